Context: an optimization exercise on an open-source flow, tuned for a short achievable clock period and few clock cycles. The choices shown serve that exercise and are no tape-out recipe.
At most, simulation tests tie the RTL to the original design; equivalence was not proved.
Runs are listed by start time; runs that overlapped did not see each other's results, and the first one shown may already differ from the original design.
The series may have gaps, and a smaller design here may also do less where the tests do not look.
For runs 2 to 4 and 7, only the layout was checked, not whether the RTL still works.
Power figures rest on the tool's default switching activity, not on a simulated workload.

[run.sh]
#!/bin/bash
# synth_recipe.tcl (not shown) runs the flow's synth.tcl, then flattens the netlist and writes it again
# the make line also repeats each setting of config.mk as NAME=value (left out here)
make -C /OpenROAD-flow-scripts/flow DESIGN_CONFIG=/design/flow/config.mk WORK_HOME=/design/flow/orfs CLKGATE_MAP_FILE= SYNTH_SCRIPT=/design/flow/synth_recipe.tcl finish
[config.mk]
export PLATFORM = sky130hd
export DESIGN_NAME = SingleCycle_MIPS
export DESIGN_NICKNAME = SingleCycle_MIPS
export VERILOG_FILES = /design/flow/design.v
export SDC_FILE = /design/flow/constraint.sdc
export NUM_CORES = 8
export LEC_CHECK = 0
export CAP_MARGIN = 20
export CORE_MARGIN = 2
export CORE_UTILIZATION = 40
export SETUP_SLACK_MARGIN = 4.0
export SLEW_MARGIN = 20
[constraint.sdc]
create_clock -name core_clock -period 7.5 [get_ports {clk}]
set_input_delay 1.5000 -clock core_clock [delete_from_list [all_inputs] [get_ports {clk}]]
set_output_delay 1.5000 -clock core_clock [all_outputs]
set_load 0.01 [all_outputs]
[design.v]
module SingleCycle_MIPS( 
    clk,
    rst_n,
    IR_addr,
    IR,
    ReadDataMem,
    CEN,
    WEN,
    A,
    ReadData2,
    OEN
);
    input         clk, rst_n;
    input  [31:0] IR;
    output [31:0] IR_addr;
    input  [31:0] ReadDataMem;   
    output        CEN;   
    output        WEN;   
    output  [6:0] A;   
    output [31:0] ReadData2;   
    output        OEN;   
	wire [31:0] PC_i;
	wire [31:0] PC_nxt;
	wire [31:0] PC_o;
	wire [31:0] PC_add4;
	wire [31:0] jump_addr;
	wire		RegDst;
	wire		Jump;
	wire		Branch;
	wire		MemRead;
	wire		MemToReg;
	wire [ 1:0]	ALUOp;
	wire		MemWrite;
	wire		ALUSrc;
	wire		RegWrite;
	wire		jal;
	wire		jr;
	wire [ 4:0] pre_Reg_W;
	wire [ 4:0] Reg_R1;
	wire [ 4:0] Reg_R2;
	wire [ 4:0] Reg_W;	
	wire [31:0] WriteData;
	wire [31:0] ReadData1;
	wire [31:0] IR_extend;
	wire [ 2:0] ALUctrl;
	wire [31:0] ALUin1;
	wire [31:0] ALUin2;
	wire [31:0] ALUresult;
	wire        ALUzero;
	wire [31:0] BranchAddr;
	wire [31:0] MUX_Branch_o;
	wire [31:0] MUX_Jump_o;
	wire [31:0] MUX_MemToReg_o;
	assign PC_i = PC_nxt ;
	PC PC (
	.PC_i(PC_i),
	.PC_o(IR_addr),
	.clk(clk),
	.rst_n(rst_n)
	);
	Control Control (
	.opcode_i(IR[31:26]),
	.func_i(IR[5:0]),
	.RegDst_o(RegDst),
	.Jump_o(Jump),
	.Branch_o(Branch),
	.MemRead_o(MemRead),
	.MemToReg_o(MemToReg),
	.ALUOp_o(ALUOp),
	.MemWrite_o(MemWrite),
	.ALUSrc_o(ALUSrc),
	.RegWrite_o(RegWrite),
	.jal_o(jal),
	.jr_o(jr)
	);
	MUX2_5b MUX_RegDST (
	.data0_i(IR[20:16]),
	.data1_i(IR[15:11]),
	.sel_i(RegDst),
	.data_o(pre_Reg_W)
	);
	MUX2_5b MUX_jal0 (
	.data0_i(pre_Reg_W),
	.data1_i(5'd31),
	.sel_i(jal),
	.data_o(Reg_W)
	);
	assign Reg_R1 = IR[25:21] ;
	assign Reg_R2 = IR[20:16] ;
	Register Register (
	.Reg_R1_i(Reg_R1),
	.Reg_R2_i(Reg_R2),
	.Reg_W_i(Reg_W),
	.RegWrite_i(RegWrite),
	.WriteData_i(WriteData),
	.ReadData1_o(ReadData1),
	.ReadData2_o(ReadData2),
	.clk(clk),
	.rst_n(rst_n)
	);
	Sign_Extend Sign_Extend (
	.data_i(IR[15:0]),
	.data_o(IR_extend)
	);
	MUX2_32b MUX_Src (
	.data0_i(ReadData2),
	.data1_i(IR_extend),
	.sel_i(ALUSrc),
	.data_o(ALUin2)
	);
	ALU_Control ALU_Control (
	.func_i(IR[3:0]),
	.ALUOp_i(ALUOp),
	.ALUctrl_o(ALUctrl)
	);
	assign ALUin1 = ReadData1 ;
	ALU ALU (
	.ALUin1_i(ALUin1),
	.ALUin2_i(ALUin2),
	.ALUctrl_i(ALUctrl),
	.ALUresult_o(ALUresult),
	.ALUzero_o(ALUzero)
	);
	assign A = ALUresult[8:2] ;
	Adder Adder0 (
	.data0_i(IR_addr),
	.data1_i(32'b100),
	.data_o(PC_add4)
	);
	assign jump_addr = {PC_add4[31:28],IR[25:0],2'b00} ;
	Adder Adder1 (
	.data0_i(PC_add4),
	.data1_i({IR_extend[29:0],2'b00}),
	.data_o(BranchAddr)
	);	
	MUX2_32b MUX_Branch (
	.data0_i(PC_add4),
	.data1_i(BranchAddr),
	.sel_i((Branch & ALUzero)),
	.data_o(MUX_Branch_o)
	);	
	MUX2_32b MUX_Jump (
	.data0_i(MUX_Branch_o),
	.data1_i(jump_addr),
	.sel_i(Jump),
	.data_o(MUX_Jump_o)
	);		
	MUX2_32b MUX_jr (
	.data0_i(MUX_Jump_o),
	.data1_i(ReadData1),
	.sel_i(jr),
	.data_o(PC_nxt)
	);	
	MUX2_32b MUX_MemToReg (
	.data0_i(ALUresult),
	.data1_i(ReadDataMem),
	.sel_i(MemToReg),
	.data_o(MUX_MemToReg_o)
	);	
	MUX2_32b MUX_jal1 (
	.data0_i(MUX_MemToReg_o),
	.data1_i(PC_add4),
	.sel_i(jal),
	.data_o(WriteData)
	);	
	assign CEN = ~(MemWrite | MemRead) ;
	assign WEN = ~MemWrite | MemRead ;
	assign OEN = 0 ;
endmodule
module Control (
	opcode_i,
	func_i,	
	RegDst_o,
	Jump_o,
	Branch_o,
	MemRead_o,
	MemToReg_o,
	ALUOp_o,
	MemWrite_o,
	ALUSrc_o,
	RegWrite_o,
	jal_o,
	jr_o
);
	input  [5:0] opcode_i;
	input  [5:0] func_i;
	output 	     RegDst_o;
	output 		 Jump_o;
	output		 Branch_o;
	output		 MemRead_o;
	output		 MemToReg_o;
	output [1:0] ALUOp_o;
	output		 MemWrite_o;
	output 		 ALUSrc_o;
	output 		 RegWrite_o;
	output		 jal_o;
	output		 jr_o;
	wire r,lw,sw,beq,jump,jal,jr;
	assign r    = ( opcode_i == 6'b000000 ) ? 1'b1 : 1'b0 ;
	assign lw   = ( opcode_i == 6'b100011 ) ? 1'b1 : 1'b0 ;
	assign sw   = ( opcode_i == 6'b101011 ) ? 1'b1 : 1'b0 ;
	assign beq  = ( opcode_i == 6'b000100 ) ? 1'b1 : 1'b0 ;
	assign jump = ( opcode_i == 6'b000010 ) ? 1'b1 : 1'b0 ;
	assign jal  = ( opcode_i == 6'b000011 ) ? 1'b1 : 1'b0 ;
	assign jr   = ( (opcode_i == 6'b000000) && (func_i == 6'b001000) ) ? 1'b1 : 1'b0 ;
	assign RegDst_o   = r ;
	assign Jump_o 	  = jump | jal ;
	assign Branch_o   = beq ;
    assign MemRead_o  = lw ;
	assign MemToReg_o = lw ;
	assign ALUOp_o	  = { r , beq } ;
	assign MemWrite_o = sw ;
	assign ALUSrc_o   = lw | sw ;
	assign RegWrite_o = r | lw | jal ;
	assign jal_o 	  = jal ;
	assign jr_o	      = jr ;	
endmodule
module Register (
	Reg_R1_i,
	Reg_R2_i,
	Reg_W_i,
	RegWrite_i,
	WriteData_i,
	ReadData1_o,
	ReadData2_o,
	clk,
	rst_n
);
	input		  clk;  
	input 	      rst_n;
	input		  RegWrite_i;
	input  [ 4:0] Reg_R1_i;
	input  [ 4:0] Reg_R2_i;
	input  [ 4:0] Reg_W_i;
	input  [31:0] WriteData_i;
	output [31:0] ReadData1_o;
	output [31:0] ReadData2_o;
	reg [31:0] register [0:31] ;  
	integer i ;  
	assign ReadData1_o = register[Reg_R1_i] ;
	assign ReadData2_o = register[Reg_R2_i] ;
	always @(posedge clk or negedge rst_n) begin
		if (~rst_n) begin
			for ( i = 0 ; i < 32 ; i = i + 1) begin
				register[i] <= 32'b0 ;
			end	
		end 
		else 
		if (RegWrite_i) begin  
			for ( i = 0 ; i < 32 ; i = i + 1) begin
				if ( i ==  Reg_W_i)
					register[i] <= WriteData_i ;
				else
					register[i] <= register[i] ;
			end			
		end
		else begin
			for ( i = 0 ; i < 32 ; i = i + 1)
				register[i] <= register[i] ;
		end	
	end	
endmodule
module PC (
	PC_i,
	PC_o,
	clk,
	rst_n
);
	input		  	  clk;
	input			  rst_n;	
	input  	   [31:0] PC_i;
	output reg [31:0] PC_o;
	always @ (posedge clk or negedge rst_n) begin
		if(~rst_n)
			PC_o <= 32'b0 ;
		else
			PC_o <= PC_i;	
	end
endmodule
module ALU (
	ALUin1_i,
	ALUin2_i,
	ALUctrl_i,
	ALUresult_o,
	ALUzero_o
);
	input signed [31:0] ALUin1_i;
	input signed [31:0] ALUin2_i;
	input 		 [ 2:0] ALUctrl_i;
	output reg signed [31:0] ALUresult_o;
	output 		  			 ALUzero_o;
	assign ALUzero_o = (ALUin1_i == ALUin2_i) ? 1'b1 : 1'b0 ;
	always @(*) begin
		case(ALUctrl_i)
			3'b000 : ALUresult_o = ALUin1_i & ALUin2_i ;  
			3'b001 : ALUresult_o = ALUin1_i | ALUin2_i ;  
			3'b010 : ALUresult_o = ALUin1_i + ALUin2_i ;  
			3'b110 : ALUresult_o = ALUin1_i - ALUin2_i ;  
			3'b111 : ALUresult_o = (ALUin1_i < ALUin2_i) ? 32'b1 : 32'b0 ;  
			default : ALUresult_o = 32'b0;
		endcase
	end 
endmodule
module ALU_Control (
	func_i,
	ALUOp_i,
	ALUctrl_o
);
	input  [3:0] func_i;
	input  [1:0] ALUOp_i;	
	output [2:0] ALUctrl_o;
	assign ALUctrl_o =
	( ALUOp_i == 2'b10 ) ?  
		(	( func_i == 4'b0000) ? 3'b010 :  
			( func_i == 4'b0010) ? 3'b110 :  
			( func_i == 4'b0100) ? 3'b000 :  
			( func_i == 4'b0101) ? 3'b001 :  
			( func_i == 4'b1010) ? 3'b111 : 3'b000  
		) :
	( ALUOp_i == 2'b01 ) ? 3'b110 :  
	( ALUOp_i == 2'b00 ) ? 3'b010 : 3'b000;  
endmodule
module Adder (
	data0_i,
	data1_i,
	data_o
);
	input  [31:0] data0_i;
	input  [31:0] data1_i;
	output [31:0] data_o;
	assign data_o = data0_i + data1_i ;
endmodule
module Sign_Extend (
	data_i,
	data_o
);
	input  [15:0] data_i;
	output [31:0] data_o;
	assign data_o = { {16{data_i[15]}} , data_i } ;
endmodule
module MUX2_5b (
	data0_i,
	data1_i,
	sel_i,
	data_o
);
	input  [4:0] data0_i;
	input  [4:0] data1_i;
	input		 sel_i;	
	output [4:0] data_o;
	assign data_o = sel_i ? data1_i : data0_i;
endmodule
module MUX2_32b (
	data0_i,
	data1_i,
	sel_i,
	data_o
);
	input  [31:0] data0_i;
	input  [31:0] data1_i;
	input	      sel_i;	
	output [31:0] data_o;
	assign data_o = sel_i ? data1_i : data0_i;
endmodule
==> key figures, run 1 <==
Yosys
  • Synth cell count leaders: dfrtp_1 (1056), nand2_1 (944), o21ai_0 (815), clkbuf_1 (508), a221oi_1 (340)
  • Seq/Total Area, Yosys: 45.9%
  • Largest family of logic cells by synthesized area: compound AO/OA/AOI/OAI gates
  • XOR/XNOR Fraction of Synth Area: 0.760%
  • Yosys top cell area share: 45.9%
  • Post-Synth Adder-Cell Area: 2.84%
  • Async S/R FF share, synth: 100%
  • Flops & latches, synth: 1056
  • Number of synthesized flops with an enable pin: 0
  • Synth area leaders: dfrtp_1 (46%), o21ai_0 (7.1%), nand2_1 (6.1%)
  • Distinct cell type count after synthesis: 86
  • Mux share of post-synthesis cell area: 4.25%
  • Cell Area, Synth: 57600 um^2
  • Top-count cell post-synth: dfrtp_1
  • Primary FF master, synth: dfrtp_1
  • Synth area leader: dfrtp_1
  • Synth Area in Simple Gates: 12.4%
  • YS warnings: 4
  • Synth Instances: 6241
  • Compound-Gate Fraction of Synth Area: 29.3%
  • Avg Synthesized Cell Area: 9.23 um^2

Critical path
  • Buf+Inv Stages, Crit Path: 9
  • Setup Crit Path Kind: input pin to output pin
  • CP max FO: 7
  • Family with the most delay on the worst path: compound AO/OA/AOI/OAI gates
  • Worst path slowest cell: o32a_1
  • Crit path DAT: 5.59 ns
  • R2r setup slk: 1.74 ns
  • Worst Setup EP: A[6]
  • Critical Path Start: IR[16]
  • Stages on worst setup path: 22
  • Critical Path Max Stage Delay: 0.46 ns
  • Crit path launch type: input pin
  • Worst reg2reg path startpoint: Register.register[29][2]$_DFFE_PN0P_
  • Worst R2R End: Register.register[15][27]$_DFFE_PN0P_
  • Reg2Reg Depth: 28
  • CP Cell Sequence: buf_6 -> buf_12 -> nor2b_4 -> nand2_4 -> nor2_4 -> buf_12 -> buf_12 -> a22o_1 -> a221oi_2 -> nand4_1 -> o32a_1 -> mux2i_1 -> buf_4 -> buf_4 -> ha_4 -> inv_2 -> a2111oi_4 -> buf_4 -> o31ai_4 -> a221o_1 -> a221o_1 -> buf_2
  • CP endpoint kind: output pin
  • Critical path data required time: 6.00 ns

Placed design
  • Gp weighted congestion: 1.05
  • Pre-CTS setup slack: -0.846 ns
  • I/O Buffers: 138
  • Area of placed instances: 71400 um^2
  • Dpl cells: 8825
  • Dpl hpwl: 271 mm

Routing
  • WL per Instance: 43.6 um
  • DR vias: 67454
  • Pre-Repair DR Iteration Count: 10
  • Post-DRT Antenna Nets: 0
  • Routed vias/inst: 7.15
  • DRC: 0
  • DR iter-0 viols: 11030
  • WL final: 411 mm

Layout
  • Seq. cell area: 26400 um^2
  • Fill cell count: 12271
  • Nets@finish: 7603
  • Finished Cell Area: 85700 um^2
  • P&R area growth vs syn: 48.7%
  • Share of post-route cells with drive strength above 1: 37.5%
  • Final cell count without fillers: 9431
  • Footprint of the multi-input gates: 34300 um^2

Clocking
  • CTS Buf Count: 115
  • Root Buffer: clkbuf_16
  • Clk slew on worst S/H paths: 0.06 ns
  • Clock buffer depth: 3
  • H-tree depth: 3
  • Clk sinks: 1056
  • Worst-skew pair later-pin latency: 0.81 ns
  • CTS tree: yes

Timing
  • Worst slew margin: 17.8%
  • RSZ-0062 raised after global routing: yes
  • Tcrit/Tclk final: 94.6%
  • Final Hold Vio Count: 0
  • PnR worst setup slack: 0.406 ns
  • Highest Clock Rate: 141 MHz
  • Count of pins over their slew limit: 0
  • Final Skew: 0.0701 ns
  • Final min period: 7.09 ns
  • Worst-Margin Slew: 1.23 ns
  • Count of final setup violators: 0

Power
  • Max VDD drop: 0.204 mV
  • Pwr/cell area: 180 nW/um^2
  • Lkg Pwr: 38.1 nW

Global routing
  • Number of global-route vias before repair: 60859
  • Largest net degree at the start of global routing: 156
  • Overflow after GRT: 0
  • Total Routing Usage GR: 51.5%
  • Antenna violations before repair: 22
  • Global-route wire length before repair: 521 mm

Floorplanning
  • Die W: 384 um
  • Die ar.: 147000 um^2
  • Die Y: 384 um
  • Initial Util: 40.2%
  • Core Box Area: 143000 um^2
  • Core Rows: 139
  • I/O pin count: 140

Status
  • Status: timing/DRC/antenna clean

Job
  • MaxCap Viol Count: 0

Worst hold path
  • Worst hold path class: flop to flop
## sequential cells by signal (all words and copies together), names as in the netlist
register / count
PC.PC_o: 32
Register.register: 1024
## logic make-up (layout without fill, tap and decap cells)
| kind of cell | after synthesis | after routing |
|---|---|---|
| xor+xnor | 50 | 50 |
| compound gates | 2462 | 2462 |
| fa+ha+maj | 129 | 129 |
| mux | 220 | 220 |
| other cells | 1 | 19 |
| buf+inv | 691 | 1958 |
| flops | 1056 | 1056 |
| simple gates | 1632 | 1634 |
## timing repair
item,CTS,global route
buffers inserted,104,176
resized for setup,220,1571
endpoints found under the setup margin,1097,1098
cloned,2,87
hold buffers,0,0
pin swaps,71,384
## worst min path at each step
stage | start | to | cells past startpoint
after CTS | Register.register[12][14]$_DFFE_PN0P_ | Register.register[12][14]$_DFFE_PN0P_ | 2
after detailed placement | Register.register[17][16]$_DFFE_PN0P_ | Register.register[17][16]$_DFFE_PN0P_ | 2
final | Register.register[17][8]$_DFFE_PN0P_ | Register.register[17][8]$_DFFE_PN0P_ | 2
after global placement | Register.register[5][16]$_DFFE_PN0P_ | Register.register[5][16]$_DFFE_PN0P_ | 2
after global routing | Register.register[12][14]$_DFFE_PN0P_ | Register.register[12][14]$_DFFE_PN0P_ | 2
after floorplan | Register.register[14][29]$_DFFE_PN0P_ | Register.register[14][29]$_DFFE_PN0P_ | 2
## layout make-up
type                    instances  area share [%]
diodes                         18          0.0526
clock buffers                 152            3.75
clock inverters                67            1.03
inverters                     119           0.536
multi-input cells            4496            40.0
flip-flops and latches       1056            30.8
well taps                    1903            2.78
repair buffers               1620            21.0
## power breakdown
| group | switching (mW) | total, mW | internal (mW) | leakage [nW] |
|---|---|---|---|---|
| combinational | 1.84 | 3.12 | 1.28 | 21.4 |
| clock | 2.76 | 6.29 | 3.53 | 1.99 |
| sequential | 0.210 | 6.04 | 5.83 | 14.7 |
## layer usage
metal	part of all wire (%)	track usage, %	vias to the layer above
met5	0.34	1.53	-
met4	9.1	34.2	30
met3	16	21.3	2075
met2	39	72.9	6189
met1	35	63.9	33180
li1	-	-	25980
## stage by stage
stage               util (%)  TNS (ns)  total power, mW  hold WS [ns]
floorplan                  -         0             7.20         0.471
global placement        49.8   -236.92             8.47         0.487
detailed placement      49.8   -237.47             8.48         0.494
CTS                     53.8         0             14.7         0.508
global route            59.8         0             15.7         0.531
finish                  59.8         0             15.5         0.506
## worst reg2reg max path: cells and delay by family, from the launching register on
family	cells	cell delay [ns]
AOI/OAI and AO/OA	11	2.92
buffers and inverters	12	1.69
DFF	1	0.46
and+or+nand+nor	3	0.32
muxes	1	0.16
adders and majority gates	1	0.14
## layout by cell type, fill, tap and decap left out, types with 32 or more instances in the layout
cell / n
nor2_4: 75
nand3_1: 99
o21ai_1: 251
buf_6: 185
a21oi_1: 198
buf_4: 948
a22oi_1: 313
clkdlybuf4s50_1: 79
o211ai_1: 32
buf_12: 264
a21oi_2: 39
a221oi_1: 210
nand4_1: 153
a221oi_2: 116
mux2_2: 190
ha_1: 92
inv_1: 103
o32a_1: 41
nand2_1: 893
xnor2_1: 32
buf_8: 37
dfrtp_1: 1056
a21o_1: 44
o21ai_2: 245
o21ai_0: 329
nor2_1: 164
a22o_1: 319
clkbuf_16: 174
Testbench counts, summed over its fixed seeds: cycles 80,427.
==> inputs of run 2 (changes only) <==
==> design.v (replaced) <==
module SingleCycle_MIPS(
    clk,
    rst_n,
    IR_addr,
    IR,
    ReadDataMem,
    CEN,
    WEN,
    A,
    ReadData2,
    OEN
);
    input         clk, rst_n;
    input  [31:0] IR;
    output [31:0] IR_addr;
    input  [31:0] ReadDataMem;
    output        CEN;
    output        WEN;
    output  [6:0] A;
    output [31:0] ReadData2;
    output        OEN;
    reg  [9:0]  pc_F;
    reg         v_D;
    reg  [31:0] ir_D;
    reg  [9:0]  pc_D;
    reg  [31:0] s1_D, s2_D;      
    reg         v_E;
    reg         we_E;
    reg  [4:0]  rd_E;
    reg         lw_E, beq_E;
    reg  [2:0]  alu_E;           
    reg  [31:0] a_E, b_E;
    reg  [9:0]  bt_E;            
    reg         cen_E, wen_E;
    reg  [6:0]  addr_E;
    reg  [31:0] sd_E;
    reg         we_M;
    reg  [4:0]  rd_M;
    reg  [31:0] res_M;
    reg  [31:0] rf [0:31];
    assign IR_addr   = {20'd0, pc_F, 2'b00};
    assign CEN       = cen_E;
    assign WEN       = wen_E;
    assign A         = addr_E;
    assign ReadData2 = sd_E;
    assign OEN       = 1'b0;
    wire [31:0] sum  = a_E + b_E;
    wire [32:0] diff = {a_E[31], a_E} - {b_E[31], b_E};
    reg  [31:0] alu_y;
    always @(*) begin
        case (alu_E)
            3'd0: alu_y = a_E & b_E;
            3'd1: alu_y = a_E | b_E;
            3'd2: alu_y = sum;
            3'd3: alu_y = diff[31:0];
            default: alu_y = {31'd0, diff[32]};
        endcase
    end
    wire [31:0] res_E = lw_E ? ReadDataMem : alu_y;
    wire taken = v_E & beq_E & (a_E == b_E);
    wire d_ok    = v_D & (pc_D == bt_E);
    wire f_ok    = ~d_ok & (pc_F == bt_E);
    wire kill_D  = taken & ~d_ok;
    wire redir_E = taken & ~d_ok & ~f_ok;
    wire [5:0]  op  = ir_D[31:26];
    wire [4:0]  rs  = ir_D[25:21];
    wire [4:0]  rt  = ir_D[20:16];
    wire [4:0]  rdf = ir_D[15:11];
    wire [5:0]  fn  = ir_D[5:0];
    wire [15:0] imm = ir_D[15:0];
    wire isR   = (op == 6'h00);
    wire isLW  = (op == 6'h23);
    wire isSW  = (op == 6'h2b);
    wire isBEQ = (op == 6'h04);
    wire isJAL = (op == 6'h03);
    wire isJR  = isR & (fn == 6'h08);
    wire wr_D  = isR | isLW | isJAL;
    wire [4:0] dst_D = isJAL ? 5'd31 : isR ? rdf : rt;
    reg  [31:0] rA, rB;
    integer k;
    always @(*) begin
        rA = 32'd0;
        rB = 32'd0;
        for (k = 0; k < 32; k = k + 1) begin
            rA = rA | ({32{s1_D[k]}} & rf[k]);
            rB = rB | ({32{s2_D[k]}} & rf[k]);
        end
    end
    wire byA = we_M & (rd_M == rs);
    wire byB = we_M & (rd_M == rt);
    wire [31:0] vA = byA ? res_M : rA;
    wire [31:0] vB = byB ? res_M : rB;
    wire hzA = v_E & we_E & (rd_E == rs);
    wire hzB = v_E & we_E & (rd_E == rt);
    wire stall = v_D & (((isLW | isSW | isJR) & hzA) | (isSW & hzB));
    wire go_D = v_D & ~kill_D & ~stall;       
    wire [8:0] ea = vA[8:0] + imm[8:0];
    wire redir_D = go_D & isJR;
    reg [2:0] alu_D;
    always @(*) begin
        if (isR) begin
            case (fn[3:0])
                4'b0000: alu_D = 3'd2;
                4'b0010: alu_D = 3'd3;
                4'b0101: alu_D = 3'd1;
                4'b1010: alu_D = 3'd4;
                default: alu_D = 3'd0;
            endcase
        end else alu_D = 3'd2;
    end
    wire [10:0] link = {1'b0, pc_D} + 11'd1;
    wire f_j = (IR[31:27] == 5'b00001);      
    wire [9:0] pc_seq = pc_F + 10'd1;
    integer i;
    always @(posedge clk or negedge rst_n) begin
        if (~rst_n) begin
            pc_F <= 10'd0;
            v_D <= 1'b0; ir_D <= 32'd0; pc_D <= 10'd0; s1_D <= 32'd0; s2_D <= 32'd0;
            v_E <= 1'b0; we_E <= 1'b0; rd_E <= 5'd0; lw_E <= 1'b0; beq_E <= 1'b0;
            alu_E <= 3'd0; a_E <= 32'd0; b_E <= 32'd0;
            bt_E <= 10'd0; cen_E <= 1'b1; wen_E <= 1'b1; addr_E <= 7'd0; sd_E <= 32'd0;
            we_M <= 1'b0; rd_M <= 5'd0; res_M <= 32'd0;
            for (i = 0; i < 32; i = i + 1) rf[i] <= 32'd0;
        end else begin
            if (redir_E) begin
                pc_F <= bt_E;
                v_D <= 1'b0;
            end else if (redir_D) begin
                pc_F <= vA[11:2];
                v_D <= 1'b0;
            end else if (stall & ~kill_D) begin
            end else begin
                pc_F <= f_j ? IR[9:0] : pc_seq;
                v_D <= 1'b1;
                ir_D <= IR;
                pc_D <= pc_F;
                for (i = 0; i < 32; i = i + 1) begin
                    s1_D[i] <= (IR[25:21] == i);
                    s2_D[i] <= (IR[20:16] == i);
                end
            end
            v_E   <= go_D;
            we_E  <= go_D & wr_D;
            rd_E  <= dst_D;
            lw_E  <= isLW;
            beq_E <= isBEQ;
            alu_E <= alu_D;
            a_E   <= isJAL ? {19'd0, link, 2'b00} : hzA ? res_E : vA;
            b_E   <= isJAL ? 32'd0 : hzB ? res_E : vB;
            bt_E  <= pc_D + 10'd1 + imm[9:0];
            cen_E <= ~(go_D & (isLW | isSW));
            wen_E <= ~(go_D & isSW);
            addr_E <= ea[8:2];
            sd_E  <= vB;
            we_M  <= we_E;
            rd_M  <= rd_E;
            res_M <= res_E;
            if (we_M)
                for (i = 0; i < 32; i = i + 1)
                    if (i == rd_M) rf[i] <= res_M;
        end
    end
endmodule
--- a/config.mk
+++ b/config.mk
@@ -7,2 +7,3 @@
 export LEC_CHECK = 0
+export ABC_CLOCK_PERIOD_IN_PS = 2000
 export CAP_MARGIN = 20
@@ -10,3 +11,3 @@
 export CORE_UTILIZATION = 40
-export SETUP_SLACK_MARGIN = 4.0
+export SETUP_SLACK_MARGIN = 5.0
 export SLEW_MARGIN = 20
==> run 2 against run 1 <==
  * Still clean
  * Utilization is 10 points lower
  * Sequential power is 23% higher
  * First-iteration DRC count is 3.1% higher
  * Sequential cell count is 249 higher
  * Final cell count is 11% lower
  * Critical path type is now flop to flop
  * Largest cell class unchanged
==> key figures, run 2 <==
Critical path
  • Reg2Reg Depth: 11
  • Worst path slowest cell: or4_4
  • Crit path DAT: 4.19 ns
  • Family with the most delay on the worst path: simple AND/OR/NAND/NOR gates
  • R2r setup slk: 3.98 ns
  • CP endpoint kind: flop
  • Critical path data required time: 8.18 ns
  • Worst R2R End: ir_D[25]$_DFFE_PN0P_
  • CP Cell Sequence: inv_2 -> ha_4 -> nor4_4 -> nand3_1 -> or3_4 -> or4_4 -> or2_4 -> nand3_4 -> buf_12 -> clkbuf_16 -> mux2_2
  • Crit path launch type: flop
  • Worst reg2reg path startpoint: b_E[31]$_DFF_PN0_
  • Setup Crit Path Kind: flop to flop
  • Critical Path Max Stage Delay: 0.61 ns
  • CP max FO: 9
  • Buf+Inv Stages, Crit Path: 3

Timing
  • Tcrit/Tclk final: 46.9%
  • Final min period: 3.52 ns
  • Highest Clock Rate: 284 MHz
  • Setup TNS Final: 0 ns
  • WHS: 0.377 ns
  • Worst slew margin: 22.5%
  • Count of final setup violators: 0
  • RSZ-0062 raised after global routing: yes
  • Final Hold Vio Count: 0
  • Final Skew: 0.0426 ns
  • Count of pins over their slew limit: 0
  • Worst-Margin Slew: 1.16 ns

Layout
  • Most flops, register: rf
  • Most frequent cells in the layout: dfrtp_1 (1213), mux2_2 (1030), a22oi_1 (761), buf_4 (283), nor2_1 (175)
  • Post-route core utilization: 49.5%
  • Fill cell count: 14417
  • P&R area growth vs syn: 23.0%
  • Finished Cell Area: 81400 um^2
  • Share of post-route cells with drive strength above 1: 38.6%
  • Commonest non-fill, non-tap cell in the layout: dfrtp_1
  • Nets@finish: 6224
  • Max reg flops: 1024

Floorplanning
  • Core Rows: 149
  • Die W: 411 um
  • Initial Util: 40.2%
  • Core Box Area: 165000 um^2
  • Die ar.: 169000 um^2
  • I/O pin count: 140
  • Die Y: 411 um

Clocking
  • CTS tree: yes
  • H-tree depth: 4
  • Worst-skew pair later-pin latency: 0.83 ns
  • CTS Buf Count: 142
  • Clk sinks: 1305
  • Clock buffer depth: 3
  • Clk slew on worst S/H paths: 0.06 ns
  • Root Buffer: clkbuf_16

Yosys
  • Synth cell count leaders: dfrtp_1 (1303), mux2_2 (1052), a22oi_1 (770), clkbuf_1 (435), nor2_1 (202)
  • Seq/Total Area, Yosys: 49.3%
  • Cell Area, Synth: 66200 um^2
  • Largest family of logic cells by synthesized area: multiplexers
  • Primary FF master, synth: dfrtp_1
  • Mux share of post-synthesis cell area: 18.1%
  • YS warnings: 2
  • XOR/XNOR Fraction of Synth Area: 1.26%
  • Number of synthesized flops with an enable pin: 0
  • Compound-Gate Fraction of Synth Area: 17.6%
  • Synth area leader: dfrtp_1
  • Post-Synth Adder-Cell Area: 2.25%
  • Synth area leaders: dfrtp_1 (49%), mux2_2 (18%), a22oi_1 (8.7%)
  • Avg Synthesized Cell Area: 11.4 um^2
  • Synth Area in Simple Gates: 7.36%
  • Top-count cell post-synth: dfrtp_1
  • Synth Instances: 5818
  • Distinct cell type count after synthesis: 79
  • Yosys top cell area share: 49.2%
  • Async S/R FF share, synth: 100%
  • Flops & latches, synth: 1305

Routing
  • DR iter-0 viols: 11370
  • DRC: 0
  • WL per Instance: 38.4 um
  • Post-DRT Antenna Nets: 0
  • WL final: 320 mm
  • DR vias: 59600
  • Routed vias/inst: 7.14
  • Pre-Repair DR Iteration Count: 10

Power
  • Max VDD drop: 0.264 mV
  • Lkg Pwr: 37.3 nW
  • Pwr Total: 16.2 mW
  • Pwr/cell area: 199 nW/um^2

Global routing
  • Overflow after GRT: 0
  • Antenna violations before repair: 15
  • Number of global-route vias before repair: 56918
  • Global-route wire length before repair: 440 mm
  • Total Routing Usage GR: 36.7%
  • Largest net degree at the start of global routing: 177

Placed design
  • I/O Buffers: 115
  • Gp weighted congestion: 0.957
  • Area of placed instances: 70000 um^2
  • Dpl hpwl: 175 mm

Job
  • MaxCap Viol Count: 0

Worst hold path
  • Worst hold path class: flop to flop
  • Worst hold stages: 0
  • Worst Hold Path EP: we_M$_DFF_PN0_
  • Hold Crit Start: we_E$_DFF_PN0_

Status
  • Status: timing/DRC/antenna clean
-- run 2: cell types whose count changed after synthesis, moves of 56 or more --
| cell | change |
|---|---|
| nor2_1 | -56 |
| nor4_1 | +71 |
| dfrtp_1 | +247 |
| a22o_1 | -181 |
| mux2_2 | +856 |
| a221oi_1 | -202 |
| o32a_1 | -64 |
| nor3_1 | +75 |
| nand3_1 | +57 |
| a22oi_1 | +444 |
| a21oi_1 | -64 |
| clkbuf_1 | -73 |
| o21ai_0 | -709 |
| nand2_1 | -769 |
-- run 2: worst max-delay path by stage --
stage	start	cells past startpoint	to	slack (ns)
global route	b_E[31]$_DFF_PN0_	13	ir_D[25]$_DFFE_PN0P_	3.95
CTS	a_E[29]$_DFF_PN0_	13	ir_D[21]$_DFFE_PN0P_	4.00
detailed placement	a_E[15]$_DFF_PN0_	10	s1_D[25]$_DFFE_PN0P_	2.23
floorplan	b_E[10]$_DFF_PN0_	15	s1_D[19]$_DFFE_PN0P_	4.32
global placement	a_E[15]$_DFF_PN0_	10	s2_D[23]$_DFFE_PN0P_	2.29
finish	b_E[31]$_DFF_PN0_	11	ir_D[25]$_DFFE_PN0P_	3.98
-- run 2: logic make-up after synthesis --
family | after synthesis
xor gates and xnor gates | 95
adders and majority gates | 117
and+or+nand+nor | 969
muxes | 1066
other | 1
buffers and inverters | 672
DFF | 1305
AOI/OAI and AO/OA | 1593
-- run 2: per-stage QoR --
| step | std cells | setup slack, ns |
|---|---|---|
| 2_1_floorplan | 5840 | 4.32 |
| 3_3_place_gp | 7760 | 2.29 |
| 3_5_place_dp | 7761 | 2.23 |
| 4_1_cts | 8250 | 4.00 |
| 5_1_grt | 8347 | 3.95 |
| 6_report | 8352 | 3.98 |
-- run 2: final cells by class --
cell class / count / area, um^2 / area share (%)
multi-input cells: 3873 / 34300 / 42.1
flip-flops and latches: 1305 / 32900 / 40.4
repair buffers: 599 / 6250 / 7.68
clock buffers: 210 / 4260 / 5.24
well taps: 2189 / 2740 / 3.36
clock inverters: 48 / 523 / 0.642
inverters: 120 / 474 / 0.582
diodes: 8 / 20.0 / 0.0246
-- run 2: repair_timing --
item / in CTS / in global routing
gates resized for setup: 830 / 245
buffers inserted: 215 / 85
hold buffers: 0 / 0
setup endpoints to repair: 1062 / 767
endpoints found under the hold margin: 0 / 0
pin swaps: 154 / 141
cloned: 16 / 7
-- run 2: metal layers --
layer / part of all wire (%) / track usage [%] / vias to the layer above
met1: 36 / 47.1 / 30073
met4: 9.0 / 25.0 / 20
met2: 39 / 49.9 / 5359
li1: - / - / 22510
met3: 15 / 15.5 / 1638
met5: 0.067 / 0.396 / -
-- run 2: power breakdown --
group          total [mW]  switching [mW]  internal, mW  leakage, nW
Combinational        1.52           0.881         0.638         17.0
Clock                7.29            3.13          4.16         2.37
Sequential           7.41           0.235          7.18         17.9
Total                16.2            4.24          12.0         37.3
==> inputs of run 3 (changes only) <==
==> design.v (replaced) <==
module SingleCycle_MIPS(
    clk,
    rst_n,
    IR_addr,
    IR,
    ReadDataMem,
    CEN,
    WEN,
    A,
    ReadData2,
    OEN
);
    input         clk, rst_n;
    input  [31:0] IR;
    output [31:0] IR_addr;
    input  [31:0] ReadDataMem;
    output        CEN;
    output        WEN;
    output  [6:0] A;
    output [31:0] ReadData2;
    output        OEN;
    reg  [9:0]  pc_F;            
    reg  [9:0]  pcn_F;           
    reg         v_D;
    reg  [31:0] ir_D;
    reg  [9:0]  pc_D;
    reg  [9:0]  bt_D;            
    reg  [31:0] rA, rB;          
    reg         hzA, hzB;        
    reg         byA, byB;        
    reg         bwA, bwB;        
    reg         we_E;            
    reg  [4:0]  rd_E;
    reg         eLW, eAND, eOR, eARI, eSLT;
    reg         cin_E;           
    reg  [31:0] a_E, b_E;
    reg  [31:0] bb_E;            
    reg  [31:0] an_E, bbn_E;     
    reg         cen_E, wen_E;
    reg  [6:0]  addr_E;
    reg  [31:0] sd_E;
    reg         we_M;
    reg  [4:0]  rd_M;
    reg  [31:0] res_M;
    reg  [31:0] res_W;           
    reg  [31:0] rf [0:31];
    reg  [9:0]  ras [0:7];
    reg  [7:0]  fv;
    reg  [9:0]  fkey [0:7];
    reg  [9:0]  ftgt [0:7];
    reg  [2:0]  fnext;
    reg         fpend;           
    reg  [9:0]  fpkey, fptgt;
    assign IR_addr   = {20'd0, pc_F, 2'b00};
    assign CEN       = cen_E;
    assign WEN       = wen_E;
    assign A         = addr_E;
    assign ReadData2 = sd_E;
    assign OEN       = 1'b0;
    integer i, k;
    wire [31:0] sum   = a_E + bb_E + {31'd0, cin_E};
    wire        slt_y = $signed(a_E) < $signed(b_E);
    wire [31:0] res_E = ({32{eLW}}  & ReadDataMem) |
                        ({32{eAND}} & (a_E & b_E)) |
                        ({32{eOR}}  & (a_E | b_E)) |
                        ({32{eARI}} & sum) |
                        {31'd0, eSLT & slt_y};
    wire [9:0]  pc  = ~pcn_F;
    wire [5:0]  op  = ir_D[31:26];
    wire [4:0]  rt  = ir_D[20:16];
    wire [4:0]  rdf = ir_D[15:11];
    wire [5:0]  fn  = ir_D[5:0];
    wire [15:0] imm = ir_D[15:0];
    wire isR   = (op == 6'h00);
    wire isLW  = (op == 6'h23);
    wire isSW  = (op == 6'h2b);
    wire isBEQ = (op == 6'h04);
    wire isJAL = (op == 6'h03);
    wire isJR  = isR & (fn == 6'h08);
    wire wr_D  = isR | isLW | isJAL;
    wire [4:0] dst_D = isJAL ? 5'd31 : isR ? rdf : rt;
    wire dADD = isR & (fn[3:0] == 4'b0000);
    wire dSUB = isR & (fn[3:0] == 4'b0010);
    wire dOR  = isR & (fn[3:0] == 4'b0101);
    wire dSLT = isR & (fn[3:0] == 4'b1010);
    wire dAND = isR & ~dADD & ~dSUB & ~dOR & ~dSLT;
    wire sub_D = dSUB | dSLT;
    wire [31:0] vA = byA ? res_M : bwA ? res_W : rA;
    wire [31:0] vB = byB ? res_M : bwB ? res_W : rB;
    wire [31:0] w  = hzA ? vB : vA;                   
    wire [31:0] ta = ~an_E;
    wire [31:0] tb = ~bbn_E;
    wire [31:0] pp = ta ^ tb;
    wire [31:0] gg = ta & tb;
    wire [31:0] cw1 = {gg[30:0], cin_E};              
    wire [31:0] cw0 = {gg[30:0] | pp[30:0], cin_E};   
    wire [31:0] sel1 = {w[30:0], 1'b1};
    reg  [31:0] zsel;
    always @(*) for (k = 0; k < 32; k = k + 1) zsel[k] = sel1[k] ? (pp[k] ^ cw1[k]) : (pp[k] ^ cw0[k]);
    wire e_arith = ~|(w ^ zsel);
    wire [31:0] xl = eLW ? ReadDataMem : eAND ? (ta & tb) : (ta | tb);
    wire e_logic = (xl == w);
    wire e_slt = ~|w[31:1] & (w[0] == slt_y);
    wire eqE = eARI ? e_arith : eSLT ? e_slt : e_logic;
    wire eqAB = (vA == vB);
    wire beq_eq = (hzA & hzB) | ((hzA | hzB) ? eqE : eqAB);
    wire stall = v_D & isJR & hzA;
    wire go_D  = v_D & ~stall;
    wire [8:0] ea_D = vA[8:0] + imm[8:0];
    wire [8:0] ea_S = ta[8:0] + tb[8:0] + {8'd0, cin_E} + imm[8:0];
    wire [8:0] ea_L = xl[8:0] + imm[8:0];
    wire [8:0] ea_T = {8'd0, slt_y} + imm[8:0];
    wire [8:0] ea = ~hzA ? ea_D : eARI ? ea_S : eSLT ? ea_T : ea_L;
    wire [10:0] link = {1'b0, pc_D} + 11'd1;
    wire taken   = v_D & isBEQ & beq_eq;
    wire redir_B = taken & (bt_D != pc);
    wire redir_J = v_D & isJR & ~hzA & (vA[11:2] != pc);
    wire redir   = redir_B | redir_J;
    wire [9:0] redir_pc = isJR ? vA[11:2] : bt_D;
    wire [31:0] fA = hzA ? res_E : isJAL ? {19'd0, link, 2'b00} : vA;
    wire [31:0] fB = hzB ? res_E : isJAL ? 32'd0 : vB;
    wire [31:0] fBB = sub_D ? ~fB : fB;
    wire f_j  = (IR[31:27] == 5'b00001);      
    wire f_jj = (IR[31:26] == 6'h02);         
    wire f_jr = (IR[31:26] == 6'h00) & (IR[5:0] == 6'h08);
    wire [9:0] pc_seq = pc + 10'd1;
    wire [9:0] ras_top = (v_D & isJAL) ? link[9:0] : (v_D & isJR) ? ras[1] : ras[0];
    reg        fhit, fdup;
    reg  [9:0] fpred;
    always @(*) begin
        fhit = 1'b0; fdup = 1'b0; fpred = 10'd0;
        for (k = 0; k < 8; k = k + 1) begin
            if (fv[k] && fkey[k] == pc) begin fhit = 1'b1; fpred = fpred | ftgt[k]; end
            if (fv[k] && fkey[k] == fpkey) fdup = 1'b1;
        end
    end
    reg  [31:0] rf_A, rf_B;
    always @(*) begin
        rf_A = 32'd0;
        rf_B = 32'd0;
        for (k = 0; k < 32; k = k + 1) begin
            rf_A = rf_A | ({32{IR[25:21] == k}} & rf[k]);
            rf_B = rf_B | ({32{IR[20:16] == k}} & rf[k]);
        end
    end
    wire [9:0] pc_pred = f_j ? IR[9:0] : f_jr ? ras_top : fhit ? fpred : pc_seq;
    wire [9:0] pc_nx = redir ? redir_pc : stall ? pc : pc_pred;
    wire uA = ~f_j;                           
    always @(posedge clk or negedge rst_n) begin
        if (~rst_n) begin
            pc_F <= 10'd0; pcn_F <= 10'h3ff;
            v_D <= 1'b0; ir_D <= 32'd0; pc_D <= 10'd0; bt_D <= 10'd0;
            rA <= 32'd0; rB <= 32'd0;
            hzA <= 1'b0; hzB <= 1'b0; byA <= 1'b0; byB <= 1'b0; bwA <= 1'b0; bwB <= 1'b0;
            we_E <= 1'b0; rd_E <= 5'd0;
            eLW <= 1'b0; eAND <= 1'b0; eOR <= 1'b0; eARI <= 1'b0; eSLT <= 1'b0; cin_E <= 1'b0;
            a_E <= 32'd0; b_E <= 32'd0; bb_E <= 32'd0;
            an_E <= 32'hffffffff; bbn_E <= 32'hffffffff;
            cen_E <= 1'b1; wen_E <= 1'b1; addr_E <= 7'd0; sd_E <= 32'd0;
            we_M <= 1'b0; rd_M <= 5'd0; res_M <= 32'd0; res_W <= 32'd0;
            for (i = 0; i < 32; i = i + 1) rf[i] <= 32'd0;
            for (i = 0; i < 8; i = i + 1) begin
                ras[i] <= 10'd0; fkey[i] <= 10'd0; ftgt[i] <= 10'd0;
            end
            fv <= 8'd0; fnext <= 3'd0; fpend <= 1'b0; fpkey <= 10'd0; fptgt <= 10'd0;
        end else begin
            pc_F  <= pc_nx;
            pcn_F <= ~pc_nx;
            if (!stall) begin
                hzA  <= uA & v_D & wr_D & (IR[25:21] == dst_D);
                hzB  <= uA & v_D & wr_D & (IR[20:16] == dst_D);
                byA  <= we_E & (IR[25:21] == rd_E);
                byB  <= we_E & (IR[20:16] == rd_E);
                bwA  <= we_M & (IR[25:21] == rd_M);
                bwB  <= we_M & (IR[20:16] == rd_M);
                rA   <= rf_A;
                rB   <= rf_B;
                ir_D <= IR;
                pc_D <= pc;
                bt_D <= pc + 10'd1 + IR[9:0];
            end else begin
                hzA  <= 1'b0;
                hzB  <= 1'b0;
                byA  <= hzA;
                byB  <= hzB;
                bwA  <= 1'b0;
                bwB  <= 1'b0;
                rA   <= vA;
                rB   <= vB;
            end
            v_D <= ~redir;
            fpend <= f_jj;
            fpkey <= pc - 10'd1;
            fptgt <= IR[9:0];
            if (fpend && !fdup) begin
                fv[fnext]   <= 1'b1;
                fkey[fnext] <= fpkey;
                ftgt[fnext] <= fptgt;
                fnext       <= fnext + 3'd1;
            end
            if (go_D & isJAL) begin
                for (i = 7; i > 0; i = i - 1) ras[i] <= ras[i-1];
                ras[0] <= link[9:0];
            end else if (go_D & isJR) begin
                for (i = 0; i < 7; i = i + 1) ras[i] <= ras[i+1];
            end
            we_E  <= go_D & wr_D;
            rd_E  <= dst_D;
            eLW   <= isLW;
            eAND  <= dAND;
            eOR   <= dOR;
            eARI  <= dADD | dSUB | isJAL;
            eSLT  <= dSLT;
            cin_E <= sub_D;
            a_E   <= fA;
            an_E  <= ~fA;
            b_E   <= fB;
            bb_E  <= fBB;
            bbn_E <= ~fBB;
            cen_E <= ~(go_D & (isLW | isSW));
            wen_E <= ~(go_D & isSW);
            addr_E <= ea[8:2];
            sd_E  <= fB;
            we_M  <= we_E;
            rd_M  <= rd_E;
            res_M <= res_E;
            res_W <= res_M;
            if (we_M)
                for (i = 0; i < 32; i = i + 1)
                    if (i == rd_M) rf[i] <= res_M;
        end
    end
endmodule
--- a/config.mk
+++ b/config.mk
@@ -7,3 +7,3 @@
 export LEC_CHECK = 0
-export ABC_CLOCK_PERIOD_IN_PS = 2000
+export ABC_CLOCK_PERIOD_IN_PS = 1000
 export CAP_MARGIN = 20
==> run 3 against run 2 <==
  * Clock power rose by 28%
  * Final cell count rose by 35%
  * Setup slack got worse by 0.37 ns
  * Count of clock-buffer cells in the layout up 48
  * Global-route usage shrank 0.90 points
  * Wire length rose by 30%
  * Register-to-register slack got worse by 0.37 ns
  * Fmax down 9.6%
  * Highest routed layer unchanged
==> key figures, run 3 <==
Status
  • Status: timing/DRC/antenna clean

Floorplanning
  • Core Box Area: 217000 um^2
  • Initial Util: 40.2%
  • Die W: 471 um
  • Die Y: 471 um
  • I/O pin count: 140
  • Die ar.: 222000 um^2
  • Core Rows: 171

Global routing
  • GR Util met2: 50.1%
  • Antenna violations before repair: 20
  • Busiest grt layer: met2
  • Total Routing Usage GR: 35.8%
  • Number of global-route vias before repair: 74225
  • Largest net degree at the start of global routing: 176
  • Met1 Usage GRT: 43.3%
  • Overflow after GRT: 0
  • Global-route wire length before repair: 569 mm
  • Met3 Track Usage GR: 16.2%

Layout
  • Share of post-route cells with drive strength above 1: 41.2%
  • Nets@finish: 8533
  • Most frequent cells in the layout: dfrtp_1 (1555), mux2_2 (1094), a22oi_1 (577), buf_4 (516), nand2_1 (339)
  • Fill cell count: 18115
  • Most flops, register: rf
  • Max reg flops: 1024
  • P&R area growth vs syn: 28.9%
  • Commonest non-fill, non-tap cell in the layout: dfrtp_1

Clocking
  • H-tree depth: 4
  • CTS Buf Count: 176
  • Clk sinks: 1683
  • Clock buffer depth: 3
  • Root Buffer: clkbuf_16
  • Hold_buf cts: 0
  • Clk slew on worst S/H paths: 0.06 ns
  • Worst-skew pair later-pin latency: 0.87 ns
  • CTS tree: yes

Yosys
  • Primary FF master, synth: dfrtp_1
  • Flops & latches, synth: 1683
  • Synth Instances: 7635
  • Avg Synthesized Cell Area: 11.4 um^2
  • YS warnings: 5
  • Seq/Total Area, Yosys: 48.4%
  • Synth cell count leaders: dfrtp_1 (1607), mux2_2 (1246), a22oi_1 (666), clkbuf_1 (505), nand2_1 (443)
  • Synth area leader: dfrtp_1
  • Synth area leaders: dfrtp_1 (46%), mux2_2 (16%), a22oi_1 (5.7%)
  • Top-count cell post-synth: dfrtp_1
  • Cell Area, Synth: 87300 um^2
  • Distinct cell type count after synthesis: 81
  • Yosys top cell area share: 46.1%
  • Async S/R FF share, synth: 100%
  • Number of synthesized flops with an enable pin: 0

Routing
  • DRC: 0
  • WL final: 416 mm
  • DR iter-0 viols: 12779
  • Routed vias/inst: 6.86
  • Pre-Repair DR Iteration Count: 12
  • Post-DRT Antenna Nets: 0
  • DR vias: 77181
  • WL per Instance: 37.0 um

Critical path
  • CP max FO: 11
  • Setup Crit Path Kind: flop to flop
  • CP endpoint kind: flop
  • Crit path DAT: 4.63 ns
  • Critical path data required time: 8.24 ns
  • Crit path launch type: flop

Power
  • Pwr/cell area: 202 nW/um^2
  • Max VDD drop: 0.201 mV
  • Lkg Pwr: 52.0 nW

Timing
  • Worst-Margin Slew: 1.20 ns
  • Highest Clock Rate: 257 MHz
  • Worst slew margin: 19.7%
  • Count of final setup violators: 0
  • RSZ-0062 raised after global routing: yes
  • PnR worst setup slack: 3.61 ns
  • Final Skew: 0.0574 ns
  • Final Hold Vio Count: 0
  • Tcrit/Tclk final: 51.8%
  • Count of pins over their slew limit: 0
  • Final min period: 3.89 ns
  • Setup TNS Final: 0 ns

Placed design
  • Gp weighted congestion: 0.977
  • Dpl hpwl: 231 mm
  • I/O Buffers: 115
  • Pre-CTS setup slack: 2.05 ns

Job
  • MaxCap Viol Count: 0

Worst hold path
  • Worst hold path class: flop to flop
run 3: changes by cell type in the layout (fill, tap and decap cells not counted), sizes merged, moves of 74 or more:
| cell | change |
|---|---|
| a22oi | -104 |
| a22o | +77 |
| buf | +418 |
| xor2 | +170 |
| inv | +128 |
| a221oi | +87 |
| dfrtp | +304 |
| ha | +115 |
| nand2 | +280 |
| dfstp | +74 |
| mux2i | +100 |
| mux2 | +211 |
| xnor2 | +192 |
run 3: final timing paths:
kind | end | from | depth (start not counted) | slack (ns)
max reg2reg | pc_F[1]$_DFF_PN0_ | bwA$_DFF_PN0_ | 15 | 3.61
min in group asynchronous | b_E[28]$_DFF_PN0_ | rst_n | 1 | 0.56
min reg2reg | we_M$_DFF_PN0_ | we_E$_DFF_PN0_ | 0 | 0.45
max | pc_F[1]$_DFF_PN0_ | bwA$_DFF_PN0_ | 15 | 3.61
min | we_M$_DFF_PN0_ | we_E$_DFF_PN0_ | 0 | 0.45
max in group asynchronous | fkey[2][3]$_DFFE_PN0P_ | rst_n | 3 | 5.19
run 3: layout make-up:
class | count | area [um^2] | share of cell area [%]
flip-flops and latches | 1683 | 42300 | 37.6
clock buffers | 258 | 5120 | 4.55
inverters | 244 | 923 | 0.820
diodes | 19 | 47.5 | 0.0422
repair buffers | 1008 | 11400 | 10.1
multi-input cells | 5114 | 48200 | 42.8
clock inverters | 67 | 960 | 0.853
well taps | 2854 | 3570 | 3.17
run 3: what timing repair did:
action / CTS / global route
pin swaps: 290 / 234
buffers inserted: 464 / 128
setup endpoints to repair: 1435 / 959
gates resized for setup: 1079 / 531
cloned: 57 / 13
run 3: stage by stage:
step / hold WS [ns] / cell area (um^2) / util, % / cells / power, mW
after detailed placement: 0.420 / 93700 / 43.2 / 10240 / 12.6
after global placement: 0.431 / 93600 / 43.1 / 10237 / 12.5
after global routing: 0.464 / 113000 / 51.9 / 11236 / 23.4
after CTS: 0.441 / 109000 / 50.0 / 11086 / 22.3
final: 0.446 / 113000 / 51.9 / 11247 / 22.8
after floorplan: 0.373 / 90300 / - / 7657 / 11.6
run 3: layer usage:
| layer | part of all wire (%) | up-vias | wire length (um) |
|---|---|---|---|
| met3 | 15 | 2250 | 60800 |
| li1 | - | 29573 | - |
| met5 | 0.11 | - | 458 |
| met2 | 41 | 6651 | 169000 |
| met1 | 35 | 38685 | 147000 |
| met4 | 9.3 | 22 | 38700 |
run 3: worst max-delay path: stages (launching register included):
cell and delay, ns:
dfrtp_4 0.53, buf_12 0.19, buf_8 0.17, mux2_2 0.25, mux2i_4 0.07, buf_12 0.19
o21ai_4 0.20, mux2i_1 0.26, xnor2_1 0.12, nor4_1 0.30, nand4_1 0.24, nor3_2 0.28
a311oi_2 0.15, o21a_2 0.26, buf_12 0.16, mux2_4 0.34
run 3: cell families after synthesis:
logic type | count (synthesis) | synth area share, %
AOI/OAI and AO/OA | 1684 | 14.5
DFF | 1683 | 48.4
muxes | 1376 | 17.7
and+or+nand+nor | 1314 | 7.27
buffers and inverters | 880 | 4.00
xor gates and xnor gates | 457 | 4.59
adders and majority gates | 240 | 3.53
other | 1 | 0.00430
run 3: report_power, final:
part	switching [mW]	total [mW]	internal, mW
combinational	1.77	3.22	1.45
sequential	0.731	10.2	9.47
clock	3.99	9.34	5.35
total	6.49	22.8	16.3
==> inputs of run 4 (changes only) <==
--- a/design.v
+++ b/design.v
@@ -29,4 +29,2 @@
     reg         hzA, hzB;        
-    reg         byA, byB;        
-    reg         bwA, bwB;        
     reg         we_E;            
@@ -35,3 +33,3 @@
     reg         cin_E;           
-    reg  [31:0] a_E, b_E;
+    reg  [31:0] a_E;
     reg  [31:0] bb_E;            
@@ -44,3 +42,2 @@
     reg  [31:0] res_M;
-    reg  [31:0] res_W;           
     reg  [31:0] rf [0:31];
@@ -59,8 +56,23 @@
     assign OEN       = 1'b0;
-    integer i, k;
-    wire [31:0] sum   = a_E + bb_E + {31'd0, cin_E};
-    wire        slt_y = $signed(a_E) < $signed(b_E);
+    integer i, k, d;
+    wire [31:0] p0 = a_E ^ bb_E;
+    wire [31:0] g0 = a_E & bb_E;
+    reg  [31:0] G, P, Gn, Pn;
+    reg  [32:0] cy;
+    always @(*) begin
+        G = g0; P = p0;
+        for (d = 1; d < 32; d = d * 2) begin
+            for (i = 0; i < 32; i = i + 1)
+                if (i >= d) begin Gn[i] = G[i] | (P[i] & G[i-d]); Pn[i] = P[i] & P[i-d]; end
+                else begin Gn[i] = G[i]; Pn[i] = P[i]; end
+            G = Gn; P = Pn;
+        end
+        cy[0] = cin_E;
+        for (i = 0; i < 32; i = i + 1) cy[i+1] = G[i] | (P[i] & cin_E);
+    end
+    wire [31:0] sum   = p0 ^ cy[31:0];
+    wire        slt_y = a_E[31] ^ bb_E[31] ^ cy[32];
     wire [31:0] res_E = ({32{eLW}}  & ReadDataMem) |
-                        ({32{eAND}} & (a_E & b_E)) |
-                        ({32{eOR}}  & (a_E | b_E)) |
+                        ({32{eAND}} & (a_E & bb_E)) |
+                        ({32{eOR}}  & (a_E | bb_E)) |
                         ({32{eARI}} & sum) |
@@ -87,5 +99,3 @@
     wire sub_D = dSUB | dSLT;
-    wire [31:0] vA = byA ? res_M : bwA ? res_W : rA;
-    wire [31:0] vB = byB ? res_M : bwB ? res_W : rB;
-    wire [31:0] w  = hzA ? vB : vA;                   
+    wire [31:0] w  = hzA ? rB : rA;                   
     wire [31:0] ta = ~an_E;
@@ -101,11 +111,13 @@
     wire [31:0] xl = eLW ? ReadDataMem : eAND ? (ta & tb) : (ta | tb);
-    wire e_logic = (xl == w);
+    wire e_logic = ~|(xl ^ w);
     wire e_slt = ~|w[31:1] & (w[0] == slt_y);
     wire eqE = eARI ? e_arith : eSLT ? e_slt : e_logic;
-    wire eqAB = (vA == vB);
+    wire eqAB = ~|(rA ^ rB);
     wire beq_eq = (hzA & hzB) | ((hzA | hzB) ? eqE : eqAB);
-    wire stall = v_D & isJR & hzA;
+    wire stall = v_D & ((isJR & hzA) | (isSW & hzB));
     wire go_D  = v_D & ~stall;
-    wire [8:0] ea_D = vA[8:0] + imm[8:0];
-    wire [8:0] ea_S = ta[8:0] + tb[8:0] + {8'd0, cin_E} + imm[8:0];
+    wire [8:0] ea_D = rA[8:0] + imm[8:0];
+    wire [8:0] cs_s = ta[8:0] ^ tb[8:0] ^ imm[8:0];
+    wire [8:0] cs_c = (ta[8:0] & tb[8:0]) | (ta[8:0] & imm[8:0]) | (tb[8:0] & imm[8:0]);
+    wire [8:0] ea_S = cs_s + {cs_c[7:0], cin_E};
     wire [8:0] ea_L = xl[8:0] + imm[8:0];
@@ -116,7 +128,7 @@
     wire redir_B = taken & (bt_D != pc);
-    wire redir_J = v_D & isJR & ~hzA & (vA[11:2] != pc);
+    wire redir_J = v_D & isJR & ~hzA & (rA[11:2] != pc);
     wire redir   = redir_B | redir_J;
-    wire [9:0] redir_pc = isJR ? vA[11:2] : bt_D;
-    wire [31:0] fA = hzA ? res_E : isJAL ? {19'd0, link, 2'b00} : vA;
-    wire [31:0] fB = hzB ? res_E : isJAL ? 32'd0 : vB;
+    wire [9:0] redir_pc = isJR ? rA[11:2] : bt_D;
+    wire [31:0] fA  = hzA ? res_E : isJAL ? {19'd0, link, 2'b00} : rA;
+    wire [31:0] fB  = hzB ? res_E : isJAL ? 32'd0 : rB;
     wire [31:0] fBB = sub_D ? ~fB : fB;
@@ -145,2 +157,8 @@
     end
+    wire byA = we_E & (IR[25:21] == rd_E);
+    wire byB = we_E & (IR[20:16] == rd_E);
+    wire bmA = we_M & (IR[25:21] == rd_M);
+    wire bmB = we_M & (IR[20:16] == rd_M);
+    wire [31:0] nA = byA ? res_E : bmA ? res_M : rf_A;
+    wire [31:0] nB = byB ? res_E : bmB ? res_M : rf_B;
     wire [9:0] pc_pred = f_j ? IR[9:0] : f_jr ? ras_top : fhit ? fpred : pc_seq;
@@ -152,10 +170,8 @@
             v_D <= 1'b0; ir_D <= 32'd0; pc_D <= 10'd0; bt_D <= 10'd0;
-            rA <= 32'd0; rB <= 32'd0;
-            hzA <= 1'b0; hzB <= 1'b0; byA <= 1'b0; byB <= 1'b0; bwA <= 1'b0; bwB <= 1'b0;
+            rA <= 32'd0; rB <= 32'd0; hzA <= 1'b0; hzB <= 1'b0;
             we_E <= 1'b0; rd_E <= 5'd0;
             eLW <= 1'b0; eAND <= 1'b0; eOR <= 1'b0; eARI <= 1'b0; eSLT <= 1'b0; cin_E <= 1'b0;
-            a_E <= 32'd0; b_E <= 32'd0; bb_E <= 32'd0;
-            an_E <= 32'hffffffff; bbn_E <= 32'hffffffff;
+            a_E <= 32'd0; bb_E <= 32'd0; an_E <= 32'hffffffff; bbn_E <= 32'hffffffff;
             cen_E <= 1'b1; wen_E <= 1'b1; addr_E <= 7'd0; sd_E <= 32'd0;
-            we_M <= 1'b0; rd_M <= 5'd0; res_M <= 32'd0; res_W <= 32'd0;
+            we_M <= 1'b0; rd_M <= 5'd0; res_M <= 32'd0;
             for (i = 0; i < 32; i = i + 1) rf[i] <= 32'd0;
@@ -171,8 +187,4 @@
                 hzB  <= uA & v_D & wr_D & (IR[20:16] == dst_D);
-                byA  <= we_E & (IR[25:21] == rd_E);
-                byB  <= we_E & (IR[20:16] == rd_E);
-                bwA  <= we_M & (IR[25:21] == rd_M);
-                bwB  <= we_M & (IR[20:16] == rd_M);
-                rA   <= rf_A;
-                rB   <= rf_B;
+                rA   <= nA;
+                rB   <= nB;
                 ir_D <= IR;
@@ -183,8 +195,4 @@
                 hzB  <= 1'b0;
-                byA  <= hzA;
-                byB  <= hzB;
-                bwA  <= 1'b0;
-                bwB  <= 1'b0;
-                rA   <= vA;
-                rB   <= vB;
+                rA   <= hzA ? res_E : rA;
+                rB   <= hzB ? res_E : rB;
             end
@@ -216,3 +224,2 @@
             an_E  <= ~fA;
-            b_E   <= fB;
             bb_E  <= fBB;
@@ -222,3 +229,3 @@
             addr_E <= ea[8:2];
-            sd_E  <= fB;
+            sd_E  <= rB;
             we_M  <= we_E;
@@ -226,3 +233,2 @@
             res_M <= res_E;
-            res_W <= res_M;
             if (we_M)
==> run 4 against run 3 <==
  * Sequential cell count fell by 36
  * Clock skew increased by 0.014 ns
  * Global-route usage grew 0.84 points
  * Still clean
  * Largest power group unchanged
  * Non-clock buffer count down 25
  * Combinational power increased by 1%
  * Utilization increased by 1.1 points
  * Clock power about the same
  * Sequential share of layout area fell by 0.81 points
  * Wire length increased by 1.4%
==> key figures, run 4 <==
Yosys
  • Top-count cell post-synth: dfrtp_1
  • Synth Instances: 7911
  • Seq/Total Area, Yosys: 48.2%
  • Synth area leader: dfrtp_1
  • Primary FF master, synth: dfrtp_1
  • Number of synthesized flops with an enable pin: 0
  • Yosys top cell area share: 45.8%
  • Synth area leaders: dfrtp_1 (46%), mux2_2 (16%), a22oi_1 (9.2%)
  • Avg Synthesized Cell Area: 10.8 um^2
  • Async S/R FF share, synth: 100%
  • Distinct cell type count after synthesis: 78
  • Cell Area, Synth: 85800 um^2
  • YS warnings: 5
  • Flops & latches, synth: 1647
  • Synth cell count leaders: dfrtp_1 (1571), mux2_2 (1190), a22oi_1 (1050), nand2_1 (629), clkbuf_1 (539)

Timing
  • Final Hold Vio Count: 0
  • Count of final setup violators: 0
  • RSZ-0062 raised after global routing: yes
  • Final min period: 3.78 ns
  • Count of pins over their slew limit: 0
  • Setup TNS Final: 0 ns
  • Worst-Margin Slew: 1.23 ns
  • Tcrit/Tclk final: 50.4%
  • Worst slew margin: 17.9%
  • Highest Clock Rate: 265 MHz
  • Final Skew: 0.0712 ns

Placed design
  • Dpl hpwl: 216 mm
  • I/O Buffers: 115
  • Gp weighted congestion: 0.942

Floorplanning
  • Die Y: 467 um
  • I/O pin count: 140
  • Core Box Area: 213000 um^2
  • Die ar.: 218000 um^2
  • Core Rows: 169
  • Die W: 467 um
  • Initial Util: 40.3%

Layout
  • Max reg flops: 1024
  • Fill cell count: 17702
  • Nets@finish: 8713
  • Post-route core utilization: 52.9%
  • P&R area growth vs syn: 31.3%
  • Footprint of the multi-input gates: 47800 um^2
  • Seq. cell area: 41400 um^2
  • Most frequent cells in the layout: dfrtp_1 (1536), mux2_2 (1058), a22oi_1 (883), nand2_1 (548), buf_4 (367)
  • Most flops, register: rf
  • Share of post-route cells with drive strength above 1: 40.1%
  • Commonest non-fill, non-tap cell in the layout: dfrtp_1

Job
  • MaxCap Viol Count: 0

Global routing
  • Largest net degree at the start of global routing: 169
  • Overflow after GRT: 0
  • Antenna violations before repair: 28
  • Total Routing Usage GR: 36.7%
  • Number of global-route vias before repair: 74649
  • Global-route wire length before repair: 571 mm

Critical path
  • Crit path launch type: flop
  • Setup Crit Path Kind: flop to flop
  • CP endpoint kind: flop
  • Critical Path Max Stage Delay: 0.74 ns
  • Worst path slowest cell: dfrtp_1
  • Family with the most delay on the worst path: compound AO/OA/AOI/OAI gates
  • Crit path DAT: 4.53 ns
  • Critical path data required time: 8.25 ns
  • CP max FO: 7
  • CP Cell Sequence: xor2_1 -> nor4_2 -> nand4_1 -> o31ai_4 -> a211o_4 -> o311a_4 -> mux2_4
  • Buf+Inv Stages, Crit Path: 0

Worst hold path
  • Worst hold path class: flop to flop

Routing
  • WL met2: 169 mm
  • WL per Instance: 36.7 um
  • Pre-Repair DR Iteration Count: 12
  • Post-DRT Antenna Nets: 0
  • Routed vias/inst: 6.85
  • DR top layer: met5
  • Metal-1 WL: 148 mm
  • DR vias: 78596
  • DR iter-0 viols: 13679
  • DRC: 0
  • Met3 wire len: 62.4 mm
  • WL final: 422 mm

Clocking
  • H-tree depth: 4
  • Worst-skew pair later-pin latency: 0.90 ns
  • CTS Buf Count: 179
  • Clk slew on worst S/H paths: 0.06 ns
  • Clock buffer depth: 3
  • Clk sinks: 1647
  • CTS tree: yes
  • Root Buffer: clkbuf_16

Status
  • Status: timing/DRC/antenna clean

Power
  • Pwr/cell area: 201 nW/um^2
  • Max VDD drop: 0.214 mV
  • Lkg Pwr: 52.0 nW
## run 4: cells by family after synthesis
logic type,count (synthesis),share of synthesized area [%]
AOI/OAI and AO/OA,1731,14.3
adders and majority gates,182,2.74
buffers and inverters,900,4.11
other,1,0.00437
xor gates and xnor gates,456,4.66
DFF,1647,48.2
muxes,1289,16.8
and+or+nand+nor,1705,9.20
## run 4: repair_timing
action	in CTS	in global routing
pin swaps	247	185
gates cloned	65	40
setup buffers	481	116
resized for setup	1212	632
setup endpoints to repair	1312	1022
hold buffers	0	0
## run 4: worst reg2reg max path, delay by kind of cell (launching register included)
family	cells	cell delay, ns
AOI/OAI and AO/OA	3	1.19
and+or+nand+nor	2	0.97
DFF	1	0.74
xor gates and xnor gates	1	0.44
muxes	1	0.33
## run 4: per-stage QoR
step	power, mW	instance area (um^2)	std cells	setup slack (ns)	hold slack (ns)
after floorplan	11.4	89100	7933	4.11	0.373
after global placement	12.4	91600	10399	1.82	0.424
final	22.7	113000	11478	3.72	0.421
after CTS	22.2	108000	11273	3.90	0.440
after global routing	23.3	113000	11452	3.90	0.449
after detailed placement	12.4	91600	10402	1.73	0.424
## run 4: worst paths after layout
check | slack (ns) | endpoint | cells past startpoint | startpoint
worst max-delay path | 3.72 | pc_F[0]$_DFF_PN0_ | 7 | rA[7]$_DFFE_PN0P_
worst min-delay path | 0.42 | rd_M[3]$_DFF_PN0_ | 0 | rd_E[3]$_DFF_PN0_
worst max register to register | 3.72 | pc_F[0]$_DFF_PN0_ | 7 | rA[7]$_DFFE_PN0P_
worst min register to register | 0.42 | rd_M[3]$_DFF_PN0_ | 0 | rd_E[3]$_DFF_PN0_
max in group asynchronous | 5.16 | rf[6][31]$_DFFE_PN0P_ | 3 | rst_n
min in group asynchronous | 0.58 | pc_F[7]$_DFF_PN0_ | 1 | rst_n
## run 4: layout make-up
| cell class | count | area share, % |
|---|---|---|
| multi-input combinational | 5412 | 42.4 |
| timing repair buffer | 983 | 11.3 |
| inverter | 242 | 0.830 |
| sequential | 1647 | 36.8 |
| antenna | 48 | 0.107 |
| clock buffer | 249 | 4.56 |
| clock inverter | 76 | 0.876 |
| tap | 2821 | 3.13 |
## run 4: power breakdown
part	internal [mW]	total (mW)	switching, mW
clock	5.36	9.36	4.00
sequential	9.31	10.1	0.761
combinational	1.48	3.26	1.78
## run 4: per-layer routing
metal / global-route usage (%) / vias up
met5: 3.54 / -
met4: 26.5 / 38
met3: 17.7 / 2507
met2: 50.7 / 6882
met1: 43.8 / 39173
li1: - / 29996
==> inputs of run 5 (changes only) <==
==> design.v (replaced) <==
module SingleCycle_MIPS(
    clk,
    rst_n,
    IR_addr,
    IR,
    ReadDataMem,
    CEN,
    WEN,
    A,
    ReadData2,
    OEN
);
    input         clk, rst_n;
    input  [31:0] IR;
    output [31:0] IR_addr;
    input  [31:0] ReadDataMem;
    output        CEN;
    output        WEN;
    output  [6:0] A;
    output [31:0] ReadData2;
    output        OEN;
    reg  [9:0]  pc_F;            
    reg  [9:0]  pcn_F;           
    reg         v_D;
    reg  [31:0] ir_D;
    reg  [9:0]  pc_D;
    reg  [31:0] rA, rB;          
    reg         hzA, hzB;        
    reg         we_E;            
    reg  [4:0]  rd_E;
    reg         eLW, eAND, eOR, eARI, eSLT;
    reg         cin_E;           
    reg         slt_E;           
    reg  [31:0] a_E;
    reg  [31:0] bb_E;            
    reg  [31:0] z1_E, z0_E;      
    reg  [31:0] xl_E;            
    reg  [8:0]  lo_E;            
    reg         cen_E, wen_E;
    reg  [6:0]  addr_E;
    reg  [31:0] sd_E;
    reg         we_M;
    reg  [4:0]  rd_M;
    reg  [31:0] res_M;
    reg  [31:0] rf [0:31];
    reg  [9:0]  ras [0:7];
    reg  [7:0]  fv;
    reg  [9:0]  fkey [0:7];
    reg  [9:0]  ftgt [0:7];
    reg  [2:0]  fnext;
    reg         fpend;           
    reg  [9:0]  fpkey, fptgt;
    assign IR_addr   = {20'd0, pc_F, 2'b00};
    assign CEN       = cen_E;
    assign WEN       = wen_E;
    assign A         = addr_E;
    assign ReadData2 = sd_E;
    assign OEN       = 1'b0;
    integer i, k;
    wire [32:0] cy;
    ks_carry #(32) u_alu (.g(a_E & bb_E), .p(a_E ^ bb_E), .cin(cin_E), .c(cy));
    wire [31:0] sum   = a_E ^ bb_E ^ cy[31:0];
    wire [31:0] res_E = ({32{eLW}}  & ReadDataMem) |
                        ({32{eAND}} & (a_E & bb_E)) |
                        ({32{eOR}}  & (a_E | bb_E)) |
                        ({32{eARI}} & sum) |
                        {31'd0, eSLT & slt_E};
    wire [9:0]  pc  = ~pcn_F;
    wire [15:0] imm = ir_D[15:0];
    reg  isR, isLW, isSW, isBEQ, isJAL, isJR, wr_D;
    reg  dADD, dSUB, dOR, dSLT, dAND;
    reg  [4:0] dst_D;
    wire [31:0] vA = rA;
    wire [31:0] vB = rB;
    reg  [31:0] zA, zB;
    always @(*) begin
        zA[0] = z1_E[0];
        zB[0] = z1_E[0];
        for (k = 1; k < 32; k = k + 1) begin
            zA[k] = vB[k-1] ? z1_E[k] : z0_E[k];
            zB[k] = vA[k-1] ? z1_E[k] : z0_E[k];
        end
    end
    wire zeqA, zeqB, xeqA, xeqB, eqAB;
    eq32 u_zA (.a(zA), .b(vB), .eq(zeqA));
    eq32 u_zB (.a(zB), .b(vA), .eq(zeqB));
    eq32 u_xA (.a(xl_E), .b(vB), .eq(xeqA));
    eq32 u_xB (.a(xl_E), .b(vA), .eq(xeqB));
    eq32 u_ab (.a(vA), .b(vB), .eq(eqAB));
    wire eqA = eARI ? zeqA : eSLT ? (~|vB[31:1] & (vB[0] == slt_E)) : xeqA;
    wire eqB = eARI ? zeqB : eSLT ? (~|vA[31:1] & (vA[0] == slt_E)) : xeqB;
    wire beq_eq = (hzA & hzB) | (hzA & ~hzB & eqA) | (~hzA & hzB & eqB) | (~hzA & ~hzB & eqAB);
    wire e_agu = eARI | eAND | eOR;
    wire stall = v_D & ((hzA & isJR) |
                        (hzA & ~eLW & isR) | (hzB & ~eLW & (isR | isSW)) |
                        (hzA & ~e_agu & (isLW | isSW)) |
                        ((hzA | hzB) & eLW & isBEQ));
    wire go_D  = v_D & ~stall;
    wire [8:0] base = ~hzA ? vA[8:0] : eARI ? lo_E : xl_E[8:0];
    wire [9:0] c_e;
    ks_carry #(9) u_ea (.g(base & imm[8:0]), .p(base ^ imm[8:0]), .cin(1'b0), .c(c_e));
    wire [8:0] ea = base ^ imm[8:0] ^ c_e[8:0];
    wire [10:0] link = {1'b0, pc_D} + 11'd1;
    wire [9:0]  bt_D = pc_D + 10'd1 + imm[9:0];       
    wire taken   = v_D & isBEQ & ~stall & beq_eq;
    wire redir_B = taken & (bt_D != pc);
    wire redir_J = v_D & isJR & ~hzA & (vA[11:2] != pc);
    wire redir   = redir_B | redir_J | stall;
    wire [9:0] redir_pc = stall ? pc_D : isJR ? vA[11:2] : bt_D;
    wire [31:0] sA  = hzA ? ReadDataMem : vA;
    wire [31:0] sB  = hzB ? ReadDataMem : vB;
    wire [31:0] fA  = isJAL ? {19'd0, link, 2'b00} : sA;
    wire [31:0] fB  = isJAL ? 32'd0 : sB;
    wire [31:0] fBB = dSUB ? ~fB : fB;
    wire slt_D;
    lt32 u_slt (.a(sA), .b(sB), .lt(slt_D));
    wire [31:0] fp = fA ^ fBB;
    wire [31:0] fg = fA & fBB;
    wire [9:0]  c_o;
    ks_carry #(9) u_lo (.g(fg[8:0]), .p(fp[8:0]), .cin(dSUB), .c(c_o));
    wire f_j  = (IR[31:27] == 5'b00001);      
    wire f_jj = (IR[31:26] == 6'h02);         
    wire f_jr = (IR[31:26] == 6'h00) & (IR[5:0] == 6'h08);
    wire [9:0] pc_seq = pc + 10'd1;
    wire [9:0] ras_top = (v_D & isJAL) ? link[9:0] : (v_D & isJR) ? ras[1] : ras[0];
    reg        fhit, fdup;
    reg  [9:0] fpred;
    always @(*) begin
        fhit = 1'b0; fdup = 1'b0; fpred = 10'd0;
        for (k = 0; k < 8; k = k + 1) begin
            if (fv[k] && fkey[k] == pc) begin fhit = 1'b1; fpred = fpred | ftgt[k]; end
            if (fv[k] && fkey[k] == fpkey) fdup = 1'b1;
        end
    end
    reg  [31:0] rf_A, rf_B;
    always @(*) begin
        rf_A = 32'd0;
        rf_B = 32'd0;
        for (k = 0; k < 32; k = k + 1) begin
            rf_A = rf_A | ({32{IR[25:21] == k}} & rf[k]);
            rf_B = rf_B | ({32{IR[20:16] == k}} & rf[k]);
        end
    end
    wire byA = we_E & (IR[25:21] == rd_E);
    wire byB = we_E & (IR[20:16] == rd_E);
    wire bmA = we_M & (IR[25:21] == rd_M);
    wire bmB = we_M & (IR[20:16] == rd_M);
    wire [31:0] nA = byA ? res_E : bmA ? res_M : rf_A;
    wire [31:0] nB = byB ? res_E : bmB ? res_M : rf_B;
    wire [9:0] pc_pred = f_j ? IR[9:0] : f_jr ? ras_top : fhit ? fpred : pc_seq;
    wire [9:0] pc_nx = redir ? redir_pc : pc_pred;
    wire uA = ~f_j;                           
    always @(posedge clk or negedge rst_n) begin
        if (~rst_n) begin
            pc_F <= 10'd0; pcn_F <= 10'h3ff;
            v_D <= 1'b0; we_E <= 1'b0; we_M <= 1'b0;
            for (i = 0; i < 32; i = i + 1) rf[i] <= 32'd0;
            fv <= 8'd0; fnext <= 3'd0; fpend <= 1'b0;
        end else begin
            pc_F  <= pc_nx;
            pcn_F <= ~pc_nx;
            v_D <= ~redir;
            fpend <= f_jj;
            if (fpend && !fdup) begin
                fv[fnext] <= 1'b1;
                fnext     <= fnext + 3'd1;
            end
            we_E  <= go_D & wr_D;
            we_M  <= we_E;
            if (we_M)
                for (i = 0; i < 32; i = i + 1)
                    if (i == rd_M) rf[i] <= res_M;
        end
    end
    wire [5:0] f_op = IR[31:26];
    wire [5:0] f_fn = IR[5:0];
    wire f_R   = (f_op == 6'h00);
    wire f_LW  = (f_op == 6'h23);
    wire f_JAL = (f_op == 6'h03);
    wire f_ADD = f_R & (f_fn[3:0] == 4'b0000);
    wire f_SUB = f_R & (f_fn[3:0] == 4'b0010);
    wire f_OR  = f_R & (f_fn[3:0] == 4'b0101);
    wire f_SLT = f_R & (f_fn[3:0] == 4'b1010);
    always @(posedge clk) begin
        isR   <= f_R;
        isLW  <= f_LW;
        isSW  <= (f_op == 6'h2b);
        isBEQ <= (f_op == 6'h04);
        isJAL <= f_JAL;
        isJR  <= f_R & (f_fn == 6'h08);
        wr_D  <= f_R | f_LW | f_JAL;
        dst_D <= f_JAL ? 5'd31 : f_R ? IR[15:11] : IR[20:16];
        dADD  <= f_ADD;
        dSUB  <= f_SUB;
        dOR   <= f_OR;
        dSLT  <= f_SLT;
        dAND  <= f_R & ~f_ADD & ~f_SUB & ~f_OR & ~f_SLT;
        hzA  <= uA & v_D & wr_D & (IR[25:21] == dst_D);
        hzB  <= uA & v_D & wr_D & (IR[20:16] == dst_D);
        rA   <= nA;
        rB   <= nB;
        ir_D <= IR;
        pc_D <= pc;
        fpkey <= pc - 10'd1;
        fptgt <= IR[9:0];
        if (fpend && !fdup) begin
            fkey[fnext] <= fpkey;
            ftgt[fnext] <= fptgt;
        end
        if (go_D & isJAL) begin
            for (i = 7; i > 0; i = i - 1) ras[i] <= ras[i-1];
            ras[0] <= link[9:0];
        end else if (go_D & isJR) begin
            for (i = 0; i < 7; i = i + 1) ras[i] <= ras[i+1];
        end
        rd_E  <= dst_D;
        eLW   <= isLW;
        eAND  <= dAND;
        eOR   <= dOR;
        eARI  <= dADD | dSUB | isJAL;
        eSLT  <= dSLT;
        cin_E <= dSUB;
        slt_E <= slt_D;
        a_E   <= fA;
        bb_E  <= fBB;
        z1_E  <= fp ^ {fg[30:0], dSUB};
        z0_E  <= fp ^ {fg[30:0] | fp[30:0], dSUB};
        xl_E  <= dAND ? fg : (fA | fBB);
        lo_E  <= fp[8:0] ^ c_o[8:0];
        addr_E <= ea[8:2];
        cen_E <= ~(go_D & (isLW | isSW));
        wen_E <= ~(go_D & isSW);
        sd_E  <= sB;
        rd_M  <= rd_E;
        res_M <= res_E;
    end
endmodule
module ks_carry #(parameter W = 32) (
    input  [W-1:0] g,
    input  [W-1:0] p,
    input          cin,
    output [W:0]   c
);
    reg [W-1:0] G, P, Gn, Pn;
    integer i, d;
    always @(*) begin
        G = g; P = p;
        for (d = 1; d < W; d = d * 2) begin
            for (i = 0; i < W; i = i + 1)
                if (i >= d) begin
                    Gn[i] = G[i] | (P[i] & G[i-d]);
                    Pn[i] = P[i] & P[i-d];
                end else begin
                    Gn[i] = G[i];
                    Pn[i] = P[i];
                end
            G = Gn; P = Pn;
        end
    end
    assign c = {G | (P & {W{cin}}), cin};
endmodule
module eq32 (
    input  [31:0] a,
    input  [31:0] b,
    output        eq
);
    assign eq = ~|(a ^ b);
endmodule
module lt32 (
    input  [31:0] a,
    input  [31:0] b,
    output        lt
);
    wire [31:0] xa = {~a[31], a[30:0]};
    wire [31:0] xb = {b[31], ~b[30:0]};
    wire [32:0] c;
    ks_carry #(32) u_c (.g(xa & xb), .p(xa ^ xb), .cin(1'b1), .c(c));
    assign lt = ~c[32];
endmodule
==> run 5 against run 4 <==
  * Final cell count fell by 7.7%
  * Combinational power decreased by 21%
  * Area after synthesis down 3.1%
  * Critical path type is now input pin to flop
  * Sequential share of layout area rose by 0.87 points
  * Non-clock buffer count grew 25
  * Sequential cell count is 22 higher
  * Largest cell class unchanged
  * Critical path depth rose by 6
==> key figures, run 5 <==
Status
  • Status: timing/DRC/antenna clean

Clocking
  • Clk sinks: 1669
  • Clock buffer depth: 3
  • CTS tree: yes
  • H-tree depth: 4
  • Clk slew on worst S/H paths: 0.06 ns
  • Root Buffer: clkbuf_16
  • CTS Buf Count: 182
  • Worst-skew pair later-pin latency: 0.90 ns

Global routing
  • Antenna violations before repair: 17
  • Overflow after GRT: 0
  • Largest net degree at the start of global routing: 170
  • Number of global-route vias before repair: 68968
  • Global-route wire length before repair: 547 mm
  • Total Routing Usage GR: 36.8%

Floorplanning
  • Die ar.: 211000 um^2
  • Core Box Area: 207000 um^2
  • I/O pin count: 140
  • Initial Util: 40.2%
  • Core Rows: 167
  • Die Y: 460 um
  • Die W: 460 um

Critical path
  • Crit path DAT: 4.23 ns
  • Crit path launch type: input pin
  • CP endpoint kind: flop
  • CP max FO: 5
  • Critical path data required time: 8.24 ns
  • Setup Crit Path Kind: input pin to flop

Yosys
  • Primary FF master, synth: dfrtp_1
  • Synth cell count leaders: mux2_2 (1115), dfrtp_1 (1049), a22oi_1 (550), clkbuf_1 (398), dfxtp_1 (370)
  • Synth area leader: dfrtp_1
  • Avg Synthesized Cell Area: 11.7 um^2
  • Synth Area in Simple Gates: 6.39%
  • Yosys top cell area share: 31.6%
  • Largest family of logic cells by synthesized area: multiplexers
  • Synth area leaders: dfrtp_1 (32%), mux2_2 (15%), dfxtp_1 (8.9%)
  • Cell Area, Synth: 83100 um^2
  • XOR/XNOR Fraction of Synth Area: 5.55%
  • Top-count cell post-synth: mux2_2
  • Synth Instances: 7119
  • Mux share of post-synthesis cell area: 17.0%
  • Distinct cell type count after synthesis: 82
  • Flops & latches, synth: 1669
  • Post-Synth Adder-Cell Area: 3.45%
  • Async S/R FF share, synth: 63.5%
  • YS warnings: 5
  • Seq/Total Area, Yosys: 49.5%
  • Compound-Gate Fraction of Synth Area: 13.8%
  • Number of synthesized flops with an enable pin: 240

Placed design
  • Pre-CTS setup slack: 1.99 ns
  • Gp weighted congestion: 0.959
  • I/O Buffers: 115
  • Dpl hpwl: 213 mm

Job
  • MaxCap Viol Count: 0

Power
  • Lkg Pwr: 47.5 nW
  • Switching power: 5.99 mW
  • Internal Power: 16.2 mW
  • Combinational fraction of design power: 11.7%
  • Pwr/cell area: 201 nW/um^2
  • Max VDD drop: 0.251 mV
  • Seq pwr share: 45.1%
  • Clock Power Share: 43.3%
  • Switching Share: 27.1%

Routing
  • Routed vias/inst: 6.99
  • WL final: 412 mm
  • DR vias: 74109
  • DRC: 0
  • Pre-Repair DR Iteration Count: 22
  • WL per Instance: 38.9 um
  • Post-DRT Antenna Nets: 0
  • DR iter-0 viols: 13849

Layout
  • Footprint of the multi-input gates: 45400 um^2
  • Fill cell count: 16955
  • Most flops, register: rf
  • Nets@finish: 8010
  • Most frequent cells in the layout: mux2_2 (1090), dfrtp_1 (1047), a22oi_1 (465), buf_4 (429), xnor2_1 (262)
  • Share of post-route cells with drive strength above 1: 43.9%
  • Commonest non-fill, non-tap cell in the layout: mux2_2
  • P&R area growth vs syn: 32.4%
  • Max reg flops: 1024
  • Post-route core utilization: 53.2%
  • Seq. cell area: 41400 um^2

Timing
  • Final Skew: 0.0419 ns
  • Worst slew margin: 19.9%
  • Worst-Margin Slew: 1.20 ns
  • Setup TNS Final: 0 ns
  • Count of pins over their slew limit: 0
  • Final Hold Vio Count: 0
  • Count of final setup violators: 0
  • Tcrit/Tclk final: 46.6%
  • PnR worst setup slack: 4.01 ns
  • Final min period: 3.49 ns
  • RSZ-0062 raised after global routing: yes
  • Highest Clock Rate: 286 MHz

Worst hold path
  • Worst hold path class: flop to flop
run 5: worst max-delay path, cell delays in order:
cell	delay (ns)
buf_12	0.10
buf_4	0.12
or3_4	0.21
nor2_4	0.09
buf_4	0.16
bufbuf_16	0.28
buf_4	0.17
a22oi_1	0.26
nand4_1	0.22
nor3_4	0.37
nand2_1	0.11
o211ai_1	0.48
o21ai_1	0.13
run 5: area by class of cell:
type,instances,area share [%]
clock buffer,267,4.82
timing repair buffer,1008,11.4
inverter,256,0.893
clock inverter,72,0.894
antenna,18,0.0409
multi-input combinational,4603,41.3
tap,2704,3.07
sequential,1669,37.7
run 5: final timing paths:
check                             from                      to  slack, ns  depth (start not counted)
max                             IR[23]           rA[3]$_DFF_P_       4.01                         13
min                        dOR$_DFF_P_             eOR$_DFF_P_       0.33                          0
max reg2reg                hzA$_DFF_P_           slt_E$_DFF_P_       4.41                         12
min reg2reg                dOR$_DFF_P_             eOR$_DFF_P_       0.33                          0
max in group asynchronous        rst_n  rf[31][13]$_DFFE_PN0P_       5.18                          2
min in group asynchronous        rst_n    rf[9][2]$_DFFE_PN0P_       0.66                          1
run 5: kinds of logic (layout without fill, tap and decap cells):
family | after synthesis | in the layout
AND/OR/NAND/NOR | 1048 | 1054
XOR/XNOR | 525 | 525
other | 1 | 41
multiplexers | 1271 | 1271
buffers and inverters | 875 | 1603
flip-flops | 1669 | 1669
adder cells (fa/ha/maj) | 224 | 224
AO/OA/AOI/OAI | 1506 | 1506
run 5: per-stage QoR:
stage | power, mW | hold slack (ns) | instance area, um^2 | std cells
finish | 22.1 | 0.330 | 110000 | 10597
global route | 22.7 | 0.342 | 110000 | 10580
CTS | 21.8 | 0.332 | 106000 | 10334
detailed placement | 12.0 | 0.317 | 90100 | 9524
global placement | 11.9 | 0.318 | 90000 | 9522
floorplan | 11.2 | 0.310 | 87600 | 7141
run 5: metal layers:
metal / part of all wire, % / global-route usage, %
met5: 0.18 / 0.115
met4: 9.3 / 24.6
met3: 16 / 17.4
met1: 36 / 46.3
met2: 39 / 49.6
run 5: timing repair:
item	4_1_cts	5_1_grt
resized for setup	1270	433
pin swaps	269	286
setup endpoints to repair	1318	1061
setup buffers	429	227
cloned	42	18
hold buffers	0	0
run 5: power groups by stage:
stage | Combinational, mW | Sequential [mW] | Clock [mW]
finish | 2.58 | 9.98 | 9.58
CTS | 2.26 | 9.99 | 9.56
global route | 2.72 | 9.98 | 9.97
floorplan | 1.49 | 9.71 | 0
detailed placement | 1.80 | 10.2 | 0
global placement | 1.78 | 10.2 | 0
Testbench counts for the RTL of run 5, summed over its fixed seeds: cycles 80,066.
==> inputs of run 6 (changes only) <==
--- a/design.v
+++ b/design.v
@@ -26,2 +26,3 @@
     reg  [9:0]  pc_D;
+    reg  [9:0]  bt_D;            
     reg  [31:0] rA, rB;          
@@ -32,3 +33,4 @@
     reg         cin_E;           
-    reg         slt_E;           
+    reg  [3:0]  ltc_E;           
+    reg  [3:1]  eqc_E;           
     reg  [31:0] a_E;
@@ -62,2 +64,3 @@
     wire [31:0] sum   = a_E ^ bb_E ^ cy[31:0];
+    wire        slt_E = ltc_E[3] | eqc_E[3] & (ltc_E[2] | eqc_E[2] & (ltc_E[1] | eqc_E[1] & ltc_E[0]));
     wire [31:0] res_E = ({32{eLW}}  & ReadDataMem) |
@@ -103,3 +106,2 @@
     wire [10:0] link = {1'b0, pc_D} + 11'd1;
-    wire [9:0]  bt_D = pc_D + 10'd1 + imm[9:0];       
     wire taken   = v_D & isBEQ & ~stall & beq_eq;
@@ -114,4 +116,5 @@
     wire [31:0] fBB = dSUB ? ~fB : fB;
-    wire slt_D;
-    lt32 u_slt (.a(sA), .b(sB), .lt(slt_D));
+    wire [3:0] ltc_D = {{~sA[31], sA[30:24]} < {~sB[31], sB[30:24]},
+                        sA[23:16] < sB[23:16], sA[15:8] < sB[15:8], sA[7:0] < sB[7:0]};
+    wire [3:1] eqc_D = {sA[31:24] == sB[31:24], sA[23:16] == sB[23:16], sA[15:8] == sB[15:8]};
     wire [31:0] fp = fA ^ fBB;
@@ -154,3 +157,3 @@
         if (~rst_n) begin
-            pc_F <= 10'd0; pcn_F <= 10'h3ff;
+            pcn_F <= 10'h3ff;
             v_D <= 1'b0; we_E <= 1'b0; we_M <= 1'b0;
@@ -159,3 +162,2 @@
         end else begin
-            pc_F  <= pc_nx;
             pcn_F <= ~pc_nx;
@@ -184,2 +186,4 @@
     always @(posedge clk) begin
+        pc_F  <= rst_n ? pc_nx : 10'd0;
+        bt_D  <= pc + 10'd1 + IR[9:0];
         isR   <= f_R;
@@ -222,3 +226,4 @@
         cin_E <= dSUB;
-        slt_E <= slt_D;
+        ltc_E <= ltc_D;
+        eqc_E <= eqc_D;
         a_E   <= fA;
@@ -268,12 +273 @@
 endmodule
-module lt32 (
-    input  [31:0] a,
-    input  [31:0] b,
-    output        lt
-);
-    wire [31:0] xa = {~a[31], a[30:0]};
-    wire [31:0] xb = {b[31], ~b[30:0]};
-    wire [32:0] c;
-    ks_carry #(32) u_c (.g(xa & xb), .p(xa ^ xb), .cin(1'b1), .c(c));
-    assign lt = ~c[32];
-endmodule
--- a/config.mk
+++ b/config.mk
@@ -7,3 +7,3 @@
 export LEC_CHECK = 0
-export ABC_CLOCK_PERIOD_IN_PS = 1000
+export ABC_AREA = 1
 export CAP_MARGIN = 20
==> run 6 against run 5 <==
  * Still clean on timing, DRC and antenna
  * Setup slack better by 0.099 ns
  * Wire length up 7.2%
  * Power rose by 4.3%
  * Synthesized cell count grew 52%
  * Critical path type unchanged
==> key figures, run 6 <==
Floorplanning
  • Initial Util: 40.2%
  • Die W: 468 um
  • Die ar.: 219000 um^2
  • Core Box Area: 214000 um^2
  • Die Y: 468 um
  • Core Rows: 170
  • I/O pin count: 140

Layout
  • Finished Cell Area: 115000 um^2
  • Nets@finish: 11771
  • Most flops, register: rf
  • Most frequent cells in the layout: nand2_1 (2751), o21ai_0 (1298), inv_1 (1047), dfrtp_1 (1039), buf_4 (568)
  • Max reg flops: 1024
  • Share of post-route cells with drive strength above 1: 22.9%
  • P&R area growth vs syn: 32.9%
  • Fill cell count: 19252
  • Commonest non-fill, non-tap cell in the layout: nand2_1

Power
  • Clock Power Share: 41.6%
  • Combinational fraction of design power: 16.2%
  • Pwr Total: 23.1 mW
  • Seq pwr share: 42.2%
  • Max VDD drop: 0.277 mV
  • Switching Share: 29.0%
  • Switching power: 6.70 mW
  • Pwr/cell area: 201 nW/um^2
  • Internal Power: 16.4 mW
  • Lkg Pwr: 48.2 nW

Timing
  • Final min period: 3.39 ns
  • Setup TNS Final: 0 ns
  • Worst slew margin: 16.7%
  • RSZ-0062 raised after global routing: yes
  • Final Skew: 0.0372 ns
  • Tcrit/Tclk final: 45.2%
  • Count of final setup violators: 0
  • Final Hold Vio Count: 0
  • Count of pins over their slew limit: 0
  • Highest Clock Rate: 295 MHz
  • Worst-Margin Slew: 1.25 ns

Global routing
  • Number of global-route vias before repair: 82100
  • Overflow after GRT: 0
  • Total Routing Usage GR: 38.8%
  • Global-route wire length before repair: 610 mm
  • Antenna violations before repair: 22
  • Largest net degree at the start of global routing: 163

Yosys
  • Synth cell count leaders: nand2_1 (2915), o21ai_0 (1491), inv_1 (1149), dfrtp_1 (1039), nor2_1 (484)
  • Synth Instances: 10795
  • Avg Synthesized Cell Area: 7.99 um^2
  • Yosys top cell area share: 30.1%
  • Synth area leaders: dfrtp_1 (30%), nand2_1 (13%), dfxtp_1 (9.2%)
  • Top-count cell post-synth: nand2_1
  • Seq/Total Area, Yosys: 48.0%
  • Number of synthesized flops with an enable pin: 240
  • Cell Area, Synth: 86300 um^2
  • Flops & latches, synth: 1685
  • Async S/R FF share, synth: 62.3%
  • Primary FF master, synth: dfrtp_1
  • YS warnings: 5
  • Synth area leader: dfrtp_1
  • Distinct cell type count after synthesis: 69

Clocking
  • CTS Buf Count: 187
  • Hold_buf cts: 0
  • Root Buffer: clkbuf_16
  • H-tree depth: 4
  • Worst-skew pair later-pin latency: 0.90 ns
  • Clock buffer depth: 3
  • Clk slew on worst S/H paths: 0.06 ns
  • CTS tree: yes
  • Clk sinks: 1685

Critical path
  • Worst reg2reg path startpoint: rd_M[2]$_DFF_P_
  • Crit path DAT: 4.13 ns
  • Crit path launch type: input pin
  • CP endpoint kind: flop
  • Reg2Reg Depth: 10
  • R2r setup slk: 4.67 ns
  • CP max FO: 6
  • Worst R2R End: rB[10]$_DFF_P_
  • Setup Crit Path Kind: input pin to flop
  • Critical path data required time: 8.24 ns

Worst hold path
  • Worst Hold Path EP: eOR$_DFF_P_
  • Worst hold path class: flop to flop
  • Worst hold stages: 0
  • Hold Crit Start: dOR$_DFF_P_

Routing
  • Routed vias/inst: 6.13
  • Post-DRT Antenna Nets: 0
  • DR vias: 88877
  • Pre-Repair DR Iteration Count: 12
  • WL final: 442 mm
  • DRC: 0
  • WL per Instance: 30.5 um
  • DR iter-0 viols: 14211

Status
  • Status: timing/DRC/antenna clean

Placed design
  • I/O Buffers: 115
  • Dpl hpwl: 270 mm
  • Gp weighted congestion: 1.03
  • Area of placed instances: 91700 um^2

Job
  • MaxCap Viol Count: 0
run 6: cell types whose count changed after synthesis, moves of 130 or more:
cell,previous run,this run
o21ai_0,150,1491
a22oi_1,550,27
nand2_1,206,2915
xnor2_1,283,93
mux2_2,1115,0
a22o_1,253,21
a21oi_1,82,264
inv_1,254,1149
nand3_1,108,309
o22ai_1,7,333
nor2_1,220,484
xor2_1,241,108
a221oi_1,276,146
mux2i_1,154,0
run 6: layout make-up:
type	count	area, um^2	area share (%)
multi-input cells	7283	45200	39.4
flip-flops and latches	1685	41600	36.3
repair buffers	1093	12300	10.7
clock buffers	275	5470	4.77
inverters	1216	5450	4.75
well taps	2838	3550	3.10
clock inverters	74	857	0.747
repair inverters	16	181	0.158
diodes	12	30.0	0.0262
run 6: timing repair:
item | CTS | global route
pin swaps | 360 | 303
buffers inserted | 593 | 173
gates resized for setup | 1743 | 586
setup endpoints to repair | 757 | 725
cloned | 50 | 10
run 6: cells by family after synthesis:
family                   after synthesis  synth area share [%]
XOR/XNOR                             202                  2.06
buffers and inverters               1865                  8.63
adder cells (fa/ha/maj)              223                  3.31
AND/OR/NAND/NOR                     4112                  19.6
other                                  1               0.00435
AO/OA/AOI/OAI                       2707                  18.4
flip-flops                          1685                  48.0
run 6: critical path, cell delays in order:
cell and delay, ns:
buf_16 0.14, buf_16 0.17, buf_12 0.13, inv_16 0.05, nand2_8 0.16, inv_16 0.05, nand2_4 0.05, o221ai_4 0.10
a2111oi_4 0.68, nand4_1 0.57, o21ai_4 0.38, nand2_1 0.09
run 6: routing by layer:
layer / vias up / track usage, % / wire length [um]
li1: 37585 / - / -
met1: 42512 / 47.4 / 160000
met2: 6675 / 54.6 / 178000
met3: 2073 / 16.2 / 62700
met4: 32 / 28.1 / 40900
met5: - / 2.73 / 727
run 6: power by group through the flow:
stage / clock [mW] / sequential [mW] / combinational (mW)
global placement: 0 / 10.0 / 2.41
finish: 9.61 / 9.74 / 3.74
CTS: 9.64 / 9.73 / 3.35
floorplan: 0 / 9.81 / 1.60
global route: 10.0 / 9.75 / 3.91
detailed placement: 0 / 10.0 / 2.42
run 6: how the worst max path moves through the flow:
stage,startpoint,to,slack (ns),cells past startpoint
2_1_floorplan,ReadDataMem[1],lo_E[7]$_DFF_P_,3.97,14
3_3_place_gp,IR[16],rB[6]$_DFF_P_,1.54,9
6_report,IR[25],rA[3]$_DFF_P_,4.11,12
5_1_grt,IR[20],rB[5]$_DFF_P_,4.27,14
3_5_place_dp,IR[18],rB[17]$_DFF_P_,1.73,10
4_1_cts,IR[20],rB[9]$_DFF_P_,4.43,13
run 6: per-stage QoR:
| step | instances | setup WS [ns] | util (%) | hold slack, ns |
|---|---|---|---|---|
| after detailed placement | 13303 | 1.73 | 42.8 | 0.319 |
| after floorplan | 10817 | 3.97 | - | 0.310 |
| final | 14492 | 4.11 | 53.5 | 0.352 |
| after CTS | 14295 | 4.43 | 51.4 | 0.349 |
| after global routing | 14481 | 4.27 | 53.5 | 0.356 |
| after global placement | 13302 | 1.54 | 42.7 | 0.318 |
Testbench counts for the RTL of run 6, summed over its fixed seeds: cycles 80,066.
==> inputs of run 7 (changes only) <==
--- a/design.v
+++ b/design.v
@@ -22,3 +22,3 @@
     reg  [9:0]  pc_F;            
-    reg  [9:0]  pcn_F;           
+    reg  [9:0]  pci_F;           
     reg         v_D;
@@ -27,2 +27,7 @@
     reg  [9:0]  bt_D;            
+    reg  [9:0]  pn_D;            
+    reg         pt_D;            
+    reg         pv_D;            
+    reg  [6:0]  pi_D;            
+    reg  [1:0]  pc2_D;
     reg  [31:0] rA, rB;          
@@ -53,2 +58,10 @@
     reg         fpend;           
+    reg  [1:0]  pht [0:127];
+    reg  [3:0]  ghist;
+    reg         bu_v, bu_t;
+    reg  [6:0]  bu_i;
+    reg  [1:0]  bu_c;
+    reg  [1:0]  pp_F;
+    reg  [9:0]  ppc_F;
+    reg  [6:0]  ppi_F;
     reg  [9:0]  fpkey, fptgt;
@@ -70,3 +83,3 @@
                         {31'd0, eSLT & slt_E};
-    wire [9:0]  pc  = ~pcn_F;
+    wire [9:0]  pc  = pci_F;
     wire [15:0] imm = ir_D[15:0];
@@ -75,2 +88,3 @@
     reg  [4:0] dst_D;
+    reg  stp_D;
     wire [31:0] vA = rA;
@@ -95,7 +109,3 @@
     wire beq_eq = (hzA & hzB) | (hzA & ~hzB & eqA) | (~hzA & hzB & eqB) | (~hzA & ~hzB & eqAB);
-    wire e_agu = eARI | eAND | eOR;
-    wire stall = v_D & ((hzA & isJR) |
-                        (hzA & ~eLW & isR) | (hzB & ~eLW & (isR | isSW)) |
-                        (hzA & ~e_agu & (isLW | isSW)) |
-                        ((hzA | hzB) & eLW & isBEQ));
+    wire stall = v_D & stp_D;
     wire go_D  = v_D & ~stall;
@@ -106,7 +116,9 @@
     wire [10:0] link = {1'b0, pc_D} + 11'd1;
-    wire taken   = v_D & isBEQ & ~stall & beq_eq;
-    wire redir_B = taken & (bt_D != pc);
-    wire redir_J = v_D & isJR & ~hzA & (vA[11:2] != pc);
-    wire redir   = redir_B | redir_J | stall;
-    wire [9:0] redir_pc = stall ? pc_D : isJR ? vA[11:2] : bt_D;
+    wire brV = v_D & isBEQ & ~stp_D;                       
+    wire brB = brV & (bt_D != pc);                         
+    wire brN = brV & pt_D;                                 
+    wire rdJ = v_D & isJR & ~hzA & (vA[11:2] != pc);
+    wire rdo = rdJ | stall;
+    wire [9:0] rdo_pc = stall ? pc_D : vA[11:2];
+    wire redir = beq_eq ? (brB | rdo) : (brN | rdo);
     wire [31:0] sA  = hzA ? ReadDataMem : vA;
@@ -122,3 +134,4 @@
     wire [9:0]  c_o;
-    ks_carry #(9) u_lo (.g(fg[8:0]), .p(fp[8:0]), .cin(dSUB), .c(c_o));
+    wire [8:0]  sBB = dSUB ? ~sB[8:0] : sB[8:0];
+    ks_carry #(9) u_lo (.g(sA[8:0] & sBB), .p(sA[8:0] ^ sBB), .cin(dSUB), .c(c_o));
     wire f_j  = (IR[31:27] == 5'b00001);      
@@ -126,3 +139,5 @@
     wire f_jr = (IR[31:26] == 6'h00) & (IR[5:0] == 6'h08);
-    wire [9:0] pc_seq = pc + 10'd1;
+    wire [10:0] c_sq;
+    ks_carry #(10) u_sq (.g(10'd0), .p(pc), .cin(1'b1), .c(c_sq));
+    wire [9:0] pc_seq = pc ^ c_sq[9:0];
     wire [9:0] ras_top = (v_D & isJAL) ? link[9:0] : (v_D & isJR) ? ras[1] : ras[0];
@@ -152,8 +167,19 @@
     wire [31:0] nB = byB ? res_E : bmB ? res_M : rf_B;
-    wire [9:0] pc_pred = f_j ? IR[9:0] : f_jr ? ras_top : fhit ? fpred : pc_seq;
-    wire [9:0] pc_nx = redir ? redir_pc : pc_pred;
+    wire       pv_F = (pc == ppc_F);                       
+    wire       pt_F = f_BEQ & pv_F & pp_F[1];
+    wire [10:0] c_bt;
+    ks_carry #(10) u_bt (.g(pc & IR[9:0]), .p(pc ^ IR[9:0]), .cin(1'b1), .c(c_bt));
+    wire [9:0] bt_F = pc ^ IR[9:0] ^ c_bt[9:0];
+    wire [9:0] pc_pred = f_j ? IR[9:0] : f_jr ? ras_top : pt_F ? bt_F : fhit ? fpred : pc_seq;
+    wire [9:0] nxb = rdo ? rdo_pc : pc_pred;
+    wire [9:0] nx0 = brN ? pn_D : nxb;                     
+    wire [9:0] nx1 = brB ? bt_D : nxb;                     
+    wire [9:0] pc_nx = beq_eq ? nx1 : nx0;
+    wire [6:0] pre_i = pc_seq[6:0] ^ {ghist, 3'b000};
     wire uA = ~f_j;                           
+    wire hzA_n = uA & v_D & wr_D & (IR[25:21] == dst_D);
+    wire hzB_n = uA & v_D & wr_D & (IR[20:16] == dst_D);
     always @(posedge clk or negedge rst_n) begin
         if (~rst_n) begin
-            pcn_F <= 10'h3ff;
+            pci_F <= 10'd0;
             v_D <= 1'b0; we_E <= 1'b0; we_M <= 1'b0;
@@ -161,5 +187,13 @@
             fv <= 8'd0; fnext <= 3'd0; fpend <= 1'b0;
+            for (i = 0; i < 128; i = i + 1) pht[i] <= 2'b01;
+            ghist <= 4'd0; bu_v <= 1'b0;
         end else begin
-            pcn_F <= ~pc_nx;
+            pci_F <= pc_nx;
             v_D <= ~redir;
+            bu_v <= brV & pv_D;
+            if (bu_v) begin
+                ghist <= {ghist[2:0], bu_t};
+                pht[bu_i] <= bu_t ? (bu_c == 2'b11 ? 2'b11 : bu_c + 2'b01)
+                                  : (bu_c == 2'b00 ? 2'b00 : bu_c - 2'b01);
+            end
             fpend <= f_jj;
@@ -180,3 +214,6 @@
     wire f_LW  = (f_op == 6'h23);
+    wire f_SW  = (f_op == 6'h2b);
+    wire f_BEQ = (f_op == 6'h04);
     wire f_JAL = (f_op == 6'h03);
+    wire f_JR  = f_R & (f_fn == 6'h08);
     wire f_ADD = f_R & (f_fn[3:0] == 4'b0000);
@@ -187,9 +224,24 @@
         pc_F  <= rst_n ? pc_nx : 10'd0;
-        bt_D  <= pc + 10'd1 + IR[9:0];
+        bt_D  <= bt_F;
+        pn_D  <= pc_seq;
+        pt_D  <= pt_F;
+        pv_D  <= pv_F;
+        pi_D  <= ppi_F;
+        pc2_D <= pp_F;
+        bu_t  <= beq_eq;
+        bu_i  <= pi_D;
+        bu_c  <= pc2_D;
+        pp_F  <= pht[pre_i];
+        ppc_F <= pc_seq;
+        ppi_F <= pre_i;
         isR   <= f_R;
         isLW  <= f_LW;
-        isSW  <= (f_op == 6'h2b);
-        isBEQ <= (f_op == 6'h04);
+        isSW  <= f_SW;
+        isBEQ <= f_BEQ;
         isJAL <= f_JAL;
-        isJR  <= f_R & (f_fn == 6'h08);
+        isJR  <= f_JR;
+        stp_D <= (hzA_n & f_JR) |
+                 (hzA_n & ~isLW & f_R) | (hzB_n & ~isLW & (f_R | f_SW)) |
+                 (hzA_n & ~(dADD | dSUB | dAND | dOR) & (f_LW | f_SW)) |
+                 ((hzA_n | hzB_n) & isLW & f_BEQ);
         wr_D  <= f_R | f_LW | f_JAL;
@@ -201,4 +253,4 @@
         dAND  <= f_R & ~f_ADD & ~f_SUB & ~f_OR & ~f_SLT;
-        hzA  <= uA & v_D & wr_D & (IR[25:21] == dst_D);
-        hzB  <= uA & v_D & wr_D & (IR[20:16] == dst_D);
+        hzA  <= hzA_n;
+        hzB  <= hzB_n;
         rA   <= nA;
@@ -233,3 +285,3 @@
         xl_E  <= dAND ? fg : (fA | fBB);
-        lo_E  <= fp[8:0] ^ c_o[8:0];
+        lo_E  <= sA[8:0] ^ sBB ^ c_o[8:0];
         addr_E <= ea[8:2];
==> flow/run.sh (new file) <==
#!/bin/bash
# The standard layout (standard.sh, ORFS from synthesis to the final layout), with
# two ORFS settings changed:
#  - MATCH_CELL_FOOTPRINT=0: timing repair may resize a cell to one of another width
#    (the platform sets 1, which keeps most weak gates at their first size);
#  - BUFFER_PORTS_ARGS: the port buffers are sky130_fd_sc_hd__buf_4, not the delay cell
#    that buffer_ports picks by default.
# Each ORFS step writes its own log under orfs/logs/; make's output goes to flow.log here.
set -euo pipefail
bash standard.sh MATCH_CELL_FOOTPRINT=0 "BUFFER_PORTS_ARGS=-buffer_cell sky130_fd_sc_hd__buf_4" finish > flow.log 2>&1
==> standard.sh (new file) <==
#!/bin/bash
# synth_recipe.tcl (not shown) runs the flow's synth.tcl, then flattens the netlist and writes it again
# the make line also repeats each setting of config.mk as NAME=value (left out here)
make -C /OpenROAD-flow-scripts/flow DESIGN_CONFIG=/design/flow/config.mk WORK_HOME=/design/flow/orfs CLKGATE_MAP_FILE= SYNTH_SCRIPT=/design/flow/synth_recipe.tcl "${@:-finish}"
removed: run.sh
==> run 7 against run 6 <==
  * Power grew 24%
  * Register-to-register slack got worse by 0.23 ns
  * Final cell count up 18%
  * Area after synthesis up 17%
  * Largest power group is now the clock network
  * Highest routed layer unchanged
  * Setup slack worse by 0.13 ns
  * Clock power rose by about 20%
  * Wire length rose by 18%
  * Critical endpoint is now rA[0]$_DFF_P_
  * Utilization fell by 0.099 points
==> key figures, run 7 <==
Status
  • Status: timing/DRC/antenna clean

Layout
  • Max reg flops: 1024
  • Most flops, register: rf
  • Share of post-route cells with drive strength above 1: 23.5%
  • Nets@finish: 13832
  • Most frequent cells in the layout: nand2_1 (3478), o21ai_0 (1582), dfrtp_1 (1179), inv_1 (1075), buf_4 (665)
  • P&R area growth vs syn: 33.0%
  • Finished Cell Area: 134000 um^2
  • Post-route core utilization: 53.4%
  • Commonest non-fill, non-tap cell in the layout: nand2_1
  • Largest regs: rf x1024, pht x256

Yosys
  • Flops & latches, synth: 1983
  • Primary FF master, synth: dfrtp_1
  • Avg Synthesized Cell Area: 7.86 um^2
  • YS warnings: 7
  • Distinct cell type count after synthesis: 66
  • Synth area leader: dfrtp_1
  • Synth area leaders: dfrtp_1 (29%), nand2_1 (14%), o21ai_0 (8.8%)
  • Synth Instances: 12803
  • Async S/R FF share, synth: 66.1%
  • Cell Area, Synth: 101000 um^2
  • Synth cell count leaders: nand2_1 (3749), o21ai_0 (1765), inv_1 (1199), dfrtp_1 (1182), nor2_1 (679)
  • Number of synthesized flops with an enable pin: 240
  • Seq/Total Area, Yosys: 48.5%
  • Top-count cell post-synth: nand2_1
  • Yosys top cell area share: 29.4%

Timing
  • Count of final setup violators: 0
  • Tcrit/Tclk final: 47.0%
  • Setup TNS Final: 0 ns
  • Final Skew: 0.0737 ns
  • Worst-Margin Slew: 1.22 ns
  • RSZ-0062 raised after global routing: yes
  • Final Hold Vio Count: 0
  • Final min period: 3.52 ns
  • Highest Clock Rate: 284 MHz
  • Count of pins over their slew limit: 0
  • Worst slew margin: 18.7%
  • WHS: 0.288 ns

Global routing
  • Global-route wire length before repair: 696 mm
  • Overflow after GRT: 0
  • Total Routing Usage GR: 37.9%
  • Antenna violations before repair: 56
  • Largest net degree at the start of global routing: 164
  • Number of global-route vias before repair: 92730

Power
  • Pwr/cell area: 214 nW/um^2
  • Lkg Pwr: 56.8 nW
  • Max VDD drop: 0.260 mV
  • Pwr Total: 28.6 mW

Critical path
  • Reg2Reg Depth: 20
  • Setup Crit Path Kind: input pin to flop
  • Critical Path Start: IR[24]
  • Worst R2R End: pp_F[1]$_DFF_P_
  • CP max FO: 6
  • R2r setup slk: 4.44 ns
  • Worst reg2reg path startpoint: pci_F[1]$_DFF_PN0_
  • CP endpoint kind: flop
  • Critical path data required time: 8.24 ns
  • Crit path launch type: input pin
  • Crit path DAT: 4.27 ns

Clocking
  • Hold_buf cts: 0
  • Root Buffer: clkbuf_16
  • CTS Buf Count: 216
  • Clk sinks: 1983
  • Clock buffer depth: 3
  • Clk slew on worst S/H paths: 0.06 ns
  • CTS tree: yes
  • H-tree depth: 4
  • Worst-skew pair later-pin latency: 0.93 ns

Routing
  • WL met2: 205 mm
  • Metal-1 WL: 188 mm
  • DR vias: 104791
  • WL final: 522 mm
  • DR top layer: met5
  • Routed vias/inst: 6.12
  • Post-DRT Antenna Nets: 0
  • DR iter-0 viols: 18243
  • Met3 wire len: 79.5 mm
  • WL per Instance: 30.4 um
  • DRC: 0
  • Pre-Repair DR Iteration Count: 13

Worst hold path
  • Worst hold path class: flop to flop
  • Worst Hold Path EP: bu_c[0]$_DFF_P_
  • Worst hold stages: 0
  • Hold Crit Start: pc2_D[0]$_DFF_P_

Placed design
  • Area of placed instances: 107000 um^2
  • Gp weighted congestion: 1.03
  • Dpl hpwl: 300 mm
  • I/O Buffers: 115

Floorplanning
  • Die W: 506 um
  • Core Rows: 184
  • Initial Util: 40.1%
  • Die Y: 506 um
  • I/O pin count: 140
  • Core Box Area: 251000 um^2
  • Die ar.: 256000 um^2

Job
  • MaxCap Viol Count: 0
[run 7: cell count changes in the layout (fill, tap and decap cells not counted), moves of 36 or more]
cell,delta
buf_6,+54
dfrtp_1,+140
nand3_1,+243
nor2_1,+144
nand2_1,+727
clkbuf_16,+58
o21ai_0,+284
dfstp_2,+127
buf_4,+97
nand2_2,+94
nand4_1,-36
diode_2,+45
[run 7: cell families after synthesis]
group                      count (synthesis)  share of synthesized area (%)
and+or+nand+nor                         5391                           21.8
buffers and inverters                   1995                           7.81
AOI/OAI and AO/OA                       2973                           17.0
other                                      1                        0.00373
muxes                                      2                         0.0199
xor gates and xnor gates                 231                           2.02
adders and majority gates                227                           2.83
DFF                                     1983                           48.5
[run 7: routing by layer]
layer  track usage [%]  vias to the layer above
met5              1.71                        -
met4              26.9                       49
met3              15.4                     2408
met2              51.7                     8380
met1              47.9                    49791
li1                  -                    44163
[run 7: worst max-delay path, stage by stage]
cell and delay, ns:
buf_12 0.12, buf_4 0.14, nand2_4 0.11, inv_1 0.13
nand3_4 0.16, buf_4 0.37, o2111ai_2 0.18, a2111oi_4 0.80
nand4_1 0.38, o211ai_1 0.26, nand2_1 0.08
[run 7: report_power, final]
| group | switching [mW] | total, mW | internal [mW] | leakage, nW |
|---|---|---|---|---|
| Clock | 4.93 | 11.5 | 6.53 | 3.69 |
| Sequential | 0.238 | 11.4 | 11.1 | 23.6 |
| Combinational | 3.77 | 5.77 | 1.99 | 29.5 |
| Total | 8.94 | 28.6 | 19.7 | 56.8 |
[run 7: how the worst max path moves through the flow]
stage,endpoint,slack [ns],cells past startpoint
after floorplan,lo_E[8]$_DFF_P_,3.89,13
after global placement,rB[24]$_DFF_P_,1.82,10
after detailed placement,rB[24]$_DFF_P_,1.85,10
after CTS,rB[14]$_DFF_P_,4.37,12
after global routing,rA[0]$_DFF_P_,4.24,11
final,rA[0]$_DFF_P_,3.98,11
[run 7: cell type report]
type	instances	area, um^2
Fill cell	22780	117000
Multi-Input combinational cell	8861	52800
Antenna cell	57	143
Sequential cell	1983	49100
Tap cell	3348	4190
Timing Repair Buffer	1210	13900
Inverter	1255	6030
Clock buffer	309	6170
Timing Repair inverter	12	139
Clock inverter	99	1400
[run 7: repair_timing]
| item | 4_1_cts | 5_1_grt |
|---|---|---|
| buffers inserted | 488 | 356 |
| pin swaps | 346 | 477 |
| gates resized for setup | 1396 | 991 |
| gates cloned | 44 | 29 |
| setup endpoints to repair | 509 | 999 |
[run 7: stage by stage]
| step | cells | worst slack (ns) |
|---|---|---|
| floorplan | 12825 | 3.89 |
| global placement | 15749 | 1.82 |
| detailed placement | 15750 | 1.85 |
| CTS | 16690 | 4.37 |
| global route | 17088 | 4.24 |
| finish | 17134 | 3.98 |
==> inputs of run 8 (changes only) <==
--- a/design.v
+++ b/design.v
@@ -23,2 +23,12 @@
     reg  [9:0]  pci_F;           
+    reg         v_R;
+    reg  [31:0] ir_R;
+    reg  [9:0]  pc_R;
+    reg  [9:0]  bt_R, pn_R;
+    reg         pt_R, pv_R;
+    reg  [6:0]  pi_R;
+    reg  [1:0]  pc2_R;
+    reg  [31:0] s1_R, s2_R;      
+    reg         byA, byB;        
+    reg         bmA, bmB;        
     reg         v_D;
@@ -38,4 +48,3 @@
     reg         cin_E;           
-    reg  [3:0]  ltc_E;           
-    reg  [3:1]  eqc_E;           
+    reg         slt_E;           
     reg  [31:0] a_E;
@@ -77,3 +86,2 @@
     wire [31:0] sum   = a_E ^ bb_E ^ cy[31:0];
-    wire        slt_E = ltc_E[3] | eqc_E[3] & (ltc_E[2] | eqc_E[2] & (ltc_E[1] | eqc_E[1] & ltc_E[0]));
     wire [31:0] res_E = ({32{eLW}}  & ReadDataMem) |
@@ -117,5 +125,5 @@
     wire brV = v_D & isBEQ & ~stp_D;                       
-    wire brB = brV & (bt_D != pc);                         
+    wire brB = brV & ~(v_R & (pc_R == bt_D));              
     wire brN = brV & pt_D;                                 
-    wire rdJ = v_D & isJR & ~hzA & (vA[11:2] != pc);
+    wire rdJ = v_D & isJR & ~hzA & ~(v_R & (pc_R == vA[11:2]));
     wire rdo = rdJ | stall;
@@ -123,4 +131,5 @@
     wire redir = beq_eq ? (brB | rdo) : (brN | rdo);
-    wire [31:0] sA  = hzA ? ReadDataMem : vA;
-    wire [31:0] sB  = hzB ? ReadDataMem : vB;
+    wire [31:0] e_early = (hzA & eLW) | (hzB & eLW) ? ReadDataMem : eSLT ? {31'd0, slt_E} : xl_E;
+    wire [31:0] sA  = (hzA & eLW) ? ReadDataMem : hzA ? e_early : vA;
+    wire [31:0] sB  = (hzB & eLW) ? ReadDataMem : hzB ? e_early : vB;
     wire [31:0] fA  = isJAL ? {19'd0, link, 2'b00} : sA;
@@ -131,2 +140,3 @@
     wire [3:1] eqc_D = {sA[31:24] == sB[31:24], sA[23:16] == sB[23:16], sA[15:8] == sB[15:8]};
+    wire slt_D = ltc_D[3] | eqc_D[3] & (ltc_D[2] | eqc_D[2] & (ltc_D[1] | eqc_D[1] & ltc_D[0]));
     wire [31:0] fp = fA ^ fBB;
@@ -134,4 +144,4 @@
     wire [9:0]  c_o;
-    wire [8:0]  sBB = dSUB ? ~sB[8:0] : sB[8:0];
-    ks_carry #(9) u_lo (.g(sA[8:0] & sBB), .p(sA[8:0] ^ sBB), .cin(dSUB), .c(c_o));
+    wire [8:0]  vBB = dSUB ? ~vB[8:0] : vB[8:0];
+    ks_carry #(9) u_lo (.g(vA[8:0] & vBB), .p(vA[8:0] ^ vBB), .cin(dSUB), .c(c_o));
     wire f_j  = (IR[31:27] == 5'b00001);      
@@ -142,3 +152,6 @@
     wire [9:0] pc_seq = pc ^ c_sq[9:0];
-    wire [9:0] ras_top = (v_D & isJAL) ? link[9:0] : (v_D & isJR) ? ras[1] : ras[0];
+    wire [9:0] link_R = pc_R + 10'd1;
+    wire [9:0] ras_top = (v_R & r_JAL) ? link_R :
+                         (v_R & r_JR)  ? ((v_D & isJAL) ? ras[0] : (v_D & isJR) ? ras[2] : ras[1]) :
+                         (v_D & isJAL) ? link[9:0] : (v_D & isJR) ? ras[1] : ras[0];
     reg        fhit, fdup;
@@ -157,10 +170,6 @@
         for (k = 0; k < 32; k = k + 1) begin
-            rf_A = rf_A | ({32{IR[25:21] == k}} & rf[k]);
-            rf_B = rf_B | ({32{IR[20:16] == k}} & rf[k]);
+            rf_A = rf_A | ({32{s1_R[k]}} & rf[k]);
+            rf_B = rf_B | ({32{s2_R[k]}} & rf[k]);
         end
     end
-    wire byA = we_E & (IR[25:21] == rd_E);
-    wire byB = we_E & (IR[20:16] == rd_E);
-    wire bmA = we_M & (IR[25:21] == rd_M);
-    wire bmB = we_M & (IR[20:16] == rd_M);
     wire [31:0] nA = byA ? res_E : bmA ? res_M : rf_A;
@@ -168,3 +177,3 @@
     wire       pv_F = (pc == ppc_F);                       
-    wire       pt_F = f_BEQ & pv_F & pp_F[1];
+    wire       pt_F = (IR[31:26] == 6'h04) & pv_F & pp_F[1];
     wire [10:0] c_bt;
@@ -178,5 +187,5 @@
     wire [6:0] pre_i = pc_seq[6:0] ^ {ghist, 3'b000};
-    wire uA = ~f_j;                           
-    wire hzA_n = uA & v_D & wr_D & (IR[25:21] == dst_D);
-    wire hzB_n = uA & v_D & wr_D & (IR[20:16] == dst_D);
+    wire uA = ~(ir_R[31:27] == 5'b00001);    
+    wire hzA_n = uA & v_D & wr_D & (ir_R[25:21] == dst_D);
+    wire hzB_n = uA & v_D & wr_D & (ir_R[20:16] == dst_D);
     always @(posedge clk or negedge rst_n) begin
@@ -184,3 +193,3 @@
             pci_F <= 10'd0;
-            v_D <= 1'b0; we_E <= 1'b0; we_M <= 1'b0;
+            v_R <= 1'b0; v_D <= 1'b0; we_E <= 1'b0; we_M <= 1'b0;
             for (i = 0; i < 32; i = i + 1) rf[i] <= 32'd0;
@@ -191,3 +200,4 @@
             pci_F <= pc_nx;
-            v_D <= ~redir;
+            v_R <= ~redir;
+            v_D <= v_R & ~redir;
             bu_v <= brV & pv_D;
@@ -210,22 +220,38 @@
     end
-    wire [5:0] f_op = IR[31:26];
-    wire [5:0] f_fn = IR[5:0];
-    wire f_R   = (f_op == 6'h00);
-    wire f_LW  = (f_op == 6'h23);
-    wire f_SW  = (f_op == 6'h2b);
-    wire f_BEQ = (f_op == 6'h04);
-    wire f_JAL = (f_op == 6'h03);
-    wire f_JR  = f_R & (f_fn == 6'h08);
-    wire f_ADD = f_R & (f_fn[3:0] == 4'b0000);
-    wire f_SUB = f_R & (f_fn[3:0] == 4'b0010);
-    wire f_OR  = f_R & (f_fn[3:0] == 4'b0101);
-    wire f_SLT = f_R & (f_fn[3:0] == 4'b1010);
+    wire [5:0] r_op = ir_R[31:26];
+    wire [5:0] r_fn = ir_R[5:0];
+    wire r_R   = (r_op == 6'h00);
+    wire r_LW  = (r_op == 6'h23);
+    wire r_SW  = (r_op == 6'h2b);
+    wire r_BEQ = (r_op == 6'h04);
+    wire r_JAL = (r_op == 6'h03);
+    wire r_JR  = r_R & (r_fn == 6'h08);
+    wire r_ADD = r_R & (r_fn[3:0] == 4'b0000);
+    wire r_SUB = r_R & (r_fn[3:0] == 4'b0010);
+    wire r_OR  = r_R & (r_fn[3:0] == 4'b0101);
+    wire r_SLT = r_R & (r_fn[3:0] == 4'b1010);
     always @(posedge clk) begin
         pc_F  <= rst_n ? pc_nx : 10'd0;
-        bt_D  <= bt_F;
-        pn_D  <= pc_seq;
-        pt_D  <= pt_F;
-        pv_D  <= pv_F;
-        pi_D  <= ppi_F;
-        pc2_D <= pp_F;
+        ir_R  <= IR;
+        for (i = 0; i < 32; i = i + 1) begin
+            s1_R[i] <= (IR[25:21] == i);
+            s2_R[i] <= (IR[20:16] == i);
+        end
+        byA   <= v_D & wr_D & (IR[25:21] == dst_D);
+        byB   <= v_D & wr_D & (IR[20:16] == dst_D);
+        bmA   <= we_E & (IR[25:21] == rd_E);
+        bmB   <= we_E & (IR[20:16] == rd_E);
+        pc_R  <= pc;
+        bt_R  <= bt_F;
+        pn_R  <= pc_seq;
+        pt_R  <= pt_F;
+        pv_R  <= pv_F;
+        pi_R  <= ppi_F;
+        pc2_R <= pp_F;
+        bt_D  <= bt_R;
+        pn_D  <= pn_R;
+        pt_D  <= pt_R;
+        pv_D  <= pv_R;
+        pi_D  <= pi_R;
+        pc2_D <= pc2_R;
         bu_t  <= beq_eq;
@@ -236,19 +262,21 @@
         ppi_F <= pre_i;
-        isR   <= f_R;
-        isLW  <= f_LW;
-        isSW  <= f_SW;
-        isBEQ <= f_BEQ;
-        isJAL <= f_JAL;
-        isJR  <= f_JR;
-        stp_D <= (hzA_n & f_JR) |
-                 (hzA_n & ~isLW & f_R) | (hzB_n & ~isLW & (f_R | f_SW)) |
-                 (hzA_n & ~(dADD | dSUB | dAND | dOR) & (f_LW | f_SW)) |
-                 ((hzA_n | hzB_n) & isLW & f_BEQ);
-        wr_D  <= f_R | f_LW | f_JAL;
-        dst_D <= f_JAL ? 5'd31 : f_R ? IR[15:11] : IR[20:16];
-        dADD  <= f_ADD;
-        dSUB  <= f_SUB;
-        dOR   <= f_OR;
-        dSLT  <= f_SLT;
-        dAND  <= f_R & ~f_ADD & ~f_SUB & ~f_OR & ~f_SLT;
+        isR   <= r_R;
+        isLW  <= r_LW;
+        isSW  <= r_SW;
+        isBEQ <= r_BEQ;
+        isJAL <= r_JAL;
+        isJR  <= r_JR;
+        stp_D <= (hzA_n & r_JR) |
+                 (hzA_n & (dADD | dSUB | isJAL) & r_R) |
+                 (hzB_n & (dADD | dSUB | isJAL) & (r_R | r_SW)) |
+                 (hzA_n & ~(dADD | dSUB | dAND | dOR) & (r_LW | r_SW)) |
+                 (hzA_n & (dADD | dSUB) & (hzA | hzB) & (r_LW | r_SW)) |
+                 ((hzA_n | hzB_n) & isLW & r_BEQ);
+        wr_D  <= r_R | r_LW | r_JAL;
+        dst_D <= r_JAL ? 5'd31 : r_R ? ir_R[15:11] : ir_R[20:16];
+        dADD  <= r_ADD;
+        dSUB  <= r_SUB;
+        dOR   <= r_OR;
+        dSLT  <= r_SLT;
+        dAND  <= r_R & ~r_ADD & ~r_SUB & ~r_OR & ~r_SLT;
         hzA  <= hzA_n;
@@ -257,4 +285,4 @@
         rB   <= nB;
-        ir_D <= IR;
-        pc_D <= pc;
+        ir_D <= ir_R;
+        pc_D <= pc_R;
         fpkey <= pc - 10'd1;
@@ -278,4 +306,3 @@
         cin_E <= dSUB;
-        ltc_E <= ltc_D;
-        eqc_E <= eqc_D;
+        slt_E <= slt_D;
         a_E   <= fA;
@@ -285,3 +312,3 @@
         xl_E  <= dAND ? fg : (fA | fBB);
-        lo_E  <= sA[8:0] ^ sBB ^ c_o[8:0];
+        lo_E  <= vA[8:0] ^ vBB ^ c_o[8:0];
         addr_E <= ea[8:2];
==> run.sh (new file) <==
#!/bin/bash
# synth_recipe.tcl (not shown) runs the flow's synth.tcl, then flattens the netlist and writes it again
# the make line also repeats each setting of config.mk as NAME=value (left out here)
make -C /OpenROAD-flow-scripts/flow DESIGN_CONFIG=/design/flow/config.mk WORK_HOME=/design/flow/orfs CLKGATE_MAP_FILE= SYNTH_SCRIPT=/design/flow/synth_recipe.tcl finish
--- a/config.mk
+++ b/config.mk
@@ -11,2 +11,4 @@
 export CORE_UTILIZATION = 40
+export CTS_CLUSTER_DIAMETER = 150
+export CTS_CLUSTER_SIZE = 25
 export SETUP_SLACK_MARGIN = 5.0
removed: flow/run.sh
removed: standard.sh
==> run 8 against run 7 <==
  * Utilization decreased by 6.2 points
  * Final cell count decreased by 2.1%
  * Register-to-register slack improved by 0.17 ns
  * Synthesized cell count increased by 3.3%
  * Critical path type is now flop to output pin
  * Via count decreased by 5.2%
  * Fmax increased by 21%
  * Highest routed layer unchanged
  * Still clean
  * Count of clock-buffer cells in the layout decreased by 142
  * Die area increased by 3.2%
  * Area after synthesis increased by 3.2%
  * Critical endpoint is now ReadData2[26]
==> key figures, run 8 <==
Critical path
  • CP endpoint kind: output pin
  • Buf+Inv Stages, Crit Path: 1
  • Setup Crit Path Kind: flop to output pin
  • Reg2Reg Depth: 20
  • Stages on worst setup path: 1
  • Crit path DAT: 1.42 ns
  • CP max FO: 1
  • Critical path data required time: 6.00 ns
  • Critical Path Max Stage Delay: 0.47 ns
  • CP Cell Sequence: buf_6
  • Worst path slowest cell: dfxtp_4
  • Crit path launch type: flop
  • Family with the most delay on the worst path: flip-flops

Floorplanning
  • Die ar.: 264000 um^2
  • Core Rows: 187
  • Die W: 514 um
  • Initial Util: 40.1%
  • Die Y: 514 um
  • Core Box Area: 259000 um^2
  • I/O pin count: 140

Power
  • Lkg Pwr: 52.8 nW
  • Clock Power Share: 26.6%
  • Seq pwr share: 51.2%
  • Pwr Total: 24.2 mW
  • Switching power: 8.04 mW
  • Pwr/cell area: 198 nW/um^2
  • Max VDD drop: 0.255 mV
  • Combinational fraction of design power: 22.2%
  • Internal Power: 16.2 mW
  • Switching Share: 33.2%

Placed design
  • Dpl hpwl: 282 mm
  • Gp weighted congestion: 0.987
  • I/O Buffers: 115
  • Pre-CTS setup slack: 3.20 ns

Clocking
  • CTS tree: yes
  • Clock buffer depth: 3
  • Clk sinks: 2114
  • Worst-skew pair later-pin latency: 0.84 ns
  • H-tree depth: 3
  • Root Buffer: clkbuf_16
  • Clk slew on worst S/H paths: 0.12 ns
  • CTS Buf Count: 94

Timing
  • Worst-Margin Slew: 1.19 ns
  • RSZ-0062 raised after global routing: yes
  • Final Skew: 0.0547 ns
  • Setup TNS Final: 0 ns
  • Final Hold Vio Count: 0
  • Count of pins over their slew limit: 0
  • PnR worst setup slack: 4.58 ns
  • Tcrit/Tclk final: 38.9%
  • Worst slew margin: 20.6%
  • Count of final setup violators: 0
  • Final min period: 2.92 ns
  • Highest Clock Rate: 342 MHz

Job
  • MaxCap Viol Count: 0

Layout
  • Largest regs: rf x1024, pht x256
  • Nets@finish: 13560
  • Commonest non-fill, non-tap cell in the layout: nand2_1
  • Share of post-route cells with drive strength above 1: 15.8%
  • P&R area growth vs syn: 17.5%
  • Most frequent cells in the layout: nand2_1 (4369), o21ai_0 (1514), dfrtp_1 (1181), nand3_1 (696), inv_1 (655)
  • Most flops, register: rf
  • Max reg flops: 1024

Global routing
  • Total Routing Usage GR: 33.5%
  • Global-route wire length before repair: 645 mm
  • Number of global-route vias before repair: 90476
  • Overflow after GRT: 0
  • Largest net degree at the start of global routing: 158
  • Antenna violations before repair: 31

Yosys
  • YS warnings: 7
  • Synth Instances: 13225
  • Number of synthesized flops with an enable pin: 240
  • Synth area leaders: dfrtp_1 (29%), nand2_1 (17%), dfxtp_1 (11%)
  • Flops & latches, synth: 2114
  • Top-count cell post-synth: nand2_1
  • Distinct cell type count after synthesis: 68
  • Avg Synthesized Cell Area: 7.85 um^2
  • Synth cell count leaders: nand2_1 (4589), o21ai_0 (1625), dfrtp_1 (1183), nand3_1 (766), inv_1 (762)
  • Primary FF master, synth: dfrtp_1
  • Async S/R FF share, synth: 62.0%
  • Synth area leader: dfrtp_1
  • Seq/Total Area, Yosys: 49.5%
  • Cell Area, Synth: 104000 um^2
  • Yosys top cell area share: 28.5%

Routing
  • DRC: 0
  • Routed vias/inst: 5.93
  • Pre-Repair DR Iteration Count: 7
  • WL per Instance: 27.5 um
  • DR vias: 99352
  • WL final: 461 mm
  • DR iter-0 viols: 13967
  • Post-DRT Antenna Nets: 0

Worst hold path
  • Worst hold stages: 0
  • Worst hold path class: flop to flop

Status
  • Status: timing/DRC/antenna clean
-- run 8: cell types whose count changed after synthesis, sizes merged, moves of 42 or more --
cell / change
nor2: -48
clkbuf: +97
o22ai: -238
a22o: +96
o21ai: -124
o2111ai: -42
a221oi: -74
nand3: +167
o221ai: -53
nand2: +841
nand4: +137
inv: -455
dfxtp: +130
-- run 8: final timing paths --
path	startpoint	to	slack [ns]
min reg2reg	pi_R[4]$_DFF_P_	pi_D[4]$_DFF_P_	0.32
min in group asynchronous	rst_n	rf[28][21]$_DFFE_PN0P_	0.62
max	sd_E[26]$_DFF_P_	ReadData2[26]	4.58
min	pi_R[4]$_DFF_P_	pi_D[4]$_DFF_P_	0.32
max in group asynchronous	rst_n	bu_v$_DFF_PN0_	5.18
max reg2reg	hzB$_DFF_P_	slt_E$_DFF_P_	4.61
-- run 8: timing repair --
| item | CTS | global route |
|---|---|---|
| cloned | 21 | 9 |
| buffers inserted | 225 | 135 |
| gates resized for setup | 1207 | 670 |
| hold buffers | 0 | 0 |
| endpoints found under the setup margin | 1004 | 1194 |
| pin swaps | 191 | 265 |
-- run 8: cell type report --
cell class                 instances  area [um^2]
sequential                      2114        51900
antenna                           22         55.1
clock inverter                     7          105
tap                             3402         4260
inverter                         791         3210
fill                           25310       137000
timing repair buffer             708         7520
multi-input combinational       9556        52300
clock buffer                     167         2670
timing repair inverter             1         7.51
-- run 8: power by group through the flow --
stage,registers [mW],logic (mW),clock network (mW)
finish,12.4,5.36,6.44
global route,12.4,5.62,6.85
CTS,12.4,4.90,6.49
detailed placement,12.7,3.90,0
global placement,12.7,3.89,0
floorplan,12.4,2.38,0
-- run 8: metrics by stage --
stage / hold slack, ns / cell area, um^2 / instances / util [%]
after CTS: 0.329 / 118000 / 16601 / 45.6
after detailed placement: 0.312 / 109000 / 16181 / 42.3
after global routing: 0.327 / 122000 / 16760 / 47.1
final: 0.323 / 122000 / 16768 / 47.1
after floorplan: 0.310 / 105000 / 13247 / -
after global placement: 0.310 / 109000 / 16181 / 42.3
-- run 8: routing by layer --
| metal | up-vias | track usage, % | routed length [um] | part of all wire (%) |
|---|---|---|---|---|
| met1 | 47821 | 44.3 | 178000 | 39 |
| met5 | - | 0.767 | 506 | 0.11 |
| li1 | 43780 | - | - | - |
| met3 | 1492 | 8.37 | 55100 | 12 |
| met2 | 6239 | 48.9 | 192000 | 42 |
| met4 | 20 | 20.8 | 35600 | 7.7 |
-- run 8: cells by family after synthesis --
group                    count (synthesis)  share of synthesized area [%]
buffers and inverters                 1588                           6.02
AO/OA/AOI/OAI                         2494                           13.6
flip-flops                            2114                           49.5
XOR/XNOR                               254                           2.16
other                                    1                        0.00361
AND/OR/NAND/NOR                       6544                           25.9
multiplexers                             2                         0.0205
adder cells (fa/ha/maj)                228                           2.75
Testbench counts for the RTL of run 8, summed over its fixed seeds: cycles 81,751.
==> inputs of run 9 (changes only) <==
--- a/design.v
+++ b/design.v
@@ -28,3 +28,3 @@
     reg         pt_R, pv_R;
-    reg  [6:0]  pi_R;
+    reg  [5:0]  pi_R;
     reg  [1:0]  pc2_R;
@@ -40,3 +40,3 @@
     reg         pv_D;            
-    reg  [6:0]  pi_D;            
+    reg  [5:0]  pi_D;            
     reg  [1:0]  pc2_D;
@@ -44,2 +44,4 @@
     reg         hzA, hzB;        
+    reg         mAl, mBl;        
+    reg         mAe, mBe;        
     reg         we_E;            
@@ -48,3 +50,4 @@
     reg         cin_E;           
-    reg         slt_E;           
+    reg  [3:0]  ltc_E;           
+    reg  [3:1]  eqc_E;           
     reg  [31:0] a_E;
@@ -67,6 +70,6 @@
     reg         fpend;           
-    reg  [1:0]  pht [0:127];
+    reg  [1:0]  pht [0:63];
     reg  [3:0]  ghist;
     reg         bu_v, bu_t;
-    reg  [6:0]  bu_i;
+    reg  [5:0]  bu_i;
     reg  [1:0]  bu_c;
@@ -74,3 +77,3 @@
     reg  [9:0]  ppc_F;
-    reg  [6:0]  ppi_F;
+    reg  [5:0]  ppi_F;
     reg  [9:0]  fpkey, fptgt;
@@ -86,2 +89,3 @@
     wire [31:0] sum   = a_E ^ bb_E ^ cy[31:0];
+    wire        slt_E = ltc_E[3] | eqc_E[3] & (ltc_E[2] | eqc_E[2] & (ltc_E[1] | eqc_E[1] & ltc_E[0]));
     wire [31:0] res_E = ({32{eLW}}  & ReadDataMem) |
@@ -131,5 +135,5 @@
     wire redir = beq_eq ? (brB | rdo) : (brN | rdo);
-    wire [31:0] e_early = (hzA & eLW) | (hzB & eLW) ? ReadDataMem : eSLT ? {31'd0, slt_E} : xl_E;
-    wire [31:0] sA  = (hzA & eLW) ? ReadDataMem : hzA ? e_early : vA;
-    wire [31:0] sB  = (hzB & eLW) ? ReadDataMem : hzB ? e_early : vB;
+    wire [31:0] e_early = eSLT ? {31'd0, slt_E} : xl_E;
+    wire [31:0] sA  = mAl ? ReadDataMem : mAe ? e_early : vA;
+    wire [31:0] sB  = mBl ? ReadDataMem : mBe ? e_early : vB;
     wire [31:0] fA  = isJAL ? {19'd0, link, 2'b00} : sA;
@@ -140,3 +144,2 @@
     wire [3:1] eqc_D = {sA[31:24] == sB[31:24], sA[23:16] == sB[23:16], sA[15:8] == sB[15:8]};
-    wire slt_D = ltc_D[3] | eqc_D[3] & (ltc_D[2] | eqc_D[2] & (ltc_D[1] | eqc_D[1] & ltc_D[0]));
     wire [31:0] fp = fA ^ fBB;
@@ -186,3 +189,3 @@
     wire [9:0] pc_nx = beq_eq ? nx1 : nx0;
-    wire [6:0] pre_i = pc_seq[6:0] ^ {ghist, 3'b000};
+    wire [5:0] pre_i = pc_seq[5:0] ^ {ghist, 2'b00};
     wire uA = ~(ir_R[31:27] == 5'b00001);    
@@ -196,3 +199,3 @@
             fv <= 8'd0; fnext <= 3'd0; fpend <= 1'b0;
-            for (i = 0; i < 128; i = i + 1) pht[i] <= 2'b01;
+            for (i = 0; i < 64; i = i + 1) pht[i] <= 2'b01;
             ghist <= 4'd0; bu_v <= 1'b0;
@@ -283,2 +286,6 @@
         hzB  <= hzB_n;
+        mAl  <= hzA_n & isLW;
+        mBl  <= hzB_n & isLW;
+        mAe  <= hzA_n & ~isLW;
+        mBe  <= hzB_n & ~isLW;
         rA   <= nA;
@@ -306,3 +313,4 @@
         cin_E <= dSUB;
-        slt_E <= slt_D;
+        ltc_E <= ltc_D;
+        eqc_E <= eqc_D;
         a_E   <= fA;
==> run 9 against run 8 <==
  * Highest routed layer unchanged
  * Clock power decreased by 5.1%
  * Non-clock buffer count decreased by 69
  * Largest cell class is now flip-flops and latches
  * Die area down 6.2%
  * Utilization is 0.42 points lower
  * Count of clock-buffer cells in the layout fell by 14
  * Fmax is 2.4% higher
  * Global-route usage increased by 0.76 points
  * Critical endpoint is now pp_F[1]$_DFF_P_
  * Still clean
  * Combinational power shrank 14%
==> key figures, run 9 <==
Yosys
  • Flops & latches, synth: 1994
  • YS warnings: 7
  • Async S/R FF share, synth: 59.3%
  • Synth cell count leaders: nand2_1 (4177), o21ai_0 (1449), dfrtp_1 (1119), inv_1 (746), nor2_1 (706)
  • Number of synthesized flops with an enable pin: 240
  • Yosys top cell area share: 28.8%
  • Synth Instances: 12298
  • Seq/Total Area, Yosys: 49.7%
  • Distinct cell type count after synthesis: 69
  • Avg Synthesized Cell Area: 7.91 um^2
  • Cell Area, Synth: 97300 um^2
  • Synth area leader: dfrtp_1
  • Primary FF master, synth: dfrtp_1
  • Synth area leaders: dfrtp_1 (29%), nand2_1 (16%), dfxtp_1 (12%)
  • Top-count cell post-synth: nand2_1

Critical path
  • CP endpoint kind: flop
  • Critical Path Max Stage Delay: 0.39 ns
  • CP max FO: 6
  • Setup Crit Path Kind: flop to flop
  • Worst path slowest cell: dfrtp_1
  • Crit path launch type: flop
  • CP Cell Sequence: buf_12 -> clkinvlp_4 -> buf_8 -> nor3_4 -> inv_2 -> nand2_4 -> xor2_4 -> inv_8 -> nand2_8 -> nor2_2 -> nand2_2 -> nand2_1 -> a211oi_2 -> nand2_1 -> nor2_1 -> nand2_1 -> nor2_2 -> nand2_1
  • Crit path DAT: 3.53 ns
  • CP most frequent cell: nand2_1
  • Critical path data required time: 8.18 ns

Global routing
  • GR Util met2: 50.5%
  • Largest net degree at the start of global routing: 182
  • Antenna violations before repair: 39
  • Met1 Usage GRT: 44.6%
  • Number of global-route vias before repair: 86906
  • Global-route wire length before repair: 620 mm
  • Total Routing Usage GR: 34.2%
  • Overflow after GRT: 0
  • Met3 Track Usage GR: 10.4%
  • Busiest grt layer: met2

Clocking
  • CTS Buf Count: 90
  • CTS tree: yes
  • H-tree depth: 3
  • Hold_buf cts: 0
  • Clk sinks: 1994
  • Clk slew on worst S/H paths: 0.11 ns
  • Root Buffer: clkbuf_16
  • Worst-skew pair later-pin latency: 0.81 ns
  • Clock buffer depth: 3

Timing
  • Highest Clock Rate: 351 MHz
  • Setup TNS Final: 0 ns
  • PnR worst setup slack: 4.65 ns
  • Tcrit/Tclk final: 38.0%
  • RSZ-0062 raised after global routing: yes
  • Final min period: 2.85 ns
  • Worst-Margin Slew: 1.23 ns
  • Final Hold Vio Count: 0
  • Count of pins over their slew limit: 0
  • Final Skew: 0.0597 ns
  • Worst slew margin: 18.1%
  • Count of final setup violators: 0

Layout
  • Final cell count without fillers: 15649
  • Most flops, register: rf
  • Commonest non-fill, non-tap cell in the layout: nand2_1
  • Nets@finish: 12656
  • Max reg flops: 1024
  • Largest regs: rf x1024, pht x128
  • P&R area growth vs syn: 16.4%
  • Fill cell count: 23542
  • Most frequent cells in the layout: nand2_1 (3990), o21ai_0 (1331), dfrtp_1 (1117), nor2_1 (614), inv_1 (610)
  • Share of post-route cells with drive strength above 1: 15.3%

Placed design
  • Dpl cells: 15108
  • Dpl hpwl: 275 mm
  • I/O Buffers: 115
  • Gp weighted congestion: 0.988
  • Pre-CTS setup slack: 3.34 ns

Power
  • Max VDD drop: 0.169 mV
  • Pwr/cell area: 198 nW/um^2
  • Pwr Total: 22.5 mW
  • Lkg Pwr: 48.4 nW

Floorplanning
  • Die Y: 497 um
  • Die ar.: 247000 um^2
  • Core Rows: 181
  • Die W: 497 um
  • I/O pin count: 140
  • Initial Util: 40.1%
  • Core Box Area: 243000 um^2

Job
  • MaxCap Viol Count: 0

Routing
  • Pre-Repair DR Iteration Count: 6
  • WL final: 444 mm
  • WL per Instance: 28.4 um
  • Post-DRT Antenna Nets: 0
  • DR iter-0 viols: 13925
  • DRC: 0
  • Routed vias/inst: 6.00
  • DR vias: 93833

Status
  • Status: timing/DRC/antenna clean

Worst hold path
  • Worst hold path class: flop to flop
[run 9: worst max-delay path: cells and delay by family (launching register included)]
family / cells / cell delay, ns
flops: 1 / 0.39
compound gates: 1 / 0.24
simple gates: 11 / 1.17
buf+inv: 5 / 0.61
xor+xnor: 1 / 0.29
[run 9: path summary, 6_finish.rpt]
check | from | to | slack (ns) | depth (start not counted)
worst min register to register | pi_D[2]$_DFF_P_ | bu_i[2]$_DFF_P_ | 0.33 | 0
worst max register to register | pci_F[3]$_DFF_PN0_ | pp_F[1]$_DFF_P_ | 4.65 | 18
worst max-delay path | pci_F[3]$_DFF_PN0_ | pp_F[1]$_DFF_P_ | 4.65 | 18
min in group asynchronous | rst_n | rf[25][29]$_DFFE_PN0P_ | 0.68 | 1
worst min-delay path | pi_D[2]$_DFF_P_ | bu_i[2]$_DFF_P_ | 0.33 | 0
max in group asynchronous | rst_n | pht[10][1]$_DFFE_PN0P_ | 5.13 | 3
[run 9: layer usage]
layer  wire, um  share of wire (%)
met3      57900                 13
met4      32200                7.3
met2     186000                 42
met1     169000                 38
met5        231              0.052
[run 9: power by group]
group | switching, mW | internal, mW
clock network | 3.74 | 2.37
registers | 0.462 | 11.3
logic | 3.02 | 1.57
[run 9: kinds of logic (layout without fill, tap and decap cells)]
family	after synthesis	count (layout)	share of synthesized area (%)
other cells	1	40	0.00385
xor+xnor	251	251	2.32
buf+inv	1480	1573	5.94
flops	1994	1994	49.7
simple gates	5968	5985	25.1
fa+ha+maj	228	228	2.94
compound gates	2375	2375	14.0
mux	1	1	0.0116
[run 9: metrics by stage]
step	hold WS (ns)	util (%)	area [um^2]
detailed placement	0.312	42.1	102000
global route	0.337	46.7	113000
global placement	0.312	42.1	102000
finish	0.330	46.7	113000
floorplan	0.310	-	98200
CTS	0.335	45.4	110000
[run 9: repair_timing]
action	CTS	global route
pin swaps	226	231
gates resized for setup	1275	537
endpoints found under the setup margin	1166	971
cloned	18	9
buffers inserted	209	127
[run 9: area by class of cell]
type / count / area [um^2] / area share, %
well taps: 3202 / 4010 / 3.54
clock inverters: 7 / 98.8 / 0.0872
diodes: 17 / 42.5 / 0.0375
inverters: 771 / 3190 / 2.82
multi-input cells: 8863 / 48000 / 42.4
repair buffers: 639 / 6490 / 5.73
repair inverters: 3 / 15.0 / 0.0132
flip-flops and latches: 1994 / 48900 / 43.1
clock buffers: 153 / 2550 / 2.25
Testbench counts for the RTL of run 9, summed over its fixed seeds: cycles 81,967.
==> inputs of run 10 (changes only) <==
--- a/config.mk
+++ b/config.mk
@@ -11,4 +11,4 @@
 export CORE_UTILIZATION = 40
-export CTS_CLUSTER_DIAMETER = 150
-export CTS_CLUSTER_SIZE = 25
+export CTS_CLUSTER_DIAMETER = 120
+export CTS_CLUSTER_SIZE = 20
 export SETUP_SLACK_MARGIN = 5.0
==> run 10 against run 9 <==
  * Still clean on timing, DRC and antenna
  * Utilization grew 0.20 points
  * First-iteration DRC count is 2.2% lower
  * Combinational power down 3%
  * Via count about the same
  * Register-to-register slack worse by 0.09 ns
  * Final cell count up 0.19%
  * Non-clock buffer count shrank 10
  * Critical path depth is 1 higher
  * Critical path type unchanged
  * Critical endpoint unchanged
  * Largest cell class unchanged
==> key figures, run 10 <==
Status
  • Status: timing/DRC/antenna clean

Yosys
  • Distinct cell type count after synthesis: 69
  • Mux share of post-synthesis cell area: 0.0116%
  • Yosys top cell area share: 28.8%
  • Top-count cell post-synth: nand2_1
  • Number of synthesized flops with an enable pin: 240
  • Avg Synthesized Cell Area: 7.91 um^2
  • Compound-Gate Fraction of Synth Area: 14.0%
  • Primary FF master, synth: dfrtp_1
  • Synth Instances: 12298
  • YS warnings: 7
  • Synth cell count leaders: nand2_1 (4177), o21ai_0 (1449), dfrtp_1 (1119), inv_1 (746), nor2_1 (706)
  • Synth Area in Simple Gates: 25.1%
  • Async S/R FF share, synth: 59.3%
  • Cell Area, Synth: 97300 um^2
  • Flops & latches, synth: 1994
  • XOR/XNOR Fraction of Synth Area: 2.32%
  • Synth area leader: dfrtp_1
  • Post-Synth Adder-Cell Area: 2.94%
  • Seq/Total Area, Yosys: 49.7%
  • Largest family of logic cells by synthesized area: simple AND/OR/NAND/NOR gates
  • Synth area leaders: dfrtp_1 (29%), nand2_1 (16%), dfxtp_1 (12%)

Layout
  • Commonest non-fill, non-tap cell in the layout: nand2_1
  • Max reg flops: 1024
  • Nets@finish: 12662
  • Most flops, register: rf
  • P&R area growth vs syn: 16.9%
  • Final cell count without fillers: 15678
  • Share of post-route cells with drive strength above 1: 15.0%
  • Largest regs: rf x1024, pht x128
  • Most frequent cells in the layout: nand2_1 (3997), o21ai_0 (1331), dfrtp_1 (1117), inv_1 (622), nor2_1 (622)

Clocking
  • Hold_buf cts: 0
  • Clk sinks: 1994
  • Clk slew on worst S/H paths: 0.10 ns
  • H-tree depth: 3
  • Root Buffer: clkbuf_16
  • CTS tree: yes
  • Clock buffer depth: 3
  • Worst-skew pair later-pin latency: 0.86 ns
  • CTS Buf Count: 110

Critical path
  • CP most frequent cell: inv_2
  • Critical Path Max Stage Delay: 0.39 ns
  • Setup Crit Path Kind: flop to flop
  • CP endpoint kind: flop
  • Critical path data required time: 8.23 ns
  • Stages on worst setup path: 19
  • Family with the most delay on the worst path: simple AND/OR/NAND/NOR gates
  • Buf+Inv Stages, Crit Path: 8
  • Worst path slowest cell: dfrtp_1
  • Reg2Reg Depth: 19
  • CP Cell Sequence: buf_12 -> clkinvlp_4 -> buf_8 -> nor3_4 -> inv_2 -> nand2_4 -> xor2_4 -> clkinv_4 -> buf_12 -> nand2_8 -> inv_2 -> nand2_2 -> inv_2 -> nand2_1 -> nand3_2 -> nor3_4 -> nand4_1 -> nor2_2 -> nand2_1
  • CP max FO: 8
  • Crit path DAT: 3.67 ns
  • Crit path launch type: flop

Power
  • Pwr/cell area: 203 nW/um^2
  • Clock Power Share: 29.7%
  • Internal Power: 15.7 mW
  • Lkg Pwr: 48.7 nW
  • Combinational fraction of design power: 19.3%
  • Switching power: 7.34 mW
  • Switching Share: 31.8%
  • Max VDD drop: 0.236 mV
  • Seq pwr share: 51.0%

Global routing
  • Number of global-route vias before repair: 87546
  • Total Routing Usage GR: 34.5%
  • Global-route wire length before repair: 624 mm
  • Antenna violations before repair: 29
  • Largest net degree at the start of global routing: 182
  • Overflow after GRT: 0

Routing
  • DRC: 0
  • Post-DRT Antenna Nets: 0
  • DR iter-0 viols: 13614
  • WL final: 444 mm
  • Routed vias/inst: 5.99
  • WL per Instance: 28.3 um
  • Pre-Repair DR Iteration Count: 9
  • DR vias: 93897

Timing
  • Worst-Margin Slew: 1.22 ns
  • Highest Clock Rate: 340 MHz
  • Setup TNS Final: 0 ns
  • Count of pins over their slew limit: 0
  • Final Skew: 0.0385 ns
  • Worst slew margin: 18.6%
  • Count of final setup violators: 0
  • WHS: 0.322 ns
  • RSZ-0062 raised after global routing: yes
  • Final min period: 2.94 ns
  • Final Hold Vio Count: 0
  • Tcrit/Tclk final: 39.2%

Placed design
  • Gp weighted congestion: 0.988
  • I/O Buffers: 115
  • Dpl hpwl: 275 mm
  • Dpl cells: 15108

Floorplanning
  • Core Rows: 181
  • Initial Util: 40.1%
  • Core Box Area: 243000 um^2
  • Die ar.: 247000 um^2
  • I/O pin count: 140
  • Die Y: 497 um
  • Die W: 497 um

Job
  • MaxCap Viol Count: 0

Worst hold path
  • Worst hold stages: 0
  • Worst hold path class: flop to flop
run 10: cell counts after synthesis:
Identical to the previous run, type by type.
run 10: routing by layer:
layer / track usage [%] / part of all wire [%]
met3: 11.1 / 13
met5: 0.386 / 0.068
met4: 19.8 / 7.2
met1: 44.6 / 38
met2: 50.6 / 42
run 10: repair_timing:
item / in CTS / in global routing
setup buffers: 209 / 116
setup endpoints to repair: 1148 / 834
cloned: 20 / 4
gates resized for setup: 1252 / 525
endpoints found under the hold margin: 0 / 0
pin swaps: 232 / 213
run 10: cell type report:
| class | instances | area [um^2] |
|---|---|---|
| fill | 23528 | 129000 |
| inverter | 771 | 3180 |
| tap | 3202 | 4010 |
| clock buffer | 196 | 3130 |
| sequential | 1994 | 48900 |
| antenna | 14 | 35.0 |
| multi-input combinational | 8859 | 47900 |
| clock inverter | 10 | 184 |
| timing repair inverter | 3 | 15.0 |
| timing repair buffer | 629 | 6510 |
run 10: cell families after synthesis:
| kind of cell | after synthesis |
|---|---|
| adder cells (fa/ha/maj) | 228 |
| flip-flops | 1994 |
| XOR/XNOR | 251 |
| multiplexers | 1 |
| other | 1 |
| AND/OR/NAND/NOR | 5968 |
| buffers and inverters | 1480 |
| AO/OA/AOI/OAI | 2375 |
run 10: path summary, 6_finish.rpt:
kind                                           to          startpoint  slack, ns
max                               pp_F[1]$_DFF_P_  pci_F[3]$_DFF_PN0_       4.56
min                              pc2_D[0]$_DFF_P_    pc2_R[0]$_DFF_P_       0.32
max reg2reg                       pp_F[1]$_DFF_P_  pci_F[3]$_DFF_PN0_       4.56
min reg2reg                      pc2_D[0]$_DFF_P_    pc2_R[0]$_DFF_P_       0.32
max in group asynchronous  pht[22][1]$_DFFE_PN0P_               rst_n       5.16
min in group asynchronous  rf[12][25]$_DFFE_PN0P_               rst_n       0.63
run 10: power by group through the flow:
stage	Clock (mW)	Combinational, mW	Sequential, mW
final	6.85	4.46	11.8
after detailed placement	0	3.29	12.0
after global routing	7.27	4.68	11.8
after CTS	6.88	4.02	11.8
after global placement	0	3.28	12.0
after floorplan	0	1.95	11.8
run 10: per-stage QoR:
| step | setup slack [ns] | instance area (um^2) | utilization, % | power, mW |
|---|---|---|---|---|
| after floorplan | 4.49 | 98200 | - | 13.7 |
| after global placement | 3.33 | 102000 | 42.1 | 15.2 |
| after detailed placement | 3.34 | 102000 | 42.1 | 15.3 |
| after CTS | 4.60 | 111000 | 45.6 | 22.7 |
| after global routing | 4.52 | 114000 | 46.9 | 23.8 |
| final | 4.56 | 114000 | 46.9 | 23.1 |
==> inputs of run 11 (changes only) <==
--- a/design.v
+++ b/design.v
@@ -129,3 +129,5 @@
     wire brV = v_D & isBEQ & ~stp_D;                       
-    wire brB = brV & ~(v_R & (pc_R == bt_D));              
+    wire brT = brV & ~(v_R & (pc_R == bt_D));
+    wire brK = brT & (pc == bt_D);                         
+    wire brB = brT & ~(pc == bt_D);                        
     wire brN = brV & pt_D;                                 
@@ -180,3 +182,3 @@
     wire       pv_F = (pc == ppc_F);                       
-    wire       pt_F = (IR[31:26] == 6'h04) & pv_F & pp_F[1];
+    wire       pt_F = (IR[31:26] == 6'h04) & pv_F & pp_F[1] & (IR[15:0] != 16'd1);
     wire [10:0] c_bt;
@@ -204,3 +206,3 @@
             v_R <= ~redir;
-            v_D <= v_R & ~redir;
+            v_D <= v_R & ~redir & ~(beq_eq & brK);
             bu_v <= brV & pv_D;
--- a/config.mk
+++ b/config.mk
@@ -11,4 +11,4 @@
 export CORE_UTILIZATION = 40
-export CTS_CLUSTER_DIAMETER = 120
-export CTS_CLUSTER_SIZE = 20
+export CTS_CLUSTER_DIAMETER = 150
+export CTS_CLUSTER_SIZE = 25
 export SETUP_SLACK_MARGIN = 5.0
==> run 11 against run 10 <==
  * Still clean on timing, DRC and antenna
  * Global-route usage is 0.59 points higher
  * First-iteration DRC count is 7.2% higher
  * Non-clock buffer count is 36 higher
  * Sequential power hardly changed
  * Clock power is 11% lower
  * Area after synthesis is 0.40% higher
  * Sequential share of layout area is 0.076 points lower
  * Via count hardly changed
  * Sequential cell count stayed put
  * Fmax is 1.9% higher
  * Combinational power is 9.4% higher
  * Wire length is 2.1% higher
  * Critical path type unchanged
  * Highest routed layer unchanged
==> key figures, run 11 <==
Status
  • Status: timing/DRC/antenna clean

Layout
  • Most flops, register: rf
  • Nets@finish: 12716
  • Fill cell count: 23571
  • Post-route core utilization: 46.9%
  • Finished Cell Area: 114000 um^2
  • Largest regs: rf x1024, pht x128
  • Most frequent cells in the layout: nand2_1 (4018), o21ai_0 (1350), dfrtp_1 (1116), inv_1 (641), nor2_1 (567)
  • Max reg flops: 1024
  • P&R area growth vs syn: 16.6%
  • Seq. cell area: 48800 um^2
  • Final cell count without fillers: 15702
  • Share of post-route cells with drive strength above 1: 15.4%
  • Footprint of the multi-input gates: 48500 um^2
  • Commonest non-fill, non-tap cell in the layout: nand2_1

Timing
  • WHS: 0.336 ns
  • Final Hold Vio Count: 0
  • Worst slew margin: 15.3%
  • Worst-Margin Slew: 1.26 ns
  • Tcrit/Tclk final: 38.5%
  • PnR worst setup slack: 4.61 ns
  • Setup TNS Final: 0 ns
  • Final min period: 2.89 ns
  • Final Skew: 0.0424 ns
  • Count of pins over their slew limit: 0
  • RSZ-0062 raised after global routing: yes
  • Highest Clock Rate: 346 MHz
  • Count of final setup violators: 0

Floorplanning
  • I/O pin count: 140
  • Initial Util: 40.2%
  • Die ar.: 248000 um^2
  • Core Box Area: 243000 um^2
  • Die Y: 498 um
  • Die W: 498 um
  • Core Rows: 181

Yosys
  • Synth Instances: 12347
  • Yosys top cell area share: 28.7%
  • YS warnings: 7
  • Top-count cell post-synth: nand2_1
  • Distinct cell type count after synthesis: 66
  • Synth cell count leaders: nand2_1 (4216), o21ai_0 (1446), dfrtp_1 (1119), inv_1 (744), nor2_1 (682)
  • Seq/Total Area, Yosys: 49.5%
  • Cell Area, Synth: 97700 um^2
  • Synth area leaders: dfrtp_1 (29%), nand2_1 (16%), dfxtp_1 (12%)
  • Async S/R FF share, synth: 59.3%
  • Primary FF master, synth: dfrtp_1
  • Synth area leader: dfrtp_1
  • Avg Synthesized Cell Area: 7.91 um^2
  • Flops & latches, synth: 1994
  • Number of synthesized flops with an enable pin: 240

Power
  • Max VDD drop: 0.190 mV
  • Pwr Total: 22.8 mW
  • Pwr/cell area: 200 nW/um^2
  • Lkg Pwr: 49.1 nW

Routing
  • DR vias: 93959
  • Post-DRT Antenna Nets: 0
  • Routed vias/inst: 5.98
  • DR iter-0 viols: 14593
  • DRC: 0
  • WL final: 453 mm
  • Pre-Repair DR Iteration Count: 9
  • WL per Instance: 28.9 um

Critical path
  • R2r setup slk: 4.61 ns
  • Worst reg2reg path startpoint: pci_F[0]$_DFF_PN0_
  • Setup Crit Path Kind: flop to flop
  • Worst R2R End: pc_F[7]$_SDFF_PN0_
  • Critical path data required time: 8.21 ns
  • Worst Setup EP: pc_F[7]$_SDFF_PN0_
  • Crit path DAT: 3.60 ns
  • CP max FO: 8
  • Reg2Reg Depth: 22
  • Crit path launch type: flop
  • CP endpoint kind: flop
  • Critical Path Start: pci_F[0]$_DFF_PN0_

Clocking
  • Root Buffer: clkbuf_16
  • Clk slew on worst S/H paths: 0.12 ns
  • H-tree depth: 3
  • Hold_buf cts: 0
  • Worst-skew pair later-pin latency: 0.85 ns
  • CTS Buf Count: 89
  • Clock buffer depth: 3
  • CTS tree: yes
  • Clk sinks: 1994

Global routing
  • Antenna violations before repair: 19
  • Total Routing Usage GR: 35.1%
  • Largest net degree at the start of global routing: 147
  • Global-route wire length before repair: 636 mm
  • Overflow after GRT: 0
  • Number of global-route vias before repair: 87290

Placed design
  • Dpl cells: 15180
  • I/O Buffers: 116
  • Area of placed instances: 103000 um^2
  • Gp weighted congestion: 0.988
  • Pre-CTS setup slack: 3.37 ns
  • Dpl hpwl: 282 mm

Worst hold path
  • Worst hold path class: flop to flop

Job
  • MaxCap Viol Count: 0
-- run 11: worst min path at each step --
stage,from,endpoint,slack [ns],cells past startpoint
2_1_floorplan,bt_R[0]$_DFF_P_,bt_D[0]$_DFF_P_,0.31,0
3_3_place_gp,bt_R[0]$_DFF_P_,bt_D[0]$_DFF_P_,0.31,0
3_5_place_dp,pc2_R[0]$_DFF_P_,pc2_D[0]$_DFF_P_,0.31,0
4_1_cts,ppi_F[3]$_DFF_P_,pi_R[3]$_DFF_P_,0.34,0
5_1_grt,pi_R[3]$_DFF_P_,pi_D[3]$_DFF_P_,0.34,0
6_report,ppi_F[3]$_DFF_P_,pi_R[3]$_DFF_P_,0.34,0
-- run 11: logic make-up after synthesis --
| group | share of synthesized area [%] |
|---|---|
| other | 0.00384 |
| flip-flops | 49.5 |
| AND/OR/NAND/NOR | 25.0 |
| adder cells (fa/ha/maj) | 2.94 |
| XOR/XNOR | 2.69 |
| buffers and inverters | 5.97 |
| multiplexers | 0.0115 |
| AO/OA/AOI/OAI | 13.9 |
-- run 11: per-layer routing --
metal	GRT usage (%)	routed length (um)	vias to the layer above
li1	-	-	40893
met1	46.3	176000	45217
met2	51.9	190000	6287
met3	10.2	56600	1556
met4	18.4	30400	6
met5	0.868	259	-
-- run 11: power by group --
group	leakage (nW)	switching, mW	internal, mW
Sequential	23.2	0.521	11.3
Combinational	24.6	3.24	1.65
Clock	1.23	3.78	2.32
-- run 11: area by class of cell --
class,count,share of cell area (%)
clock buffer,148,2.19
sequential,1994,42.9
timing repair buffer,665,5.95
clock inverter,6,0.0692
inverter,773,2.85
antenna,16,0.0351
tap,3202,3.52
timing repair inverter,4,0.0209
multi-input combinational,8894,42.5
-- run 11: timing repair --
action | 4_1_cts | 5_1_grt
gates cloned | 19 | 8
setup endpoints to repair | 914 | 809
pin swaps | 169 | 190
resized for setup | 1259 | 525
buffers inserted | 223 | 102
-- run 11: worst max-delay path, stage by stage (launching register included) --
cell	delay [ns]
dfrtp_2	0.54
buf_6	0.15
buf_8	0.12
inv_12	0.06
buf_6	0.11
nand2_2	0.04
nand2_1	0.05
nor2_1	0.09
nand2_1	0.10
nor2_4	0.29
nand2_2	0.13
nand2_2	0.10
nor2_4	0.09
buf_4	0.15
buf_6	0.10
nand3_2	0.05
nand3_2	0.08
nand2_2	0.07
nand2_1	0.07
a21oi_2	0.12
nor2_1	0.05
nor2_1	0.13
nor2_1	0.05
Testbench counts for the RTL of run 11, summed over its fixed seeds: cycles 80,631.
==> inputs of run 12 (changes only) <==
--- a/design.v
+++ b/design.v
@@ -76,3 +76,5 @@
     reg  [1:0]  pp_F;
-    reg  [9:0]  ppc_F;
+    reg  [9:0]  ppc_F;           
+    reg         ffh_F;           
+    reg  [9:0]  fft_F;           
     reg  [5:0]  ppi_F;
@@ -161,8 +163,8 @@
                          (v_D & isJAL) ? link[9:0] : (v_D & isJR) ? ras[1] : ras[0];
-    reg        fhit, fdup;
-    reg  [9:0] fpred;
+    reg        fhit_n, fdup;
+    reg  [9:0] fpred_n;
     always @(*) begin
-        fhit = 1'b0; fdup = 1'b0; fpred = 10'd0;
+        fhit_n = 1'b0; fdup = 1'b0; fpred_n = 10'd0;
         for (k = 0; k < 8; k = k + 1) begin
-            if (fv[k] && fkey[k] == pc) begin fhit = 1'b1; fpred = fpred | ftgt[k]; end
+            if (fv[k] && fkey[k] == pc) begin fhit_n = 1'b1; fpred_n = fpred_n | ftgt[k]; end
             if (fv[k] && fkey[k] == fpkey) fdup = 1'b1;
@@ -182,2 +184,4 @@
     wire       pv_F = (pc == ppc_F);                       
+    wire       fhit = pv_F & ffh_F;
+    wire [9:0] fpred = fft_F;
     wire       pt_F = (IR[31:26] == 6'h04) & pv_F & pp_F[1] & (IR[15:0] != 16'd1);
@@ -191,3 +195,3 @@
     wire [9:0] pc_nx = beq_eq ? nx1 : nx0;
-    wire [5:0] pre_i = pc_seq[5:0] ^ {ghist, 2'b00};
+    wire [5:0] pre_i = pc[5:0] ^ {ghist, 2'b00};
     wire uA = ~(ir_R[31:27] == 5'b00001);    
@@ -266,2 +270,4 @@
         ppc_F <= pc_seq;
+        ffh_F <= fhit_n;
+        fft_F <= fpred_n;
         ppi_F <= pre_i;
@@ -296,3 +302,3 @@
         pc_D <= pc_R;
-        fpkey <= pc - 10'd1;
+        fpkey <= pc - 10'd2;
         fptgt <= IR[9:0];
==> run 12 against run 11 <==
  * Still clean
  * Clock skew up 0.015 ns
  * Setup slack gained 0.038 ns
  * Area after synthesis rose by 0.46%
  * Wire length down 4.0%
  * Clock power is 0.8% lower
  * Sequential cell count grew 11
  * Final cell count shrank 0.62%
  * Synthesized cell count rose by 0.39%
  * Worst hold slack got worse by 0.038 ns
  * Utilization down 0.66 points
  * Critical path type is now flop to output pin
==> key figures, run 12 <==
Status
  • Status: timing/DRC/antenna clean

Routing
  • WL final: 435 mm
  • DR vias: 94621
  • Routed vias/inst: 6.06
  • DRC: 0
  • WL per Instance: 27.9 um
  • Post-DRT Antenna Nets: 0
  • DR iter-0 viols: 13690
  • Pre-Repair DR Iteration Count: 10

Critical path
  • Family with the most delay on the worst path: flip-flops
  • CP Cell Sequence: buf_6
  • Setup Crit Path Kind: flop to output pin
  • Worst reg2reg path startpoint: s1_R[9]$_DFF_P_
  • Worst path slowest cell: dfxtp_4
  • Critical Path Max Stage Delay: 0.42 ns
  • Crit path DAT: 1.35 ns
  • Buf+Inv Stages, Crit Path: 1
  • Critical path data required time: 6.00 ns
  • Stages on worst setup path: 1
  • CP endpoint kind: output pin
  • Crit path launch type: flop
  • CP max FO: 1
  • Reg2Reg Depth: 8
  • R2r setup slk: 4.72 ns
  • Worst R2R End: rA[7]$_DFF_P_

Floorplanning
  • Die W: 499 um
  • Core Rows: 181
  • I/O pin count: 140
  • Initial Util: 40.3%
  • Die ar.: 249000 um^2
  • Core Box Area: 244000 um^2
  • Die Y: 499 um

Yosys
  • Synth Instances: 12395
  • Yosys top cell area share: 28.5%
  • Flops & latches, synth: 2005
  • Async S/R FF share, synth: 59.0%
  • Seq/Total Area, Yosys: 49.4%
  • Primary FF master, synth: dfrtp_1
  • Number of synthesized flops with an enable pin: 240
  • Synth area leaders: dfrtp_1 (29%), nand2_1 (16%), dfxtp_1 (12%)
  • Synth area leader: dfrtp_1
  • Avg Synthesized Cell Area: 7.92 um^2
  • YS warnings: 7
  • Distinct cell type count after synthesis: 68
  • Top-count cell post-synth: nand2_1
  • Synth cell count leaders: nand2_1 (4131), o21ai_0 (1487), dfrtp_1 (1119), inv_1 (821), nand3_1 (605)
  • Cell Area, Synth: 98200 um^2

Global routing
  • Global-route wire length before repair: 614 mm
  • Antenna violations before repair: 25
  • Overflow after GRT: 0
  • Number of global-route vias before repair: 87684
  • Total Routing Usage GR: 33.5%
  • Largest net degree at the start of global routing: 174

Worst hold path
  • Worst hold path class: flop to flop
  • Worst hold stages: 0
  • Worst Hold Path EP: bu_c[0]$_DFF_P_
  • Hold Crit Start: pc2_D[0]$_DFF_P_

Timing
  • Count of pins over their slew limit: 0
  • Tcrit/Tclk final: 38.0%
  • Final Hold Vio Count: 0
  • Count of final setup violators: 0
  • WHS: 0.298 ns
  • RSZ-0062 raised after global routing: yes
  • Final min period: 2.85 ns
  • Final Skew: 0.0578 ns
  • Setup TNS Final: 0 ns
  • Worst-Margin Slew: 1.20 ns
  • Worst slew margin: 20.2%
  • Highest Clock Rate: 351 MHz

Clocking
  • Root Buffer: clkbuf_16
  • CTS Buf Count: 90
  • Clk slew on worst S/H paths: 0.12 ns
  • CTS tree: yes
  • Worst-skew pair later-pin latency: 0.82 ns
  • H-tree depth: 3
  • Clock buffer depth: 3
  • Clk sinks: 2005
  • Hold_buf cts: 0

Placed design
  • Gp weighted congestion: 0.986
  • I/O Buffers: 116
  • Dpl hpwl: 274 mm

Layout
  • Post-route core utilization: 46.2%
  • Nets@finish: 12632
  • Most frequent cells in the layout: nand2_1 (3964), o21ai_0 (1404), dfrtp_1 (1112), inv_1 (745), nand3_1 (523)
  • P&R area growth vs syn: 14.8%
  • Largest regs: rf x1024, pht x128
  • Commonest non-fill, non-tap cell in the layout: nand2_1
  • Max reg flops: 1024
  • Most flops, register: rf
  • Share of post-route cells with drive strength above 1: 14.2%

Job
  • MaxCap Viol Count: 0

Power
  • Lkg Pwr: 47.9 nW
  • Pwr/cell area: 195 nW/um^2
  • Max VDD drop: 0.173 mV
-- run 12: cell families after synthesis --
kind of cell,count (synthesis),share of synthesized area (%)
xor+xnor,264,2.36
fa+ha+maj,229,2.93
buf+inv,1606,6.37
compound gates,2434,14.2
simple gates,5851,24.6
flops,2005,49.4
mux,5,0.0535
other cells,1,0.00382
-- run 12: where the power goes --
group / switching, mW / internal, mW / leakage (nW) / total (mW)
sequential: 0.475 / 11.4 / 23.3 / 11.9
clock: 3.73 / 2.32 / 1.23 / 6.04
combinational: 2.77 / 1.36 / 23.4 / 4.12
total: 6.97 / 15.1 / 47.9 / 22.0
-- run 12: worst max path at each step --
| stage | start | end | slack [ns] |
|---|---|---|---|
| 2_1_floorplan | IR[1] | pc_F[5]$_SDFF_PN0_ | 4.59 |
| 3_3_place_gp | IR[28] | pc_F[0]$_SDFF_PN0_ | 3.24 |
| 3_5_place_dp | IR[3] | pc_F[2]$_SDFF_PN0_ | 3.29 |
| 4_1_cts | sd_E[2]$_DFF_P_ | ReadData2[2] | 4.59 |
| 5_1_grt | sd_E[3]$_DFF_P_ | ReadData2[3] | 4.62 |
| 6_report | sd_E[11]$_DFF_P_ | ReadData2[11] | 4.65 |
-- run 12: worst register-to-register path: cells and delay by family, from the launching register on --
family / cells / cell delay [ns]
AND/OR/NAND/NOR: 3 / 0.96
AO/OA/AOI/OAI: 4 / 0.83
flip-flops: 1 / 0.56
buffers and inverters: 1 / 0.34
-- run 12: timing repair --
action,CTS,global route
setup buffers,104,115
gates cloned,8,9
resized for setup,927,727
pin swaps,95,220
setup endpoints to repair,977,785
-- run 12: layout make-up --
type                            count  area, um^2
Sequential cell                  2005       49000
Fill cell                       23537      131000
Antenna cell                       15        37.5
Inverter                          874        3500
Multi-Input combinational cell   8810       47700
Tap cell                         3202        4010
Clock buffer                      138        2470
Timing Repair Buffer              555        5830
Clock inverter                      5        91.3
Timing Repair inverter              1        7.51
-- run 12: per-layer routing --
metal  vias to the layer above  routed length (um)  track usage, %
met2                      6409              178000            47.9
met4                        30               32600            20.1
li1                      40967                   -               -
met5                         -                 203          0.0772
met1                     45718              169000            44.8
met3                      1497               56000            9.28
-- run 12: stage by stage --
step	cells	power, mW	setup slack, ns	area, um^2
after global placement	15210	15.2	3.24	103000
after global routing	15592	22.7	4.62	113000
after CTS	15466	21.5	4.59	109000
after detailed placement	15211	15.2	3.29	103000
final	15605	22.0	4.65	113000
after floorplan	12417	13.7	4.59	99100
Testbench counts for the RTL of run 12, summed over its fixed seeds: cycles 80,589.
==> inputs of run 13 (changes only) <==
--- a/design.v
+++ b/design.v
@@ -60,4 +60,3 @@
     reg  [31:0] sd_E;
-    reg         we_M;
-    reg  [4:0]  rd_M;
+    reg  [31:0] ws_M;            
     reg  [31:0] res_M;
@@ -202,3 +201,3 @@
             pci_F <= 10'd0;
-            v_R <= 1'b0; v_D <= 1'b0; we_E <= 1'b0; we_M <= 1'b0;
+            v_R <= 1'b0; v_D <= 1'b0; we_E <= 1'b0; ws_M <= 32'd0;
             for (i = 0; i < 32; i = i + 1) rf[i] <= 32'd0;
@@ -223,6 +222,5 @@
             we_E  <= go_D & wr_D;
-            we_M  <= we_E;
-            if (we_M)
-                for (i = 0; i < 32; i = i + 1)
-                    if (i == rd_M) rf[i] <= res_M;
+            for (i = 0; i < 32; i = i + 1) ws_M[i] <= we_E & (rd_E == i);
+            for (i = 0; i < 32; i = i + 1)
+                if (ws_M[i]) rf[i] <= res_M;
         end
@@ -333,3 +331,2 @@
         sd_E  <= sB;
-        rd_M  <= rd_E;
         res_M <= res_E;
==> flow/run.sh (new file) <==
#!/bin/bash
set -euo pipefail
here=$(pwd)
bash standard.sh "POST_GLOBAL_PLACE_TCL=$here/flow/move_oflops.tcl" finish > "$here/flow.log" 2>&1
==> flow/move_oflops.tcl (new file) <==
# Move each output port's buffer, and the flip-flop that drives only that buffer, to the
# point of the core nearest the port's pin; detailed placement then legalizes them there.
set block [ord::get_db_block]
set core [$block getCoreArea]
set cx0 [$core xMin]; set cy0 [$core yMin]; set cx1 [$core xMax]; set cy1 [$core yMax]
set moved 0
foreach bterm [$block getBTerms] {
  if {[$bterm getIoType] != "OUTPUT"} { continue }
  set net [$bterm getNet]
  if {$net == "NULL"} { continue }
  set buf ""
  foreach it [$net getITerms] { if {[$it isOutputSignal]} { set buf [$it getInst] } }
  if {$buf == ""} { continue }
  set innet ""
  foreach it [$buf getITerms] { if {[$it isInputSignal] && [$it getNet] != "NULL"} { set innet [$it getNet] } }
  if {$innet == ""} { continue }
  set ff ""
  foreach it [$innet getITerms] { if {[$it isOutputSignal]} { set ff [$it getInst] } }
  if {$ff == ""} { continue }
  if {![string match "*df*" [[$ff getMaster] getName]]} { continue }
  if {[llength [$innet getITerms]] != 2} { continue }
  set bb [$bterm getBBox]
  set px [expr {([$bb xMin] + [$bb xMax]) / 2}]
  set py [expr {([$bb yMin] + [$bb yMax]) / 2}]
  set w [[$ff getMaster] getWidth]
  set h [[$ff getMaster] getHeight]
  set x [expr {min(max($px, $cx0), $cx1 - 2 * $w)}]
  set y [expr {min(max($py, $cy0), $cy1 - 2 * $h)}]
  $buf setLocation $x $y
  $ff setLocation $x $y
  incr moved
}
puts "move_oflops: moved $moved output buffers and flip-flops next to their pins"
==> standard.sh (new file) <==
#!/bin/bash
# synth_recipe.tcl (not shown) runs the flow's synth.tcl, then flattens the netlist and writes it again
# the make line also repeats each setting of config.mk as NAME=value (left out here)
make -C /OpenROAD-flow-scripts/flow DESIGN_CONFIG=/design/flow/config.mk WORK_HOME=/design/flow/orfs CLKGATE_MAP_FILE= SYNTH_SCRIPT=/design/flow/synth_recipe.tcl "${@:-finish}"
removed: run.sh
==> run 13 against run 12 <==
  * Via count grew 1.6%
  * Power increased by 6.2%
  * Fmax increased by 2.4%
  * Worst hold slack gained 0.017 ns
  * Clock skew down 0.018 ns
  * Register-to-register slack improved by 0.13 ns
  * Critical path depth unchanged
  * Global-route usage rose by 2.1 points
  * Count of clock-buffer cells in the layout increased by 21
  * Design area grew 4.1%
  * Clock power grew 3%
==> key figures, run 13 <==
Status
  • Status: timing/DRC/antenna clean

Worst hold path
  • Worst Hold Path EP: bu_i[4]$_DFF_P_
  • Worst hold stages: 0
  • Worst hold path class: flop to flop
  • Hold Crit Start: pi_D[4]$_DFF_P_

Power
  • Max VDD drop: 0.179 mV
  • Lkg Pwr: 49.2 nW
  • Pwr/cell area: 199 nW/um^2
  • Pwr Total: 23.4 mW

Clocking
  • Clock buffer depth: 3
  • Root Buffer: clkbuf_16
  • Clk slew on worst S/H paths: 0.12 ns
  • H-tree depth: 3
  • Clk sinks: 2031
  • Worst-skew pair later-pin latency: 0.83 ns
  • CTS Buf Count: 91
  • Hold_buf cts: 0
  • CTS tree: yes

Layout
  • Most flops, register: rf
  • Final cell count without fillers: 15774
  • Finished Cell Area: 117000 um^2
  • Most frequent cells in the layout: nand2_1 (2956), inv_1 (1208), dfrtp_1 (1110), o21ai_0 (1028), nor2_1 (612)
  • Post-route core utilization: 46.8%
  • Footprint of the multi-input gates: 48000 um^2
  • Fill cell count: 24007
  • Commonest non-fill, non-tap cell in the layout: nand2_1
  • P&R area growth vs syn: 16.6%
  • Nets@finish: 12607
  • Share of post-route cells with drive strength above 1: 18.7%
  • Seq. cell area: 49700 um^2
  • Largest regs: rf x1024, pht x128
  • Max reg flops: 1024

Floorplanning
  • Die ar.: 255000 um^2
  • Die Y: 505 um
  • Die W: 505 um
  • I/O pin count: 140
  • Core Rows: 184
  • Core Box Area: 251000 um^2
  • Initial Util: 40.1%

Yosys
  • Yosys top cell area share: 28.6%
  • Flops & latches, synth: 2031
  • Top-count cell post-synth: nand2_1
  • Post-Synth Adder-Cell Area: 2.86%
  • Avg Synthesized Cell Area: 8.23 um^2
  • Synth cell count leaders: nand2_1 (3141), inv_1 (1332), dfrtp_1 (1150), o21ai_0 (1140), nor2_1 (720)
  • Number of synthesized flops with an enable pin: 240
  • XOR/XNOR Fraction of Synth Area: 2.26%
  • Primary FF master, synth: dfrtp_1
  • Largest family of logic cells by synthesized area: simple AND/OR/NAND/NOR gates
  • Cell Area, Synth: 101000 um^2
  • Synth Instances: 12222
  • Distinct cell type count after synthesis: 66
  • Mux share of post-synthesis cell area: 3.58%
  • Synth area leader: dfrtp_1
  • Synth Area in Simple Gates: 19.7%
  • Compound-Gate Fraction of Synth Area: 14.6%
  • Synth area leaders: dfrtp_1 (29%), nand2_1 (12%), dfxtp_1 (11%)
  • YS warnings: 7
  • Seq/Total Area, Yosys: 48.9%
  • Async S/R FF share, synth: 59.8%

Critical path
  • Reg2Reg Depth: 8
  • Critical path data required time: 6.00 ns
  • CP Cell Sequence: buf_2
  • R2r setup slk: 4.85 ns
  • CP max FO: 1
  • Family with the most delay on the worst path: flip-flops
  • Worst R2R End: rB[22]$_DFF_P_
  • Crit path launch type: flop
  • Critical Path Max Stage Delay: 0.33 ns
  • Buf+Inv Stages, Crit Path: 1
  • CP endpoint kind: output pin
  • Worst path slowest cell: dfxtp_1
  • Setup Crit Path Kind: flop to output pin
  • Crit path DAT: 1.28 ns
  • Worst reg2reg path startpoint: s2_R[21]$_DFF_P_

Routing
  • DR iter-0 viols: 15159
  • WL final: 474 mm
  • Post-DRT Antenna Nets: 0
  • Pre-Repair DR Iteration Count: 9
  • DRC: 0
  • WL per Instance: 30.1 um
  • Routed vias/inst: 6.09
  • DR vias: 96092

Placed design
  • Dpl cells: 15235
  • Dpl hpwl: 300 mm
  • I/O Buffers: 116
  • Area of placed instances: 106000 um^2

Timing
  • Final Skew: 0.0396 ns
  • Final min period: 2.78 ns
  • Count of final setup violators: 0
  • RSZ-0062 raised after global routing: yes
  • Worst slew margin: 18.6%
  • Worst-Margin Slew: 1.22 ns
  • Setup TNS Final: 0 ns
  • Tcrit/Tclk final: 37.1%
  • Final Hold Vio Count: 0
  • Count of pins over their slew limit: 0
  • Highest Clock Rate: 360 MHz

Global routing
  • Largest net degree at the start of global routing: 180
  • Number of global-route vias before repair: 89170
  • Antenna violations before repair: 33
  • Global-route wire length before repair: 658 mm
  • Overflow after GRT: 0
  • Total Routing Usage GR: 35.6%

Job
  • MaxCap Viol Count: 0
## run 13: cell types whose count changed in the layout (fill, tap and decap cells not counted), sizes merged, moves of 117 or more
| cell | delta |
|---|---|
| nand4 | -117 |
| mux2 | +316 |
| o22ai | +142 |
| nand2 | -986 |
| o21ai | -369 |
| buf | +136 |
| inv | +469 |
| nor2 | +201 |
| nand3 | -136 |
| a21oi | +125 |
## run 13: kinds of logic (layout without fill, tap and decap cells)
family	Yosys count	after routing
adders and majority gates	229	229
muxes	320	320
AOI/OAI and AO/OA	2460	2460
xor gates and xnor gates	259	259
and+or+nand+nor	4819	4824
buffers and inverters	2103	2239
DFF	2031	2031
other	1	64
## run 13: per-stage QoR
step / setup WS (ns) / hold WS (ns)
6_report: 4.72 / 0.315
5_1_grt: 4.69 / 0.336
4_1_cts: 4.68 / 0.329
3_5_place_dp: 3.13 / 0.312
3_3_place_gp: 3.22 / 0.310
2_1_floorplan: 4.56 / 0.310
## run 13: worst max path at each step
stage | start | to | slack, ns | cells past startpoint
after floorplan | IR[2] | pc_F[5]$_SDFF_PN0_ | 4.56 | 16
after global placement | IR[2] | pc_F[5]$_SDFF_PN0_ | 3.22 | 15
after detailed placement | IR[4] | pc_F[9]$_SDFF_PN0_ | 3.13 | 14
after CTS | pc_F[6]$_SDFF_PN0_ | IR_addr[8] | 4.68 | 1
after global routing | pc_F[0]$_SDFF_PN0_ | IR_addr[2] | 4.69 | 1
final | sd_E[17]$_DFF_P_ | ReadData2[17] | 4.72 | 1
## run 13: area by class of cell
class | count | area share, %
antenna | 41 | 0.0875
clock buffer | 159 | 2.20
multi-input combinational | 8115 | 41.0
inverter | 1381 | 4.82
timing repair buffer | 690 | 5.88
clock inverter | 7 | 0.0971
tap | 3348 | 3.57
timing repair inverter | 2 | 0.0107
sequential | 2031 | 42.4
## run 13: timing repair
| item | in CTS | in global routing |
|---|---|---|
| endpoints found under the setup margin | 674 | 535 |
| resized for setup | 1102 | 789 |
| pin swaps | 137 | 232 |
| setup buffers | 174 | 138 |
| gates cloned | 12 | 7 |
## run 13: routing by layer
layer  track usage, %  up-vias  share of wire, %
met1             46.6    46370                38
met2             50.3     7144                40
met4             21.6       30               7.8
met5           0.0563        -             0.050
li1                 -    40704                 -
met3             12.3     1844                14
## run 13: worst reg2reg max path, delay by kind of cell (launching register included)
family | cells | cell delay, ns
and+or+nand+nor | 2 | 0.36
buffers and inverters | 3 | 0.55
DFF | 1 | 0.32
AOI/OAI and AO/OA | 3 | 1.29
## run 13: report_power, final
| group | switching, mW | total, mW | internal (mW) |
|---|---|---|---|
| Combinational | 3.32 | 4.99 | 1.67 |
| Clock | 3.82 | 6.23 | 2.42 |
| Sequential | 0.560 | 12.2 | 11.6 |
| Total | 7.70 | 23.4 | 15.7 |
Testbench counts for the RTL of run 13, summed over its fixed seeds: cycles 80,589.
==> inputs of run 14 (changes only) <==
--- a/design.v
+++ b/design.v
@@ -202,3 +202,2 @@
             v_R <= 1'b0; v_D <= 1'b0; we_E <= 1'b0; ws_M <= 32'd0;
-            for (i = 0; i < 32; i = i + 1) rf[i] <= 32'd0;
             fv <= 8'd0; fnext <= 3'd0; fpend <= 1'b0;
@@ -223,4 +222,2 @@
             for (i = 0; i < 32; i = i + 1) ws_M[i] <= we_E & (rd_E == i);
-            for (i = 0; i < 32; i = i + 1)
-                if (ws_M[i]) rf[i] <= res_M;
         end
@@ -332,2 +329,4 @@
         res_M <= res_E;
+        for (i = 0; i < 32; i = i + 1)
+            if (ws_M[i] | ~rst_n) rf[i] <= res_M & {32{rst_n}};
     end
--- a/config.mk
+++ b/config.mk
@@ -11,4 +11,4 @@
 export CORE_UTILIZATION = 40
-export CTS_CLUSTER_DIAMETER = 150
-export CTS_CLUSTER_SIZE = 25
+export CTS_CLUSTER_DIAMETER = 140
+export CTS_CLUSTER_SIZE = 22
 export SETUP_SLACK_MARGIN = 5.0
==> run 14 against run 13 <==
  * Sequential cell count unchanged
  * Critical path depth unchanged
  * Critical path type unchanged
  * Clock power increased by 3.7%
  * Sequential power increased by 14%
  * Still clean on timing, DRC and antenna
==> key figures, run 14 <==
Status
  • Status: timing/DRC/antenna clean

Layout
  • Share of post-route cells with drive strength above 1: 18.0%
  • Largest regs: rf x1024, pht x128
  • Fill cell count: 21700
  • Footprint of the multi-input gates: 39500 um^2
  • Nets@finish: 10752
  • Max reg flops: 1024
  • Most frequent cells in the layout: nand2_1 (2943), edfxtp_1 (1264), inv_1 (668), nor2_1 (514), nand3_1 (488)
  • Commonest non-fill, non-tap cell in the layout: nand2_1
  • Seq. cell area: 54800 um^2
  • P&R area growth vs syn: 18.2%
  • Most flops, register: rf

Placed design
  • Dpl hpwl: 250 mm
  • I/O Buffers: 116

Routing
  • Post-DRT Antenna Nets: 0
  • Routed vias/inst: 6.21
  • WL per Instance: 32.0 um
  • WL final: 438 mm
  • Pre-Repair DR Iteration Count: 7
  • DR iter-0 viols: 13972
  • DR vias: 84996
  • DRC: 0

Timing
  • Final Hold Vio Count: 0
  • Final min period: 2.82 ns
  • Worst slew margin: 25.0%
  • Count of pins over their slew limit: 0
  • Highest Clock Rate: 354 MHz
  • Setup TNS Final: 0 ns
  • Worst-Margin Slew: 1.13 ns
  • Count of final setup violators: 0
  • Tcrit/Tclk final: 37.6%
  • WHS: 0.325 ns
  • RSZ-0062 raised after global routing: yes
  • Final Skew: 0.131 ns

Yosys
  • Flops & latches, synth: 2031
  • Yosys top cell area share: 40.3%
  • Async S/R FF share, synth: 9.35%
  • Avg Synthesized Cell Area: 9.29 um^2
  • Primary FF master, synth: edfxtp_1
  • Synth cell count leaders: nand2_1 (3137), edfxtp_1 (1264), inv_1 (783), nor2_1 (616), nand3_1 (578)
  • Synth Instances: 10142
  • Number of synthesized flops with an enable pin: 1264
  • Top-count cell post-synth: nand2_1
  • Cell Area, Synth: 94200 um^2
  • Synth area leaders: edfxtp_1 (40%), nand2_1 (12%), dfxtp_1 (12%)
  • Synth area leader: edfxtp_1
  • YS warnings: 7
  • Seq/Total Area, Yosys: 57.7%
  • Distinct cell type count after synthesis: 72

Power
  • Clock Power Share: 22.6%
  • Switching Share: 35.4%
  • Seq pwr share: 48.7%
  • Switching power: 10.1 mW
  • Internal Power: 18.5 mW
  • Pwr/cell area: 257 nW/um^2
  • Max VDD drop: 0.238 mV
  • Combinational fraction of design power: 28.7%
  • Lkg Pwr: 43.8 nW

Critical path
  • Stages on worst setup path: 1
  • Crit path launch type: flop
  • Family with the most delay on the worst path: flip-flops
  • Buf+Inv Stages, Crit Path: 1
  • Reg2Reg Depth: 9
  • Worst path slowest cell: dfxtp_1
  • Critical Path Start: sd_E[21]$_DFF_P_
  • Crit path DAT: 1.32 ns
  • CP max FO: 1
  • CP endpoint kind: output pin
  • Worst reg2reg path startpoint: s2_R[1]$_DFF_P_
  • CP Cell Sequence: buf_2
  • Setup Crit Path Kind: flop to output pin
  • Critical path data required time: 6.00 ns
  • Critical Path Max Stage Delay: 0.32 ns

Clocking
  • CTS Buf Count: 102
  • CTS tree: yes
  • Clock buffer depth: 3
  • H-tree depth: 3
  • Root Buffer: clkbuf_16
  • Clk sinks: 2031
  • Worst-skew pair later-pin latency: 0.90 ns
  • Hold_buf cts: 0
  • Clk slew on worst S/H paths: 0.10 ns

Global routing
  • Antenna violations before repair: 34
  • Largest net degree at the start of global routing: 158
  • Number of global-route vias before repair: 76853
  • Overflow after GRT: 0
  • Global-route wire length before repair: 587 mm
  • Total Routing Usage GR: 34.8%

Floorplanning
  • Core Rows: 178
  • Initial Util: 40.1%
  • I/O pin count: 140
  • Core Box Area: 235000 um^2
  • Die Y: 489 um
  • Die W: 489 um
  • Die ar.: 239000 um^2

Job
  • MaxCap Viol Count: 0

Worst hold path
  • Hold Crit Start: pi_D[5]$_DFF_P_
  • Worst hold path class: flop to flop
  • Worst hold stages: 0
run 14: power groups by stage:
stage | Combinational [mW] | Clock, mW | Sequential [mW]
2_1_floorplan | 3.67 | 0 | 13.6
6_report | 8.20 | 6.46 | 13.9
3_3_place_gp | 5.82 | 0 | 14.1
3_5_place_dp | 5.90 | 0 | 14.1
4_1_cts | 6.64 | 6.44 | 13.9
5_1_grt | 8.59 | 6.82 | 14.0
run 14: cell families after synthesis:
group / after synthesis / share of synthesized area, %
multiplexers: 4 / 0.0452
flip-flops: 2031 / 57.7
other: 1 / 0.00398
AND/OR/NAND/NOR: 4955 / 22.1
AO/OA/AOI/OAI: 1348 / 9.07
adder cells (fa/ha/maj): 229 / 3.05
buffers and inverters: 1292 / 5.38
XOR/XNOR: 282 / 2.65
run 14: final cells by class:
cell class / count / area share [%]
antenna: 18 / 0.0404
clock buffer: 164 / 2.50
clock inverter: 9 / 0.174
inverter: 838 / 3.15
multi-input combinational: 6886 / 35.4
sequential: 2031 / 49.2
tap: 3150 / 3.54
timing repair buffer: 597 / 5.95
timing repair inverter: 1 / 0.00449
run 14: timing repair:
action	in CTS	in global routing
resized for setup	900	802
setup buffers	136	202
pin swaps	111	231
endpoints found under the setup margin	1576	976
gates cloned	46	15
run 14: path summary, 6_finish.rpt:
check	endpoint	slack (ns)
max	ReadData2[21]	4.68
min	bu_i[5]$_DFF_P_	0.33
max reg2reg	rB[31]$_DFF_P_	4.78
min reg2reg	bu_i[5]$_DFF_P_	0.33
max in group asynchronous	pht[19][1]$_DFFE_PN0P_	5.53
min in group asynchronous	ws_M[21]$_DFF_PN0_	0.63
run 14: layer usage:
| layer | routed length [um] | part of all wire, % | track usage [%] | vias to the layer above |
|---|---|---|---|---|
| met5 | 506 | 0.12 | 0.866 | - |
| met1 | 160000 | 37 | 45.5 | 40766 |
| met3 | 67600 | 15 | 12.5 | 1807 |
| met2 | 176000 | 40 | 49.4 | 7219 |
| li1 | - | - | - | 35182 |
| met4 | 33800 | 7.7 | 20.1 | 22 |
run 14: per-stage QoR:
stage | utilization (%) | instances | power (mW) | cell area [um^2] | setup slack [ns]
floorplan | - | 10164 | 17.3 | 95400 | 4.51
global placement | 42.5 | 13104 | 20.0 | 99700 | 3.00
detailed placement | 42.5 | 13104 | 20.0 | 99700 | 2.69
CTS | 45.2 | 13459 | 26.9 | 106000 | 4.66
global route | 47.4 | 13677 | 29.4 | 111000 | 4.64
finish | 47.4 | 13694 | 28.6 | 111000 | 4.68
Testbench counts for the RTL of run 14, summed over its fixed seeds: cycles 80,589.
==> inputs of run 15 (changes only) <==
==> flow/run.sh (replaced) <==
#!/bin/bash
set -euo pipefail
here=$(pwd)
bash standard.sh "POST_GLOBAL_PLACE_TCL=$here/flow/move_oflops.tcl" MATCH_CELL_FOOTPRINT=0 finish > "$here/flow.log" 2>&1
--- a/config.mk
+++ b/config.mk
@@ -11,4 +11,4 @@
 export CORE_UTILIZATION = 40
-export CTS_CLUSTER_DIAMETER = 140
-export CTS_CLUSTER_SIZE = 22
+export CTS_CLUSTER_DIAMETER = 150
+export CTS_CLUSTER_SIZE = 25
 export SETUP_SLACK_MARGIN = 5.0
==> run 15 against run 14 <==
  * Clock power down 3.7%
  * Area after synthesis unchanged
  * Sequential power about the same
  * Power down 1.5%
  * First-iteration DRC count up 0.61%
  * Setup slack worse by 0.025 ns
  * Synthesized cell count unchanged
  * Critical endpoint is now ReadData2[24]
==> key figures, run 15 <==
Floorplanning
  • Core Box Area: 235000 um^2
  • Die Y: 489 um
  • I/O pin count: 140
  • Core Rows: 178
  • Die W: 489 um
  • Initial Util: 40.1%
  • Die ar.: 239000 um^2

Power
  • Max VDD drop: 0.240 mV
  • Switching power: 9.99 mW
  • Switching Share: 35.4%
  • Clock Power Share: 22.1%
  • Internal Power: 18.2 mW
  • Lkg Pwr: 43.9 nW
  • Seq pwr share: 49.6%
  • Combinational fraction of design power: 28.4%
  • Pwr/cell area: 253 nW/um^2

Global routing
  • Number of global-route vias before repair: 76882
  • Overflow after GRT: 0
  • Global-route wire length before repair: 583 mm
  • Total Routing Usage GR: 34.5%
  • Antenna violations before repair: 27
  • Largest net degree at the start of global routing: 89

Clocking
  • Root Buffer: clkbuf_16
  • H-tree depth: 3
  • Clk slew on worst S/H paths: 0.12 ns
  • Clk sinks: 2031
  • Clock buffer depth: 3
  • Worst-skew pair later-pin latency: 0.91 ns
  • CTS Buf Count: 91
  • CTS tree: yes
  • Hold_buf cts: 0

Yosys
  • Mux share of post-synthesis cell area: 0.0452%
  • Compound-Gate Fraction of Synth Area: 9.07%
  • Synth Area in Simple Gates: 22.1%
  • Avg Synthesized Cell Area: 9.29 um^2
  • Top-count cell post-synth: nand2_1
  • Yosys top cell area share: 40.3%
  • Primary FF master, synth: edfxtp_1
  • Synth area leader: edfxtp_1
  • Synth Instances: 10142
  • Distinct cell type count after synthesis: 72
  • Number of synthesized flops with an enable pin: 1264
  • Synth cell count leaders: nand2_1 (3137), edfxtp_1 (1264), inv_1 (783), nor2_1 (616), nand3_1 (578)
  • Cell Area, Synth: 94200 um^2
  • Async S/R FF share, synth: 9.35%
  • Seq/Total Area, Yosys: 57.7%
  • Post-Synth Adder-Cell Area: 3.05%
  • XOR/XNOR Fraction of Synth Area: 2.65%
  • Synth area leaders: edfxtp_1 (40%), nand2_1 (12%), dfxtp_1 (12%)
  • YS warnings: 7
  • Largest family of logic cells by synthesized area: simple AND/OR/NAND/NOR gates
  • Flops & latches, synth: 2031

Timing
  • Setup TNS Final: 0 ns
  • Final min period: 2.85 ns
  • Final Skew: 0.0911 ns
  • Tcrit/Tclk final: 38.0%
  • Count of final setup violators: 0
  • Final Hold Vio Count: 0
  • Worst slew margin: 25.1%
  • Highest Clock Rate: 351 MHz
  • WHS: 0.292 ns
  • Worst-Margin Slew: 1.12 ns
  • Count of pins over their slew limit: 0
  • RSZ-0062 raised after global routing: yes

Routing
  • WL per Instance: 31.7 um
  • Post-DRT Antenna Nets: 0
  • DR vias: 84795
  • DRC: 0
  • Routed vias/inst: 6.19
  • Pre-Repair DR Iteration Count: 9
  • DR iter-0 viols: 14057
  • WL final: 435 mm

Worst hold path
  • Worst hold path class: flop to flop

Layout
  • Fill cell count: 21850
  • Max reg flops: 1024
  • Largest regs: rf x1024, pht x128
  • P&R area growth vs syn: 18.1%
  • Most frequent cells in the layout: nand2_1 (2967), edfxtp_1 (1264), inv_1 (665), nor2_1 (520), nand3_1 (489)
  • Nets@finish: 10768
  • Share of post-route cells with drive strength above 1: 18.1%
  • Most flops, register: rf
  • Commonest non-fill, non-tap cell in the layout: nand2_1

Critical path
  • Crit path DAT: 1.35 ns
  • Critical path data required time: 6.00 ns
  • CP endpoint kind: output pin
  • Setup Crit Path Kind: flop to output pin
  • CP Cell Sequence: buf_6
  • Worst path slowest cell: dfxtp_2
  • Buf+Inv Stages, Crit Path: 1
  • Family with the most delay on the worst path: flip-flops
  • Crit path launch type: flop
  • CP max FO: 1
  • Critical Path Max Stage Delay: 0.34 ns

Placed design
  • Dpl hpwl: 252 mm
  • I/O Buffers: 116

Job
  • MaxCap Viol Count: 0

Status
  • Status: timing/DRC/antenna clean
run 15: cell counts after synthesis:
Identical to the previous run, type by type.
run 15: final timing paths:
check	from	to	slack (ns)	cells after the start
worst max-delay path	sd_E[24]$_DFF_P_	ReadData2[24]	4.65	1
worst min register to register	pi_D[4]$_DFF_P_	bu_i[4]$_DFF_P_	0.29	0
worst min-delay path	pi_D[4]$_DFF_P_	bu_i[4]$_DFF_P_	0.29	0
worst max register to register	s1_R[23]$_DFF_P_	rA[4]$_DFF_P_	4.84	6
max in group asynchronous	rst_n	pht[19][0]$_DFFE_PN1P_	5.33	3
min in group asynchronous	rst_n	ws_M[18]$_DFF_PN0_	0.66	1
run 15: power groups by stage:
| stage | Combinational (mW) | Clock, mW | Sequential [mW] |
|---|---|---|---|
| floorplan | 3.67 | 0 | 13.6 |
| global placement | 5.70 | 0 | 14.2 |
| detailed placement | 5.78 | 0 | 14.2 |
| CTS | 6.75 | 6.18 | 13.9 |
| global route | 8.41 | 6.54 | 14.0 |
| finish | 7.99 | 6.22 | 14.0 |
run 15: what timing repair did:
item	4_1_cts	5_1_grt
gates cloned	50	14
buffers inserted	192	168
endpoints found under the setup margin	1707	1265
gates resized for setup	905	724
pin swaps	125	220
run 15: metrics by stage:
step | setup WS, ns | area [um^2] | cells | utilization [%] | power, mW
4_1_cts | 4.64 | 107000 | 13503 | 45.4 | 26.9
3_3_place_gp | 2.96 | 99700 | 13106 | 42.5 | 19.9
3_5_place_dp | 2.70 | 99700 | 13106 | 42.5 | 19.9
6_report | 4.65 | 111000 | 13707 | 47.4 | 28.2
2_1_floorplan | 4.51 | 95400 | 10164 | - | 17.3
5_1_grt | 4.64 | 111000 | 13691 | 47.4 | 29.0
run 15: area by class of cell:
| type | instances | area [um^2] | share of cell area [%] |
|---|---|---|---|
| clock inverter | 10 | 219 | 0.197 |
| timing repair inverter | 3 | 20.0 | 0.0180 |
| antenna | 22 | 55.1 | 0.0495 |
| timing repair buffer | 622 | 6690 | 6.01 |
| inverter | 838 | 3620 | 3.26 |
| tap | 3150 | 3940 | 3.54 |
| clock buffer | 145 | 2500 | 2.25 |
| sequential | 2031 | 54800 | 49.3 |
| multi-input combinational | 6886 | 39400 | 35.4 |
run 15: cells by family after synthesis:
family / count (synthesis)
AND/OR/NAND/NOR: 4955
flip-flops: 2031
AO/OA/AOI/OAI: 1348
buffers and inverters: 1292
XOR/XNOR: 282
adder cells (fa/ha/maj): 229
multiplexers: 4
other: 1
run 15: per-layer routing:
layer	vias up	routed length, um	GRT usage (%)
met5	-	252	0.121
met4	16	33500	20.3
met3	1727	66900	12.6
met2	6878	176000	49.2
met1	40960	158000	44.7
li1	35214	-	-
==> inputs of run 16 (changes only) <==
==> flow/run.sh (replaced) <==
#!/bin/bash
set -euo pipefail
here=$(pwd)
bash standard.sh "POST_GLOBAL_PLACE_TCL=$here/flow/move_oflops.tcl" finish > "$here/flow.log" 2>&1
--- a/config.mk
+++ b/config.mk
@@ -12,3 +12,3 @@
 export CTS_CLUSTER_DIAMETER = 150
-export CTS_CLUSTER_SIZE = 25
+export CTS_CLUSTER_SIZE = 24
 export SETUP_SLACK_MARGIN = 5.0
==> run 16 against run 15 <==
  * Combinational power is 1% lower
  * Final cell count fell by 0.55%
  * First-iteration DRC count grew 1.6%
  * Fmax up 2.3%
  * Synthesized cell count did not move
  * Die area did not move
  * Utilization shrank 0.37 points
  * Critical endpoint is now ReadData2[28]
  * Largest cell class unchanged
==> key figures, run 16 <==
Power
  • Pwr/cell area: 254 nW/um^2
  • Lkg Pwr: 43.4 nW
  • Pwr Total: 28.1 mW
  • Max VDD drop: 0.256 mV

Critical path
  • Worst path slowest cell: dfxtp_1
  • Family with the most delay on the worst path: flip-flops
  • Setup Crit Path Kind: flop to output pin
  • CP max FO: 1
  • Crit path DAT: 1.28 ns
  • Critical path data required time: 6.00 ns
  • CP endpoint kind: output pin
  • Buf+Inv Stages, Crit Path: 1
  • R2r setup slk: 4.81 ns
  • Reg2Reg Depth: 6
  • CP Cell Sequence: buf_2
  • Worst R2R End: rB[28]$_DFF_P_
  • Worst reg2reg path startpoint: s2_R[16]$_DFF_P_
  • Crit path launch type: flop
  • Critical Path Max Stage Delay: 0.32 ns

Layout
  • Nets@finish: 10696
  • Share of post-route cells with drive strength above 1: 17.2%
  • Commonest non-fill, non-tap cell in the layout: nand2_1
  • P&R area growth vs syn: 17.2%
  • Most flops, register: rf
  • Most frequent cells in the layout: nand2_1 (2972), edfxtp_1 (1264), inv_1 (674), nor2_1 (522), nand3_1 (490)
  • Largest regs: rf x1024, pht x128
  • Post-route core utilization: 47.0%
  • Final cell count without fillers: 13632
  • Max reg flops: 1024

Placed design
  • Dpl cells: 13104
  • Pre-CTS setup slack: 2.69 ns
  • I/O Buffers: 116
  • Dpl hpwl: 250 mm

Status
  • Status: timing/DRC/antenna clean

Timing
  • PnR worst setup slack: 4.72 ns
  • Worst slew margin: 21.9%
  • Final min period: 2.78 ns
  • RSZ-0062 raised after global routing: yes
  • Setup TNS Final: 0 ns
  • Worst-Margin Slew: 1.17 ns
  • Final Hold Vio Count: 0
  • Count of final setup violators: 0
  • Final Skew: 0.0639 ns
  • Highest Clock Rate: 359 MHz
  • Tcrit/Tclk final: 37.1%
  • Count of pins over their slew limit: 0

Floorplanning
  • Core Rows: 178
  • Die Y: 489 um
  • Core Box Area: 235000 um^2
  • Die ar.: 239000 um^2
  • Initial Util: 40.1%
  • I/O pin count: 140
  • Die W: 489 um

Routing
  • WL final: 435 mm
  • WL per Instance: 31.9 um
  • Post-DRT Antenna Nets: 0
  • Routed vias/inst: 6.21
  • DR iter-0 viols: 14283
  • Pre-Repair DR Iteration Count: 7
  • DR vias: 84593
  • DRC: 0

Job
  • MaxCap Viol Count: 0

Clocking
  • Hold_buf cts: 0
  • Clk slew on worst S/H paths: 0.12 ns
  • Clock buffer depth: 3
  • Clk sinks: 2031
  • Root Buffer: clkbuf_16
  • CTS tree: yes
  • H-tree depth: 3
  • CTS Buf Count: 95
  • Worst-skew pair later-pin latency: 0.86 ns

Yosys
  • Avg Synthesized Cell Area: 9.29 um^2
  • YS warnings: 7
  • Seq/Total Area, Yosys: 57.7%
  • Synth Instances: 10142
  • Primary FF master, synth: edfxtp_1
  • Yosys top cell area share: 40.3%
  • Synth cell count leaders: nand2_1 (3137), edfxtp_1 (1264), inv_1 (783), nor2_1 (616), nand3_1 (578)
  • Synth area leaders: edfxtp_1 (40%), nand2_1 (12%), dfxtp_1 (12%)
  • Top-count cell post-synth: nand2_1
  • Flops & latches, synth: 2031
  • Cell Area, Synth: 94200 um^2
  • Distinct cell type count after synthesis: 72
  • Synth area leader: edfxtp_1
  • Async S/R FF share, synth: 9.35%
  • Number of synthesized flops with an enable pin: 1264

Global routing
  • Total Routing Usage GR: 34.7%
  • Global-route wire length before repair: 586 mm
  • Largest net degree at the start of global routing: 158
  • Number of global-route vias before repair: 77030
  • Overflow after GRT: 0
  • Antenna violations before repair: 34

Worst hold path
  • Worst hold stages: 0
  • Worst hold path class: flop to flop
  • Worst Hold Path EP: pi_D[2]$_DFF_P_
  • Hold Crit Start: pi_R[2]$_DFF_P_
run 16: cell counts after synthesis:
Identical to the previous run, type by type.
run 16: where the power goes:
group | switching, mW | internal [mW]
registers | 1.01 | 12.9
clock network | 3.82 | 2.44
logic | 5.10 | 2.79
run 16: worst max-delay path by stage:
stage | from | depth (start not counted) | endpoint
2_1_floorplan | fpkey[8]$_DFF_P_ | 12 | fkey[0][0]$_DFFE_PP_
3_3_place_gp | IR[8] | 14 | pc_F[6]$_SDFF_PN0_
3_5_place_dp | IR[8] | 14 | pc_F[9]$_SDFF_PN0_
4_1_cts | sd_E[13]$_DFF_P_ | 1 | ReadData2[13]
5_1_grt | sd_E[6]$_DFF_P_ | 1 | ReadData2[6]
6_report | sd_E[28]$_DFF_P_ | 1 | ReadData2[28]
run 16: logic make-up (layout without fill, tap and decap cells):
logic type,after synthesis,after routing,synth area share (%)
other,1,38,0.00398
adder cells (fa/ha/maj),229,229,3.05
XOR/XNOR,282,282,2.65
flip-flops,2031,2031,57.7
AO/OA/AOI/OAI,1348,1348,9.07
multiplexers,4,4,0.0452
AND/OR/NAND/NOR,4955,4996,22.1
buffers and inverters,1292,1554,5.38
run 16: per-layer routing:
metal  track usage [%]  routed length [um]  vias up
met4              20.4               33300       32
met2              49.4              176000     7032
met1              45.1              160000    40660
met3              12.5               65200     1821
li1                  -                   -    35048
met5              1.01                 710        -
run 16: per-stage QoR:
| stage | hold slack, ns | instance area, um^2 |
|---|---|---|
| 2_1_floorplan | 0.310 | 95400 |
| 3_3_place_gp | 0.310 | 99700 |
| 3_5_place_dp | 0.312 | 99700 |
| 5_1_grt | 0.333 | 110000 |
| 4_1_cts | 0.323 | 106000 |
| 6_report | 0.319 | 110000 |
run 16: cell type report:
cell class / count / area [um^2]
antenna: 15 / 37.5
clock buffer: 153 / 2590
clock inverter: 10 / 181
fill: 21878 / 124000
inverter: 838 / 3510
multi-input combinational: 6882 / 39300
sequential: 2031 / 54800
tap: 3150 / 3940
timing repair buffer: 552 / 6020
timing repair inverter: 1 / 5.00
run 16: repair_timing:
action,4_1_cts,5_1_grt
pin swaps,120,213
buffers inserted,170,130
cloned,44,6
resized for setup,979,654
setup endpoints to repair,1572,1153
==> inputs of run 17 (changes only) <==
--- a/design.v
+++ b/design.v
@@ -30,5 +30,7 @@
     reg  [1:0]  pc2_R;
-    reg  [31:0] s1_R, s2_R;      
+    reg  [31:0] gA_R [0:3];      
+    reg  [31:0] gB_R [0:3];      
     reg         byA, byB;        
     reg         bmA, bmB;        
+    reg         bwA, bwB;        
     reg         v_D;
@@ -62,2 +64,3 @@
     reg  [31:0] res_M;
+    reg  [31:0] res_W;           
     reg  [31:0] rf [0:31];
@@ -171,13 +174,18 @@
     end
-    reg  [31:0] rf_A, rf_B;
+    wire [31:0] rf_A = gA_R[0] | gA_R[1] | gA_R[2] | gA_R[3];
+    wire [31:0] rf_B = gB_R[0] | gB_R[1] | gB_R[2] | gB_R[3];
+    wire [31:0] nA = byA ? res_E : bmA ? res_M : bwA ? res_W : rf_A;
+    wire [31:0] nB = byB ? res_E : bmB ? res_M : bwB ? res_W : rf_B;
+    reg  [31:0] fgA [0:3];
+    reg  [31:0] fgB [0:3];
     always @(*) begin
-        rf_A = 32'd0;
-        rf_B = 32'd0;
+        for (k = 0; k < 4; k = k + 1) begin
+            fgA[k] = 32'd0;
+            fgB[k] = 32'd0;
+        end
         for (k = 0; k < 32; k = k + 1) begin
-            rf_A = rf_A | ({32{s1_R[k]}} & rf[k]);
-            rf_B = rf_B | ({32{s2_R[k]}} & rf[k]);
+            fgA[k/8] = fgA[k/8] | ({32{IR[25:21] == k}} & rf[k]);
+            fgB[k/8] = fgB[k/8] | ({32{IR[20:16] == k}} & rf[k]);
         end
     end
-    wire [31:0] nA = byA ? res_E : bmA ? res_M : rf_A;
-    wire [31:0] nB = byB ? res_E : bmB ? res_M : rf_B;
     wire       pv_F = (pc == ppc_F);                       
@@ -239,6 +247,8 @@
         ir_R  <= IR;
-        for (i = 0; i < 32; i = i + 1) begin
-            s1_R[i] <= (IR[25:21] == i);
-            s2_R[i] <= (IR[20:16] == i);
+        for (i = 0; i < 4; i = i + 1) begin
+            gA_R[i] <= fgA[i];
+            gB_R[i] <= fgB[i];
         end
+        bwA   <= ws_M[IR[25:21]];
+        bwB   <= ws_M[IR[20:16]];
         byA   <= v_D & wr_D & (IR[25:21] == dst_D);
@@ -329,2 +339,3 @@
         res_M <= res_E;
+        res_W <= res_M;
         for (i = 0; i < 32; i = i + 1)
--- a/config.mk
+++ b/config.mk
@@ -12,3 +12,3 @@
 export CTS_CLUSTER_DIAMETER = 150
-export CTS_CLUSTER_SIZE = 24
+export CTS_CLUSTER_SIZE = 25
 export SETUP_SLACK_MARGIN = 5.0
==> run 17 against run 16 <==
  * Synthesized cell count fell by 1.0%
  * Sequential cell count rose by 226
  * Design area rose by 6.2%
  * Wire length fell by 6.2%
  * Sequential share of layout area rose by 0.82 points
  * Fmax fell by 1.9%
  * Critical path depth rose by 2
  * Utilization rose by 0.56 points
  * Register-to-register slack improved by 0.12 ns
  * Sequential power rose by about 10%
==> key figures, run 17 <==
Global routing
  • Met1 Usage GRT: 41.1%
  • Overflow after GRT: 0
  • GR Util met2: 46.7%
  • Global-route wire length before repair: 560 mm
  • Total Routing Usage GR: 30.9%
  • Largest net degree at the start of global routing: 76
  • Number of global-route vias before repair: 76229
  • Met3 Track Usage GR: 6.75%
  • Antenna violations before repair: 39
  • Busiest grt layer: met2

Critical path
  • Setup Crit Path Kind: input pin to flop
  • CP max FO: 72
  • Crit path launch type: input pin
  • Critical path data required time: 7.79 ns
  • CP endpoint kind: flop
  • Crit path DAT: 3.13 ns

Yosys
  • Flops & latches, synth: 2257
  • Yosys top cell area share: 38.2%
  • Post-Synth Adder-Cell Area: 2.88%
  • Primary FF master, synth: edfxtp_1
  • Seq/Total Area, Yosys: 59.3%
  • Compound-Gate Fraction of Synth Area: 13.8%
  • Synth cell count leaders: nand2_1 (1933), edfxtp_1 (1264), inv_1 (1264), dfxtp_1 (803), nor2_1 (627)
  • Avg Synthesized Cell Area: 9.89 um^2
  • Mux share of post-synthesis cell area: 0.0328%
  • Number of synthesized flops with an enable pin: 1264
  • Synth Area in Simple Gates: 14.5%
  • Largest family of logic cells by synthesized area: simple AND/OR/NAND/NOR gates
  • XOR/XNOR Fraction of Synth Area: 2.47%
  • Synth area leader: edfxtp_1
  • Async S/R FF share, synth: 8.42%
  • YS warnings: 11
  • Synth Instances: 10041
  • Cell Area, Synth: 99300 um^2
  • Top-count cell post-synth: nand2_1
  • Synth area leaders: edfxtp_1 (38%), dfxtp_1 (16%), nand2_1 (7.3%)
  • Distinct cell type count after synthesis: 73

Layout
  • P&R area growth vs syn: 18.1%
  • Share of post-route cells with drive strength above 1: 19.6%
  • Seq. cell area: 59200 um^2
  • Max reg flops: 1024
  • Most flops, register: rf
  • Commonest non-fill, non-tap cell in the layout: nand2_1
  • Most frequent cells in the layout: nand2_1 (1759), edfxtp_1 (1264), inv_1 (1108), dfxtp_1 (675), nor2_1 (517)
  • Footprint of the multi-input gates: 39100 um^2
  • Nets@finish: 10676
  • Fill cell count: 22635

Floorplanning
  • Die ar.: 252000 um^2
  • Core Box Area: 246000 um^2
  • Core Rows: 182
  • Die W: 502 um
  • I/O pin count: 140
  • Die Y: 502 um
  • Initial Util: 40.3%

Timing
  • Count of pins over their slew limit: 0
  • Final Hold Vio Count: 0
  • RSZ-0062 raised after global routing: yes
  • Tcrit/Tclk final: 37.8%
  • WHS: 0.319 ns
  • Count of final setup violators: 0
  • Final min period: 2.84 ns
  • Worst slew margin: 10.5%
  • Final Skew: 0.0497 ns
  • Setup TNS Final: 0 ns
  • Highest Clock Rate: 353 MHz
  • Worst-Margin Slew: 1.32 ns

Power
  • Max VDD drop: 0.243 mV
  • Lkg Pwr: 45.4 nW
  • Pwr/cell area: 249 nW/um^2

Routing
  • WL per Instance: 29.5 um
  • DRC: 0
  • Post-DRT Antenna Nets: 0
  • WL final: 407 mm
  • DR iter-0 viols: 10983
  • Routed vias/inst: 5.93
  • Pre-Repair DR Iteration Count: 6
  • DR vias: 81762

Placed design
  • Dpl hpwl: 263 mm
  • I/O Buffers: 116

Clocking
  • CTS tree: yes
  • Hold_buf cts: 0
  • Clock buffer depth: 3
  • Clk slew on worst S/H paths: 0.11 ns
  • Worst-skew pair later-pin latency: 0.84 ns
  • Clk sinks: 2257
  • CTS Buf Count: 100
  • Root Buffer: clkbuf_16
  • H-tree depth: 3

Worst hold path
  • Worst hold path class: flop to flop

Status
  • Status: timing/DRC/antenna clean

Job
  • MaxCap Viol Count: 0
[run 17: cell types whose count changed after synthesis, sizes merged, moves of 78 or more]
| cell | before | now |
|---|---|---|
| buf | 115 | 193 |
| a22oi | 1 | 79 |
| dfxtp | 577 | 803 |
| clkbuf | 339 | 257 |
| nand4 | 331 | 129 |
| o21ai | 458 | 540 |
| o22ai | 113 | 378 |
| nand3 | 580 | 493 |
| nand2 | 3142 | 1941 |
| a221oi | 106 | 335 |
| a22o | 119 | 17 |
| inv | 831 | 1302 |
[run 17: cells by family after synthesis]
logic type	after synthesis
other	1
AND/OR/NAND/NOR	3418
adder cells (fa/ha/maj)	228
flip-flops	2257
XOR/XNOR	278
buffers and inverters	1767
AO/OA/AOI/OAI	2089
multiplexers	3
[run 17: area by class of cell]
class | count | share of cell area [%]
multi-input combinational | 6072 | 33.3
sequential | 2257 | 50.4
clock buffer | 179 | 2.42
timing repair inverter | 23 | 0.141
tap | 3312 | 3.53
antenna | 15 | 0.0320
clock inverter | 6 | 0.100
timing repair buffer | 611 | 5.29
inverter | 1317 | 4.71
[run 17: path summary, 6_finish.rpt]
kind	from	to	slack (ns)	depth (start not counted)
min reg2reg	pc2_R[1]$_DFF_P_	pc2_D[1]$_DFF_P_	0.32	0
max	rst_n	rf[26][18]$_DFFE_PP_	4.66	3
max reg2reg	pci_F[3]$_DFF_PN0_	pc_F[7]$_SDFF_PN0_	4.93	19
min	pc2_R[1]$_DFF_P_	pc2_D[1]$_DFF_P_	0.32	0
max in group asynchronous	rst_n	pht[38][1]$_DFFE_PN0P_	5.31	3
min in group asynchronous	rst_n	pci_F[7]$_DFF_PN0_	0.57	1
[run 17: repair_timing]
item,4_1_cts,5_1_grt
buffers inserted,218,147
endpoints found under the hold margin,0,0
pin swaps,140,183
gates resized for setup,975,608
setup endpoints to repair,2383,1163
gates cloned,46,18
[run 17: report_power, final]
part	leakage [nW]	internal, mW	switching, mW	total, mW
registers	21.8	14.2	1.14	15.3
clock network	1.40	2.62	4.06	6.68
logic	22.2	2.66	4.49	7.15
total	45.4	19.5	9.69	29.2
[run 17: routing by layer]
layer	vias to the layer above	share of wire (%)
met1	40100	39
li1	35553	-
met3	1041	11
met4	16	6.9
met2	5052	43
met5	-	0.017
[run 17: per-stage QoR]
step | area (um^2) | power [mW] | util [%] | instances | setup slack, ns
final | 117000 | 29.2 | 47.6 | 13792 | 4.66
after global routing | 117000 | 30.2 | 47.6 | 13783 | 4.67
after CTS | 114000 | 28.2 | 46.1 | 13612 | 4.66
after detailed placement | 106000 | 21.1 | 43.2 | 13163 | 2.06
after global placement | 106000 | 21.0 | 43.2 | 13163 | 2.09
after floorplan | 103000 | 18.7 | - | 10063 | 4.52
[run 17: critical path: stages]
cell and delay [ns]:
buf_12 0.16, nand2_1 0.49, clkinvlp_4 0.78
Testbench counts for the RTL of run 17, summed over its fixed seeds: cycles 80,589.
==> inputs of run 18 (changes only) <==
--- a/design.v
+++ b/design.v
@@ -63,3 +63,3 @@
     reg  [31:0] ws_M;            
-    reg  [31:0] res_M;
+    reg  [31:0] res_M;           
     reg  [31:0] res_W;           
@@ -209,3 +209,3 @@
             pci_F <= 10'd0;
-            v_R <= 1'b0; v_D <= 1'b0; we_E <= 1'b0; ws_M <= 32'd0;
+            v_R <= 1'b0; v_D <= 1'b0; we_E <= 1'b0; ws_M <= 32'hffffffff; res_M <= 32'd0;
             fv <= 8'd0; fnext <= 3'd0; fpend <= 1'b0;
@@ -230,2 +230,3 @@
             for (i = 0; i < 32; i = i + 1) ws_M[i] <= we_E & (rd_E == i);
+            res_M <= res_E;
         end
@@ -338,6 +339,5 @@
         sd_E  <= sB;
-        res_M <= res_E;
         res_W <= res_M;
         for (i = 0; i < 32; i = i + 1)
-            if (ws_M[i] | ~rst_n) rf[i] <= res_M & {32{rst_n}};
+            if (ws_M[i]) rf[i] <= res_M;
     end
==> run 18 against run 17 <==
  * Still clean on timing, DRC and antenna
  * Sequential power is 3% lower
  * Combinational power is 2% lower
  * Wire length is 0.50% higher
  * Critical path depth is 2 lower
  * Power is 1.9% lower
  * First-iteration DRC count is 6.2% higher
  * Design area is 0.75% higher
  * Worst hold slack worse by 0.0096 ns
  * Non-clock buffer count is 10 higher
==> key figures, run 18 <==
Yosys
  • Primary FF master, synth: edfxtp_1
  • Number of synthesized flops with an enable pin: 1264
  • YS warnings: 11
  • Synth area leaders: edfxtp_1 (38%), dfxtp_1 (15%), nand2_1 (7.3%)
  • Flops & latches, synth: 2257
  • Seq/Total Area, Yosys: 59.1%
  • Synth cell count leaders: nand2_1 (1946), inv_1 (1273), edfxtp_1 (1264), dfxtp_1 (771), nor2_1 (666)
  • Avg Synthesized Cell Area: 9.85 um^2
  • Synth Instances: 10142
  • Async S/R FF share, synth: 9.84%
  • Cell Area, Synth: 99900 um^2
  • Synth area leader: edfxtp_1
  • Distinct cell type count after synthesis: 75
  • Yosys top cell area share: 38.0%
  • Top-count cell post-synth: nand2_1

Critical path
  • Worst path slowest cell: dfxtp_2
  • Worst reg2reg path startpoint: fpkey[1]$_DFF_P_
  • Family with the most delay on the worst path: flip-flops
  • Critical path data required time: 6.00 ns
  • CP max FO: 1
  • Stages on worst setup path: 1
  • CP Cell Sequence: buf_6
  • Reg2Reg Depth: 11
  • R2r setup slk: 4.86 ns
  • Worst R2R End: ftgt[3][3]$_DFFE_PP_
  • Setup Crit Path Kind: flop to output pin
  • Buf+Inv Stages, Crit Path: 1
  • Critical Path Max Stage Delay: 0.34 ns
  • Crit path launch type: flop
  • Crit path DAT: 1.30 ns
  • CP endpoint kind: output pin

Clocking
  • Root Buffer: clkbuf_16
  • Clock buffer depth: 3
  • Clk slew on worst S/H paths: 0.12 ns
  • H-tree depth: 3
  • Worst-skew pair later-pin latency: 0.85 ns
  • CTS Buf Count: 100
  • Clk sinks: 2257
  • CTS tree: yes

Timing
  • Setup TNS Final: 0 ns
  • Final Hold Vio Count: 0
  • Worst-Margin Slew: 1.32 ns
  • Highest Clock Rate: 358 MHz
  • RSZ-0062 raised after global routing: yes
  • Final Skew: 0.0874 ns
  • Count of final setup violators: 0
  • Tcrit/Tclk final: 37.3%
  • Count of pins over their slew limit: 0
  • Final min period: 2.80 ns
  • Worst slew margin: 10.8%

Power
  • Switching Share: 33.5%
  • Combinational fraction of design power: 24.6%
  • Switching power: 9.59 mW
  • Clock Power Share: 23.3%
  • Max VDD drop: 0.199 mV
  • Lkg Pwr: 46.1 nW
  • Seq pwr share: 52.2%
  • Pwr/cell area: 242 nW/um^2
  • Internal Power: 19.0 mW

Worst hold path
  • Worst hold path class: flop to flop
  • Hold Crit Start: pi_D[1]$_DFF_P_
  • Worst Hold Path EP: bu_i[1]$_DFF_P_
  • Worst hold stages: 0

Floorplanning
  • Initial Util: 40.2%
  • Core Rows: 183
  • Die W: 504 um
  • Die Y: 504 um
  • Die ar.: 254000 um^2
  • I/O pin count: 140
  • Core Box Area: 248000 um^2

Routing
  • Post-DRT Antenna Nets: 0
  • DR vias: 81972
  • Pre-Repair DR Iteration Count: 11
  • WL final: 409 mm
  • DR iter-0 viols: 11665
  • Routed vias/inst: 5.89
  • WL per Instance: 29.4 um
  • DRC: 0

Layout
  • Most flops, register: rf
  • Final cell count without fillers: 13907
  • Max reg flops: 1024
  • P&R area growth vs syn: 18.2%
  • Nets@finish: 10762
  • Most frequent cells in the layout: nand2_1 (1781), edfxtp_1 (1264), inv_1 (1161), dfxtp_1 (637), nor2_1 (550)
  • Share of post-route cells with drive strength above 1: 19.6%
  • Commonest non-fill, non-tap cell in the layout: nand2_1

Global routing
  • Largest net degree at the start of global routing: 146
  • Overflow after GRT: 0
  • Number of global-route vias before repair: 76155
  • Global-route wire length before repair: 561 mm
  • Antenna violations before repair: 37
  • Total Routing Usage GR: 30.4%

Placed design
  • I/O Buffers: 116
  • Dpl cells: 13310
  • Dpl hpwl: 264 mm

Status
  • Status: timing/DRC/antenna clean

Job
  • MaxCap Viol Count: 0
[run 18: stage by stage]
step	worst slack, ns	total power, mW	utilization, %	instance area [um^2]	hold slack [ns]
2_1_floorplan	4.55	18.2	-	104000	0.310
5_1_grt	4.65	29.6	47.5	118000	0.328
3_5_place_dp	2.46	20.6	43.1	107000	0.312
6_report	4.70	28.6	47.6	118000	0.309
3_3_place_gp	2.50	20.6	43.1	107000	0.310
4_1_cts	4.62	27.6	45.9	114000	0.302
[run 18: power by group through the flow]
stage	logic [mW]	registers, mW	clock network (mW)
global route	7.49	15.0	7.15
CTS	6.06	14.9	6.73
global placement	5.44	15.1	0
finish	7.04	14.9	6.65
floorplan	3.66	14.6	0
detailed placement	5.50	15.1	0
[run 18: cell families (layout without fill, tap and decap cells)]
logic type      after synthesis  count (layout)  share of synthesized area, %
other cells                   1              50                       0.00375
flops                      2257            2257                          59.1
buf+inv                    1801            2167                          7.18
xor+xnor                    302             302                          2.66
fa+ha+maj                   228             228                          2.86
compound gates             2086            2086                          13.6
mux                           3               3                        0.0325
simple gates               3464            3484                          14.6
[run 18: worst max-delay path by stage]
stage                                to        startpoint
global placement    gB_R[3][30]$_DFF_P_            IR[17]
finish                    ReadData2[25]  sd_E[25]$_DFF_P_
global route              ReadData2[26]  sd_E[26]$_DFF_P_
floorplan            pc_F[6]$_SDFF_PN0_             IR[2]
CTS                       ReadData2[25]  sd_E[25]$_DFF_P_
detailed placement  gB_R[3][30]$_DFF_P_            IR[17]
[run 18: per-layer routing]
| metal | vias up | GRT usage (%) | routed length [um] |
|---|---|---|---|
| met5 | - | 0 | 129 |
| met4 | 18 | 17.2 | 26900 |
| met3 | 979 | 6.08 | 43900 |
| met2 | 5065 | 45.6 | 177000 |
| met1 | 40137 | 41.0 | 162000 |
| li1 | 35773 | - | - |
[run 18: layout make-up]
type / count / area (um^2)
Inverter: 1356 / 5630
Clock buffer: 177 / 2830
Antenna cell: 27 / 67.6
Fill cell: 22611 / 130000
Sequential cell: 2257 / 59400
Tap cell: 3330 / 4170
Multi-Input combinational cell: 6126 / 39400
Timing Repair inverter: 6 / 48.8
Timing Repair Buffer: 621 / 6490
Clock inverter: 7 / 119
[run 18: what timing repair did]
action | in CTS | in global routing
setup buffers | 187 | 147
resized for setup | 959 | 617
hold buffers | 0 | 0
endpoints found under the setup margin | 798 | 585
cloned | 23 | 27
pin swaps | 105 | 209
Testbench counts for the RTL of run 18, summed over its fixed seeds: cycles 80,589.

==> separate check: timing with driven ports <==
Ports are ideal in the flow. The routed layouts listed here were re-timed in OpenROAD. Step 1 assumes that a clkbuf_16 drives the clock port and a buf_2 every other input. Step 2 moves the port delays by t, midway between the first and last clock arrival at a register: inputs arrive t later, outputs are due t later. That takes back most of the time a late clock gives input paths. Three values: ideal, step 1, step 2; two values: the first two.
run | shift t [ns] | setup slack, ns | slew at the worst register clock pin (ns) | pins driven straight from the clock port
run 1 | 0.865 | 0.406 / 0.354 / -0.235 | 0.08 / 0.08 | 1
run 2 | 0.907 | 3.984 / 3.984 / 3.745 | 0.07 / 0.07 | 1
run 3 | 0.944 | 3.611 / 3.611 / 3.035 | 0.07 / 0.07 | 1
run 4 | 0.954 | 3.721 / 3.721 / 3.042 | 0.07 / 0.07 | 1
run 5 | 0.967 | 4.008 / 3.860 / 2.893 | 0.08 / 0.08 | 1
run 6 | 0.964 | 4.107 / 4.059 / 3.096 | 0.07 / 0.07 | 1
run 7 | 0.990 | 3.978 / 4.029 / 3.038 | 0.07 / 0.07 | 1
run 8 | 0.920 | 4.579 / 4.471 / 3.728 | 0.12 / 0.12 | 1
run 9 | 0.891 | 4.647 / 4.575 / 3.970 | 0.12 / 0.12 | 1
run 10 | 0.942 | 4.558 / 4.541 / 3.941 | 0.10 / 0.10 | 1
run 11 | 0.925 | 4.613 / 4.568 / 3.997 | 0.12 / 0.12 | 1
run 12 | 0.891 | 4.652 / 4.559 / 3.958 | 0.12 / 0.12 | 1
run 13 | 0.914 | 4.720 / 4.616 / 4.063 | 0.12 / 0.12 | 1
run 14 | 0.929 | 4.678 / 4.580 / 3.998 | 0.11 / 0.11 | 1
run 15 | 0.932 | 4.653 / 4.561 / 3.983 | 0.12 / 0.12 | 1
run 16 | 0.922 | 4.716 / 4.619 / 4.012 | 0.12 / 0.12 | 1
run 17 | 0.904 | 4.663 / 4.627 / 3.797 | 0.12 / 0.12 | 1
run 18 | 0.898 | 4.703 / 4.607 / 3.956 | 0.12 / 0.12 | 1
With both steps, setup timing fails in run 1, where it was met with ideal ports. For run 5, which loses most, drivers alone change the setup slack by -0.148 ns; drivers and shift together by -1.115 ns.
